Context: an optimization exercise on an open-source flow, tuned for small area and a short achievable clock period. The choices shown serve that exercise and are no tape-out recipe. At most, simulation tests tie the RTL to the original design; equivalence was not proved. Order is by start time. A run may have started before the one above it ended, and the first run may already hold edits. Not every run is shown, and edits may drop behaviour that the tests do not exercise. The RTL of runs 3 to 16 was laid out without a check of its function. No activity file was given, so power comes from the tool's default toggle rates. The clock port is modelled as an ideal driver; clocking choices that lean on that would not hold on a real chip.

==> flow/design.v <==
`timescale 1ns / 1ps
module v_count(
    input clk,
    input rst,
    input valid,
    input vsync,
    output wire [15:0] o_v_cnt,
    output wire [15:0] o_h_cnt
    );
    reg d_vsync;
    reg d_valid;
    reg [15:0] v_cnt;
    reg [15:0] h_cnt;
    reg init;
    assign o_v_cnt = v_cnt;
    assign o_h_cnt = valid == 1 ? h_cnt : 0;
    always @(posedge clk) begin
      if(rst) begin
        d_vsync <= 1'b0;
        d_valid <= 1'b0;
      end else begin
        d_vsync <= vsync;
        d_valid <= valid;
      end
    end
    always @(posedge clk) begin
      if(rst) begin
        v_cnt <= 0;
        h_cnt <= 0;
      end else begin
      if(d_vsync == 0 && vsync == 1) begin
        v_cnt <= 0;
      end
      if(d_valid == 1 && valid == 0) begin
        v_cnt <= v_cnt + 1;
        h_cnt <= 0;
      end else if(valid == 1) begin
        h_cnt <= h_cnt + 1;
      end
      end
    end
endmodule
`timescale 1ns / 1ps
module data_gen(
    input clk_100mhz,
    output wire d_out,
    input reset,
    input [7:0] red,
    input [7:0] green,
    input [7:0] blue,
    input trig_in,
    output nxt_out,
    output wire t_valid,
    output wire rdy
    );
    localparam T0H=59;  
    localparam T1H=119;  
    localparam T0L=126;  
    localparam T1L=67;  
    localparam minTres=3713;  
    localparam Tres=59400;  
    localparam IDLE=4'b0000, TRANS=4'b0001, TRANS0=4'b0010, TRANS1=4'b0011, UPDATE=4'b0100, FIN=4'b0101; 
    reg [15:0] counter;  
    reg [3:0] state, l_state;
    reg i_out;
    reg trig_reg, trig, d_trig;
    reg [7:0] idx;
    reg [23:0] buf_color;
    reg [23:0] cur_color;  
    reg buf_up;   
    reg nxt;
    assign d_out = i_out;
    assign rdy = (state == IDLE);
    always @(posedge clk_100mhz) begin
	  if(reset) { trig, trig_reg } <= 2'b00;
	  else { trig, trig_reg } <= { trig_reg, trig_in };
	end
    assign t_valid = d_trig;
    assign nxt_out = nxt & !t_valid;
    always @(posedge clk_100mhz) begin
      if(reset) nxt <= 1;
      else if(d_trig == 0 && trig == 1 && (nxt || rdy)) begin
        buf_color <= {green, red, blue};
        nxt <= 0;
      end
      else if(buf_up) nxt <= 1;
      if(reset) d_trig <= 0;
      else d_trig <= trig;
    end
    always @(posedge clk_100mhz) begin
      if(l_state != state) counter <= 0;
      else counter <= counter + 1;
      l_state <= state;
    end
    always @(posedge clk_100mhz) begin
      buf_up <= 0;
      if(reset) begin
        state <= IDLE;
        i_out <= 0;
        idx <= 23;
      end
      else begin
        case(state)
          IDLE: begin
            i_out <= 0;
            if(nxt == 0) begin  
              state <= TRANS;
              cur_color <= buf_color;
              buf_up <= 1;
              idx <= 23;
            end
          end
          TRANS: begin
            i_out <= 0;
            if(cur_color[idx] == 1'b0) state <= TRANS0;
            else state <= TRANS1;
          end
          TRANS0: begin
            if(counter < T0H) i_out <= 1;
            else i_out <= 0;
            if(counter >= T0H+T0L-3) state <= UPDATE;
          end
          TRANS1: begin
            if(counter < T1H) i_out <= 1;
            else i_out <= 0;
            if(counter >= T1H+T1L-3) state <= UPDATE;
          end
          UPDATE: begin
            i_out <= 0;
            if(idx == 0) begin
              if(nxt == 0) begin
                idx <= 23;
                cur_color <= buf_color;
                buf_up <= 1;
                state <= TRANS;
              end else if(counter > minTres) state <= FIN;
            end
            else begin 
              idx <= idx-1;
              state <= TRANS;
            end
          end
          FIN: begin
            i_out <= 0;
            buf_up <= 1;  
            if(counter > Tres - minTres) state <= IDLE;
          end
        endcase
      end
    end
endmodule
`timescale 1ns / 1ps
module get_average_sv #(
    parameter v_pix = 1080,
    parameter h_pix = 1920,
    parameter num_h = 19,
    parameter num_v = 11,
    parameter cnt4pixavg = 64
)(
    input clk,
    input rst,
    input [23:0] rgb,
    input [15:0] h_cnt,
    input [15:0] v_cnt,
    input v_sync,
    input p_valid,
    output reg [23:0] avg_rgb,
    output reg trig,
    input nxt_in,
    input t_valid_in,
    input rdy
    );
    localparam X_BITS = $clog2(cnt4pixavg);  
    localparam MAX_DIST = cnt4pixavg>>($clog2(cnt4pixavg)/2);   
    localparam pix_h = h_pix/num_h;
    localparam pix_v = v_pix/num_v;
    localparam num_leds = num_h+2*num_v-2;
    wire [num_leds:0] [1:0] [15:0] led_pos_lut;  
    genvar gi;
    generate
      for(gi = 0; gi<=num_leds; gi=gi+1) begin : g_lut
        if(gi == num_leds) begin : g_unused
          assign led_pos_lut[gi][0] = 16'd0;
          assign led_pos_lut[gi][1] = 16'd0;
        end else if(gi < num_v) begin : g_left
          assign led_pos_lut[gi][0] = 16'd0;
          assign led_pos_lut[gi][1] = v_pix-pix_v*gi-pix_v/2;
        end else if(gi > num_v+num_h-2) begin : g_right
          assign led_pos_lut[gi][0] = h_pix-1;
          assign led_pos_lut[gi][1] = pix_v/2+pix_v*(gi-num_v-num_h+2);
        end else begin : g_top
          assign led_pos_lut[gi][0] = pix_h/2+pix_h*(gi-num_v+1);
          assign led_pos_lut[gi][1] = 16'd0;
        end
      end
    endgenerate
    wire [7:0] h_pos, v_pos; 
    wire [7:0] led_id;       
    reg [15:0] x_dist;       
    reg [15:0] y_dist;       
    reg d_vsync;             
    reg [7:0] out_cnt;    
    reg t_valid_reg, t_valid;
    reg nxt_reg, nxt;
    reg [23:0] rgb_delayed;
    reg [7:0] led_id_delayed;
    reg buf_valid;
    wire [7+X_BITS:0] r_sum [0:num_leds];
    wire [7+X_BITS:0] g_sum [0:num_leds];
    wire [7+X_BITS:0] b_sum [0:num_leds];
    wire [7+X_BITS:0] out_r_sum [0:num_leds];
    wire [7+X_BITS:0] out_g_sum [0:num_leds];
    wire [7+X_BITS:0] out_b_sum [0:num_leds];
    wire sum_clr;    
    wire sum_add;    
    wire out_load;   
    wire [7+X_BITS:0] r_new, g_new, b_new;
    assign h_pos = h_cnt/pix_h;
    assign v_pos = v_cnt/pix_v;
    assign led_id = (h_pos == 0)       ? num_v-v_pos-1 :  
                    (v_pos == 0)       ? num_v+h_pos-1 :  
                    (h_pos == num_h-1) ? num_v+h_pos+v_pos-1 :  
                    8'hFF;  
    always @(posedge clk) begin
        if(rst) d_vsync <= 1'b0;
        else d_vsync <= v_sync;
    end
    always @(posedge clk) begin
      buf_valid <= 0;
      if(led_id < num_leds && p_valid) begin
        x_dist <= (led_pos_lut[led_id][0]>h_cnt)?(led_pos_lut[led_id][0] - h_cnt):(h_cnt - led_pos_lut[led_id][0]);
        y_dist <= (led_pos_lut[led_id][1]>v_cnt)?(led_pos_lut[led_id][1] - v_cnt):(v_cnt - led_pos_lut[led_id][1]);
        rgb_delayed <= rgb;
        led_id_delayed <= led_id;
        buf_valid <= 1'b1;
      end
      if(rst) buf_valid <= 1'b0;
    end
    assign sum_add = buf_valid && (x_dist+y_dist<MAX_DIST);
    assign sum_clr = rst || (d_vsync == 1 && v_sync == 0);
    assign r_new = r_sum[led_id_delayed] + rgb_delayed[23:16];
    assign g_new = g_sum[led_id_delayed] + rgb_delayed[15:8];
    assign b_new = b_sum[led_id_delayed] + rgb_delayed[7:0];
    genvar li;
    generate
      for(li = 0; li <= num_leds; li = li + 1) begin : g_led
        reg [7+X_BITS:0] r_q, g_q, b_q;
        reg [7+X_BITS:0] out_r_q, out_g_q, out_b_q;
        always @(posedge clk) begin
          if(sum_clr) begin
            r_q <= 0;
            g_q <= 0;
            b_q <= 0;
          end else if(sum_add && led_id_delayed == li) begin
            r_q <= r_new;
            g_q <= g_new;
            b_q <= b_new;
          end
          if(out_load) begin
            out_r_q <= r_q;
            out_g_q <= g_q;
            out_b_q <= b_q;
          end
        end
        assign r_sum[li] = r_q;
        assign g_sum[li] = g_q;
        assign b_sum[li] = b_q;
        assign out_r_sum[li] = out_r_q;
        assign out_g_sum[li] = out_g_q;
        assign out_b_sum[li] = out_b_q;
      end
    endgenerate
    always @(posedge clk) begin
      if(rst) begin
        {t_valid, t_valid_reg} <= 2'b00;
        {nxt, nxt_reg} <= 2'b11;
      end else begin
        {t_valid, t_valid_reg} <= {t_valid_reg, t_valid_in};
        {nxt, nxt_reg} <= {nxt_reg, nxt_in};
      end
    end
    assign out_load = !rst && (d_vsync == 0) && (v_sync == 1) && (out_cnt == num_leds) && rdy;
    always @(posedge clk) begin
      if(rst) begin
        out_cnt <= num_leds;
        trig <= 1'b0;
      end
      else if(out_load) begin
        out_cnt <= 0;
      end
      else if(out_cnt < num_leds) begin
        avg_rgb[23:16] <= out_r_sum[out_cnt][X_BITS+7:X_BITS];
        avg_rgb[15:8] <= out_g_sum[out_cnt][X_BITS+7:X_BITS];
        avg_rgb[7:0] <= out_b_sum[out_cnt][X_BITS+7:X_BITS];
        if(nxt) trig <= 1;
        if(t_valid && trig) begin
          trig <= 0;
          out_cnt <= out_cnt + 1;
        end
      end
      else  
        out_cnt <= num_leds;
    end
endmodule
`timescale 1ns / 1ps
module get_average #(
parameter v_pix = 1080,
    parameter h_pix = 1920,
    parameter num_h = 10,
    parameter num_v = 5,
    parameter cnt4pixavg = 64
)(
    input clk,
    input rst,
    input [23:0] rbg,
    input [15:0] h_cnt,
    input [15:0] v_cnt,
    input p_valid,
    input v_sync,
    output [23:0] avg_rgb,
    output trig,
    input nxt,
    input t_valid,
    input rdy
    );
    wire [23:0] rgb;
    assign rgb = {rbg[23:16], rbg[7:0], rbg[15:8]};
    get_average_sv #(
      .v_pix(v_pix),
      .h_pix(h_pix),
      .num_h(num_h),
      .num_v(num_v),
      .cnt4pixavg(cnt4pixavg)
    ) inst_ave (
      .clk(clk),
      .rst(rst),
      .rgb(rgb),
      .h_cnt(h_cnt),
      .v_cnt(v_cnt),
      .p_valid(p_valid),
      .v_sync(v_sync),
      .avg_rgb(avg_rgb),
      .trig(trig),
      .nxt_in(nxt),
      .t_valid_in(t_valid),
      .rdy(rdy)
    );
endmodule
`timescale 1ns / 1ps
module ambilight (
    input clk,           
    input rst,           
    input [23:0] rbg,    
    input vde,           
    input vsync,         
    output led_data      
    );
    wire [15:0] h_cnt, v_cnt;
    wire [23:0] avg_rgb;
    wire trig, nxt, t_valid, rdy;
    v_count u_v_count (
      .clk(clk),
      .rst(rst),
      .valid(vde),
      .vsync(vsync),
      .o_v_cnt(v_cnt),
      .o_h_cnt(h_cnt)
    );
    get_average #(
      .v_pix(1080),
      .h_pix(1920),
      .num_h(19),
      .num_v(11),
      .cnt4pixavg(64)
    ) u_get_average (
      .clk(clk),
      .rst(rst),
      .rbg(rbg),
      .h_cnt(h_cnt),
      .v_cnt(v_cnt),
      .p_valid(vde),
      .v_sync(vsync),
      .avg_rgb(avg_rgb),
      .trig(trig),
      .nxt(nxt),
      .t_valid(t_valid),
      .rdy(rdy)
    );
    data_gen u_data_gen (
      .clk_100mhz(clk),
      .d_out(led_data),
      .reset(rst),
      .red(avg_rgb[23:16]),
      .green(avg_rgb[15:8]),
      .blue(avg_rgb[7:0]),
      .trig_in(trig),
      .nxt_out(nxt),
      .t_valid(t_valid),
      .rdy(rdy)
    );
endmodule
==> flow/run.sh <==
#!/bin/bash
# synth_recipe.tcl (not shown) runs the flow's synth.tcl, then flattens the netlist and writes it again
# the make line also repeats each setting of config.mk as NAME=value (left out here)
make -C /OpenROAD-flow-scripts/flow DESIGN_CONFIG=/design/flow/config.mk WORK_HOME=/design/flow/orfs CLKGATE_MAP_FILE= SYNTH_SCRIPT=/design/flow/synth_recipe.tcl finish
==> flow/config.mk <==
export PLATFORM = sky130hd
export DESIGN_NAME = ambilight
export DESIGN_NICKNAME = ambilight
export VERILOG_FILES = /design/flow/design.v
export SDC_FILE = /design/flow/constraint.sdc
export NUM_CORES = 8
export LEC_CHECK = 0
export CAP_MARGIN = 40
export CORE_MARGIN = 2
export CORE_UTILIZATION = 40
export SLEW_MARGIN = 40
==> flow/constraint.sdc <==
create_clock -name core_clock -period 20.0 [get_ports {clk}]
set_input_delay 4.0000 -clock core_clock [delete_from_list [all_inputs] [get_ports {clk}]]
set_output_delay 4.0000 -clock core_clock [all_outputs]
set_load 0.01 [all_outputs]
==> flow_summary_export.csv, run 1 <==
group,metric,value,unit
status,outcome,"no timing/DRC/antenna violations",
global_routing,grt_start_max_net_pins,119,
cells_and_area,nFillCells,28100,
job,maxCapViolCount,0,
floorplanning,core,300000,um^2
sta,worst_pin_slew,1040,ps
global_routing,track_usage,0.372,
floorplanning,dieArea,307000,um^2
setup_path,max_stage_delay,510,ps
sta,fin_skew,63.0,ps
sta,finalSetupViolations,0,
cells_and_area,fin_util,0.459,
routing,initialDrtViolationCount,23700,
clock_tree,clkTransAtPathRegs,60,ps
routing,first_pass_iters,9,
place,finalWeightedCongestion,0.952,
setup_path,r2r_slack,3400,ps
clock_tree,cts_root_buffer,"clkbuf_16",
setup_path,cp_data_arrival_time,19380,ps
pwr,power_density,87.9,nW/um^2
cells_and_area,nets,12700,
global_routing,grt_pass1_wl,807,mm
clock_tree,postCtsSetupBuffers,0,
setup_path,critical_path.startpoint_type,"primary input",
floorplanning,io_pins,29,
setup_path,r2r_cells,66,
clock_tree,cts_buffers,299,
floorplanning,start_util,0.403,
routing,antenna_left,0,
logic_synthesis,synth_top_flop_cell,"dfxtp_1",
setup_path,reg2reg_to,"u_get_average.inst_ave.x_dist[14]$_DFFE_PP_",
place,dp_hpwl,342,mm
logic_synthesis,synth_area_per_cell,9.46,um^2
setup_path,timing.rr.start,"u_v_count.v_cnt[11]$_SDFFE_PP0P_",
pwr,p_leak,46.0,nW
clock_tree,cts_sinks,2860,
hold_path,whs_path_depth,0,
place,portBuffers,28,
setup_path,crit_top_cell,"a21o_1",
logic_synthesis,yosys_warnings,3,
sta,hold_viol_final,0,
global_routing,grt_antenna_before_repair,72,
logic_synthesis,synth_seq_area_share,0.564,
hold_path,holdPathEnd,"u_data_gen.cur_color[17]$_DFFE_PP_",
logic_synthesis,async_flop_share,0,
clock_tree,htreeDepth,5,
hold_path,hp-start,"u_data_gen.buf_color[17]$_DFFE_PP_",
sta,final.period_utilization,0.937,
logic_synthesis,synth_edf_count,1096,
routing,via_per_inst,6.76,
place,numPlacedInstances,16200,
cells_and_area,stdcell_count,16800,
routing,drc,0,
sta,rsz0062_at_grt,"no",
clock_tree,cts_tree,"done",
logic_synthesis,syn_inst,12800,
logic_synthesis,synth-seq-cells,2860,
setup_path,path_class,"in -> reg",
clock_tree,cts_buffer_depth,4,
sta,holdWs,411,ps
logic_synthesis,synth.distinct_cells,129,
setup_path,critPathMaxFanout,9,
cells_and_area,largestRegisters,"u_get_average.inst_ave.g_led.b_q x560, u_get_average.inst_ave.g_led.g_q x560, u_get_average.inst_ave.g_led.r_q x560",
clock_tree,clk_latency,910,ps
sta,period_needed,18750,ps
pwr,vdd_drop_max,0.0612,mV
sta,tns,0,ps
sta,timing.fmax,0.0533,GHz
global_routing,grt_pass1_vias,101000,
routing,wl,596,mm
logic_synthesis,syn-cell-area,121000,um^2
floorplanning,rows,201,
setup_path,cp_slowest_cell,"clkdlybuf4s50_1",
cells_and_area,area_delta_synth_final,14.0,%
floorplanning,dieWidth,554,um
sta,maxSlewViolCount,0,
sta,relSlewSlack,0.309,
setup_path,end_kind,"register",
global_routing,grt_overflow_total,0,
setup_path,worstPathRequired,20640,ps
hold_path,hold_class,"reg -> reg",
floorplanning,die_h,554,um
cells_and_area,layout-drive-gt1-share,0.102,
routing,routedWlPerCell,35.4,um
routing,vias,114000,
## Yosys cell counts (12+ instances only)
cell type	number	area (um^2)
nand3_1	144	721
xnor2_1	112	981
a22o_1	193	1690
o21ai_1	16	80.1
o21a_1	19	143
nor4_1	81	507
xor2_1	48	420
inv_1	95	357
dfxtp_1	1764	35300
edfxtp_1	1096	32900
nand2_1	2204	8270
o21bai_1	36	270
a21o_1	60	450
ha_1	122	1530
mux2i_1	41	410
a21oi_1	1647	8240
a211oi_1	262	1970
a222oi_1	67	671
a22oi_1	818	6140
o211ai_1	32	240
nor2_1	1538	5770
a31oi_1	34	213
nand2b_1	26	163
or3_1	28	175
nor3_1	93	465
and2_1	35	219
o31ai_1	26	195
o22ai_1	28	175
clkbuf_1	1001	3760
o21ai_0	113	566
buf_1	58	218
nor2b_1	29	181
o211a_1	12	120
buf_2	14	70.1
and3_1	60	375
nand4_1	301	1880
mux2_2	15	169
a211o_1	12	105
a221oi_1	195	1710
or2_2	22	138
## per-layer routing
metal / GRT usage / share of wire / vias up
met3: 0.139 / 0.16 / 3028
met4: 0.280 / 0.091 / 36
li1: - / - / 45900
met2: 0.520 / 0.40 / 10900
met5: 0 / 0.00054 / -
met1: 0.463 / 0.35 / 53800
## worst max-delay path, delay by kind of cell
family | cells | cell delay [ps]
mux | 2 | 400
simple gates | 15 | 2560
buf+inv | 10 | 1420
xor+xnor | 4 | 500
compound gates | 41 | 8400
fa+ha+maj | 8 | 2110
## timing repair
action / CTS / global route
gates resized for setup: 0 / 2
endpoints found under the setup margin: 0 / 1
hold buffers: 0 / 0
## cell usage in the layout (no fill, tap or decap), types with 41 or more instances in the layout
cell type,count
a221oi_1,195
dfxtp_1,1764
a22o_1,193
buf_4,447
a21oi_1,1641
diode_2,55
clkbuf_1,89
nor2_4,90
clkbuf_16,309
o21ai_0,113
inv_1,93
mux2i_1,41
nand3_1,144
ha_1,121
a211oi_1,261
nor2_1,1448
clkinv_2,49
nor4_1,80
nor3_1,90
xnor2_1,91
a222oi_1,67
a21o_1,59
nand2_1,2163
buf_6,46
a22oi_1,818
edfxtp_1,1096
nand4_1,301
## cells by family after synthesis
family | share of synthesized area
xor+xnor | 0.0121
compound gates | 0.204
other cells | 0.0000310
flops | 0.564
fa+ha+maj | 0.0143
buf+inv | 0.0380
mux | 0.00646
simple gates | 0.161
## worst max-delay path by stage
stage          depth (start not counted)                                               endpoint  slack, ps  from
2_1_floorplan                          3  u_get_average.inst_ave.g_led[0].out_b_q[10]$_DFFE_PP_        690   rst
3_3_place_gp                          84            u_get_average.inst_ave.x_dist[14]$_DFFE_PP_         90   vde
3_5_place_dp                          79            u_get_average.inst_ave.x_dist[14]$_DFFE_PP_        410   vde
4_1_cts                               80            u_get_average.inst_ave.x_dist[14]$_DFFE_PP_       1230   vde
5_1_grt                               78            u_get_average.inst_ave.x_dist[14]$_DFFE_PP_         90   vde
6_report                              80            u_get_average.inst_ave.x_dist[14]$_DFFE_PP_       1250   vde
## layout make-up
cell class / instances / area (um^2) / share of cell area
antenna: 55 / 138 / 0.000998
inverter: 112 / 425 / 0.00309
tap: 3958 / 4950 / 0.0359
multi-input combinational: 8727 / 49500 / 0.359
timing repair buffer: 569 / 5170 / 0.0375
sequential: 2860 / 68200 / 0.495
clock buffer: 426 / 8450 / 0.0613
clock inverter: 109 / 975 / 0.00707
## per-stage QoR
stage               worst slack, ps  cell area (um^2)  total power, mW
global route                   90.2            138000             12.3
global placement               90.5            127000             6.66
floorplan                       693            121000             6.53
CTS                            1230            138000             12.1
finish                         1250            138000             12.1
detailed placement              405            128000             6.67
## power by group
part / switching, mW / leakage, nW / internal [mW]
logic: 0.338 / 17.0 / 0.0885
clock network: 2.43 / 4.63 / 3.12
registers: 0.0410 / 24.4 / 6.10
==> inputs of run 2 (changes only) <==
==> flow/design.v (replaced) <==
`timescale 1ns / 1ps
module ambilight (
    input clk,           
    input rst,           
    input [23:0] rbg,    
    input vde,           
    input vsync,         
    output led_data      
    );
    localparam N = 39;           
    localparam W = 14;           
    reg d_vsync, d_valid;
    reg [6:0] hs, vs;
    reg [4:0] hp;
    reg [3:0] vp;
    wire rise = vsync & ~d_vsync;
    wire fall = ~vsync & d_vsync;
    wire lend = d_valid & ~vde;
    always @(posedge clk) begin
      if (rst) begin
        d_vsync <= 1'b0; d_valid <= 1'b0;
        hs <= 0; hp <= 0; vs <= 0; vp <= 0;
      end else begin
        d_vsync <= vsync; d_valid <= vde;
        if (lend) begin
          hs <= 0; hp <= 0;
          if (vs == 97) begin
            vs <= 0;
            if (vp != 11) vp <= vp + 1'b1;
          end else vs <= vs + 1'b1;
        end else begin
          if (vde) begin
            if (hs == 100) begin
              hs <= 0;
              if (hp != 19) hp <= hp + 1'b1;
            end else hs <= hs + 1'b1;
          end
          if (rise) begin vs <= 0; vp <= 0; end
        end
      end
    end
    wire [6:0] dvl = (vs > 51) ? vs - 7'd51 : 7'd51 - vs;
    wire [6:0] dvr = (vs > 49) ? vs - 7'd49 : 7'd49 - vs;
    wire [6:0] dht = (hs > 50) ? hs - 7'd50 : 7'd50 - hs;
    wire [6:0] dhr = 7'd101 - hs;
    wire in_l = (hp == 0) && (vp <= 10) && (hs < 8) && (dvl < 8) && (hs + dvl < 8);
    wire in_t = (vp == 0) && (hp != 0) && (hp <= 18) && (dht < 8) && (vs < 8) && (dht + vs < 8);
    wire in_r = (hp == 18) && (vp != 0) && (vp <= 10) && (dhr < 8) && (dvr < 8) && (dhr + dvr < 8);
    wire [5:0] led1 = in_l ? 6'd10 - vp : in_t ? 6'd10 + hp : 6'd28 + vp;
    reg pv;
    reg [5:0] pled;
    reg [23:0] pix;      
    always @(posedge clk) begin
      pv <= vde & ~rst & (in_l | in_t | in_r);
      pled <= led1;
      pix <= {rbg[7:0], rbg[23:16], rbg[15:8]};
    end
    wire clr = rst | fall;
    reg [5:0] pos;                   
    reg [5:0] cc;                    
    reg [3*W*N-1:0] ring;            
    wire [3*W-1:0] rin = ring[3*W*N-1 -: 3*W];
    wire stale = (cc != N);
    reg av, bv;
    reg [5:0] aled, bled;
    reg [3*W-1:0] asum;              
    reg [32:0] bsum;                 
    wire ma = av && (aled == pos);
    wire mb = bv && (bled == pos);
    wire [3*W-1:0] bsum_w = {3'b0, bsum[32:22], 3'b0, bsum[21:11], 3'b0, bsum[10:0]};
    wire [3*W-1:0] xadd = ma ? asum : mb ? bsum_w : {3*W{1'b0}};
    wire [3*W-1:0] rbase = stale ? {3*W{1'b0}} : rin;
    wire [3*W-1:0] hsum;
    assign hsum[3*W-1 -: W] = rbase[3*W-1 -: W] + xadd[3*W-1 -: W];
    assign hsum[2*W-1 -: W] = rbase[2*W-1 -: W] + xadd[2*W-1 -: W];
    assign hsum[W-1 -: W]   = rbase[W-1 -: W]   + xadd[W-1 -: W];
    wire a_same = av && (aled == pled);
    wire [3*W-1:0] abase = (a_same && !ma) ? asum : {3*W{1'b0}};
    wire [3*W-1:0] anew;
    assign anew[3*W-1 -: W] = abase[3*W-1 -: W] + pix[23:16];
    assign anew[2*W-1 -: W] = abase[2*W-1 -: W] + pix[15:8];
    assign anew[W-1 -: W]   = abase[W-1 -: W]   + pix[7:0];
    always @(posedge clk) begin
      if (rst) pos <= 0;
      else pos <= (pos == N-1) ? 6'd0 : pos + 1'b1;
      if (clr) cc <= 1;
      else if (cc != N) cc <= cc + 1'b1;
      ring <= {ring[3*W*(N-1)-1:0], clr ? {3*W{1'b0}} : hsum};
      if (clr) begin
        av <= 1'b0; bv <= 1'b0;
      end else begin
        if (ma) av <= 1'b0;
        if (mb) bv <= 1'b0;
        if (pv) begin
          av <= 1'b1; aled <= pled; asum <= anew;
          if (!a_same && av && !ma) begin
            bv <= 1'b1; bled <= aled;
            bsum <= {asum[3*W-4 -: 11], asum[2*W-4 -: 11], asum[W-4 -: 11]};
          end
        end
      end
    end
    reg [6:0] out_cnt_dummy;   
    reg [5:0] out_cnt;
    reg rdy;
    wire load = ~rst & rise & (out_cnt == N) & rdy;
    reg fact;                        
    reg [5:0] fd;                    
    reg [5:0] sleft;                 
    reg sav, sbv;
    reg [5:0] saled, sbled;
    reg [3*W-1:0] sasum;
    reg [32:0] sbsum;
    wire sma = sav && (saled == pos);
    wire smb = sbv && (sbled == pos);
    wire [3*W-1:0] sbsum_w = {3'b0, sbsum[32:22], 3'b0, sbsum[21:11], 3'b0, sbsum[10:0]};
    wire [3*W-1:0] sxadd = sma ? sasum : smb ? sbsum_w : {3*W{1'b0}};
    wire [3*W-1:0] sbase = (sleft != 0) ? {3*W{1'b0}} : rin;
    wire [3*W-1:0] fsum;
    assign fsum[3*W-1 -: W] = sbase[3*W-1 -: W] + sxadd[3*W-1 -: W];
    assign fsum[2*W-1 -: W] = sbase[2*W-1 -: W] + sxadd[2*W-1 -: W];
    assign fsum[W-1 -: W]   = sbase[W-1 -: W]   + sxadd[W-1 -: W];
    wire [3*W-1:0] fsel = load ? hsum : fsum;
    wire [23:0] fval = {fsel[3*W-1 -: 8], fsel[2*W-1 -: 8], fsel[W-1 -: 8]};
    reg [24*N-1:0] oring;            
    reg [5:0] opos;
    always @(posedge clk) begin
      if (rst) begin
        fact <= 1'b0;
      end else if (load) begin
        fact <= 1'b1; fd <= N-2;
        sleft <= stale ? (N-1) - cc : 6'd0;
      end else if (fact) begin
        if (fd == 0) fact <= 1'b0;
        fd <= fd - 1'b1;
        if (sleft != 0) sleft <= sleft - 1'b1;
      end
      if (!fact) begin
        sav <= av; sbv <= bv; saled <= aled; sbled <= bled; sasum <= asum; sbsum <= bsum;
      end
      oring <= {oring[24*(N-1)-1:0], (load | fact) ? fval : oring[24*N-1 -: 24]};
      opos <= pos;
    end
    reg trig, t_valid_reg, t_valid, nxt_reg, nxt_s;
    reg [5:0] avg_led;
    wire d_trig_w;
    wire nxt_out_w;
    always @(posedge clk) begin
      if (rst) begin
        {t_valid, t_valid_reg} <= 2'b00;
        {nxt_s, nxt_reg} <= 2'b11;
      end else begin
        {t_valid, t_valid_reg} <= {t_valid_reg, d_trig_w};
        {nxt_s, nxt_reg} <= {nxt_reg, nxt_out_w};
      end
      if (rst) begin
        out_cnt <= N;
        trig <= 1'b0;
      end else if (load) begin
        out_cnt <= 0;
      end else if (out_cnt < N) begin
        avg_led <= out_cnt;
        if (nxt_s) trig <= 1'b1;
        if (t_valid && trig) begin
          trig <= 1'b0;
          out_cnt <= out_cnt + 1'b1;
        end
      end else
        out_cnt <= N;
    end
    localparam IDLE=3'd0, TRANS=3'd1, TRANSX=3'd2, UPDATE=3'd4, FIN=3'd5;
    reg [2:0] state;
    reg [15:0] counter;
    reg chg;
    reg i_out;
    reg dg_trig_reg, dg_trig, d_trig;
    reg [4:0] idx;
    reg [5:0] buf_led, cur_led;
    reg cur_bit;
    reg buf_up;
    reg nxt;
    reg [2:0] state_n;
    assign led_data = i_out;
    assign d_trig_w = d_trig;
    assign nxt_out_w = nxt & ~d_trig;
    always @(*) rdy = (state == IDLE);
    wire capture = ~d_trig & dg_trig & (nxt | rdy);
    always @(posedge clk) begin
      if (rst) {dg_trig, dg_trig_reg} <= 2'b00;
      else {dg_trig, dg_trig_reg} <= {dg_trig_reg, trig};
      if (rst) nxt <= 1'b1;
      else if (capture) begin
        buf_led <= avg_led;
        nxt <= 1'b0;
      end else if (buf_up) nxt <= 1'b1;
      if (rst) d_trig <= 1'b0;
      else d_trig <= dg_trig;
      if (opos == cur_led) cur_bit <= oring[idx];
    end
    always @(*) begin
      state_n = state;
      if (rst) state_n = IDLE;
      else case (state)
        IDLE:   if (!nxt) state_n = TRANS;
        TRANS:  state_n = TRANSX;
        TRANSX: if (counter >= 16'd182 + cur_bit) state_n = UPDATE;
        UPDATE: if (idx == 0) begin
                  if (!nxt) state_n = TRANS;
                  else if (counter > 16'd3713) state_n = FIN;
                end else state_n = TRANS;
        FIN:    if (counter > 16'd55687) state_n = IDLE;
        default: ;
      endcase
    end
    always @(posedge clk) begin
      counter <= chg ? 16'd0 : counter + 1'b1;
      chg <= (state_n != state);
      state <= state_n;
      buf_up <= 1'b0;
      if (rst) begin
        i_out <= 1'b0;
        idx <= 5'd23;
      end else begin
        case (state)
          IDLE: begin
            i_out <= 1'b0;
            if (!nxt) begin
              cur_led <= buf_led; buf_up <= 1'b1; idx <= 5'd23;
            end
          end
          TRANS: i_out <= 1'b0;
          TRANSX: i_out <= (counter < 16'd59) | ((counter < 16'd119) & cur_bit);
          UPDATE: begin
            i_out <= 1'b0;
            if (idx == 0) begin
              if (!nxt) begin
                idx <= 5'd23; cur_led <= buf_led; buf_up <= 1'b1;
              end
            end else idx <= idx - 1'b1;
          end
          FIN: begin
            i_out <= 1'b0;
            buf_up <= 1'b1;
          end
          default: ;
        endcase
      end
    end
endmodule
==> run 2 against run 1 <==
First-iteration DRC count shrank 94%. Via count shrank 73%. Count of clock-buffer cells in the layout shrank 40. Maximum frequency grew to 3.1 times the previous value. Area after synthesis shrank 41%. Critical path type unchanged.
==> flow_summary_export.csv, run 2 <==
group,metric,value,unit
cells_and_area,stdcell_count,7302,
clock_tree,clk_latency,880,ps
sta,holdWs,285,ps
place,numPlacedInstances,6823,
setup_path,end_kind,"register",
logic_synthesis,synth_seq_area_share,0.846,
setup_path,cp_data_arrival_time,6600,ps
sta,timing.fmax,0.163,GHz
status,outcome,"no timing/DRC/antenna violations",
floorplanning,die_h,426,um
pwr,finalPower,11.6,mW
floorplanning,core,176000,um^2
pwr,power_density,139,nW/um^2
setup_path,path_class,"in -> reg",
floorplanning,io_pins,29,
logic_synthesis,synth_most_common_cell,"dfxtp_1",
routing,via_per_inst,4.23,
global_routing,track_usage,0.115,
sta,worst_pin_slew,807,ps
clock_tree,cts_tree,"done",
clock_tree,clkTransAtPathRegs,60,ps
clock_tree,htreeDepth,5,
setup_path,crit_end,"bsum[4]$_DFFE_PP_",
clock_tree,cts_root_buffer,"clkbuf_16",
sta,maxSlewViolCount,0,
routing,vias,30900,
place,portBuffers,28,
routing,antenna_left,0,
global_routing,grt_antenna_before_repair,5,
cells_and_area,multi_input_area,10300,um^2
setup_path,worstPathRequired,20470,ps
cells_and_area,final_common_cell,"dfxtp_1",
routing,routedWlPerCell,14.2,um
hold_path,hold_class,"reg -> reg",
setup_path,critical_path.startpoint_type,"primary input",
logic_synthesis,synth_edf_count,207,
cells_and_area,largestRegisters,"ring x1638, oring x936",
routing,drc,0,
cells_and_area,largest_reg_flops,1638,
clock_tree,cts_buffer_depth,4,
sta,rsz0062_at_grt,"no",
sta,tns,0,ps
place,dp_hpwl,62.2,mm
setup_path,critPathMaxFanout,49,
cells_and_area,nets,4954,
place,finalWeightedCongestion,0.789,
logic_synthesis,yosysTopAreaCellShare,0.759,
clock_tree,cts_resized,0,
sta,final.period_utilization,0.307,
logic_synthesis,synth-seq-cells,2900,
cells_and_area,nFillCells,15000,
global_routing,grt_overflow_total,0,
routing,wl,104,mm
logic_synthesis,synthTopCellsByArea,"dfxtp_1 (76%), edfxtp_1 (8.7%), ha_1 (2.7%)",
pwr,p_leak,33.4,nW
clock_tree,cts_sinks,2900,
floorplanning,rows,154,
sta,period_needed,6140,ps
routing,first_pass_iters,5,
routing,initialDrtViolationCount,1420,
logic_synthesis,ys_top_cells_by_count,"dfxtp_1 (2693), edfxtp_1 (207), nor2_1 (200)",
floorplanning,dieArea,181000,um^2
clock_tree,cts_buffers,278,
job,maxCapViolCount,0,
global_routing,grt_pass1_vias,30900,
logic_synthesis,synth_top_flop_cell,"dfxtp_1",
logic_synthesis,syn_inst,4522,
clock_tree,postCtsSetupBuffers,0,
setup_path,r2r_cells,16,
setup_path,timing.rr.start,"pos[1]$_SDFF_PP0_",
sta,hold_viol_final,0,
floorplanning,start_util,0.403,
logic_synthesis,async_flop_share,0,
setup_path,reg2reg_to,"oring[15]$_DFF_P_",
cells_and_area,area_delta_synth_final,17.2,%
cells_and_area,regMostFlops,"ring",
cells_and_area,layout-drive-gt1-share,0.101,
logic_synthesis,synth.distinct_cells,92,
cells_and_area,layout.area.seq,60100,um^2
cells_and_area,mostFrequentLayoutCells,"dfxtp_1 (2693), clkbuf_16 (288), edfxtp_1 (207)",
logic_synthesis,synth_area_per_cell,15.7,um^2
sta,relSlewSlack,0.462,
global_routing,grt_pass1_wl,164,mm
setup_path,r2r_slack,14700,ps
sta,fin_skew,61.0,ps
pwr,vdd_drop_max,0.0920,mV
logic_synthesis,synth_top_area_cell,"dfxtp_1",
sta,finalSetupViolations,0,
logic_synthesis,syn-cell-area,71100,um^2
setup_path,crit_start,"vsync",
logic_synthesis,yosys_warnings,1,
clock_tree,ctsHoldBuffers,0,
global_routing,grt_start_max_net_pins,87,
floorplanning,dieWidth,426,um
-- run 2: cell count changes in the layout (fill, tap and decap cells not counted), sizes merged, moves of 279 or more --
cell,change
a21oi,-1541
a22oi,-813
buf,-522
dfxtp,+929
edfxtp,-889
nand2,-2083
nand4,-279
nor2,-1340
-- run 2: kinds of logic after synthesis --
| family | share of synthesized area |
|---|---|
| fa+ha+maj | 0.0293 |
| flops | 0.846 |
| buf+inv | 0.00919 |
| xor+xnor | 0.0218 |
| mux | 0.00569 |
| simple gates | 0.0463 |
| compound gates | 0.0416 |
-- run 2: metrics by stage --
step                      instance area (um^2)   util  worst slack (ps)
after floorplan                          71100      -             13040
after global placement                   74100  0.420             12630
after detailed placement                 74100  0.420             12910
after CTS                                83300  0.472             13830
after global routing                     83300  0.472             13730
final                                    83300  0.472             13860
-- run 2: area by class of cell --
cell class,count,area share
sequential,2900,0.722
multi-input combinational,1461,0.124
clock buffer,386,0.0968
tap,2340,0.0352
clock inverter,89,0.0135
timing repair buffer,47,0.00511
inverter,76,0.00346
antenna,3,0.0000901
-- run 2: where the power goes --
group / leakage [nW] / internal (mW) / switching (mW)
sequential: 23.9 / 6.16 / 0.110
combinational: 5.00 / 0.0678 / 0.104
clock: 4.54 / 3.13 / 2.03
total: 33.4 / 9.35 / 2.24
-- run 2: worst max-delay path, cell delays in order --
cell and delay (ps):
clkdlybuf4s50_1 580, inv_1 120, a21oi_1 150, buf_4 240
and2_2 170, buf_4 590, and3_4 720
-- run 2: worst min path at each step --
| stage | depth (start not counted) | to | start | slack [ps] |
|---|---|---|---|---|
| 5_1_grt | 0 | ring[809]$_DFF_P_ | ring[767]$_DFF_P_ | 280 |
| 2_1_floorplan | 0 | oring[100]$_DFF_P_ | oring[76]$_DFF_P_ | 310 |
| 3_5_place_dp | 0 | oring[235]$_DFF_P_ | oring[211]$_DFF_P_ | 310 |
| 3_3_place_gp | 0 | ring[977]$_DFF_P_ | ring[935]$_DFF_P_ | 310 |
| 4_1_cts | 0 | oring[538]$_DFF_P_ | oring[514]$_DFF_P_ | 270 |
| 6_report | 0 | ring[1110]$_DFF_P_ | ring[1068]$_DFF_P_ | 290 |
-- run 2: layer usage --
layer / vias up / global-route usage / routed length [um]
li1: 15500 / - / -
met4: 0 / 0.0489 / 3480
met2: 534 / 0.175 / 45100
met3: 252 / 0.0287 / 4460
met5: - / 0 / 0
met1: 14600 / 0.155 / 50500
==> inputs of run 3 (changes only) <==
--- a/flow/design.v
+++ b/flow/design.v
@@ -16,27 +16,22 @@
     wire rise = vsync & ~d_vsync;
     wire fall = ~vsync & d_vsync;
     wire lend = d_valid & ~vde;
-    always @(posedge clk) begin
-      if (rst) begin
-        d_vsync <= 1'b0; d_valid <= 1'b0;
-        hs <= 0; hp <= 0; vs <= 0; vp <= 0;
-      end else begin
-        d_vsync <= vsync; d_valid <= vde;
-        if (lend) begin
-          hs <= 0; hp <= 0;
-          if (vs == 97) begin
-            vs <= 0;
-            if (vp != 11) vp <= vp + 1'b1;
-          end else vs <= vs + 1'b1;
-        end else begin
-          if (vde) begin
-            if (hs == 100) begin
-              hs <= 0;
-              if (hp != 19) hp <= hp + 1'b1;
-            end else hs <= hs + 1'b1;
-          end
-          if (rise) begin vs <= 0; vp <= 0; end
-        end
+    wire [6:0] hs_inc = (hs == 100) ? 7'd0 : hs + 1'b1;
+    wire [4:0] hp_inc = (hs == 100 && hp != 19) ? hp + 1'b1 : hp;
+    wire [6:0] vs_inc = (vs == 97) ? 7'd0 : vs + 1'b1;
+    wire [3:0] vp_inc = (vs == 97 && vp != 11) ? vp + 1'b1 : vp;
+    always @(posedge clk) begin
+      d_vsync <= vsync & ~rst;
+      d_valid <= vde & ~rst;
+      if (rst | lend) begin
+        hs <= 0; hp <= 0;
+      end else if (vde) begin
+        hs <= hs_inc; hp <= hp_inc;
+      end
+      if (rst | (rise & ~lend)) begin
+        vs <= 0; vp <= 0;
+      end else if (lend) begin
+        vs <= vs_inc; vp <= vp_inc;
       end
     end
     wire [6:0] dvl = (vs > 51) ? vs - 7'd51 : 7'd51 - vs;
@@ -55,18 +50,19 @@
       pled <= led1;
       pix <= {rbg[7:0], rbg[23:16], rbg[15:8]};
     end
-    wire clr = rst | fall;
+    reg clr_r;                       
+    always @(posedge clk) clr_r <= rst | fall;
     reg [5:0] pos;                   
     reg [5:0] cc;                    
     reg [3*W*N-1:0] ring;            
     wire [3*W-1:0] rin = ring[3*W*N-1 -: 3*W];
-    wire stale = (cc != N);
+    wire stale = (cc != N) | clr_r;
     reg av, bv;
     reg [5:0] aled, bled;
     reg [3*W-1:0] asum;              
     reg [32:0] bsum;                 
-    wire ma = av && (aled == pos);
-    wire mb = bv && (bled == pos);
+    wire ma = av && (aled == pos) && !clr_r;
+    wire mb = bv && (bled == pos) && !clr_r;
     wire [3*W-1:0] bsum_w = {3'b0, bsum[32:22], 3'b0, bsum[21:11], 3'b0, bsum[10:0]};
     wire [3*W-1:0] xadd = ma ? asum : mb ? bsum_w : {3*W{1'b0}};
     wire [3*W-1:0] rbase = stale ? {3*W{1'b0}} : rin;
@@ -74,7 +70,7 @@
     assign hsum[3*W-1 -: W] = rbase[3*W-1 -: W] + xadd[3*W-1 -: W];
     assign hsum[2*W-1 -: W] = rbase[2*W-1 -: W] + xadd[2*W-1 -: W];
     assign hsum[W-1 -: W]   = rbase[W-1 -: W]   + xadd[W-1 -: W];
-    wire a_same = av && (aled == pled);
+    wire a_same = av && (aled == pled) && !clr_r;
     wire [3*W-1:0] abase = (a_same && !ma) ? asum : {3*W{1'b0}};
     wire [3*W-1:0] anew;
     assign anew[3*W-1 -: W] = abase[3*W-1 -: W] + pix[23:16];
@@ -83,11 +79,11 @@
     always @(posedge clk) begin
       if (rst) pos <= 0;
       else pos <= (pos == N-1) ? 6'd0 : pos + 1'b1;
-      if (clr) cc <= 1;
+      if (clr_r) cc <= 1;
       else if (cc != N) cc <= cc + 1'b1;
-      ring <= {ring[3*W*(N-1)-1:0], clr ? {3*W{1'b0}} : hsum};
-      if (clr) begin
-        av <= 1'b0; bv <= 1'b0;
+      ring <= {ring[3*W*(N-1)-1:0], hsum};
+      if (clr_r) begin
+        av <= pv; aled <= pled; asum <= anew; bv <= 1'b0;
       end else begin
         if (ma) av <= 1'b0;
         if (mb) bv <= 1'b0;
@@ -100,7 +96,6 @@
         end
       end
     end
-    reg [6:0] out_cnt_dummy;   
     reg [5:0] out_cnt;
     reg rdy;
     wire load = ~rst & rise & (out_cnt == N) & rdy;
@@ -111,8 +106,9 @@
     reg [5:0] saled, sbled;
     reg [3*W-1:0] sasum;
     reg [32:0] sbsum;
-    wire sma = sav && (saled == pos);
-    wire smb = sbv && (sbled == pos);
+    wire flast = (fd == 0);          
+    wire sma = sav && (saled == pos) && !flast;
+    wire smb = sbv && (sbled == pos) && !flast;
     wire [3*W-1:0] sbsum_w = {3'b0, sbsum[32:22], 3'b0, sbsum[21:11], 3'b0, sbsum[10:0]};
     wire [3*W-1:0] sxadd = sma ? sasum : smb ? sbsum_w : {3*W{1'b0}};
     wire [3*W-1:0] sbase = (sleft != 0) ? {3*W{1'b0}} : rin;
@@ -120,25 +116,25 @@
     assign fsum[3*W-1 -: W] = sbase[3*W-1 -: W] + sxadd[3*W-1 -: W];
     assign fsum[2*W-1 -: W] = sbase[2*W-1 -: W] + sxadd[2*W-1 -: W];
     assign fsum[W-1 -: W]   = sbase[W-1 -: W]   + sxadd[W-1 -: W];
-    wire [3*W-1:0] fsel = load ? hsum : fsum;
-    wire [23:0] fval = {fsel[3*W-1 -: 8], fsel[2*W-1 -: 8], fsel[W-1 -: 8]};
+    wire [23:0] fval = {fsum[3*W-1 -: 8], fsum[2*W-1 -: 8], fsum[W-1 -: 8]};
     reg [24*N-1:0] oring;            
     reg [5:0] opos;
     always @(posedge clk) begin
       if (rst) begin
         fact <= 1'b0;
       end else if (load) begin
-        fact <= 1'b1; fd <= N-2;
-        sleft <= stale ? (N-1) - cc : 6'd0;
+        fact <= 1'b1; fd <= N-1;
+        sleft <= (stale | (cc == N-1)) ? (N-1) - (clr_r ? 6'd0 : cc) : 6'd0;
       end else if (fact) begin
-        if (fd == 0) fact <= 1'b0;
+        if (flast) fact <= 1'b0;
         fd <= fd - 1'b1;
         if (sleft != 0) sleft <= sleft - 1'b1;
       end
       if (!fact) begin
-        sav <= av; sbv <= bv; saled <= aled; sbled <= bled; sasum <= asum; sbsum <= bsum;
-      end
-      oring <= {oring[24*(N-1)-1:0], (load | fact) ? fval : oring[24*N-1 -: 24]};
+        sav <= av & ~clr_r; sbv <= bv & ~clr_r;
+        saled <= aled; sbled <= bled; sasum <= asum; sbsum <= bsum;
+      end
+      oring <= {oring[24*(N-1)-1:0], fact ? fval : oring[24*N-1 -: 24]};
       opos <= pos;
     end
     reg trig, t_valid_reg, t_valid, nxt_reg, nxt_s;
==> run 3 against run 2 <==
Count of clock-buffer cells in the layout up 7. Power down 1.7%. Via count down 2.4%. Die area down 0.41%. Setup slack better by 390 ps. Maximum frequency up 6.7%. Sequential power down 2%. Routed wire length down 6.7%. Critical endpoint is now led_data. Largest cell class unchanged.
==> flow_summary_export.csv, run 3 <==
group,metric,value,unit
status,outcome,"no timing/DRC/antenna violations",
clock_tree,ctsHoldBuffers,0,
clock_tree,clkTransAtPathRegs,60,ps
cells_and_area,multi_input_area,9970,um^2
logic_synthesis,synth_top_area_cell,"dfxtp_1",
setup_path,path_class,"reg -> out",
cells_and_area,regMostFlops,"ring",
sta,finalSetupViolations,0,
logic_synthesis,yosysTopAreaCellShare,0.762,
job,maxCapViolCount,0,
place,dp_hpwl,57.1,mm
setup_path,critical_path.startpoint_type,"register",
global_routing,grt_pass1_vias,30200,
setup_path,crit_family,"buffers and inverters",
routing,antenna_left,0,
global_routing,track_usage,0.109,
pwr,intPower,9.16,mW
cells_and_area,nFillCells,14800,
cells_and_area,mostFrequentLayoutCells,"dfxtp_1 (2692), clkbuf_16 (289), edfxtp_1 (208)",
setup_path,end_kind,"output pin",
clock_tree,htreeDepth,5,
setup_path,path_buf_inv,1,
setup_path,worstPathRequired,16000,ps
place,dp_worst_setup_slack,13700,ps
floorplanning,core,176000,um^2
clock_tree,cts_buffer_depth,4,
cells_and_area,largestRegisters,"ring x1638, oring x936",
cells_and_area,layout-drive-gt1-share,0.107,
logic_synthesis,yosys_warnings,1,
logic_synthesis,synth_seq_area_share,0.850,
logic_synthesis,ys_top_cells_by_count,"dfxtp_1 (2693), edfxtp_1 (208), nor2_1 (167)",
clock_tree,postCtsSetupBuffers,0,
logic_synthesis,syn_inst,4468,
sta,timing.fmax,0.174,GHz
pwr,power_density,137,nW/um^2
cells_and_area,final_cell_area,82900,um^2
routing,first_pass_iters,5,
global_routing,grt_pass1_wl,158,mm
sta,period_needed,5750,ps
floorplanning,start_util,0.402,
global_routing,grt_antenna_before_repair,3,
floorplanning,io_pins,29,
sta,relSlewSlack,0.464,
sta,maxSlewViolCount,0,
cells_and_area,n_antenna_cell,0,
sta,fin_skew,54.2,ps
routing,via_per_inst,4.16,
clock_tree,cts_root_buffer,"clkbuf_16",
routing,vias,30200,
cells_and_area,final_common_cell,"dfxtp_1",
clock_tree,cts_resized,0,
logic_synthesis,synth.distinct_cells,85,
routing,routedWlPerCell,13.3,um
logic_synthesis,async_flop_share,0,
place,finalWeightedCongestion,0.784,
logic_synthesis,synth-seq-cells,2901,
floorplanning,dieArea,180000,um^2
logic_synthesis,synth_most_common_cell,"dfxtp_1",
cells_and_area,largest_reg_flops,1638,
setup_path,worstPathCellList,"clkdlybuf4s50_1",
setup_path,cp_slowest_cell,"clkdlybuf4s50_1",
routing,wl,96.6,mm
pwr,p_leak,33.2,nW
clock_tree,cts_buffers,284,
global_routing,grt_start_max_net_pins,51,
place,portBuffers,28,
sta,rsz0062_at_grt,"no",
routing,initialDrtViolationCount,1431,
sta,tns,0,ps
routing,drc,0,
pwr,switching_share,0.196,
pwr,clock_power_share,0.445,
sta,hold_viol_final,0,
clock_tree,clk_latency,890,ps
hold_path,hold_class,"reg -> reg",
logic_synthesis,synth_edf_count,208,
logic_synthesis,synth_area_per_cell,15.8,um^2
clock_tree,cts_sinks,2901,
pwr,finalPower,11.4,mW
place,placed_area,73900,um^2
logic_synthesis,synth_top_flop_cell,"dfxtp_1",
pwr,power_switching,2.24,mW
setup_path,critPathMaxFanout,2,
cells_and_area,layout.area.seq,60200,um^2
clock_tree,cts_tree,"done",
floorplanning,rows,154,
setup_path,max_stage_delay,540,ps
logic_synthesis,syn-cell-area,70800,um^2
cells_and_area,area_delta_synth_final,17.2,%
sta,fin_ws,14250,ps
logic_synthesis,synthTopCellsByArea,"dfxtp_1 (76%), edfxtp_1 (8.8%), ha_1 (2.8%)",
sta,worst_pin_slew,803,ps
pwr,p_comb_frac,0.016,
sta,final.period_utilization,0.287,
floorplanning,die_h,425,um
cells_and_area,nets,4916,
setup_path,cp_data_arrival_time,1750,ps
pwr,vdd_drop_max,0.0861,mV
floorplanning,dieWidth,425,um
global_routing,grt_overflow_total,0,
pwr,seq_power_share,0.539,
sta,holdWs,287,ps
[run 3: cell types whose count changed after synthesis, moves of 10 or more]
cell / delta
a22o_1: -12
nor2_1: -33
xor2_1: -14
mux2_2: +15
o21ai_0: +12
inv_1: +33
nor3_1: +10
and3_1: -10
xnor2_1: +17
a31oi_1: -14
[run 3: cell families (layout without fill, tap and decap cells)]
kind of cell,after synthesis,count (layout),synth area share
flops,2901,2901,0.850
simple gates,626,626,0.0445
compound gates,372,372,0.0354
buf+inv,183,637,0.00990
xor+xnor,180,180,0.0223
fa+ha+maj,164,164,0.0296
mux,42,42,0.00829
[run 3: final cells by class]
cell class / count / area share
Clock buffer: 393 / 0.0981
Clock inverter: 91 / 0.0112
Inverter: 110 / 0.00499
Multi-Input combinational cell: 1384 / 0.120
Sequential cell: 2901 / 0.725
Tap cell: 2340 / 0.0353
Timing Repair Buffer: 43 / 0.00489
[run 3: worst paths after layout]
path	from	end	slack [ps]	cells past startpoint
min	oring[491]$_DFF_P_	oring[515]$_DFF_P_	290	0
max	i_out$_SDFFE_PP0P_	led_data	14250	1
max reg2reg	clr_r$_DFF_P_	asum[24]$_DFFE_PP_	15040	18
min reg2reg	oring[491]$_DFF_P_	oring[515]$_DFF_P_	290	0
[run 3: routing by layer]
metal	up-vias	share of wire	wire (um)	global-route usage
li1	15200	-	-	-
met1	14200	0.50	48600	0.152
met2	477	0.42	40600	0.159
met3	246	0.045	4370	0.0290
met4	0	0.031	2990	0.0465
met5	-	0	0	0
[run 3: metrics by stage]
stage	instances	util
6_report	7262	0.471
5_1_grt	7262	0.471
4_1_cts	7262	0.471
3_3_place_gp	6777	0.420
3_5_place_dp	6778	0.420
2_1_floorplan	4468	-
[run 3: power by group through the flow]
stage	Clock [mW]	Combinational, mW	Sequential (mW)
2_1_floorplan	0	0.142	6.23
3_3_place_gp	0	0.179	6.26
3_5_place_dp	0	0.187	6.27
4_1_cts	5.24	0.188	6.14
5_1_grt	5.48	0.210	6.16
6_report	5.07	0.185	6.14
==> inputs of run 4 (changes only) <==
--- a/flow/config.mk
+++ b/flow/config.mk
@@ -8,4 +8,7 @@
 export CAP_MARGIN = 40
 export CORE_MARGIN = 2
 export CORE_UTILIZATION = 40
+export CTS_BUF_LIST = sky130_fd_sc_hd__clkbuf_16
+export CTS_CLUSTER_DIAMETER = 60
+export CTS_CLUSTER_SIZE = 30
 export SLEW_MARGIN = 40
==> run 4 against run 3 <==
Sequential share of layout area up 3.9 points. Flip-flop and latch count unchanged. First-iteration DRC count up 5.2%. Critical path depth unchanged. Maximum frequency up 1.2%. Register-to-register slack about the same. Count of clock-buffer cells in the layout down 252. Largest cell class unchanged. Synthesized cell count unchanged. Final cell count down 3.4%. Critical path type unchanged. Clock power down 35%. Hold slack better by 7.2 ps. Via count down 3.6%.
==> flow_summary_export.csv, run 4 <==
group,metric,value,unit
status,outcome,"no timing/DRC/antenna violations",
routing,vias,29100,
sta,rsz0062_at_grt,"no",
pwr,power_density,122,nW/um^2
logic_synthesis,synth.distinct_cells,85,
setup_path,worstPathRequired,16000,ps
clock_tree,cts_buffers,140,
setup_path,cp_slowest_cell,"clkdlybuf4s50_1",
sta,tns,0,ps
cells_and_area,area_delta_synth_final,11.2,%
cells_and_area,nets,4772,
logic_synthesis,yosys_warnings,1,
cells_and_area,largestRegisters,"ring x1638, oring x936",
setup_path,timing.rr.start,"clr_r$_DFF_P_",
clock_tree,cts_tree,"done",
logic_synthesis,synthMuxAreaShare,0.00829,
clock_tree,clk_latency,800,ps
clock_tree,cts_root_buffer,"clkbuf_16",
sta,worst_pin_slew,790,ps
logic_synthesis,synth_simple_gate_area_frac,0.0445,
floorplanning,core,176000,um^2
floorplanning,io_pins,29,
sta,timing.fmax,0.176,GHz
setup_path,r2r_slack,15050,ps
setup_path,critPathMaxFanout,2,
routing,drc,0,
clock_tree,cts_buffer_depth,3,
pwr,vdd_drop_max,0.0926,mV
clock_tree,htreeDepth,4,
pwr,p_leak,31.0,nW
setup_path,reg2reg_to,"asum[24]$_DFFE_PP_",
floorplanning,dieArea,180000,um^2
hold_path,hold_class,"reg -> reg",
floorplanning,die_h,425,um
setup_path,path_buf_inv,1,
global_routing,grt_start_max_net_pins,51,
hold_path,hp-start,"oring[419]$_DFF_P_",
logic_synthesis,synth_edf_count,208,
setup_path,end_kind,"output pin",
hold_path,whs_path_depth,0,
place,placed_area,73900,um^2
floorplanning,dieWidth,425,um
logic_synthesis,synth_top_area_cell,"dfxtp_1",
cells_and_area,regMostFlops,"ring",
logic_synthesis,synth_seq_area_share,0.850,
cells_and_area,mostFrequentLayoutCells,"dfxtp_1 (2692), edfxtp_1 (208), nor2_1 (165)",
routing,routedWlPerCell,13.1,um
logic_synthesis,synthTopCellsByArea,"dfxtp_1 (76%), edfxtp_1 (8.8%), ha_1 (2.8%)",
sta,relSlewSlack,0.472,
logic_synthesis,synth_top_family_by_area,"simple AND/OR/NAND/NOR gates",
cells_and_area,layout-drive-gt1-share,0.0683,
place,dp_worst_setup_slack,13700,ps
floorplanning,start_util,0.402,
cells_and_area,final_common_cell,"dfxtp_1",
sta,fin_skew,41.9,ps
logic_synthesis,synth_compound_area_frac,0.0354,
clock_tree,cts_resized,0,
sta,fin_ws,14320,ps
logic_synthesis,synth_top_flop_cell,"dfxtp_1",
sta,holdWs,295,ps
global_routing,grt_pass1_wl,150,mm
logic_synthesis,synth-seq-cells,2901,
clock_tree,clkTransAtPathRegs,100,ps
logic_synthesis,synth_most_common_cell,"dfxtp_1",
setup_path,cp_data_arrival_time,1680,ps
routing,first_pass_iters,5,
cells_and_area,stdcell_count,7012,
place,dp_hpwl,57.1,mm
clock_tree,cts_sinks,2901,
setup_path,crit_family,"buffers and inverters",
clock_tree,ctsHoldBuffers,0,
setup_path,max_stage_delay,540,ps
place,portBuffers,28,
logic_synthesis,syn-cell-area,70800,um^2
logic_synthesis,syn_inst,4468,
global_routing,grt_antenna_before_repair,4,
global_routing,grt_pass1_vias,28300,
routing,antenna_left,0,
logic_synthesis,ys_top_cells_by_count,"dfxtp_1 (2693), edfxtp_1 (208), nor2_1 (167)",
cells_and_area,final_cell_area,78700,um^2
logic_synthesis,async_flop_share,0,
setup_path,worstPathCellList,"clkdlybuf4s50_1",
logic_synthesis,synth_area_per_cell,15.8,um^2
hold_path,holdPathEnd,"oring[443]$_DFF_P_",
job,maxCapViolCount,0,
routing,wl,91.8,mm
setup_path,path_class,"reg -> out",
cells_and_area,nFillCells,15200,
sta,finalSetupViolations,0,
clock_tree,postCtsSetupBuffers,0,
setup_path,r2r_cells,18,
sta,period_needed,5680,ps
setup_path,critical_path.startpoint_type,"register",
global_routing,track_usage,0.103,
routing,via_per_inst,4.15,
logic_synthesis,synth_fa_ha_area_frac,0.0296,
sta,final.period_utilization,0.284,
place,finalWeightedCongestion,0.784,
routing,initialDrtViolationCount,1505,
global_routing,grt_overflow_total,0,
cells_and_area,largest_reg_flops,1638,
floorplanning,rows,154,
logic_synthesis,yosysTopAreaCellShare,0.762,
place,numPlacedInstances,6778,
logic_synthesis,yosys.area_share.xor_xnor,0.0223,
sta,hold_viol_final,0,
sta,maxSlewViolCount,0,
run 4: cell count changes in the layout (fill, tap and decap cells not counted), sizes merged:
cell	before	now
clkinv	55	32
clkbuf	393	141
bufinv	15	2
diode	0	1
inv	126	162
clkinvlp	5	6
run 4: cells by family (layout without fill, tap and decap cells):
logic type               Yosys count  count (layout)
buffers and inverters            183             386
XOR/XNOR                         180             180
AO/OA/AOI/OAI                    372             372
adder cells (fa/ha/maj)          164             164
other                              0               1
flip-flops                      2901            2901
multiplexers                      42              42
AND/OR/NAND/NOR                  626             626
run 4: how the worst max path moves through the flow:
stage,from,endpoint,depth (start not counted)
4_1_cts,i_out$_SDFFE_PP0P_,led_data,1
3_3_place_gp,rst,sleft[0]$_DFFE_PP_,5
3_5_place_dp,rst,sleft[3]$_DFFE_PP_,5
6_report,i_out$_SDFFE_PP0P_,led_data,1
5_1_grt,i_out$_SDFFE_PP0P_,led_data,1
2_1_floorplan,rst,cur_led[0]$_DFFE_PP_,3
run 4: layout make-up:
cell class / instances / area, um^2 / share of cell area
diodes: 1 / 2.50 / 0.0000318
clock buffers: 141 / 3530 / 0.0449
clock inverters: 92 / 1260 / 0.0160
inverters: 110 / 414 / 0.00526
multi-input cells: 1384 / 9970 / 0.127
flip-flops and latches: 2901 / 60200 / 0.765
well taps: 2340 / 2930 / 0.0372
repair buffers: 43 / 405 / 0.00515
run 4: routing by layer:
layer | global-route usage | up-vias | wire (um)
li1 | - | 14800 | -
met1 | 0.150 | 13800 | 47700
met2 | 0.151 | 341 | 38200
met3 | 0.0209 | 160 | 3360
met4 | 0.0389 | 0 | 2510
met5 | 0 | - | 0
run 4: per-stage QoR:
step / power, mW / util
after floorplan: 6.37 / -
after global placement: 6.44 / 0.420
after detailed placement: 6.46 / 0.420
after CTS: 9.77 / 0.447
after global routing: 10.0 / 0.447
final: 9.63 / 0.447
run 4: report_power, final:
part | internal, mW | leakage, nW | switching, mW | total (mW)
clock | 1.43 | 2.33 | 1.89 | 3.32
combinational | 0.0732 | 4.93 | 0.112 | 0.185
sequential | 6.05 | 23.8 | 0.0841 | 6.13
total | 7.55 | 31.0 | 2.08 | 9.63
==> inputs of run 5 (changes only) <==
--- a/flow/config.mk
+++ b/flow/config.mk
@@ -7,8 +7,8 @@
 export LEC_CHECK = 0
 export CAP_MARGIN = 40
 export CORE_MARGIN = 2
-export CORE_UTILIZATION = 40
+export CORE_UTILIZATION = 60
 export CTS_BUF_LIST = sky130_fd_sc_hd__clkbuf_16
-export CTS_CLUSTER_DIAMETER = 60
-export CTS_CLUSTER_SIZE = 30
+export CTS_CLUSTER_DIAMETER = 50
+export CTS_CLUSTER_SIZE = 24
 export SLEW_MARGIN = 40
==> run 5 against run 4 <==
Cell area fell by 0.24%. Maximum frequency rose by 0.24%. Via count rose by 0.86%. Setup slack improved by 14 ps. Synthesized cell count did not move. First-iteration DRC count rose by 10%. Global-route usage rose by 5.3 points. Final cell count fell by 11%. Combinational power barely moved. Count of clock-buffer cells in the layout rose by 28. Power rose by 3.2%. Largest cell class unchanged. Largest power group unchanged.
==> flow_summary_export.csv, run 5 <==
group,metric,value,unit
status,outcome,"no timing/DRC/antenna violations",
place,portBuffers,28,
hold_path,hp-start,"oring[460]$_DFF_P_",
logic_synthesis,synth_top_area_cell,"dfxtp_1",
setup_path,worstPathCellList,"clkdlybuf4s50_1",
pwr,vdd_drop_max,0.108,mV
setup_path,timing.rr.start,"clr_r$_DFF_P_",
floorplanning,dieArea,121000,um^2
pwr,power_density,127,nW/um^2
pwr,p_comb_frac,0.019,
setup_path,path_class,"reg -> out",
setup_path,path_buf_inv,1,
setup_path,r2r_slack,15130,ps
logic_synthesis,synth.distinct_cells,85,
clock_tree,clk_latency,790,ps
cells_and_area,mostFrequentLayoutCells,"dfxtp_1 (2692), edfxtp_1 (208), clkbuf_16 (169)",
sta,fin_skew,34.2,ps
sta,final.period_utilization,0.283,
setup_path,r2r_cells,18,
logic_synthesis,synth-seq-cells,2901,
global_routing,grt_antenna_before_repair,8,
setup_path,critPathMaxFanout,2,
global_routing,grt_pass1_wl,149,mm
place,dp_worst_setup_slack,13710,ps
clock_tree,cts_buffer_depth,3,
logic_synthesis,syn-cell-area,70800,um^2
sta,timing.fmax,0.177,GHz
pwr,power_switching,2.12,mW
hold_path,whs_path_depth,0,
routing,drc,0,
global_routing,grt_overflow_total,0,
cells_and_area,nets,4801,
job,maxCapViolCount,0,
floorplanning,io_pins,29,
place,finalWeightedCongestion,0.810,
routing,initialDrtViolationCount,1655,
pwr,intPower,7.82,mW
floorplanning,rows,125,
logic_synthesis,syn_inst,4468,
cells_and_area,final_common_cell,"dfxtp_1",
cells_and_area,layout-drive-gt1-share,0.0766,
logic_synthesis,synth_seq_area_share,0.850,
clock_tree,cts_resized,0,
clock_tree,cts_sinks,2901,
sta,fin_ws,14330,ps
setup_path,cp_num_cells,1,
setup_path,crit_start,"i_out$_SDFFE_PP0P_",
cells_and_area,largestRegisters,"ring x1638, oring x936",
global_routing,grt_start_max_net_pins,56,
clock_tree,cts_buffers,168,
sta,finalSetupViolations,0,
logic_synthesis,synth_most_common_cell,"dfxtp_1",
global_routing,grt_pass1_vias,28400,
cells_and_area,fin_util,0.673,
pwr,clock_power_share,0.365,
place,dp_hpwl,56.2,mm
setup_path,worstPathRequired,16000,ps
floorplanning,die_h,347,um
setup_path,reg2reg_to,"asum[38]$_DFFE_PP_",
clock_tree,cts_tree,"done",
routing,via_per_inst,4.69,
routing,wl,93.0,mm
setup_path,end_kind,"output pin",
logic_synthesis,synthTopCellsByArea,"dfxtp_1 (76%), edfxtp_1 (8.8%), ha_1 (2.8%)",
cells_and_area,regMostFlops,"ring",
setup_path,cp_data_arrival_time,1670,ps
sta,tns,0,ps
logic_synthesis,synth_edf_count,208,
setup_path,max_stage_delay,540,ps
setup_path,critical_path.startpoint_type,"register",
pwr,switching_share,0.213,
logic_synthesis,yosys_warnings,1,
sta,relSlewSlack,0.480,
clock_tree,ctsHoldBuffers,0,
logic_synthesis,yosysTopAreaCellShare,0.762,
logic_synthesis,synth_top_flop_cell,"dfxtp_1",
sta,maxSlewViolCount,0,
pwr,seq_power_share,0.616,
routing,first_pass_iters,5,
routing,antenna_left,0,
cells_and_area,area_delta_synth_final,10.9,%
sta,worst_pin_slew,780,ps
setup_path,cp_slowest_cell,"clkdlybuf4s50_1",
hold_path,hold_class,"reg -> reg",
logic_synthesis,ys_top_cells_by_count,"dfxtp_1 (2693), edfxtp_1 (208), nor2_1 (167)",
setup_path,crit_family,"buffers and inverters",
clock_tree,postCtsSetupBuffers,0,
global_routing,track_usage,0.156,
clock_tree,htreeDepth,4,
cells_and_area,largest_reg_flops,1638,
sta,hold_viol_final,0,
pwr,p_leak,31.4,nW
hold_path,holdPathEnd,"oring[484]$_DFF_P_",
sta,rsz0062_at_grt,"no",
floorplanning,dieWidth,347,um
sta,period_needed,5670,ps
floorplanning,core,117000,um^2
clock_tree,clkTransAtPathRegs,80,ps
clock_tree,cts_root_buffer,"clkbuf_16",
logic_synthesis,synth_area_per_cell,15.8,um^2
routing,routedWlPerCell,14.9,um
logic_synthesis,async_flop_share,0,
routing,vias,29300,
floorplanning,start_util,0.607,
[run 5: cell counts after synthesis]
Identical to the previous run, type by type.
[run 5: kinds of logic after synthesis]
kind of cell | after synthesis | share of synthesized area
multiplexers | 42 | 0.00829
AO/OA/AOI/OAI | 372 | 0.0354
XOR/XNOR | 180 | 0.0223
flip-flops | 2901 | 0.850
AND/OR/NAND/NOR | 626 | 0.0445
adder cells (fa/ha/maj) | 164 | 0.0296
buffers and inverters | 183 | 0.00990
[run 5: per-layer routing]
layer	vias up	global-route usage	routed length [um]
met5	-	0	19
met4	2	0.0543	2170
met3	162	0.0286	3560
met2	373	0.231	39200
met1	13900	0.232	48000
li1	14900	-	-
[run 5: how the worst max path moves through the flow]
stage / end
floorplan: cur_led[0]$_DFFE_PP_
global placement: sleft[4]$_DFFE_PP_
detailed placement: sleft[5]$_DFFE_PP_
CTS: led_data
global route: led_data
finish: led_data
[run 5: layout make-up]
| class | instances | area, um^2 |
|---|---|---|
| multi-input cells | 1384 | 9970 |
| clock buffers | 169 | 4230 |
| repair buffers | 44 | 400 |
| diodes | 4 | 10.0 |
| flip-flops and latches | 2901 | 60200 |
| inverters | 110 | 414 |
| clock inverters | 117 | 1380 |
| fillers | 8102 | 38000 |
| well taps | 1524 | 1910 |
[run 5: power by group through the flow]
stage / Combinational [mW] / Clock (mW) / Sequential (mW)
floorplan: 0.142 / 0 / 6.23
global placement: 0.181 / 0 / 6.26
detailed placement: 0.185 / 0 / 6.27
CTS: 0.188 / 3.74 / 6.13
global route: 0.207 / 3.96 / 6.15
finish: 0.185 / 3.63 / 6.13
[run 5: metrics by stage]
| stage | cells | total power [mW] | cell area [um^2] | hold WS (ps) |
|---|---|---|---|---|
| detailed placement | 5963 | 6.45 | 72800 | 312 |
| global route | 6249 | 10.3 | 78500 | 317 |
| floorplan | 4468 | 6.37 | 70800 | 310 |
| global placement | 5963 | 6.44 | 72800 | 310 |
| finish | 6253 | 9.94 | 78500 | 316 |
| CTS | 6249 | 10.1 | 78400 | 309 |
==> inputs of run 6 (changes only) <==
--- a/flow/config.mk
+++ b/flow/config.mk
@@ -7,8 +7,8 @@
 export LEC_CHECK = 0
 export CAP_MARGIN = 40
 export CORE_MARGIN = 2
-export CORE_UTILIZATION = 60
+export CORE_UTILIZATION = 40
 export CTS_BUF_LIST = sky130_fd_sc_hd__clkbuf_16
 export CTS_CLUSTER_DIAMETER = 50
-export CTS_CLUSTER_SIZE = 24
+export CTS_CLUSTER_SIZE = 36
 export SLEW_MARGIN = 40
==> run 6 against run 5 <==
Still clean on timing, DRC and antenna. Via count fell by 0.32%. Count of clock-buffer cells in the layout fell by 10. Combinational power barely moved. Area after synthesis did not move. Setup slack got worse by 21 ps. Power rose by 2.9%. Critical path depth did not move. Sequential share of layout area fell by 1.7 points. Clock skew rose by 17 ps. Flip-flop and latch count did not move. Final cell count rose by 13%. Critical path type unchanged. Highest routed layer is now met4.
==> flow_summary_export.csv, run 6 <==
group,metric,value,unit
logic_synthesis,ys_top_cells_by_count,"dfxtp_1 (2693), edfxtp_1 (208), nor2_1 (167)",
setup_path,path_buf_inv,1,
cells_and_area,fin_util,0.456,
logic_synthesis,yosys_warnings,1,
logic_synthesis,synth.distinct_cells,85,
cells_and_area,largestRegisters,"ring x1638, oring x936",
setup_path,max_stage_delay,540,ps
global_routing,grt_start_max_net_pins,51,
hold_path,hold_class,"reg -> reg",
cells_and_area,final_common_cell,"dfxtp_1",
routing,vias,29300,
logic_synthesis,syn_inst,4468,
floorplanning,dieArea,180000,um^2
cells_and_area,area_delta_synth_final,13.4,%
place,finalWeightedCongestion,0.784,
global_routing,grt_pass1_wl,150,mm
routing,initialDrtViolationCount,1524,
setup_path,cp_data_arrival_time,1690,ps
routing,m1WireLength,47.8,mm
routing,first_pass_iters,5,
sta,relSlewSlack,0.474,
sta,fin_skew,50.7,ps
sta,maxSlewViolCount,0,
routing,route.met2.wl,38.7,mm
setup_path,cp_slowest_cell,"clkdlybuf4s50_1",
clock_tree,cts_root_buffer,"clkbuf_16",
cells_and_area,layout-drive-gt1-share,0.0818,
cells_and_area,regMostFlops,"ring",
logic_synthesis,synth_area_per_cell,15.8,um^2
clock_tree,ctsHoldBuffers,0,
floorplanning,rows,154,
global_routing,track_usage,0.104,
logic_synthesis,syn-cell-area,70800,um^2
setup_path,end_kind,"output pin",
clock_tree,clkTransAtPathRegs,110,ps
clock_tree,cts_tree,"done",
logic_synthesis,synth_seq_area_share,0.850,
clock_tree,cts_buffers,158,
setup_path,r2r_slack,15100,ps
logic_synthesis,synthTopCellsByArea,"dfxtp_1 (76%), edfxtp_1 (8.8%), ha_1 (2.8%)",
floorplanning,dieWidth,425,um
routing,wl,92.5,mm
routing,dr_wl_met3,3.53,mm
pwr,p_leak,31.7,nW
cells_and_area,mostFrequentLayoutCells,"dfxtp_1 (2692), edfxtp_1 (208), nor2_1 (165)",
place,portBuffers,28,
logic_synthesis,synth_most_common_cell,"dfxtp_1",
global_routing,grt_antenna_before_repair,4,
routing,via_per_inst,4.14,
floorplanning,start_util,0.402,
setup_path,worstPathRequired,16000,ps
clock_tree,cts_resized,0,
floorplanning,core,176000,um^2
logic_synthesis,synth_edf_count,208,
logic_synthesis,yosysTopAreaCellShare,0.762,
sta,rsz0062_at_grt,"no",
floorplanning,die_h,425,um
cells_and_area,largest_reg_flops,1638,
place,dp_worst_setup_slack,13700,ps
place,dp_hpwl,57.1,mm
setup_path,crit_family,"buffers and inverters",
sta,finalSetupViolations,0,
setup_path,path_class,"reg -> out",
cells_and_area,stdcell_count,7072,
logic_synthesis,synth_top_flop_cell,"dfxtp_1",
routing,top_layer_used,"met4",
place,numPlacedInstances,6778,
global_routing,grt_overflow_total,0,
setup_path,worstPathCellList,"clkdlybuf4s50_1",
clock_tree,clk_latency,820,ps
clock_tree,cts_buffer_depth,3,
cells_and_area,nets,4790,
job,maxCapViolCount,0,
clock_tree,htreeDepth,4,
setup_path,critPathMaxFanout,2,
clock_tree,postCtsSetupBuffers,0,
pwr,power_density,128,nW/um^2
sta,period_needed,5690,ps
sta,hold_viol_final,0,
setup_path,critical_path.startpoint_type,"register",
clock_tree,cts_sinks,2901,
sta,worst_pin_slew,788,ps
sta,timing.fmax,0.176,GHz
global_routing,grt_pass1_vias,28500,
logic_synthesis,synth_top_area_cell,"dfxtp_1",
floorplanning,io_pins,29,
routing,drc,0,
sta,fin_ws,14310,ps
routing,routedWlPerCell,13.1,um
logic_synthesis,async_flop_share,0,
logic_synthesis,synth-seq-cells,2901,
sta,final.period_utilization,0.284,
status,outcome,"no timing/DRC/antenna violations",
pwr,finalPower,10.2,mW
sta,tns,0,ps
routing,antenna_left,0,
pwr,vdd_drop_max,0.0963,mV
run 6: cell counts after synthesis:
Identical to the previous run, type by type.
run 6: path summary, 6_finish.rpt:
| path | endpoint | startpoint | cells past startpoint |
|---|---|---|---|
| setup / recovery | led_data | i_out$_SDFFE_PP0P_ | 1 |
| hold / removal | ring[578]$_DFF_P_ | ring[536]$_DFF_P_ | 0 |
| setup reg to reg | asum[24]$_DFFE_PP_ | clr_r$_DFF_P_ | 18 |
| hold reg to reg | ring[578]$_DFF_P_ | ring[536]$_DFF_P_ | 0 |
run 6: power by group:
| group | leakage [nW] | switching, mW | internal [mW] | total, mW |
|---|---|---|---|---|
| sequential | 23.8 | 0.0838 | 6.05 | 6.13 |
| combinational | 4.93 | 0.112 | 0.0732 | 0.185 |
| clock | 3.01 | 2.18 | 1.73 | 3.91 |
| total | 31.7 | 2.38 | 7.85 | 10.2 |
run 6: layout make-up:
cell class | count | area [um^2]
fill | 15000 | 95700
clock inverter | 134 | 2380
timing repair buffer | 43 | 405
antenna | 1 | 2.50
clock buffer | 159 | 3980
inverter | 110 | 414
tap | 2340 | 2930
sequential | 2901 | 60200
multi-input combinational | 1384 | 9970
run 6: cells by family (layout without fill, tap and decap cells):
group	after synthesis	in the layout	share of synthesized area
compound gates	372	372	0.0354
xor+xnor	180	180	0.0223
fa+ha+maj	164	164	0.0296
buf+inv	183	446	0.00990
flops	2901	2901	0.850
mux	42	42	0.00829
other cells	0	1	0
simple gates	626	626	0.0445
run 6: layer usage:
layer / vias up / GRT usage
li1: 14900 / -
met1: 13800 / 0.149
met2: 366 / 0.152
met3: 176 / 0.0222
met4: 0 / 0.0390
met5: - / 0
run 6: stage by stage:
stage               hold WS, ps  instance area [um^2]
floorplan                   310                 70800
global placement            310                 73800
detailed placement          312                 73900
CTS                         294                 80200
global route                295                 80200
finish                      297                 80200
==> inputs of run 7 (changes only) <==
==> flow/flow/run.sh (new file) <==
#!/bin/bash
# Standard layout, with the port buffers made from buf_4 cells instead of
# the default (slow delay) buffer cell.
bash standard.sh "BUFFER_PORTS_ARGS=-buffer_cell sky130_fd_sc_hd__buf_4" finish > standard.log 2>&1
==> flow/standard.sh (new file) <==
#!/bin/bash
# synth_recipe.tcl (not shown) runs the flow's synth.tcl, then flattens the netlist and writes it again
# the make line also repeats each setting of config.mk as NAME=value (left out here)
make -C /OpenROAD-flow-scripts/flow DESIGN_CONFIG=/design/flow/config.mk WORK_HOME=/design/flow/orfs CLKGATE_MAP_FILE= SYNTH_SCRIPT=/design/flow/synth_recipe.tcl "${@:-finish}"
--- a/flow/config.mk
+++ b/flow/config.mk
@@ -9,6 +9,6 @@
 export CORE_MARGIN = 2
 export CORE_UTILIZATION = 40
 export CTS_BUF_LIST = sky130_fd_sc_hd__clkbuf_16
-export CTS_CLUSTER_DIAMETER = 50
-export CTS_CLUSTER_SIZE = 36
+export CTS_CLUSTER_DIAMETER = 60
+export CTS_CLUSTER_SIZE = 30
 export SLEW_MARGIN = 40
removed: flow/run.sh
==> run 7 against run 6 <==
Still clean. Count of clock-buffer cells in the layout fell by 17. Clock skew fell by 13 ps. Routed wire length hardly changed. Maximum frequency grew 7.5%. Utilization decreased by 0.88 points. Largest cell class unchanged. Largest power group unchanged.
==> flow_summary_export.csv, run 7 <==
group,metric,value,unit
status,outcome,"no timing/DRC/antenna violations",
floorplanning,dieWidth,425,um
cells_and_area,nets,4774,
pwr,intPower,7.57,mW
logic_synthesis,yosys_warnings,1,
logic_synthesis,synth_top_flop_cell,"dfxtp_1",
setup_path,cp_num_cells,1,
sta,worst_pin_slew,805,ps
routing,first_pass_iters,5,
pwr,clock_power_share,0.346,
global_routing,grt_pass1_vias,28500,
cells_and_area,nFillCells,15200,
routing,vias,29100,
setup_path,path_class,"reg -> out",
setup_path,r2r_slack,15090,ps
pwr,seq_power_share,0.634,
sta,maxSlewViolCount,0,
floorplanning,start_util,0.402,
setup_path,end_kind,"output pin",
logic_synthesis,synth_area_per_cell,15.8,um^2
sta,relSlewSlack,0.462,
hold_path,hold_class,"reg -> reg",
setup_path,crit_family,"flip-flops",
global_routing,grt_antenna_before_repair,2,
clock_tree,cts_resized,0,
sta,timing.fmax,0.189,GHz
floorplanning,die_h,425,um
logic_synthesis,synth_seq_area_share,0.850,
setup_path,worstPathRequired,16000,ps
global_routing,track_usage,0.103,
clock_tree,postCtsSetupBuffers,0,
place,portBuffers,28,
routing,routedWlPerCell,13.2,um
setup_path,worstPathCellList,"buf_4",
place,numPlacedInstances,6780,
clock_tree,cts_buffers,140,
logic_synthesis,yosys.area_share.xor_xnor,0.0223,
pwr,finalPower,9.66,mW
pwr,switching_share,0.216,
logic_synthesis,syn-cell-area,70800,um^2
pwr,p_comb_frac,0.019,
pwr,vdd_drop_max,0.0902,mV
clock_tree,cts_tree,"done",
logic_synthesis,synth_top_family_by_area,"simple AND/OR/NAND/NOR gates",
logic_synthesis,synthMuxAreaShare,0.00829,
logic_synthesis,yosysTopAreaCellShare,0.762,
clock_tree,ctsHoldBuffers,0,
routing,antenna_left,0,
setup_path,crit_start,"i_out$_SDFFE_PP0P_",
clock_tree,clk_latency,800,ps
logic_synthesis,synth-seq-cells,2901,
place,finalWeightedCongestion,0.791,
sta,holdWs,299,ps
setup_path,timing.rr.start,"clr_r$_DFF_P_",
floorplanning,dieArea,180000,um^2
cells_and_area,stdcell_count,7015,
setup_path,cp_data_arrival_time,1290,ps
sta,fin_skew,37.6,ps
logic_synthesis,synth_top_area_cell,"dfxtp_1",
cells_and_area,largest_reg_flops,1638,
routing,drc,0,
clock_tree,cts_buffer_depth,3,
floorplanning,core,176000,um^2
logic_synthesis,syn_inst,4468,
global_routing,grt_pass1_wl,149,mm
setup_path,critPathMaxFanout,2,
cells_and_area,final_common_cell,"dfxtp_1",
setup_path,crit_end,"led_data",
routing,initialDrtViolationCount,1747,
clock_tree,cts_sinks,2901,
global_routing,grt_start_max_net_pins,50,
logic_synthesis,synth_fa_ha_area_frac,0.0296,
setup_path,max_stage_delay,370,ps
sta,finalSetupViolations,0,
routing,via_per_inst,4.15,
setup_path,r2r_cells,18,
logic_synthesis,synthTopCellsByArea,"dfxtp_1 (76%), edfxtp_1 (8.8%), ha_1 (2.8%)",
global_routing,grt_overflow_total,0,
cells_and_area,regMostFlops,"ring",
cells_and_area,largestRegisters,"ring x1638, oring x936",
pwr,p_leak,31.1,nW
routing,wl,92.4,mm
clock_tree,htreeDepth,4,
floorplanning,io_pins,29,
job,maxCapViolCount,0,
logic_synthesis,ys_top_cells_by_count,"dfxtp_1 (2693), edfxtp_1 (208), nor2_1 (167)",
sta,tns,0,ps
pwr,power_density,123,nW/um^2
setup_path,reg2reg_to,"asum[26]$_DFFE_PP_",
logic_synthesis,synth.distinct_cells,85,
cells_and_area,mostFrequentLayoutCells,"dfxtp_1 (2692), edfxtp_1 (208), nor2_1 (165)",
clock_tree,clkTransAtPathRegs,100,ps
sta,period_needed,5290,ps
logic_synthesis,synth_compound_area_frac,0.0354,
sta,hold_viol_final,0,
logic_synthesis,synth_most_common_cell,"dfxtp_1",
sta,rsz0062_at_grt,"no",
place,dp_hpwl,57.4,mm
setup_path,critical_path.startpoint_type,"register",
setup_path,cp_slowest_cell,"dfxtp_1",
cells_and_area,area_delta_synth_final,11.2,%
pwr,power_switching,2.09,mW
logic_synthesis,async_flop_share,0,
logic_synthesis,synth_edf_count,208,
clock_tree,cts_root_buffer,"clkbuf_16",
logic_synthesis,synth_simple_gate_area_frac,0.0445,
setup_path,path_buf_inv,1,
floorplanning,rows,154,
sta,final.period_utilization,0.265,
cells_and_area,layout-drive-gt1-share,0.0736,
run 7: how the worst min path moves through the flow:
stage | end | cells after the start | from | slack (ps)
2_1_floorplan | oring[100]$_DFF_P_ | 0 | oring[76]$_DFF_P_ | 310
3_3_place_gp | ring[807]$_DFF_P_ | 0 | ring[765]$_DFF_P_ | 310
3_5_place_dp | oring[788]$_DFF_P_ | 0 | oring[764]$_DFF_P_ | 310
4_1_cts | ring[618]$_DFF_P_ | 0 | ring[576]$_DFF_P_ | 290
5_1_grt | ring[618]$_DFF_P_ | 0 | ring[576]$_DFF_P_ | 300
6_report | ring[618]$_DFF_P_ | 0 | ring[576]$_DFF_P_ | 300
run 7: kinds of logic (layout without fill, tap and decap cells):
logic type | Yosys count | count (layout)
adder cells (fa/ha/maj) | 164 | 164
multiplexers | 42 | 42
flip-flops | 2901 | 2901
AO/OA/AOI/OAI | 372 | 372
XOR/XNOR | 180 | 180
AND/OR/NAND/NOR | 626 | 626
buffers and inverters | 183 | 389
other | 0 | 1
run 7: area by class of cell:
type	instances	area [um^2]	area share
Multi-Input combinational cell	1384	9960	0.127
Tap cell	2340	2930	0.0372
Sequential cell	2901	60200	0.764
Timing Repair Buffer	45	350	0.00445
Clock inverter	92	1330	0.0169
Clock buffer	142	3550	0.0452
Antenna cell	1	2.50	0.0000318
Inverter	110	414	0.00526
run 7: per-stage QoR:
step	utilization	setup WS (ps)	instance area [um^2]
after detailed placement	0.419	14130	73800
after global routing	0.447	14610	78700
after floorplan	-	14470	70800
after global placement	0.419	14220	73800
final	0.447	14710	78700
after CTS	0.447	14610	78700
run 7: power by group through the flow:
stage                     registers [mW]  logic (mW)  clock network (mW)
after global placement              6.26       0.178                   0
after detailed placement            6.27       0.189                   0
after floorplan                     6.23       0.142                   0
after global routing                6.16       0.210                3.69
final                               6.13       0.185                3.35
after CTS                           6.14       0.190                3.47
run 7: layer usage:
layer	GRT usage	share of wire	vias up
li1	-	-	14800
met5	0	0	-
met2	0.151	0.41	306
met1	0.149	0.52	13800
met3	0.0215	0.033	179
met4	0.0431	0.033	0
==> inputs of run 8 (changes only) <==
==> flow/flow/run.sh (replaced) <==
#!/bin/bash
bash standard.sh "BUFFER_PORTS_ARGS=-buffer_cell sky130_fd_sc_hd__buf_4" "CTS_ARGS=-sink_clustering_enable -repair_clock_nets -sink_clustering_size 30 -sink_clustering_max_diameter 60 -buf_list sky130_fd_sc_hd__clkbuf_16 -dont_use_dummy_load" finish > standard.log 2>&1
--- a/flow/config.mk
+++ b/flow/config.mk
@@ -8,7 +8,4 @@
 export CAP_MARGIN = 40
 export CORE_MARGIN = 2
 export CORE_UTILIZATION = 40
-export CTS_BUF_LIST = sky130_fd_sc_hd__clkbuf_16
-export CTS_CLUSTER_DIAMETER = 60
-export CTS_CLUSTER_SIZE = 30
 export SLEW_MARGIN = 40
==> run 8 against run 7 <==
Highest routed layer unchanged. Non-clock buffer count unchanged. Clock skew increased by 51 ps. Via count is 0.53% lower. Largest cell class unchanged. Maximum frequency rose by 1.4%. Still clean on timing, DRC and antenna. Hold slack got worse by 72 ps.
==> flow_summary_export.csv, run 8 <==
group,metric,value,unit
routing,wl,91.9,mm
setup_path,cp_data_arrival_time,1220,ps
cells_and_area,nets,4774,
setup_path,end_kind,"output pin",
global_routing,use_met3,0.0217,
clock_tree,postCtsSetupBuffers,0,
logic_synthesis,synth.distinct_cells,85,
global_routing,grt_overflow_total,0,
global_routing,grt_start_max_net_pins,50,
hold_path,whs_path_depth,0,
setup_path,timing.rr.start,"clr_r$_DFF_P_",
setup_path,critPathMaxFanout,2,
pwr,intPower,7.37,mW
logic_synthesis,synthTopCellsByArea,"dfxtp_1 (76%), edfxtp_1 (8.8%), ha_1 (2.8%)",
sta,holdWs,226,ps
routing,vias,29000,
setup_path,path_class,"reg -> out",
logic_synthesis,synth_top_area_cell,"dfxtp_1",
sta,tns,0,ps
logic_synthesis,ys_top_cells_by_count,"dfxtp_1 (2693), edfxtp_1 (208), nor2_1 (167)",
clock_tree,cts_buffer_depth,3,
sta,fin_skew,88.2,ps
clock_tree,cts_resized,0,
sta,maxSlewViolCount,0,
cells_and_area,multi_input_area,9960,um^2
setup_path,r2r_slack,15090,ps
clock_tree,clkTransAtPathRegs,100,ps
cells_and_area,nFillCells,15400,
pwr,switching_share,0.195,
logic_synthesis,yosys_warnings,1,
cells_and_area,layout-drive-gt1-share,0.0579,
global_routing,grt_pass1_wl,148,mm
sta,relSlewSlack,0.459,
logic_synthesis,synth_area_per_cell,15.8,um^2
sta,rsz0062_at_grt,"no",
cells_and_area,mostFrequentLayoutCells,"dfxtp_1 (2692), edfxtp_1 (208), nor2_1 (165)",
logic_synthesis,synth_edf_count,208,
pwr,p_comb_frac,0.020,
status,outcome,"no timing/DRC/antenna violations",
logic_synthesis,yosysTopAreaCellShare,0.762,
global_routing,grt.met2_usage,0.151,
floorplanning,die_h,425,um
hold_path,hp-start,"ring[576]$_DFF_P_",
setup_path,worstPathRequired,16000,ps
routing,via_per_inst,4.18,
sta,worst_pin_slew,810,ps
cells_and_area,layout.area.seq,60200,um^2
global_routing,grt_antenna_before_repair,2,
cells_and_area,regMostFlops,"ring",
routing,drc,0,
place,numPlacedInstances,6780,
sta,fin_ws,14780,ps
pwr,vdd_drop_max,0.0891,mV
job,maxCapViolCount,0,
floorplanning,dieArea,180000,um^2
cells_and_area,area_delta_synth_final,9.25,%
floorplanning,io_pins,29,
routing,initialDrtViolationCount,1649,
floorplanning,core,176000,um^2
hold_path,hold_class,"reg -> reg",
setup_path,r2r_cells,18,
logic_synthesis,syn-cell-area,70800,um^2
clock_tree,clk_latency,770,ps
place,portBuffers,28,
clock_tree,cts_sinks,2901,
clock_tree,cts_tree,"done",
logic_synthesis,syn_inst,4468,
floorplanning,dieWidth,425,um
global_routing,grt_pass1_vias,28300,
clock_tree,cts_buffers,140,
setup_path,worstPathCellList,"buf_4",
setup_path,critical_path.startpoint_type,"register",
pwr,power_density,118,nW/um^2
place,dp_worst_setup_slack,14130,ps
sta,hold_viol_final,0,
setup_path,path_buf_inv,1,
routing,routedWlPerCell,13.3,um
logic_synthesis,synth-seq-cells,2901,
cells_and_area,largest_reg_flops,1638,
clock_tree,htreeDepth,4,
routing,antenna_left,0,
clock_tree,ctsHoldBuffers,0,
setup_path,reg2reg_to,"asum[26]$_DFFE_PP_",
global_routing,track_usage,0.103,
floorplanning,rows,154,
place,dp_hpwl,57.4,mm
logic_synthesis,async_flop_share,0,
global_routing,grt_util_met1,0.147,
place,finalWeightedCongestion,0.791,
pwr,clock_power_share,0.310,
pwr,finalPower,9.16,mW
logic_synthesis,synth_most_common_cell,"dfxtp_1",
cells_and_area,largestRegisters,"ring x1638, oring x936",
setup_path,max_stage_delay,350,ps
sta,final.period_utilization,0.261,
logic_synthesis,synth_seq_area_share,0.850,
floorplanning,start_util,0.402,
pwr,power_switching,1.79,mW
global_routing,busiest_layer,"met2",
pwr,seq_power_share,0.669,
sta,timing.fmax,0.192,GHz
setup_path,crit_family,"flip-flops",
sta,period_needed,5220,ps
sta,finalSetupViolations,0,
clock_tree,cts_root_buffer,"clkbuf_16",
pwr,p_leak,30.5,nW
cells_and_area,stdcell_count,6921,
setup_path,cp_slowest_cell,"dfxtp_1",
logic_synthesis,synth_top_flop_cell,"dfxtp_1",
hold_path,holdPathEnd,"ring[618]$_DFF_P_",
routing,first_pass_iters,5,
cells_and_area,final_common_cell,"dfxtp_1",
[run 8: cell count changes in the layout (fill, tap and decap cells not counted), sizes merged]
| cell | change |
|---|---|
| bufinv | -3 |
| clkinvlp | -5 |
| clkinv | -39 |
| clkbuf | -2 |
| inv | -45 |
[run 8: worst max path at each step]
stage / startpoint / to / slack, ps / cells past startpoint
after detailed placement: rst / sleft[0]$_DFFE_PP_ / 14130 / 4
after global placement: rst / sleft[3]$_DFFE_PP_ / 14220 / 4
after global routing: clr_r$_DFF_P_ / asum[24]$_DFFE_PP_ / 14650 / 18
after CTS: i_out$_SDFFE_PP0P_ / led_data / 14670 / 1
after floorplan: rst / cur_led[0]$_DFFE_PP_ / 14470 / 3
final: i_out$_SDFFE_PP0P_ / led_data / 14780 / 1
[run 8: layout make-up]
type / count / share of cell area
multi-input combinational: 1384 / 0.129
clock buffer: 140 / 0.0453
timing repair buffer: 45 / 0.00453
sequential: 2901 / 0.778
antenna: 1 / 0.0000324
tap: 2340 / 0.0379
inverter: 110 / 0.00536
[run 8: kinds of logic after synthesis]
family,count (synthesis),synth area share
xor gates and xnor gates,180,0.0223
buffers and inverters,183,0.00990
and+or+nand+nor,626,0.0445
adders and majority gates,164,0.0296
muxes,42,0.00829
AOI/OAI and AO/OA,372,0.0354
DFF,2901,0.850
[run 8: power groups by stage]
stage	Clock, mW	Combinational (mW)	Sequential, mW
finish	2.84	0.185	6.13
global route	3.17	0.210	6.16
CTS	2.96	0.189	6.14
detailed placement	0	0.189	6.27
global placement	0	0.178	6.26
floorplan	0	0.142	6.23
[run 8: worst reg2reg max path, delay by kind of cell (launching register included)]
family | cells | cell delay [ps]
adder cells (fa/ha/maj) | 2 | 570
buffers and inverters | 2 | 370
flip-flops | 1 | 510
AO/OA/AOI/OAI | 6 | 1280
AND/OR/NAND/NOR | 7 | 1760
XOR/XNOR | 1 | 140
[run 8: stage by stage]
stage	utilization	cell area, um^2
final	0.439	77300
after CTS	0.439	77300
after floorplan	-	70800
after global placement	0.419	73800
after detailed placement	0.419	73800
after global routing	0.439	77300
[run 8: routing by layer]
layer | share of wire | vias to the layer above | wire length, um
met5 | 0 | - | 0
met4 | 0.032 | 0 | 2970
met3 | 0.035 | 180 | 3180
met2 | 0.41 | 324 | 37900
met1 | 0.52 | 13700 | 47800
li1 | - | 14700 | -
==> inputs of run 9 (changes only) <==
==> flow/flow/run.sh (replaced) <==
#!/bin/bash
bash standard.sh "BUFFER_PORTS_ARGS=-buffer_cell sky130_fd_sc_hd__buf_4" "CTS_ARGS=-sink_clustering_enable -repair_clock_nets -sink_clustering_size 20 -sink_clustering_max_diameter 50 -buf_list sky130_fd_sc_hd__clkbuf_8 -dont_use_dummy_load" finish > standard.log 2>&1
==> run 9 against run 8 <==
Still clean on timing, DRC and antenna. Count of clock-buffer cells in the layout is 50 higher. Via count is 0.66% higher. Combinational power hardly changed. Setup slack worse by 160 ps. Die area stayed put. Maximum frequency is 2.9% lower. Routed wire length is 0.49% higher. Power is 4.8% lower. Area after synthesis stayed put. Cell area is 1.1% lower. Critical path depth stayed put. Synthesized cell count stayed put. Largest cell class unchanged.
==> flow_summary_export.csv, run 9 <==
group,metric,value,unit
place,finalWeightedCongestion,0.791,
hold_path,hp-start,"oring[855]$_DFF_P_",
setup_path,end_kind,"output pin",
setup_path,path_buf_inv,1,
routing,routedWlPerCell,13.2,um
floorplanning,io_pins,29,
logic_synthesis,syn_inst,4468,
logic_synthesis,syn-cell-area,70800,um^2
setup_path,cp_slowest_cell,"dfxtp_1",
pwr,p_leak,30.1,nW
logic_synthesis,synth.distinct_cells,85,
place,portBuffers,28,
setup_path,max_stage_delay,350,ps
sta,hold_viol_final,0,
setup_path,path_class,"reg -> out",
sta,final.period_utilization,0.269,
pwr,seq_power_share,0.703,
floorplanning,rows,154,
logic_synthesis,synth_area_per_cell,15.8,um^2
logic_synthesis,async_flop_share,0,
cells_and_area,largest_reg_flops,1638,
sta,period_needed,5370,ps
pwr,intPower,6.97,mW
pwr,clock_power_share,0.276,
cells_and_area,nFillCells,15500,
logic_synthesis,ys_top_cells_by_count,"dfxtp_1 (2693), edfxtp_1 (208), nor2_1 (167)",
setup_path,worstPathRequired,16000,ps
global_routing,grt_overflow_total,0,
pwr,p_comb_frac,0.021,
setup_path,critical_path.startpoint_type,"register",
pwr,power_switching,1.75,mW
hold_path,hold_class,"reg -> reg",
sta,finalSetupViolations,0,
cells_and_area,nets,4824,
sta,timing.fmax,0.186,GHz
cells_and_area,largestRegisters,"ring x1638, oring x936",
cells_and_area,final_common_cell,"dfxtp_1",
clock_tree,clk_latency,930,ps
clock_tree,cts_resized,0,
clock_tree,ctsHoldBuffers,0,
pwr,finalPower,8.73,mW
pwr,power_density,114,nW/um^2
sta,fin_skew,122,ps
floorplanning,die_h,425,um
logic_synthesis,synth-seq-cells,2901,
setup_path,worstPathCellList,"buf_4",
floorplanning,start_util,0.402,
global_routing,track_usage,0.103,
sta,worst_pin_slew,811,ps
sta,relSlewSlack,0.458,
routing,antenna_left,0,
global_routing,grt_pass1_vias,28800,
clock_tree,cts_sinks,2901,
clock_tree,cts_root_buffer,"clkbuf_8",
clock_tree,htreeDepth,4,
logic_synthesis,synth_most_common_cell,"dfxtp_1",
global_routing,grt_pass1_wl,150,mm
cells_and_area,layout-drive-gt1-share,0.0680,
logic_synthesis,synth_top_flop_cell,"dfxtp_1",
clock_tree,postCtsSetupBuffers,0,
clock_tree,cts_buffers,190,
cells_and_area,area_delta_synth_final,7.99,%
pwr,switching_share,0.201,
routing,via_per_inst,4.18,
clock_tree,cts_buffer_depth,3,
routing,drc,0,
routing,wl,92.3,mm
global_routing,grt_start_max_net_pins,50,
setup_path,cp_data_arrival_time,1370,ps
place,dp_hpwl,57.4,mm
sta,rsz0062_at_grt,"no",
floorplanning,core,176000,um^2
cells_and_area,regMostFlops,"ring",
logic_synthesis,synth_seq_area_share,0.850,
place,numPlacedInstances,6780,
status,outcome,"no timing/DRC/antenna violations",
logic_synthesis,synth_top_area_cell,"dfxtp_1",
logic_synthesis,synthTopCellsByArea,"dfxtp_1 (76%), edfxtp_1 (8.8%), ha_1 (2.8%)",
logic_synthesis,yosysTopAreaCellShare,0.762,
setup_path,crit_start,"i_out$_SDFFE_PP0P_",
cells_and_area,layout.area.seq,60200,um^2
cells_and_area,mostFrequentLayoutCells,"dfxtp_1 (2692), edfxtp_1 (208), clkbuf_8 (190)",
floorplanning,dieWidth,425,um
routing,initialDrtViolationCount,1633,
setup_path,crit_family,"flip-flops",
floorplanning,dieArea,180000,um^2
sta,maxSlewViolCount,0,
setup_path,timing.rr.start,"clr_r$_DFF_P_",
setup_path,critPathMaxFanout,2,
logic_synthesis,synth_edf_count,208,
logic_synthesis,yosys_warnings,1,
routing,first_pass_iters,5,
cells_and_area,stdcell_count,6971,
cells_and_area,multi_input_area,9960,um^2
routing,vias,29100,
sta,tns,0,ps
global_routing,grt_antenna_before_repair,4,
clock_tree,clkTransAtPathRegs,80,ps
pwr,vdd_drop_max,0.0810,mV
job,maxCapViolCount,0,
clock_tree,cts_tree,"done",
[run 9: cell counts after synthesis]
No cell type changed its count.
[run 9: layout make-up]
type | count | share of cell area
inverters | 110 | 0.00542
well taps | 2340 | 0.0383
clock buffers | 190 | 0.0342
multi-input cells | 1384 | 0.130
repair buffers | 45 | 0.00458
diodes | 1 | 0.0000327
flip-flops and latches | 2901 | 0.787
[run 9: cell families (layout without fill, tap and decap cells)]
group | Yosys count | count (layout) | share of synthesized area
other | 0 | 1 | 0
XOR/XNOR | 180 | 180 | 0.0223
adder cells (fa/ha/maj) | 164 | 164 | 0.0296
flip-flops | 2901 | 2901 | 0.850
AO/OA/AOI/OAI | 372 | 372 | 0.0354
multiplexers | 42 | 42 | 0.00829
buffers and inverters | 183 | 345 | 0.00990
AND/OR/NAND/NOR | 626 | 626 | 0.0445
[run 9: power by group through the flow]
stage                     registers (mW)  logic, mW  clock network, mW
after floorplan                     6.23      0.142                  0
after global placement              6.26      0.178                  0
after detailed placement            6.27      0.189                  0
after CTS                           6.14      0.189               2.54
after global routing                6.16      0.210               2.75
final                               6.13      0.185               2.41
[run 9: through the flow]
step	setup slack (ps)	util	hold slack [ps]	instance area [um^2]
after floorplan	14470	-	310	70800
after global placement	14220	0.419	310	73800
after detailed placement	14130	0.419	312	73800
after CTS	14440	0.434	183	76400
after global routing	14470	0.434	193	76400
final	14630	0.434	193	76400
[run 9: final timing paths]
path | depth (start not counted) | to | slack (ps)
min | 0 | oring[879]$_DFF_P_ | 190
min reg2reg | 0 | oring[879]$_DFF_P_ | 190
max reg2reg | 18 | asum[26]$_DFFE_PP_ | 15050
max | 1 | led_data | 14630
[run 9: worst reg2reg max path, stage by stage (launching register included)]
cell,delay [ps]
dfxtp_1,520
nor2b_1,390
nand4_1,140
nor4_1,560
nor2b_2,260
buf_4,310
and2_1,220
ha_1,160
inv_1,50
fa_1,410
nor2b_1,120
o21ai_0,100
a21boi_0,290
o21ai_0,180
a21boi_0,270
o21ai_0,210
a21oi_1,240
xnor2_1,140
nor2_1,60
[run 9: routing by layer]
metal  part of all wire  vias to the layer above  GRT usage
li1                   -                    14800          -
met1               0.52                    13800      0.147
met2               0.41                      356      0.152
met3              0.040                      186     0.0250
met4              0.027                        0     0.0387
met5                  0                        -          0
==> inputs of run 10 (changes only) <==
--- a/flow/design.v
+++ b/flow/design.v
@@ -9,6 +9,8 @@
     );
     localparam N = 39;           
     localparam W = 14;           
+    reg rst_r;                   
+    always @(posedge clk) rst_r <= rst;
     reg d_vsync, d_valid;
     reg [6:0] hs, vs;
     reg [4:0] hp;
@@ -16,22 +18,30 @@
     wire rise = vsync & ~d_vsync;
     wire fall = ~vsync & d_vsync;
     wire lend = d_valid & ~vde;
-    wire [6:0] hs_inc = (hs == 100) ? 7'd0 : hs + 1'b1;
-    wire [4:0] hp_inc = (hs == 100 && hp != 19) ? hp + 1'b1 : hp;
-    wire [6:0] vs_inc = (vs == 97) ? 7'd0 : vs + 1'b1;
-    wire [3:0] vp_inc = (vs == 97 && vp != 11) ? vp + 1'b1 : vp;
+    wire [6:0] hsb = rst_r ? 7'd0 : hs;
+    wire [4:0] hpb = rst_r ? 5'd0 : hp;
+    wire [6:0] vsb = rst_r ? 7'd0 : vs;
+    wire [3:0] vpb = rst_r ? 4'd0 : vp;
+    wire [6:0] hs_inc = (hsb == 100) ? 7'd0 : hsb + 1'b1;
+    wire [4:0] hp_inc = (hsb == 100 && hpb != 19) ? hpb + 1'b1 : hpb;
+    wire [6:0] vs_inc = (vsb == 97) ? 7'd0 : vsb + 1'b1;
+    wire [3:0] vp_inc = (vsb == 97 && vpb != 11) ? vpb + 1'b1 : vpb;
     always @(posedge clk) begin
       d_vsync <= vsync & ~rst;
       d_valid <= vde & ~rst;
-      if (rst | lend) begin
+      if (vde) begin
+        hs <= hs_inc; hp <= hp_inc;
+      end else if (d_valid) begin
         hs <= 0; hp <= 0;
-      end else if (vde) begin
-        hs <= hs_inc; hp <= hp_inc;
-      end
-      if (rst | (rise & ~lend)) begin
+      end else begin
+        hs <= hsb; hp <= hpb;
+      end
+      if (lend) begin
+        vs <= vs_inc; vp <= vp_inc;
+      end else if (rise) begin
         vs <= 0; vp <= 0;
-      end else if (lend) begin
-        vs <= vs_inc; vp <= vp_inc;
+      end else begin
+        vs <= vsb; vp <= vpb;
       end
     end
     wire [6:0] dvl = (vs > 51) ? vs - 7'd51 : 7'd51 - vs;
@@ -41,12 +51,13 @@
     wire in_l = (hp == 0) && (vp <= 10) && (hs < 8) && (dvl < 8) && (hs + dvl < 8);
     wire in_t = (vp == 0) && (hp != 0) && (hp <= 18) && (dht < 8) && (vs < 8) && (dht + vs < 8);
     wire in_r = (hp == 18) && (vp != 0) && (vp <= 10) && (dhr < 8) && (dvr < 8) && (dhr + dvr < 8);
+    wire in_any = in_l | in_t | in_r;
     wire [5:0] led1 = in_l ? 6'd10 - vp : in_t ? 6'd10 + hp : 6'd28 + vp;
     reg pv;
     reg [5:0] pled;
     reg [23:0] pix;      
     always @(posedge clk) begin
-      pv <= vde & ~rst & (in_l | in_t | in_r);
+      pv <= vde & ~rst & ~rst_r & in_any;
       pled <= led1;
       pix <= {rbg[7:0], rbg[23:16], rbg[15:8]};
     end
@@ -77,7 +88,7 @@
     assign anew[2*W-1 -: W] = abase[2*W-1 -: W] + pix[15:8];
     assign anew[W-1 -: W]   = abase[W-1 -: W]   + pix[7:0];
     always @(posedge clk) begin
-      if (rst) pos <= 0;
+      if (rst_r) pos <= 0;
       else pos <= (pos == N-1) ? 6'd0 : pos + 1'b1;
       if (clr_r) cc <= 1;
       else if (cc != N) cc <= cc + 1'b1;
@@ -98,20 +109,24 @@
     end
     reg [5:0] out_cnt;
     reg rdy;
-    wire load = ~rst & rise & (out_cnt == N) & rdy;
+    reg load_r;
+    wire ready = (out_cnt == N) & rdy;
+    always @(posedge clk) load_r <= rise & ~rst & (ready | rst_r);
     reg fact;                        
     reg [5:0] fd;                    
-    reg [5:0] sleft;                 
+    reg [5:0] fcc;                   
     reg sav, sbv;
     reg [5:0] saled, sbled;
     reg [3*W-1:0] sasum;
     reg [32:0] sbsum;
-    wire flast = (fd == 0);          
+    wire fnow = load_r | fact;
+    wire flast = fact & (fd == 0);   
+    wire sstale = load_r ? stale : (fcc != N);
     wire sma = sav && (saled == pos) && !flast;
     wire smb = sbv && (sbled == pos) && !flast;
     wire [3*W-1:0] sbsum_w = {3'b0, sbsum[32:22], 3'b0, sbsum[21:11], 3'b0, sbsum[10:0]};
     wire [3*W-1:0] sxadd = sma ? sasum : smb ? sbsum_w : {3*W{1'b0}};
-    wire [3*W-1:0] sbase = (sleft != 0) ? {3*W{1'b0}} : rin;
+    wire [3*W-1:0] sbase = (sstale && !flast) ? {3*W{1'b0}} : rin;
     wire [3*W-1:0] fsum;
     assign fsum[3*W-1 -: W] = sbase[3*W-1 -: W] + sxadd[3*W-1 -: W];
     assign fsum[2*W-1 -: W] = sbase[2*W-1 -: W] + sxadd[2*W-1 -: W];
@@ -120,21 +135,21 @@
     reg [24*N-1:0] oring;            
     reg [5:0] opos;
     always @(posedge clk) begin
-      if (rst) begin
+      if (rst_r) begin
         fact <= 1'b0;
-      end else if (load) begin
-        fact <= 1'b1; fd <= N-1;
-        sleft <= (stale | (cc == N-1)) ? (N-1) - (clr_r ? 6'd0 : cc) : 6'd0;
+      end else if (load_r) begin
+        fact <= 1'b1; fd <= N-2;
+        fcc <= (cc == N) ? cc : cc + 1'b1;
       end else if (fact) begin
-        if (flast) fact <= 1'b0;
+        if (fd == 0) fact <= 1'b0;
         fd <= fd - 1'b1;
-        if (sleft != 0) sleft <= sleft - 1'b1;
-      end
-      if (!fact) begin
+        if (fcc != N) fcc <= fcc + 1'b1;
+      end
+      if (!fnow) begin
         sav <= av & ~clr_r; sbv <= bv & ~clr_r;
         saled <= aled; sbled <= bled; sasum <= asum; sbsum <= bsum;
       end
-      oring <= {oring[24*(N-1)-1:0], fact ? fval : oring[24*N-1 -: 24]};
+      oring <= {oring[24*(N-1)-1:0], fnow ? fval : oring[24*N-1 -: 24]};
       opos <= pos;
     end
     reg trig, t_valid_reg, t_valid, nxt_reg, nxt_s;
@@ -142,18 +157,20 @@
     wire d_trig_w;
     wire nxt_out_w;
     always @(posedge clk) begin
-      if (rst) begin
+      if (rst_r) begin
         {t_valid, t_valid_reg} <= 2'b00;
         {nxt_s, nxt_reg} <= 2'b11;
       end else begin
         {t_valid, t_valid_reg} <= {t_valid_reg, d_trig_w};
         {nxt_s, nxt_reg} <= {nxt_reg, nxt_out_w};
       end
-      if (rst) begin
+      if (rst_r) begin
         out_cnt <= N;
         trig <= 1'b0;
-      end else if (load) begin
+      end else if (load_r) begin
         out_cnt <= 0;
+        avg_led <= 0;
+        if (nxt_s) trig <= 1'b1;
       end else if (out_cnt < N) begin
         avg_led <= out_cnt;
         if (nxt_s) trig <= 1'b1;
@@ -176,26 +193,27 @@
     reg buf_up;
     reg nxt;
     reg [2:0] state_n;
+    reg i_next;
     assign led_data = i_out;
     assign d_trig_w = d_trig;
     assign nxt_out_w = nxt & ~d_trig;
     always @(*) rdy = (state == IDLE);
     wire capture = ~d_trig & dg_trig & (nxt | rdy);
     always @(posedge clk) begin
-      if (rst) {dg_trig, dg_trig_reg} <= 2'b00;
+      if (rst_r) {dg_trig, dg_trig_reg} <= 2'b00;
       else {dg_trig, dg_trig_reg} <= {dg_trig_reg, trig};
-      if (rst) nxt <= 1'b1;
+      if (rst_r) nxt <= 1'b1;
       else if (capture) begin
         buf_led <= avg_led;
         nxt <= 1'b0;
       end else if (buf_up) nxt <= 1'b1;
-      if (rst) d_trig <= 1'b0;
+      if (rst_r) d_trig <= 1'b0;
       else d_trig <= dg_trig;
       if (opos == cur_led) cur_bit <= oring[idx];
     end
     always @(*) begin
       state_n = state;
-      if (rst) state_n = IDLE;
+      if (rst_r) state_n = IDLE;
       else case (state)
         IDLE:   if (!nxt) state_n = TRANS;
         TRANS:  state_n = TRANSX;
@@ -208,36 +226,34 @@
         default: ;
       endcase
     end
+    always @(*) begin
+      i_next = 1'b0;
+      if (!rst_r && state == TRANSX)
+        i_next = (counter < 16'd59) | ((counter < 16'd119) & cur_bit);
+    end
     always @(posedge clk) begin
       counter <= chg ? 16'd0 : counter + 1'b1;
       chg <= (state_n != state);
       state <= state_n;
+      i_out <= i_next & ~rst;
       buf_up <= 1'b0;
-      if (rst) begin
-        i_out <= 1'b0;
+      if (rst_r) begin
         idx <= 5'd23;
       end else begin
         case (state)
           IDLE: begin
-            i_out <= 1'b0;
             if (!nxt) begin
               cur_led <= buf_led; buf_up <= 1'b1; idx <= 5'd23;
             end
           end
-          TRANS: i_out <= 1'b0;
-          TRANSX: i_out <= (counter < 16'd59) | ((counter < 16'd119) & cur_bit);
           UPDATE: begin
-            i_out <= 1'b0;
             if (idx == 0) begin
               if (!nxt) begin
                 idx <= 5'd23; cur_led <= buf_led; buf_up <= 1'b1;
               end
             end else idx <= idx - 1'b1;
           end
-          FIN: begin
-            i_out <= 1'b0;
-            buf_up <= 1'b1;
-          end
+          FIN: buf_up <= 1'b1;
           default: ;
         endcase
       end
==> flow/flow/run.sh (replaced) <==
#!/bin/bash
bash standard.sh "BUFFER_PORTS_ARGS=-buffer_cell sky130_fd_sc_hd__buf_4" "CTS_ARGS=-sink_clustering_enable -repair_clock_nets -sink_clustering_size 30 -sink_clustering_max_diameter 60 -buf_list sky130_fd_sc_hd__clkbuf_16 -dont_use_dummy_load" finish > standard.log 2>&1
==> run 10 against run 9 <==
Critical path type is now reg -> reg. Non-clock buffer count fell by 4. Maximum frequency grew 1.3%. Clock skew fell by 40 ps. Utilization is 0.38 points higher. Critical path depth grew 16. Critical endpoint is now oring[23]$_DFF_P_. Sequential share of layout area is 0.54 points lower.
==> flow_summary_export.csv, run 10 <==
group,metric,value,unit
status,outcome,"no timing/DRC/antenna violations",
place,finalWeightedCongestion,0.768,
pwr,p_leak,30.5,nW
logic_synthesis,synth_area_per_cell,15.9,um^2
setup_path,crit_start,"fd[0]$_SDFFCE_PP1P_",
place,placed_area,73500,um^2
place,numPlacedInstances,6752,
logic_synthesis,synth_edf_count,208,
setup_path,cp_data_arrival_time,5950,ps
pwr,vdd_drop_max,0.0935,mV
logic_synthesis,yosysTopAreaCellShare,0.765,
logic_synthesis,ys_top_cells_by_count,"dfxtp_1 (2695), edfxtp_1 (208), nor2_1 (164)",
setup_path,end_kind,"register",
clock_tree,ctsHoldBuffers,0,
cells_and_area,area_delta_synth_final,9.16,%
setup_path,r2r_cells,17,
routing,via_per_inst,4.17,
cells_and_area,layout.area.seq,60200,um^2
sta,holdWs,245,ps
setup_path,r2r_slack,14690,ps
floorplanning,start_util,0.401,
cells_and_area,layout-drive-gt1-share,0.0501,
setup_path,path_class,"reg -> reg",
clock_tree,postCtsSetupBuffers,0,
setup_path,reg2reg_to,"oring[23]$_DFF_P_",
place,dp_worst_setup_slack,14440,ps
sta,timing.fmax,0.188,GHz
logic_synthesis,yosys_warnings,1,
logic_synthesis,synth_seq_area_share,0.853,
routing,vias,28700,
place,dp_hpwl,57.0,mm
hold_path,hp-start,"ring[787]$_DFF_P_",
logic_synthesis,syn-cell-area,70500,um^2
hold_path,holdPathEnd,"ring[829]$_DFF_P_",
sta,finalSetupViolations,0,
cells_and_area,regMostFlops,"ring",
routing,routedWlPerCell,13.4,um
logic_synthesis,synth_top_area_cell,"dfxtp_1",
setup_path,critPathMaxFanout,19,
cells_and_area,final_cell_area,77000,um^2
clock_tree,cts_resized,0,
logic_synthesis,synth_top_flop_cell,"dfxtp_1",
clock_tree,clkTransAtPathRegs,100,ps
logic_synthesis,async_flop_share,0,
global_routing,grt_overflow_total,0,
cells_and_area,nets,4741,
cells_and_area,fin_util,0.438,
sta,period_needed,5310,ps
clock_tree,clk_latency,790,ps
clock_tree,cts_buffers,139,
setup_path,worstPathRequired,20640,ps
setup_path,critical_path.startpoint_type,"register",
hold_path,whs_path_depth,0,
routing,antenna_left,0,
cells_and_area,stdcell_count,6894,
sta,fin_skew,81.6,ps
sta,hold_viol_final,0,
sta,relSlewSlack,0.431,
logic_synthesis,syn_inst,4441,
routing,first_pass_iters,5,
pwr,power_density,117,nW/um^2
job,maxCapViolCount,0,
sta,final.period_utilization,0.265,
cells_and_area,largestRegisters,"ring x1638, oring x936",
clock_tree,htreeDepth,4,
global_routing,grt_antenna_before_repair,2,
cells_and_area,largest_reg_flops,1638,
routing,initialDrtViolationCount,1031,
setup_path,timing.rr.start,"fd[0]$_SDFFCE_PP1P_",
place,portBuffers,28,
cells_and_area,multi_input_area,9720,um^2
routing,wl,92.1,mm
floorplanning,die_h,424,um
hold_path,hold_class,"reg -> reg",
clock_tree,cts_buffer_depth,3,
sta,maxSlewViolCount,0,
routing,drc,0,
cells_and_area,mostFrequentLayoutCells,"dfxtp_1 (2693), edfxtp_1 (208), nor2_1 (163)",
logic_synthesis,synth-seq-cells,2903,
floorplanning,core,176000,um^2
clock_tree,cts_tree,"done",
sta,tns,0,ps
floorplanning,dieWidth,424,um
floorplanning,dieArea,180000,um^2
sta,worst_pin_slew,846,ps
sta,rsz0062_at_grt,"no",
global_routing,grt_pass1_wl,147,mm
clock_tree,cts_sinks,2903,
cells_and_area,nFillCells,15500,
logic_synthesis,synth.distinct_cells,80,
global_routing,grt_start_max_net_pins,86,
logic_synthesis,synth_most_common_cell,"dfxtp_1",
logic_synthesis,synthTopCellsByArea,"dfxtp_1 (76%), edfxtp_1 (8.9%), ha_1 (2.7%)",
clock_tree,cts_root_buffer,"clkbuf_16",
cells_and_area,final_common_cell,"dfxtp_1",
floorplanning,io_pins,29,
global_routing,grt_pass1_vias,27800,
global_routing,track_usage,0.103,
sta,fin_ws,14690,ps
pwr,finalPower,9.01,mW
floorplanning,rows,154,
## run 10: cell types whose count changed in the layout (fill, tap and decap cells not counted), sizes merged, moves of 7 or more
cell    before  now
nand3       37   47
nor2b       25   39
xnor2      122  107
a22o        51   60
o21a        12    5
inv        109   96
a21oi       99   82
nand2b       8   20
nand2      132  125
nor4        15   22
clkbuf     190  139
mux2        20    4
nor3        46   38
## run 10: how the worst max path moves through the flow
stage                        end  slack, ps  depth (start not counted)
2_1_floorplan      hp[4]$_DFF_P_      14800                          6
3_3_place_gp       vp[3]$_DFF_P_      14420                          6
3_5_place_dp       vp[3]$_DFF_P_      14440                          6
4_1_cts        oring[23]$_DFF_P_      14690                         17
5_1_grt        oring[23]$_DFF_P_      14360                         17
6_report       oring[23]$_DFF_P_      14690                         17
## run 10: final cells by class
cell class              count  share of cell area
diodes                      3           0.0000975
flip-flops and latches   2903               0.782
inverters                  96             0.00471
clock buffers             139              0.0452
repair buffers             41             0.00405
multi-input cells        1372               0.126
well taps                2340              0.0380
## run 10: logic make-up after synthesis
group           count (synthesis)  share of synthesized area
flops                        2903                      0.853
simple gates                  650                     0.0473
compound gates                375                     0.0354
buf+inv                       166                    0.00935
xor+xnor                      160                     0.0199
fa+ha+maj                     160                     0.0290
mux                            27                    0.00573
## run 10: layer usage
layer | share of wire | up-vias | track usage
met1 | 0.53 | 13600 | 0.150
met4 | 0.030 | 0 | 0.0397
met2 | 0.41 | 338 | 0.149
met5 | 0 | - | 0
met3 | 0.036 | 169 | 0.0209
li1 | - | 14700 | -
## run 10: power breakdown
part           switching, mW  total, mW  internal [mW]
registers             0.0652       6.07           6.01
logic                 0.0621      0.107         0.0450
clock network           1.59       2.83           1.24
## run 10: critical path: stages, from the launching register on
cell       delay (ps)
edfxtp_1          380
inv_1              50
ha_1              210
nor3b_2           180
and3_1            260
nor3_1            730
nor2b_2           630
buf_4             380
a22o_1            180
ha_1              240
a21o_1            180
a2111oi_0         400
o21bai_1          150
a221oi_2          460
o21ai_2           150
o41ai_1           330
xnor2_1           170
a21oi_1            80
==> inputs of run 11 (changes only) <==
==> flow/flow/run.sh (replaced) <==
#!/bin/bash
bash standard.sh "BUFFER_PORTS_ARGS=-buffer_cell sky130_fd_sc_hd__buf_4" "CTS_ARGS=-sink_clustering_enable -repair_clock_nets -sink_clustering_size 24 -sink_clustering_max_diameter 45 -buf_list sky130_fd_sc_hd__clkbuf_16 -dont_use_dummy_load" finish > standard.log 2>&1
==> run 11 against run 10 <==
Final cell count rose by 0.75%. Flip-flop and latch count did not move. Largest cell class unchanged. Register-to-register slack improved by 70 ps. Hold slack got worse by 27 ps. Via count rose by 1.1%. Non-clock buffer count did not move. Maximum frequency rose by 1.3%. Global-route usage rose by 0.17 points. Area after synthesis did not move. Combinational power barely moved.
==> flow_summary_export.csv, run 11 <==
group,metric,value,unit
logic_synthesis,yosys_warnings,1,
clock_tree,cts_tree,"done",
logic_synthesis,synth-seq-cells,2903,
logic_synthesis,synth_top_flop_cell,"dfxtp_1",
routing,antenna_left,0,
place,dp_hpwl,57.0,mm
setup_path,cp_slowest_cell,"nor3_1",
cells_and_area,largestRegisters,"ring x1638, oring x936",
clock_tree,ctsHoldBuffers,0,
sta,fin_ws,14760,ps
routing,first_pass_iters,5,
floorplanning,start_util,0.401,
floorplanning,dieArea,180000,um^2
setup_path,worstPathCellList,"inv_1, ha_1, nor3b_2, and3_1, nor3_1, nor2b_2, buf_4, a22o_1, ha_1, a21o_1, a2111oi_0, o21bai_1, a221oi_2, o21ai_2, o41ai_1, xnor2_1, a21oi_1",
setup_path,crit_top_cell,"ha_1",
setup_path,crit_family,"compound AO/OA/AOI/OAI gates",
sta,fin_skew,106,ps
logic_synthesis,ys_top_cells_by_count,"dfxtp_1 (2695), edfxtp_1 (208), nor2_1 (164)",
cells_and_area,largest_reg_flops,1638,
pwr,clock_power_share,0.351,
setup_path,critPathMaxFanout,19,
sta,rsz0062_at_grt,"no",
logic_synthesis,synth_most_common_cell,"dfxtp_1",
cells_and_area,layout-drive-gt1-share,0.0606,
logic_synthesis,synth_seq_area_share,0.853,
logic_synthesis,synth.distinct_cells,80,
routing,wl,92.8,mm
setup_path,crit_start,"fd[0]$_SDFFCE_PP1P_",
global_routing,use_met3,0.0233,
hold_path,hold_class,"reg -> reg",
sta,period_needed,5240,ps
pwr,power_density,122,nW/um^2
routing,initialDrtViolationCount,968,
clock_tree,cts_buffers,190,
pwr,intPower,7.72,mW
sta,final.period_utilization,0.262,
global_routing,grt_pass1_vias,28400,
logic_synthesis,yosysTopAreaCellShare,0.765,
place,dp_worst_setup_slack,14440,ps
status,outcome,"no timing/DRC/antenna violations",
global_routing,grt_start_max_net_pins,86,
setup_path,end_kind,"register",
global_routing,track_usage,0.104,
sta,tns,0,ps
clock_tree,cts_root_buffer,"clkbuf_16",
pwr,finalPower,9.52,mW
floorplanning,core,176000,um^2
logic_synthesis,synthTopCellsByArea,"dfxtp_1 (76%), edfxtp_1 (8.9%), ha_1 (2.7%)",
pwr,p_leak,31.1,nW
global_routing,grt_antenna_before_repair,3,
setup_path,worstPathRequired,20630,ps
pwr,p_comb_frac,0.011,
sta,worst_pin_slew,790,ps
sta,relSlewSlack,0.474,
clock_tree,cts_resized,0,
sta,hold_viol_final,0,
logic_synthesis,synth_area_per_cell,15.9,um^2
cells_and_area,regMostFlops,"ring",
setup_path,timing.rr.start,"fd[0]$_SDFFCE_PP1P_",
hold_path,hp-start,"oring[826]$_DFF_P_",
floorplanning,dieWidth,424,um
pwr,power_switching,1.80,mW
cells_and_area,mostFrequentLayoutCells,"dfxtp_1 (2693), edfxtp_1 (208), clkbuf_16 (190)",
routing,routedWlPerCell,13.4,um
place,finalWeightedCongestion,0.768,
logic_synthesis,synth_top_area_cell,"dfxtp_1",
clock_tree,clkTransAtPathRegs,80,ps
logic_synthesis,syn-cell-area,70500,um^2
place,portBuffers,28,
global_routing,grt_overflow_total,0,
routing,drc,0,
routing,via_per_inst,4.18,
clock_tree,postCtsSetupBuffers,0,
clock_tree,cts_buffer_depth,3,
global_routing,grt_util_met1,0.151,
floorplanning,rows,154,
cells_and_area,final_cell_area,78300,um^2
clock_tree,htreeDepth,4,
setup_path,cp_data_arrival_time,5860,ps
cells_and_area,nFillCells,15400,
cells_and_area,nets,4792,
setup_path,critical_path.startpoint_type,"register",
setup_path,path_buf_inv,2,
floorplanning,die_h,424,um
pwr,seq_power_share,0.638,
global_routing,grt_pass1_wl,150,mm
setup_path,max_stage_delay,640,ps
global_routing,grt.met2_usage,0.151,
place,numPlacedInstances,6752,
logic_synthesis,syn_inst,4441,
sta,finalSetupViolations,0,
routing,vias,29100,
cells_and_area,area_delta_synth_final,11.0,%
global_routing,busiest_layer,"met2",
sta,maxSlewViolCount,0,
job,maxCapViolCount,0,
floorplanning,io_pins,29,
cells_and_area,final_common_cell,"dfxtp_1",
clock_tree,cts_sinks,2903,
logic_synthesis,synth_edf_count,208,
pwr,switching_share,0.189,
sta,timing.fmax,0.191,GHz
logic_synthesis,async_flop_share,0,
setup_path,path_class,"reg -> reg",
pwr,vdd_drop_max,0.0898,mV
cells_and_area,layout.area.seq,60200,um^2
cells_and_area,fin_util,0.446,
place,placed_area,73500,um^2
cells_and_area,multi_input_area,9720,um^2
clock_tree,clk_latency,830,ps
sta,holdWs,218,ps
cells_and_area,stdcell_count,6946,
## run 11: final cells by class
| cell class | count | share of cell area |
|---|---|---|
| diodes | 4 | 0.000128 |
| clock buffers | 190 | 0.0607 |
| inverters | 96 | 0.00463 |
| multi-input cells | 1372 | 0.124 |
| flip-flops and latches | 2903 | 0.769 |
| well taps | 2340 | 0.0374 |
| repair buffers | 41 | 0.00398 |
## run 11: cell families (layout without fill, tap and decap cells)
group | count (synthesis) | count (layout) | share of synthesized area
flops | 2903 | 2903 | 0.853
simple gates | 650 | 650 | 0.0473
compound gates | 375 | 375 | 0.0354
buf+inv | 166 | 327 | 0.00935
fa+ha+maj | 160 | 160 | 0.0290
xor+xnor | 160 | 160 | 0.0199
mux | 27 | 27 | 0.00573
other cells | 0 | 4 | 0
## run 11: worst paths after layout
check                             to  slack (ps)  cells after the start
setup / recovery   oring[23]$_DFF_P_       14760                     17
hold / removal    oring[850]$_DFF_P_         220                      0
setup reg to reg   oring[23]$_DFF_P_       14760                     17
hold reg to reg   oring[850]$_DFF_P_         220                      0
## run 11: worst reg2reg max path: cells and delay by family, from the launching register on
family	cells	cell delay [ps]
buffers and inverters	2	430
adders and majority gates	2	450
and+or+nand+nor	4	1720
AOI/OAI and AO/OA	8	1940
DFF	1	370
xor gates and xnor gates	1	170
## run 11: layer usage
metal	vias to the layer above	wire length, um	part of all wire
met5	-	0	0
met4	0	2860	0.031
met3	194	3570	0.038
met2	355	38000	0.41
met1	13700	48400	0.52
li1	14800	-	-
## run 11: power groups by stage
stage               Sequential, mW  Combinational (mW)  Clock, mW
global placement              6.20               0.105          0
finish                        6.07               0.107       3.34
floorplan                     6.17              0.0851          0
global route                  6.09               0.122       3.68
detailed placement            6.21               0.108          0
CTS                           6.08               0.109       3.47
==> inputs of run 12 (changes only) <==
--- a/flow/design.v
+++ b/flow/design.v
@@ -67,13 +67,17 @@
     reg [5:0] cc;                    
     reg [3*W*N-1:0] ring;            
     wire [3*W-1:0] rin = ring[3*W*N-1 -: 3*W];
-    wire stale = (cc != N) | clr_r;
+    reg st_r;                        
+    wire stale = st_r | clr_r;
+    wire [5:0] pos_n = (rst_r || pos == N-1) ? 6'd0 : pos + 1'b1;
+    wire [5:0] cc_n = clr_r ? 6'd1 : (cc == N) ? cc : cc + 1'b1;
     reg av, bv;
     reg [5:0] aled, bled;
     reg [3*W-1:0] asum;              
     reg [32:0] bsum;                 
-    wire ma = av && (aled == pos) && !clr_r;
-    wire mb = bv && (bled == pos) && !clr_r;
+    reg ma_r, mb_r;                  
+    wire ma = ma_r & ~clr_r;
+    wire mb = mb_r & ~clr_r;
     wire [3*W-1:0] bsum_w = {3'b0, bsum[32:22], 3'b0, bsum[21:11], 3'b0, bsum[10:0]};
     wire [3*W-1:0] xadd = ma ? asum : mb ? bsum_w : {3*W{1'b0}};
     wire [3*W-1:0] rbase = stale ? {3*W{1'b0}} : rin;
@@ -82,29 +86,32 @@
     assign hsum[2*W-1 -: W] = rbase[2*W-1 -: W] + xadd[2*W-1 -: W];
     assign hsum[W-1 -: W]   = rbase[W-1 -: W]   + xadd[W-1 -: W];
     wire a_same = av && (aled == pled) && !clr_r;
-    wire [3*W-1:0] abase = (a_same && !ma) ? asum : {3*W{1'b0}};
+    wire akeep = pv ? (a_same && !ma) : 1'b1;
+    wire [3*W-1:0] abase = akeep ? asum : {3*W{1'b0}};
+    wire [23:0] apix = pv ? pix : 24'd0;
     wire [3*W-1:0] anew;
-    assign anew[3*W-1 -: W] = abase[3*W-1 -: W] + pix[23:16];
-    assign anew[2*W-1 -: W] = abase[2*W-1 -: W] + pix[15:8];
-    assign anew[W-1 -: W]   = abase[W-1 -: W]   + pix[7:0];
-    always @(posedge clk) begin
-      if (rst_r) pos <= 0;
-      else pos <= (pos == N-1) ? 6'd0 : pos + 1'b1;
-      if (clr_r) cc <= 1;
-      else if (cc != N) cc <= cc + 1'b1;
+    assign anew[3*W-1 -: W] = abase[3*W-1 -: W] + apix[23:16];
+    assign anew[2*W-1 -: W] = abase[2*W-1 -: W] + apix[15:8];
+    assign anew[W-1 -: W]   = abase[W-1 -: W]   + apix[7:0];
+    wire move = !clr_r && pv && !a_same && av && !ma;      
+    wire av_n = pv | (~clr_r & av & ~ma);
+    wire [5:0] aled_n = (pv | clr_r) ? pled : aled;
+    wire bv_n = ~clr_r & (move | (bv & ~mb));
+    wire [5:0] bled_n = move ? aled : bled;
+    always @(posedge clk) begin
+      pos <= pos_n;
+      cc <= cc_n;
+      st_r <= (cc_n != N);
+      ma_r <= av_n & (aled_n == pos_n);
+      mb_r <= bv_n & (bled_n == pos_n);
       ring <= {ring[3*W*(N-1)-1:0], hsum};
-      if (clr_r) begin
-        av <= pv; aled <= pled; asum <= anew; bv <= 1'b0;
-      end else begin
-        if (ma) av <= 1'b0;
-        if (mb) bv <= 1'b0;
-        if (pv) begin
-          av <= 1'b1; aled <= pled; asum <= anew;
-          if (!a_same && av && !ma) begin
-            bv <= 1'b1; bled <= aled;
-            bsum <= {asum[3*W-4 -: 11], asum[2*W-4 -: 11], asum[W-4 -: 11]};
-          end
-        end
+      av <= av_n;
+      bv <= bv_n;
+      asum <= anew;
+      if (pv | clr_r) aled <= pled;
+      if (move) begin
+        bled <= aled;
+        bsum <= {asum[3*W-4 -: 11], asum[2*W-4 -: 11], asum[W-4 -: 11]};
       end
     end
     reg [5:0] out_cnt;
@@ -115,42 +122,45 @@
     reg fact;                        
     reg [5:0] fd;                    
     reg [5:0] fcc;                   
+    reg fst;                         
+    reg flast_r;                     
     reg sav, sbv;
-    reg [5:0] saled, sbled;
+    reg [5:0] saled;
     reg [3*W-1:0] sasum;
-    reg [32:0] sbsum;
+    reg sma_r, smb_r;                
     wire fnow = load_r | fact;
-    wire flast = fact & (fd == 0);   
-    wire sstale = load_r ? stale : (fcc != N);
-    wire sma = sav && (saled == pos) && !flast;
-    wire smb = sbv && (sbled == pos) && !flast;
-    wire [3*W-1:0] sbsum_w = {3'b0, sbsum[32:22], 3'b0, sbsum[21:11], 3'b0, sbsum[10:0]};
-    wire [3*W-1:0] sxadd = sma ? sasum : smb ? sbsum_w : {3*W{1'b0}};
-    wire [3*W-1:0] sbase = (sstale && !flast) ? {3*W{1'b0}} : rin;
+    wire [3*W-1:0] sxadd = sma_r ? sasum : smb_r ? bsum_w : {3*W{1'b0}};
+    wire [3*W-1:0] sbase = fst ? {3*W{1'b0}} : rin;
     wire [3*W-1:0] fsum;
     assign fsum[3*W-1 -: W] = sbase[3*W-1 -: W] + sxadd[3*W-1 -: W];
     assign fsum[2*W-1 -: W] = sbase[2*W-1 -: W] + sxadd[2*W-1 -: W];
     assign fsum[W-1 -: W]   = sbase[W-1 -: W]   + sxadd[W-1 -: W];
     wire [23:0] fval = {fsum[3*W-1 -: 8], fsum[2*W-1 -: 8], fsum[W-1 -: 8]};
     reg [24*N-1:0] oring;            
-    reg [5:0] opos;
+    reg hit;                         
+    wire [5:0] fcc_n = fnow ? ((fcc == N) ? fcc : fcc + 1'b1) : cc_n;
+    wire flast_n = fact & (fd == 1);
+    wire sav_n = fnow ? sav : av & ~clr_r;
+    wire [5:0] saled_n = fnow ? saled : aled;
+    wire sbv_n = fnow ? sbv : bv & ~clr_r;
     always @(posedge clk) begin
       if (rst_r) begin
         fact <= 1'b0;
       end else if (load_r) begin
         fact <= 1'b1; fd <= N-2;
-        fcc <= (cc == N) ? cc : cc + 1'b1;
       end else if (fact) begin
         if (fd == 0) fact <= 1'b0;
         fd <= fd - 1'b1;
-        if (fcc != N) fcc <= fcc + 1'b1;
-      end
-      if (!fnow) begin
-        sav <= av & ~clr_r; sbv <= bv & ~clr_r;
-        saled <= aled; sbled <= bled; sasum <= asum; sbsum <= bsum;
-      end
+      end
+      fcc <= fcc_n;
+      fst <= (fcc_n != N) & ~flast_n;
+      flast_r <= flast_n;
+      sav <= sav_n; sbv <= sbv_n; saled <= saled_n;
+      if (!fnow) sasum <= asum;
+      sma_r <= sav_n & (saled_n == pos_n) & ~flast_n;
+      smb_r <= sbv_n & (bled == pos_n) & ~flast_n;
       oring <= {oring[24*(N-1)-1:0], fnow ? fval : oring[24*N-1 -: 24]};
-      opos <= pos;
+      hit <= (pos == cur_led);
     end
     reg trig, t_valid_reg, t_valid, nxt_reg, nxt_s;
     reg [5:0] avg_led;
@@ -209,7 +219,7 @@
       end else if (buf_up) nxt <= 1'b1;
       if (rst_r) d_trig <= 1'b0;
       else d_trig <= dg_trig;
-      if (opos == cur_led) cur_bit <= oring[idx];
+      if (hit) cur_bit <= oring[idx];
     end
     always @(*) begin
       state_n = state;
==> flow/flow/run.sh (replaced) <==
#!/bin/bash
bash standard.sh "BUFFER_PORTS_ARGS=-buffer_cell sky130_fd_sc_hd__buf_4" "CTS_ARGS=-sink_clustering_enable -repair_clock_nets -sink_clustering_size 36 -sink_clustering_max_diameter 80 -buf_list sky130_fd_sc_hd__clkbuf_16 -dont_use_dummy_load" finish > standard.log 2>&1
==> run 12 against run 11 <==
Setup slack improved by 120 ps. Hold slack improved by 14 ps. Final cell count fell by 0.88%. Register-to-register slack improved by 890 ps. Non-clock buffer count did not move. Area after synthesis fell by 1.7%. Maximum frequency rose by 2.3%. First-iteration DRC count rose by 22%. Combinational power fell by 7%. Utilization fell by 0.98 points. Cell area fell by 4.3%. Largest cell class unchanged.
==> flow_summary_export.csv, run 12 <==
group,metric,value,unit
cells_and_area,area_delta_synth_final,8.01,%
status,outcome,"no timing/DRC/antenna violations",
sta,final.period_utilization,0.256,
global_routing,grt_start_max_net_pins,76,
cells_and_area,final_common_cell,"dfxtp_1",
routing,drc,0,
setup_path,critical_path.startpoint_type,"register",
logic_synthesis,synth.distinct_cells,85,
floorplanning,io_pins,29,
pwr,vdd_drop_max,0.0714,mV
clock_tree,ctsHoldBuffers,0,
pwr,finalPower,8.60,mW
setup_path,crit_start,"i_out$_DFF_P_",
global_routing,grt_pass1_wl,147,mm
place,dp_hpwl,54.6,mm
routing,wl,90.8,mm
logic_synthesis,synth-seq-cells,2865,
cells_and_area,largest_reg_flops,1638,
hold_path,hold_class,"reg -> reg",
clock_tree,cts_resized,0,
routing,first_pass_iters,7,
logic_synthesis,synth_most_common_cell,"dfxtp_1",
floorplanning,die_h,420,um
sta,tns,0,ps
logic_synthesis,yosys_warnings,1,
floorplanning,start_util,0.403,
routing,antenna_left,0,
routing,initialDrtViolationCount,1182,
setup_path,cp_data_arrival_time,1120,ps
setup_path,worstPathCellList,"buf_4",
setup_path,crit_family,"flip-flops",
clock_tree,clkTransAtPathRegs,120,ps
clock_tree,cts_sinks,2865,
logic_synthesis,yosysTopAreaCellShare,0.798,
cells_and_area,regMostFlops,"ring",
setup_path,worstPathRequired,16000,ps
setup_path,critPathMaxFanout,1,
sta,holdWs,232,ps
floorplanning,dieArea,177000,um^2
sta,maxSlewViolCount,0,
logic_synthesis,syn-cell-area,69400,um^2
routing,via_per_inst,4.18,
global_routing,grt_overflow_total,0,
global_routing,track_usage,0.103,
pwr,power_density,115,nW/um^2
setup_path,cp_slowest_cell,"dfxtp_1",
setup_path,path_buf_inv,1,
setup_path,end_kind,"output pin",
logic_synthesis,synth_top_flop_cell,"dfxtp_1",
clock_tree,clk_latency,750,ps
cells_and_area,nFillCells,15300,
sta,period_needed,5120,ps
cells_and_area,nets,4763,
cells_and_area,layout-drive-gt1-share,0.0486,
clock_tree,cts_buffer_depth,3,
sta,timing.fmax,0.195,GHz
logic_synthesis,synth_top_area_cell,"dfxtp_1",
job,maxCapViolCount,0,
sta,relSlewSlack,0.438,
hold_path,hp-start,"ring[520]$_DFF_P_",
setup_path,timing.rr.start,"vs[2]$_DFF_P_",
global_routing,grt_antenna_before_repair,4,
cells_and_area,largestRegisters,"ring x1638, oring x936",
floorplanning,core,172000,um^2
sta,hold_viol_final,0,
clock_tree,cts_buffers,105,
logic_synthesis,synth_area_per_cell,15.4,um^2
sta,worst_pin_slew,832,ps
clock_tree,cts_root_buffer,"clkbuf_16",
pwr,p_leak,29.8,nW
logic_synthesis,synth_seq_area_share,0.841,
cells_and_area,mostFrequentLayoutCells,"dfxtp_1 (2761), nand2_1 (184), ha_1 (155)",
routing,routedWlPerCell,13.2,um
place,portBuffers,28,
logic_synthesis,ys_top_cells_by_count,"dfxtp_1 (2765), nand2_1 (184), ha_1 (155)",
sta,fin_skew,95.1,ps
place,finalWeightedCongestion,0.762,
global_routing,grt_pass1_vias,27900,
clock_tree,cts_tree,"done",
sta,rsz0062_at_grt,"no",
logic_synthesis,synthTopCellsByArea,"dfxtp_1 (80%), edfxtp_1 (4.3%), ha_1 (2.8%)",
setup_path,path_class,"reg -> out",
setup_path,max_stage_delay,320,ps
clock_tree,postCtsSetupBuffers,0,
routing,vias,28800,
logic_synthesis,synth_edf_count,100,
logic_synthesis,async_flop_share,0,
floorplanning,dieWidth,420,um
sta,finalSetupViolations,0,
logic_synthesis,syn_inst,4505,
clock_tree,htreeDepth,3,
floorplanning,rows,152,
-- run 12: cell types whose count changed after synthesis, moves of 9 or more --
cell / delta
edfxtp_1: -108
dfxtp_1: +70
clkbuf_1: +9
inv_1: -26
mux2_2: +10
nand2_1: +59
nor2b_1: +38
nor2_1: -34
a21boi_0: -15
a22o_1: -30
a21oi_1: +28
xnor2_1: +11
-- run 12: report_power, final --
part           switching, mW  leakage [nW]  internal [mW]
combinational         0.0580          4.98         0.0418
sequential            0.0724          23.5           5.96
clock                   1.53          1.29          0.945
-- run 12: cell families (layout without fill, tap and decap cells) --
family / count (synthesis) / after routing / synth area share
AO/OA/AOI/OAI: 383 / 383 / 0.0362
XOR/XNOR: 174 / 174 / 0.0221
adder cells (fa/ha/maj): 161 / 161 / 0.0297
buffers and inverters: 148 / 215 / 0.00860
flip-flops: 2865 / 2865 / 0.841
multiplexers: 38 / 38 / 0.00759
other: 0 / 3 / 0
AND/OR/NAND/NOR: 736 / 736 / 0.0545
-- run 12: area by class of cell --
| type | instances | area [um^2] | share of cell area |
|---|---|---|---|
| Inverter | 69 | 259 | 0.00346 |
| Tap cell | 2310 | 2890 | 0.0386 |
| Antenna cell | 3 | 7.51 | 0.000100 |
| Multi-Input combinational cell | 1492 | 10400 | 0.139 |
| Clock buffer | 105 | 2630 | 0.0351 |
| Timing Repair Buffer | 41 | 324 | 0.00433 |
| Sequential cell | 2865 | 58400 | 0.779 |
-- run 12: per-layer routing --
| layer | vias to the layer above | track usage | part of all wire |
|---|---|---|---|
| met4 | 2 | 0.0353 | 0.024 |
| li1 | 14700 | - | - |
| met2 | 280 | 0.152 | 0.41 |
| met3 | 124 | 0.0170 | 0.036 |
| met5 | - | 0 | 0.000088 |
| met1 | 13700 | 0.154 | 0.53 |
-- run 12: metrics by stage --
stage,util,worst slack (ps),area (um^2),std cells
after detailed placement,0.420,14780,72300,6776
after global routing,0.436,14820,74900,6882
after floorplan,-,15030,69400,4505
after global placement,0.420,14820,72200,6776
after CTS,0.436,14780,74900,6881
final,0.436,14880,74900,6885
-- run 12: worst paths after layout --
check	cells after the start	endpoint	slack, ps
max	1	led_data	14880
min	0	ring[562]$_DFF_P_	230
max reg2reg	14	pled[2]$_DFF_P_	15650
min reg2reg	0	ring[562]$_DFF_P_	230
==> inputs of run 13 (changes only) <==
--- a/flow/design.v
+++ b/flow/design.v
@@ -9,6 +9,17 @@
     );
     localparam N = 39;           
     localparam W = 14;           
+    function automatic [13:0] radd(input [13:0] a, input [13:0] b);
+      integer i;
+      reg c;
+      begin
+        c = 1'b0;
+        for (i = 0; i < 14; i = i + 1) begin
+          radd[i] = a[i] ^ b[i] ^ c;
+          c = (a[i] & b[i]) | (a[i] & c) | (b[i] & c);
+        end
+      end
+    endfunction
     reg rst_r;                   
     always @(posedge clk) rst_r <= rst;
     reg d_vsync, d_valid;
@@ -82,17 +93,17 @@
     wire [3*W-1:0] xadd = ma ? asum : mb ? bsum_w : {3*W{1'b0}};
     wire [3*W-1:0] rbase = stale ? {3*W{1'b0}} : rin;
     wire [3*W-1:0] hsum;
-    assign hsum[3*W-1 -: W] = rbase[3*W-1 -: W] + xadd[3*W-1 -: W];
-    assign hsum[2*W-1 -: W] = rbase[2*W-1 -: W] + xadd[2*W-1 -: W];
-    assign hsum[W-1 -: W]   = rbase[W-1 -: W]   + xadd[W-1 -: W];
+    assign hsum[3*W-1 -: W] = radd(rbase[3*W-1 -: W], xadd[3*W-1 -: W]);
+    assign hsum[2*W-1 -: W] = radd(rbase[2*W-1 -: W], xadd[2*W-1 -: W]);
+    assign hsum[W-1 -: W] = radd(rbase[W-1 -: W], xadd[W-1 -: W]);
     wire a_same = av && (aled == pled) && !clr_r;
     wire akeep = pv ? (a_same && !ma) : 1'b1;
     wire [3*W-1:0] abase = akeep ? asum : {3*W{1'b0}};
     wire [23:0] apix = pv ? pix : 24'd0;
     wire [3*W-1:0] anew;
-    assign anew[3*W-1 -: W] = abase[3*W-1 -: W] + apix[23:16];
-    assign anew[2*W-1 -: W] = abase[2*W-1 -: W] + apix[15:8];
-    assign anew[W-1 -: W]   = abase[W-1 -: W]   + apix[7:0];
+    assign anew[3*W-1 -: W] = radd(abase[3*W-1 -: W], {6'd0, apix[23:16]});
+    assign anew[2*W-1 -: W] = radd(abase[2*W-1 -: W], {6'd0, apix[15:8]});
+    assign anew[W-1 -: W] = radd(abase[W-1 -: W], {6'd0, apix[7:0]});
     wire move = !clr_r && pv && !a_same && av && !ma;      
     wire av_n = pv | (~clr_r & av & ~ma);
     wire [5:0] aled_n = (pv | clr_r) ? pled : aled;
@@ -132,9 +143,9 @@
     wire [3*W-1:0] sxadd = sma_r ? sasum : smb_r ? bsum_w : {3*W{1'b0}};
     wire [3*W-1:0] sbase = fst ? {3*W{1'b0}} : rin;
     wire [3*W-1:0] fsum;
-    assign fsum[3*W-1 -: W] = sbase[3*W-1 -: W] + sxadd[3*W-1 -: W];
-    assign fsum[2*W-1 -: W] = sbase[2*W-1 -: W] + sxadd[2*W-1 -: W];
-    assign fsum[W-1 -: W]   = sbase[W-1 -: W]   + sxadd[W-1 -: W];
+    assign fsum[3*W-1 -: W] = radd(sbase[3*W-1 -: W], sxadd[3*W-1 -: W]);
+    assign fsum[2*W-1 -: W] = radd(sbase[2*W-1 -: W], sxadd[2*W-1 -: W]);
+    assign fsum[W-1 -: W] = radd(sbase[W-1 -: W], sxadd[W-1 -: W]);
     wire [23:0] fval = {fsum[3*W-1 -: 8], fsum[2*W-1 -: 8], fsum[W-1 -: 8]};
     reg [24*N-1:0] oring;            
     reg hit;                         
==> run 13 against run 12 <==
Clock power down 4%. Clock skew up 1.9 ps. Register-to-register slack worse by 1900 ps. Hold slack better by 44 ps. Final cell count down 6.5%. Power down 4.4%. Non-clock buffer count down 3. Count of clock-buffer cells in the layout down 10. Setup slack worse by 1200 ps. Die area down 2.2%.
==> flow_summary_export.csv, run 13 <==
group,metric,value,unit
global_routing,grt_start_max_net_pins,83,
global_routing,grt_pass1_wl,137,mm
routing,initialDrtViolationCount,1473,
floorplanning,core,169000,um^2
place,portBuffers,28,
sta,hold_viol_final,0,
hold_path,hold_class,"reg -> reg",
pwr,power_density,113,nW/um^2
logic_synthesis,synth_seq_area_share,0.861,
place,dp_hpwl,53.1,mm
setup_path,max_stage_delay,660,ps
pwr,power_switching,1.56,mW
pwr,switching_share,0.190,
sta,final.period_utilization,0.314,
floorplanning,start_util,0.401,
cells_and_area,nets,4399,
clock_tree,postCtsSetupBuffers,0,
cells_and_area,final_common_cell,"dfxtp_1",
logic_synthesis,synth_top_area_cell,"dfxtp_1",
setup_path,crit_top_cell,"fa_1",
cells_and_area,fin_util,0.432,
floorplanning,dieArea,173000,um^2
setup_path,crit_start,"clr_r$_DFF_P_",
setup_path,r2r_cells,19,
floorplanning,io_pins,29,
place,finalWeightedCongestion,0.798,
logic_synthesis,synth_top_flop_cell,"dfxtp_1",
global_routing,grt_antenna_before_repair,6,
place,placed_area,70600,um^2
clock_tree,clkTransAtPathRegs,120,ps
cells_and_area,mostFrequentLayoutCells,"dfxtp_1 (2761), nand2_1 (170), and2_1 (117)",
setup_path,worstPathCellList,"nor2b_4, buf_4, a22o_1, ha_1, fa_1, inv_1, fa_1, inv_1, fa_1, fa_1, fa_1, fa_1, fa_1, fa_1, fa_1, fa_1, fa_1, fa_1, xnor2_1",
sta,finalSetupViolations,0,
routing,vias,26500,
cells_and_area,largest_reg_flops,1638,
clock_tree,cts_sinks,2865,
place,dp_worst_setup_slack,13650,ps
global_routing,grt_util_met1,0.145,
sta,fin_ws,13720,ps
routing,first_pass_iters,5,
clock_tree,ctsHoldBuffers,0,
cells_and_area,layout-drive-gt1-share,0.0441,
setup_path,cp_slowest_cell,"dfxtp_1",
cells_and_area,stdcell_count,6435,
setup_path,r2r_slack,13720,ps
logic_synthesis,ys_top_cells_by_count,"dfxtp_1 (2765), nand2_1 (170), and2_1 (117)",
logic_synthesis,synth-seq-cells,2865,
routing,drc,0,
logic_synthesis,syn_inst,4160,
global_routing,busiest_layer,"met1",
clock_tree,htreeDepth,3,
global_routing,grt_overflow_total,0,
setup_path,cp_data_arrival_time,6890,ps
pwr,clock_power_share,0.287,
sta,rsz0062_at_grt,"no",
pwr,p_comb_frac,0.010,
logic_synthesis,synth_area_per_cell,16.3,um^2
global_routing,grt_pass1_vias,25500,
logic_synthesis,synth_most_common_cell,"dfxtp_1",
setup_path,cp_num_cells,19,
setup_path,reg2reg_to,"ring[41]$_DFF_P_",
logic_synthesis,async_flop_share,0,
status,outcome,"no timing/DRC/antenna violations",
floorplanning,dieWidth,416,um
setup_path,end_kind,"register",
setup_path,critical_path.startpoint_type,"register",
routing,via_per_inst,4.11,
pwr,intPower,6.66,mW
clock_tree,cts_buffer_depth,3,
logic_synthesis,synth.distinct_cells,76,
logic_synthesis,synth_edf_count,100,
sta,tns,0,ps
setup_path,path_buf_inv,3,
cells_and_area,final_cell_area,73000,um^2
logic_synthesis,yosys_warnings,1,
routing,routedWlPerCell,13.3,um
cells_and_area,largestRegisters,"ring x1638, oring x936",
clock_tree,cts_tree,"done",
clock_tree,cts_root_buffer,"clkbuf_16",
setup_path,crit_family,"adder cells",
setup_path,critPathMaxFanout,42,
global_routing,track_usage,0.0984,
job,maxCapViolCount,0,
routing,antenna_left,0,
setup_path,path_class,"reg -> reg",
sta,relSlewSlack,0.445,
clock_tree,cts_buffers,95,
logic_synthesis,syn-cell-area,67800,um^2
setup_path,timing.rr.start,"clr_r$_DFF_P_",
sta,maxSlewViolCount,0,
pwr,vdd_drop_max,0.0600,mV
cells_and_area,regMostFlops,"ring",
place,numPlacedInstances,6337,
global_routing,grt.met2_usage,0.143,
logic_synthesis,synthTopCellsByArea,"dfxtp_1 (82%), edfxtp_1 (4.4%), fa_1 (2.3%)",
floorplanning,die_h,416,um
global_routing,use_met3,0.0186,
pwr,seq_power_share,0.704,
pwr,finalPower,8.22,mW
sta,period_needed,6280,ps
sta,holdWs,276,ps
sta,fin_skew,97.0,ps
setup_path,crit_end,"ring[41]$_DFF_P_",
sta,worst_pin_slew,821,ps
logic_synthesis,yosysTopAreaCellShare,0.816,
clock_tree,cts_resized,0,
sta,timing.fmax,0.159,GHz
clock_tree,clk_latency,750,ps
cells_and_area,area_delta_synth_final,7.61,%
setup_path,worstPathRequired,20610,ps
pwr,p_leak,28.7,nW
floorplanning,rows,151,
routing,wl,85.5,mm
run 13: cell count changes after synthesis, moves of 11 or more:
| cell | change |
|---|---|
| nor2b_1 | -26 |
| a21oi_1 | -65 |
| fa_1 | +72 |
| o21ai_0 | -43 |
| ha_1 | -78 |
| a21o_1 | -18 |
| nand3_1 | -18 |
| xnor2_1 | -68 |
| xor2_1 | -18 |
| a22o_1 | +28 |
| nor2_1 | -50 |
| nand2_1 | -14 |
| inv_1 | -11 |
run 13: cells by family after synthesis:
group | after synthesis | synth area share
AO/OA/AOI/OAI | 255 | 0.0266
AND/OR/NAND/NOR | 610 | 0.0469
buffers and inverters | 139 | 0.00795
adder cells (fa/ha/maj) | 163 | 0.0384
flip-flops | 2865 | 0.861
multiplexers | 41 | 0.00829
XOR/XNOR | 87 | 0.0112
run 13: how the worst min path moves through the flow:
stage	startpoint	to	slack [ps]	cells after the start
2_1_floorplan	oring[76]$_DFF_P_	oring[100]$_DFF_P_	310	0
3_3_place_gp	ring[1119]$_DFF_P_	ring[1161]$_DFF_P_	310	0
3_5_place_dp	oring[122]$_DFF_P_	oring[146]$_DFF_P_	310	0
4_1_cts	oring[411]$_DFF_P_	oring[435]$_DFF_P_	280	0
5_1_grt	ring[893]$_DFF_P_	ring[935]$_DFF_P_	280	0
6_report	oring[314]$_DFF_P_	oring[338]$_DFF_P_	280	0
run 13: power by group through the flow:
stage	logic (mW)	clock network [mW]	registers, mW
floorplan	0.0621	0	5.90
global placement	0.0763	0	5.92
detailed placement	0.0791	0	5.92
CTS	0.0796	2.45	5.79
global route	0.0892	2.64	5.79
finish	0.0781	2.36	5.79
run 13: layer usage:
layer / vias up / routed length (um)
met2: 274 / 34700
met3: 139 / 2750
li1: 13400 / -
met5: - / 8
met1: 12600 / 45000
met4: 2 / 3040
run 13: layout make-up:
class	count	area, um^2
fillers	15000	95900
repair buffers	38	289
clock buffers	95	2380
well taps	2218	2780
multi-input cells	1156	8930
inverters	60	225
diodes	3	7.51
flip-flops and latches	2865	58400
==> inputs of run 14 (changes only) <==
--- a/flow/design.v
+++ b/flow/design.v
@@ -9,17 +9,6 @@
     );
     localparam N = 39;           
     localparam W = 14;           
-    function automatic [13:0] radd(input [13:0] a, input [13:0] b);
-      integer i;
-      reg c;
-      begin
-        c = 1'b0;
-        for (i = 0; i < 14; i = i + 1) begin
-          radd[i] = a[i] ^ b[i] ^ c;
-          c = (a[i] & b[i]) | (a[i] & c) | (b[i] & c);
-        end
-      end
-    endfunction
     reg rst_r;                   
     always @(posedge clk) rst_r <= rst;
     reg d_vsync, d_valid;
@@ -55,15 +44,18 @@
         vs <= vsb; vp <= vpb;
       end
     end
-    wire [6:0] dvl = (vs > 51) ? vs - 7'd51 : 7'd51 - vs;
-    wire [6:0] dvr = (vs > 49) ? vs - 7'd49 : 7'd49 - vs;
-    wire [6:0] dht = (hs > 50) ? hs - 7'd50 : 7'd50 - hs;
-    wire [6:0] dhr = 7'd101 - hs;
-    wire in_l = (hp == 0) && (vp <= 10) && (hs < 8) && (dvl < 8) && (hs + dvl < 8);
-    wire in_t = (vp == 0) && (hp != 0) && (hp <= 18) && (dht < 8) && (vs < 8) && (dht + vs < 8);
-    wire in_r = (hp == 18) && (vp != 0) && (vp <= 10) && (dhr < 8) && (dvr < 8) && (dhr + dvr < 8);
-    wire in_any = in_l | in_t | in_r;
-    wire [5:0] led1 = in_l ? 6'd10 - vp : in_t ? 6'd10 + hp : 6'd28 + vp;
+    wire reg_l = (hp == 0) & (vp <= 10);
+    wire reg_t = (vp == 0) & (hp != 0) & (hp <= 18);
+    wire reg_r = (hp == 18) & (vp != 0) & (vp <= 10);
+    wire [6:0] cx = reg_l ? 7'd0 : reg_t ? 7'd50 : 7'd101;
+    wire [6:0] cy = reg_l ? 7'd51 : reg_t ? 7'd0 : 7'd49;
+    wire [7:0] ex = {1'b0, hs} - {1'b0, cx};
+    wire [7:0] ey = {1'b0, vs} - {1'b0, cy};
+    wire [6:0] dx = ex[7] ? -ex[6:0] : ex[6:0];
+    wire [6:0] dy = ey[7] ? -ey[6:0] : ey[6:0];
+    wire [3:0] dsum = dx[2:0] + dy[2:0];
+    wire in_any = (reg_l | reg_t | reg_r) & (dx[6:3] == 0) & (dy[6:3] == 0) & ~dsum[3];
+    wire [5:0] led1 = reg_l ? 6'd10 - vp : reg_t ? 6'd10 + hp : 6'd28 + vp;
     reg pv;
     reg [5:0] pled;
     reg [23:0] pix;      
@@ -93,17 +85,17 @@
     wire [3*W-1:0] xadd = ma ? asum : mb ? bsum_w : {3*W{1'b0}};
     wire [3*W-1:0] rbase = stale ? {3*W{1'b0}} : rin;
     wire [3*W-1:0] hsum;
-    assign hsum[3*W-1 -: W] = radd(rbase[3*W-1 -: W], xadd[3*W-1 -: W]);
-    assign hsum[2*W-1 -: W] = radd(rbase[2*W-1 -: W], xadd[2*W-1 -: W]);
-    assign hsum[W-1 -: W] = radd(rbase[W-1 -: W], xadd[W-1 -: W]);
+    assign hsum[3*W-1 -: W] = rbase[3*W-1 -: W] + xadd[3*W-1 -: W];
+    assign hsum[2*W-1 -: W] = rbase[2*W-1 -: W] + xadd[2*W-1 -: W];
+    assign hsum[W-1 -: W]   = rbase[W-1 -: W]   + xadd[W-1 -: W];
     wire a_same = av && (aled == pled) && !clr_r;
     wire akeep = pv ? (a_same && !ma) : 1'b1;
     wire [3*W-1:0] abase = akeep ? asum : {3*W{1'b0}};
     wire [23:0] apix = pv ? pix : 24'd0;
     wire [3*W-1:0] anew;
-    assign anew[3*W-1 -: W] = radd(abase[3*W-1 -: W], {6'd0, apix[23:16]});
-    assign anew[2*W-1 -: W] = radd(abase[2*W-1 -: W], {6'd0, apix[15:8]});
-    assign anew[W-1 -: W] = radd(abase[W-1 -: W], {6'd0, apix[7:0]});
+    assign anew[3*W-1 -: W] = abase[3*W-1 -: W] + apix[23:16];
+    assign anew[2*W-1 -: W] = abase[2*W-1 -: W] + apix[15:8];
+    assign anew[W-1 -: W]   = abase[W-1 -: W]   + apix[7:0];
     wire move = !clr_r && pv && !a_same && av && !ma;      
     wire av_n = pv | (~clr_r & av & ~ma);
     wire [5:0] aled_n = (pv | clr_r) ? pled : aled;
@@ -143,9 +135,9 @@
     wire [3*W-1:0] sxadd = sma_r ? sasum : smb_r ? bsum_w : {3*W{1'b0}};
     wire [3*W-1:0] sbase = fst ? {3*W{1'b0}} : rin;
     wire [3*W-1:0] fsum;
-    assign fsum[3*W-1 -: W] = radd(sbase[3*W-1 -: W], sxadd[3*W-1 -: W]);
-    assign fsum[2*W-1 -: W] = radd(sbase[2*W-1 -: W], sxadd[2*W-1 -: W]);
-    assign fsum[W-1 -: W] = radd(sbase[W-1 -: W], sxadd[W-1 -: W]);
+    assign fsum[3*W-1 -: W] = sbase[3*W-1 -: W] + sxadd[3*W-1 -: W];
+    assign fsum[2*W-1 -: W] = sbase[2*W-1 -: W] + sxadd[2*W-1 -: W];
+    assign fsum[W-1 -: W]   = sbase[W-1 -: W]   + sxadd[W-1 -: W];
     wire [23:0] fval = {fsum[3*W-1 -: 8], fsum[2*W-1 -: 8], fsum[W-1 -: 8]};
     reg [24*N-1:0] oring;            
     reg hit;                         
==> flow/flow/run.sh (replaced) <==
#!/bin/bash
bash standard.sh "BUFFER_PORTS_ARGS=-buffer_cell sky130_fd_sc_hd__buf_4" "CTS_ARGS=-sink_clustering_enable -repair_clock_nets -sink_clustering_size 33 -sink_clustering_max_diameter 80 -buf_list sky130_fd_sc_hd__clkbuf_16 -dont_use_dummy_load " finish > standard.log 2>&1
==> run 14 against run 13 <==
Final cell count increased by 7.0%. Via count increased by 8.5%. Utilization increased by 0.35 points. Hold slack got worse by 54 ps. Count of clock-buffer cells in the layout increased by 16. Clock skew decreased by 3.9 ps. Clock power increased by 7%. Highest routed layer is now met4.
==> flow_summary_export.csv, run 14 <==
group,metric,value,unit
global_routing,grt_start_max_net_pins,76,
cells_and_area,largest_reg_flops,1638,
clock_tree,cts_buffers,111,
sta,timing.fmax,0.194,GHz
floorplanning,rows,152,
pwr,finalPower,8.66,mW
cells_and_area,mostFrequentLayoutCells,"dfxtp_1 (2760), nand2_1 (193), nor2_1 (144)",
setup_path,critical_path.startpoint_type,"register",
sta,maxSlewViolCount,0,
cells_and_area,multi_input_area,10100,um^2
floorplanning,die_h,419,um
setup_path,reg2reg_to,"pv$_DFF_P_",
cells_and_area,stdcell_count,6883,
sta,worst_pin_slew,814,ps
hold_path,whs_path_depth,0,
place,numPlacedInstances,6770,
routing,antenna_left,0,
floorplanning,core,172000,um^2
clock_tree,clk_latency,770,ps
sta,hold_viol_final,0,
logic_synthesis,syn_inst,4492,
pwr,p_leak,29.8,nW
setup_path,cp_slowest_cell,"dfxtp_1",
logic_synthesis,yosysTopAreaCellShare,0.802,
routing,via_per_inst,4.18,
setup_path,crit_family,"flip-flops",
sta,holdWs,222,ps
clock_tree,clkTransAtPathRegs,110,ps
setup_path,timing.rr.start,"hp[1]$_DFF_P_",
logic_synthesis,syn-cell-area,69000,um^2
logic_synthesis,synth_seq_area_share,0.846,
hold_path,hold_class,"reg -> reg",
global_routing,grt_pass1_wl,149,mm
logic_synthesis,synthTopCellsByArea,"dfxtp_1 (80%), edfxtp_1 (4.4%), ha_1 (2.5%)",
routing,initialDrtViolationCount,1498,
routing,routedWlPerCell,13.3,um
cells_and_area,largestRegisters,"ring x1638, oring x936",
place,finalWeightedCongestion,0.781,
sta,period_needed,5140,ps
cells_and_area,layout.area.seq,58400,um^2
floorplanning,start_util,0.402,
setup_path,critPathMaxFanout,1,
routing,first_pass_iters,5,
sta,relSlewSlack,0.457,
global_routing,track_usage,0.106,
place,portBuffers,28,
cells_and_area,fin_util,0.436,
job,maxCapViolCount,0,
global_routing,grt_pass1_vias,28400,
clock_tree,postCtsSetupBuffers,0,
logic_synthesis,synth-seq-cells,2865,
clock_tree,ctsHoldBuffers,0,
clock_tree,cts_tree,"done",
clock_tree,htreeDepth,3,
hold_path,holdPathEnd,"oring[582]$_DFF_P_",
cells_and_area,layout-drive-gt1-share,0.0451,
logic_synthesis,synth.distinct_cells,76,
pwr,power_density,116,nW/um^2
floorplanning,io_pins,29,
status,outcome,"no timing/DRC/antenna violations",
clock_tree,cts_buffer_depth,3,
routing,wl,91.7,mm
routing,vias,28700,
pwr,vdd_drop_max,0.0831,mV
global_routing,grt_antenna_before_repair,4,
cells_and_area,nets,4749,
sta,fin_skew,93.1,ps
logic_synthesis,synth_top_area_cell,"dfxtp_1",
sta,rsz0062_at_grt,"no",
sta,final.period_utilization,0.257,
sta,finalSetupViolations,0,
cells_and_area,regMostFlops,"ring",
global_routing,grt_overflow_total,0,
logic_synthesis,synth_area_per_cell,15.4,um^2
logic_synthesis,synth_edf_count,100,
setup_path,cp_data_arrival_time,1140,ps
clock_tree,cts_resized,0,
clock_tree,cts_sinks,2865,
cells_and_area,area_delta_synth_final,8.30,%
hold_path,hp-start,"oring[558]$_DFF_P_",
floorplanning,dieWidth,419,um
sta,tns,0,ps
cells_and_area,final_common_cell,"dfxtp_1",
setup_path,worstPathRequired,16000,ps
setup_path,max_stage_delay,310,ps
logic_synthesis,async_flop_share,0,
setup_path,r2r_slack,15340,ps
logic_synthesis,yosys_warnings,1,
setup_path,path_class,"reg -> out",
setup_path,r2r_cells,19,
floorplanning,dieArea,176000,um^2
logic_synthesis,synth_most_common_cell,"dfxtp_1",
clock_tree,cts_root_buffer,"clkbuf_16",
setup_path,path_buf_inv,1,
setup_path,worstPathCellList,"buf_4",
setup_path,end_kind,"output pin",
place,dp_hpwl,56.9,mm
logic_synthesis,ys_top_cells_by_count,"dfxtp_1 (2765), nand2_1 (193), nor2_1 (145)",
cells_and_area,nFillCells,15500,
routing,drc,0,
logic_synthesis,synth_top_flop_cell,"dfxtp_1",
-- run 14: cells by family (layout without fill, tap and decap cells) --
family                   Yosys count  after routing  synth area share
adder cells (fa/ha/maj)          149            149            0.0279
XOR/XNOR                         171            171            0.0217
buffers and inverters            161            240           0.00883
AO/OA/AOI/OAI                    383            383            0.0359
AND/OR/NAND/NOR                  732            732            0.0533
other                              0              2                 0
multiplexers                      31             31           0.00658
flip-flops                      2865           2865             0.846
-- run 14: how the worst max path moves through the flow --
stage,to,cells past startpoint,startpoint,slack [ps]
2_1_floorplan,vp[3]$_DFF_P_,6,vde,14840
3_3_place_gp,vp[3]$_DFF_P_,6,vde,14400
3_5_place_dp,vp[3]$_DFF_P_,6,vde,14400
4_1_cts,led_data,1,i_out$_DFF_P_,14770
5_1_grt,led_data,1,i_out$_DFF_P_,14770
6_report,led_data,1,i_out$_DFF_P_,14860
-- run 14: power by group --
group | leakage (nW) | total [mW] | switching [mW] | internal [mW]
clock | 1.37 | 2.53 | 1.53 | 0.994
combinational | 4.89 | 0.0934 | 0.0522 | 0.0412
sequential | 23.5 | 6.04 | 0.0731 | 5.96
total | 29.8 | 8.66 | 1.66 | 7.00
-- run 14: cell type report --
cell class / instances / area share
inverters: 91 / 0.00457
diodes: 2 / 0.0000670
well taps: 2310 / 0.0387
flip-flops and latches: 2865 / 0.781
repair buffers: 38 / 0.00382
clock buffers: 111 / 0.0372
multi-input cells: 1466 / 0.135
-- run 14: through the flow --
step	worst slack, ps	instance area, um^2
after global placement	14400	71900
after detailed placement	14400	71900
after CTS	14770	74700
after global routing	14770	74700
after floorplan	14840	69000
final	14860	74700
-- run 14: routing by layer --
layer	vias up	share of wire	GRT usage
li1	14700	-	-
met1	13600	0.51	0.150
met2	304	0.41	0.158
met3	161	0.037	0.0214
met4	0	0.037	0.0423
met5	-	0	0
==> inputs of run 15 (changes only) <==
==> flow/flow/run.sh (replaced) <==
#!/bin/bash
bash standard.sh "BUFFER_PORTS_ARGS=-buffer_cell sky130_fd_sc_hd__buf_4" "CTS_ARGS=-sink_clustering_enable -repair_clock_nets -sink_clustering_size 36 -sink_clustering_max_diameter 80 -buf_list sky130_fd_sc_hd__clkbuf_16 -dont_use_dummy_load" finish > standard.log 2>&1
==> run 15 against run 14 <==
Clock power down 2%. Maximum frequency increased by 0.66%. Utilization fell by 0.090 points. Critical endpoint unchanged. First-iteration DRC count is 0.87% lower. Area after synthesis unchanged. Still clean on timing, DRC and antenna.
==> flow_summary_export.csv, run 15 <==
group,metric,value,unit
clock_tree,cts_root_buffer,"clkbuf_16",
logic_synthesis,synth_top_flop_cell,"dfxtp_1",
sta,hold_viol_final,0,
clock_tree,postCtsSetupBuffers,0,
clock_tree,cts_buffer_depth,3,
place,dp_hpwl,56.9,mm
logic_synthesis,yosysTopAreaCellShare,0.802,
logic_synthesis,yosys_warnings,1,
routing,first_pass_iters,4,
setup_path,path_class,"reg -> out",
logic_synthesis,synth_top_area_cell,"dfxtp_1",
routing,routedWlPerCell,13.3,um
cells_and_area,layout-drive-gt1-share,0.0438,
clock_tree,htreeDepth,3,
routing,wl,91.6,mm
pwr,vdd_drop_max,0.0885,mV
setup_path,cp_slowest_cell,"dfxtp_1",
logic_synthesis,ys_top_cells_by_count,"dfxtp_1 (2765), nand2_1 (193), nor2_1 (145)",
global_routing,track_usage,0.105,
global_routing,grt_start_max_net_pins,76,
clock_tree,cts_tree,"done",
setup_path,r2r_cells,19,
routing,vias,28700,
logic_synthesis,synth_area_per_cell,15.4,um^2
logic_synthesis,async_flop_share,0,
floorplanning,start_util,0.402,
clock_tree,clk_latency,770,ps
logic_synthesis,synth_seq_area_share,0.846,
setup_path,max_stage_delay,300,ps
cells_and_area,nets,4743,
global_routing,grt_antenna_before_repair,4,
floorplanning,die_h,419,um
hold_path,hold_class,"reg -> reg",
job,maxCapViolCount,0,
floorplanning,rows,152,
routing,antenna_left,0,
setup_path,cp_data_arrival_time,1110,ps
cells_and_area,final_common_cell,"dfxtp_1",
logic_synthesis,synth_edf_count,100,
cells_and_area,stdcell_count,6875,
floorplanning,dieWidth,419,um
place,portBuffers,28,
place,finalWeightedCongestion,0.781,
cells_and_area,n_antenna_cell,0,
sta,tns,0,ps
floorplanning,io_pins,29,
sta,fin_skew,127,ps
cells_and_area,area_delta_synth_final,8.07,%
setup_path,critical_path.startpoint_type,"register",
setup_path,end_kind,"output pin",
pwr,p_leak,29.7,nW
clock_tree,clkTransAtPathRegs,110,ps
place,numPlacedInstances,6770,
cells_and_area,nFillCells,15500,
sta,period_needed,5110,ps
logic_synthesis,syn-cell-area,69000,um^2
logic_synthesis,synthTopCellsByArea,"dfxtp_1 (80%), edfxtp_1 (4.4%), ha_1 (2.5%)",
setup_path,crit_family,"flip-flops",
sta,relSlewSlack,0.439,
pwr,power_density,115,nW/um^2
routing,initialDrtViolationCount,1485,
setup_path,worstPathCellList,"buf_4",
hold_path,whs_path_depth,0,
sta,rsz0062_at_grt,"no",
sta,timing.fmax,0.196,GHz
setup_path,worstPathRequired,16000,ps
clock_tree,cts_resized,0,
clock_tree,cts_buffers,105,
floorplanning,core,172000,um^2
cells_and_area,multi_input_area,10100,um^2
cells_and_area,largestRegisters,"ring x1638, oring x936",
global_routing,grt_pass1_wl,148,mm
floorplanning,dieArea,176000,um^2
sta,maxSlewViolCount,0,
status,outcome,"no timing/DRC/antenna violations",
routing,via_per_inst,4.17,
cells_and_area,largest_reg_flops,1638,
global_routing,grt_overflow_total,0,
sta,final.period_utilization,0.256,
clock_tree,ctsHoldBuffers,0,
setup_path,cp_num_cells,1,
logic_synthesis,syn_inst,4492,
cells_and_area,layout.area.seq,58400,um^2
setup_path,path_buf_inv,1,
global_routing,grt_pass1_vias,28300,
sta,worst_pin_slew,834,ps
cells_and_area,regMostFlops,"ring",
clock_tree,cts_sinks,2865,
setup_path,critPathMaxFanout,1,
routing,drc,0,
logic_synthesis,synth-seq-cells,2865,
cells_and_area,mostFrequentLayoutCells,"dfxtp_1 (2760), nand2_1 (193), nor2_1 (144)",
logic_synthesis,synth.distinct_cells,76,
sta,finalSetupViolations,0,
logic_synthesis,synth_most_common_cell,"dfxtp_1",
run 15: cell counts after synthesis:
No cell type changed its count.
run 15: final timing paths:
check,endpoint,startpoint,slack (ps)
max reg2reg,pv$_DFF_P_,hp[1]$_DFF_P_,15340
max,led_data,i_out$_DFF_P_,14890
min,oring[534]$_DFF_P_,oring[510]$_DFF_P_,200
min reg2reg,oring[534]$_DFF_P_,oring[510]$_DFF_P_,200
run 15: logic make-up after synthesis:
| group | share of synthesized area |
|---|---|
| DFF | 0.846 |
| and+or+nand+nor | 0.0533 |
| AOI/OAI and AO/OA | 0.0359 |
| xor gates and xnor gates | 0.0217 |
| buffers and inverters | 0.00883 |
| adders and majority gates | 0.0279 |
| muxes | 0.00658 |
run 15: cell type report:
| class | count | area share |
|---|---|---|
| clock buffers | 105 | 0.0352 |
| well taps | 2310 | 0.0388 |
| repair buffers | 38 | 0.00383 |
| multi-input cells | 1466 | 0.135 |
| inverters | 91 | 0.00458 |
| flip-flops and latches | 2865 | 0.783 |
run 15: routing by layer:
layer / GRT usage / vias to the layer above / wire (um)
met5: 0 / - / 0
met4: 0.0430 / 0 / 3180
met3: 0.0183 / 144 / 3220
met2: 0.158 / 312 / 38000
met1: 0.150 / 13600 / 47200
li1: - / 14600 / -
run 15: per-stage QoR:
stage                      util  hold slack (ps)  power [mW]  setup WS (ps)  instance area [um^2]
after floorplan               -              310        6.21          14840                 69000
after global placement    0.419              310        6.26          14400                 71900
after detailed placement  0.419              312        6.27          14400                 71900
after CTS                 0.435              198        8.72          14790                 74600
after global routing      0.435              205        8.94          14820                 74600
final                     0.435              200        8.60          14890                 74600
run 15: power breakdown:
part | total (mW) | switching, mW | internal (mW) | leakage (nW)
clock network | 2.47 | 1.52 | 0.945 | 1.29
registers | 6.04 | 0.0736 | 5.97 | 23.5
logic | 0.0937 | 0.0525 | 0.0412 | 4.89
total | 8.60 | 1.65 | 6.95 | 29.7
==> inputs of run 16 (changes only) <==
--- a/flow/config.mk
+++ b/flow/config.mk
@@ -7,5 +7,5 @@
 export LEC_CHECK = 0
 export CAP_MARGIN = 40
 export CORE_MARGIN = 2
-export CORE_UTILIZATION = 40
+export CORE_UTILIZATION = 55
 export SLEW_MARGIN = 40
==> run 16 against run 15 <==
Routed wire length fell by 4.0%. Global-route usage rose by 3.4 points. Clock skew fell by 35 ps. Non-clock buffer count rose by 3. First-iteration DRC count rose by 3.5%. Hold slack improved by 52 ps. Largest cell class unchanged. Synthesized cell count did not move. Still clean. Clock power fell by 4%. Setup slack got worse by 56 ps. Utilization rose by 16 points.
==> flow_summary_export.csv, run 16 <==
group,metric,value,unit
sta,maxSlewViolCount,0,
pwr,p_leak,29.6,nW
pwr,vdd_drop_max,0.0825,mV
logic_synthesis,yosys.area_share.xor_xnor,0.0217,
setup_path,r2r_cells,18,
sta,hold_viol_final,0,
job,maxCapViolCount,0,
place,finalWeightedCongestion,0.790,
logic_synthesis,synth_top_family_by_area,"simple AND/OR/NAND/NOR gates",
routing,vias,28100,
pwr,power_density,116,nW/um^2
place,dp_worst_setup_slack,14450,ps
logic_synthesis,synth_simple_gate_area_frac,0.0533,
cells_and_area,largest_reg_flops,1638,
routing,antenna_left,0,
hold_path,hold_class,"reg -> reg",
clock_tree,ctsHoldBuffers,0,
clock_tree,htreeDepth,3,
sta,fin_skew,92.2,ps
floorplanning,dieWidth,358,um
global_routing,track_usage,0.139,
cells_and_area,largestRegisters,"ring x1638, oring x936",
cells_and_area,area_delta_synth_final,6.55,%
logic_synthesis,synth-seq-cells,2865,
sta,tns,0,ps
logic_synthesis,synth.distinct_cells,76,
clock_tree,cts_resized,0,
routing,via_per_inst,4.54,
floorplanning,dieArea,128000,um^2
setup_path,timing.rr.start,"vp[2]$_DFF_P_",
global_routing,grt_start_max_net_pins,66,
clock_tree,cts_tree,"done",
setup_path,crit_family,"flip-flops",
sta,worst_pin_slew,696,ps
cells_and_area,nets,4737,
clock_tree,cts_buffer_depth,3,
clock_tree,clkTransAtPathRegs,120,ps
setup_path,worstPathRequired,16000,ps
setup_path,cp_data_arrival_time,1170,ps
place,portBuffers,28,
floorplanning,rows,129,
sta,relSlewSlack,0.536,
clock_tree,cts_buffers,96,
setup_path,max_stage_delay,330,ps
logic_synthesis,synth_top_flop_cell,"dfxtp_1",
sta,fin_ws,14830,ps
sta,period_needed,5170,ps
routing,first_pass_iters,5,
global_routing,grt_overflow_total,0,
setup_path,worstPathCellList,"buf_4",
logic_synthesis,synth_edf_count,100,
floorplanning,die_h,358,um
place,dp_hpwl,54.6,mm
logic_synthesis,synthTopCellsByArea,"dfxtp_1 (80%), edfxtp_1 (4.4%), ha_1 (2.5%)",
clock_tree,cts_sinks,2865,
setup_path,crit_start,"i_out$_DFF_P_",
floorplanning,start_util,0.556,
logic_synthesis,synth_top_area_cell,"dfxtp_1",
sta,finalSetupViolations,0,
clock_tree,cts_root_buffer,"clkbuf_16",
sta,rsz0062_at_grt,"no",
routing,initialDrtViolationCount,1537,
routing,drc,0,
logic_synthesis,yosysTopAreaCellShare,0.802,
logic_synthesis,syn_inst,4492,
global_routing,grt_antenna_before_repair,1,
setup_path,path_class,"reg -> out",
setup_path,cp_num_cells,1,
setup_path,reg2reg_to,"pv$_DFF_P_",
cells_and_area,regMostFlops,"ring",
cells_and_area,layout-drive-gt1-share,0.0421,
logic_synthesis,synth_compound_area_frac,0.0359,
global_routing,grt_pass1_wl,142,mm
cells_and_area,layout.area.seq,58400,um^2
logic_synthesis,yosys_warnings,1,
logic_synthesis,synth_fa_ha_area_frac,0.0279,
logic_synthesis,synthMuxAreaShare,0.00658,
cells_and_area,nFillCells,9688,
global_routing,grt_pass1_vias,27100,
setup_path,critPathMaxFanout,1,
status,outcome,"no timing/DRC/antenna violations",
routing,wl,88.0,mm
cells_and_area,multi_input_area,10000,um^2
setup_path,r2r_slack,15390,ps
logic_synthesis,ys_top_cells_by_count,"dfxtp_1 (2765), nand2_1 (193), nor2_1 (145)",
logic_synthesis,async_flop_share,0,
setup_path,end_kind,"output pin",
cells_and_area,final_common_cell,"dfxtp_1",
setup_path,crit_end,"led_data",
logic_synthesis,synth_seq_area_share,0.846,
cells_and_area,mostFrequentLayoutCells,"dfxtp_1 (2762), nand2_1 (193), nor2_1 (144)",
clock_tree,clk_latency,720,ps
logic_synthesis,syn-cell-area,69000,um^2
sta,timing.fmax,0.194,GHz
routing,routedWlPerCell,14.2,um
clock_tree,postCtsSetupBuffers,0,
sta,final.period_utilization,0.258,
logic_synthesis,synth_most_common_cell,"dfxtp_1",
setup_path,path_buf_inv,1,
setup_path,cp_slowest_cell,"dfxtp_1",
logic_synthesis,synth_area_per_cell,15.4,um^2
setup_path,critical_path.startpoint_type,"register",
floorplanning,core,124000,um^2
floorplanning,io_pins,29,
## run 16: metrics by stage
| stage | cell area [um^2] | hold WS, ps | util | power, mW | std cells |
|---|---|---|---|---|---|
| 2_1_floorplan | 69000 | 310 | - | 6.21 | 4492 |
| 3_3_place_gp | 71100 | 310 | 0.573 | 6.26 | 6100 |
| 3_5_place_dp | 71100 | 312 | 0.573 | 6.27 | 6100 |
| 4_1_cts | 73500 | 253 | 0.592 | 8.61 | 6196 |
| 5_1_grt | 73500 | 260 | 0.592 | 8.83 | 6196 |
| 6_report | 73500 | 252 | 0.592 | 8.50 | 6198 |
## run 16: report_power, final
group | switching, mW | internal, mW | leakage, nW
clock network | 1.50 | 0.871 | 1.18
registers | 0.0751 | 5.97 | 23.5
logic | 0.0537 | 0.0415 | 4.91
## run 16: layer usage
layer,track usage,wire (um)
met1,0.218,49000
met2,0.197,33900
met3,0.0234,2480
met4,0.0423,2520
met5,0,0
## run 16: worst min-delay path by stage
| stage | from | end | depth (start not counted) |
|---|---|---|---|
| after detailed placement | oring[790]$_DFF_P_ | oring[814]$_DFF_P_ | 0 |
| after CTS | ring[1552]$_DFF_P_ | ring[1594]$_DFF_P_ | 0 |
| after global routing | ring[1468]$_DFF_P_ | ring[1510]$_DFF_P_ | 0 |
| after global placement | ring[1202]$_DFF_P_ | ring[1244]$_DFF_P_ | 0 |
| final | ring[1552]$_DFF_P_ | ring[1594]$_DFF_P_ | 0 |
| after floorplan | oring[76]$_DFF_P_ | oring[100]$_DFF_P_ | 0 |
## run 16: cell families after synthesis
group	after synthesis
buffers and inverters	161
and+or+nand+nor	732
adders and majority gates	149
xor gates and xnor gates	171
muxes	31
AOI/OAI and AO/OA	383
DFF	2865
## run 16: area by class of cell
cell class,instances,area share
antenna,2,0.0000681
clock buffer,96,0.0327
timing repair buffer,41,0.00419
tap,1637,0.0279
inverter,91,0.00465
multi-input combinational,1466,0.137
sequential,2865,0.794
==> inputs of run 17 (changes only) <==
--- a/flow/design.v
+++ b/flow/design.v
@@ -9,6 +9,26 @@
     );
     localparam N = 39;           
     localparam W = 14;           
+    function automatic [13:0] bkadd(input [13:0] a, input [13:0] b);
+      reg [15:0] p, G, P;
+      integer s, i;
+      begin
+        p = {2'b00, a ^ b};
+        G = {2'b00, a & b};
+        P = p;
+        for (s = 1; s < 16; s = s * 2)
+          for (i = 2 * s - 1; i < 16; i = i + 2 * s) begin
+            G[i] = G[i] | (P[i] & G[i - s]);
+            P[i] = P[i] & P[i - s];
+          end
+        for (s = 4; s >= 1; s = s / 2)
+          for (i = 3 * s - 1; i < 16; i = i + 2 * s) begin
+            G[i] = G[i] | (P[i] & G[i - s]);
+            P[i] = P[i] & P[i - s];
+          end
+        bkadd = p[13:0] ^ {G[12:0], 1'b0};
+      end
+    endfunction
     reg rst_r;                   
     always @(posedge clk) rst_r <= rst;
     reg d_vsync, d_valid;
@@ -85,17 +105,17 @@
     wire [3*W-1:0] xadd = ma ? asum : mb ? bsum_w : {3*W{1'b0}};
     wire [3*W-1:0] rbase = stale ? {3*W{1'b0}} : rin;
     wire [3*W-1:0] hsum;
-    assign hsum[3*W-1 -: W] = rbase[3*W-1 -: W] + xadd[3*W-1 -: W];
-    assign hsum[2*W-1 -: W] = rbase[2*W-1 -: W] + xadd[2*W-1 -: W];
-    assign hsum[W-1 -: W]   = rbase[W-1 -: W]   + xadd[W-1 -: W];
+    assign hsum[3*W-1 -: W] = bkadd(rbase[3*W-1 -: W], xadd[3*W-1 -: W]);
+    assign hsum[2*W-1 -: W] = bkadd(rbase[2*W-1 -: W], xadd[2*W-1 -: W]);
+    assign hsum[W-1 -: W] = bkadd(rbase[W-1 -: W], xadd[W-1 -: W]);
     wire a_same = av && (aled == pled) && !clr_r;
     wire akeep = pv ? (a_same && !ma) : 1'b1;
     wire [3*W-1:0] abase = akeep ? asum : {3*W{1'b0}};
     wire [23:0] apix = pv ? pix : 24'd0;
     wire [3*W-1:0] anew;
-    assign anew[3*W-1 -: W] = abase[3*W-1 -: W] + apix[23:16];
-    assign anew[2*W-1 -: W] = abase[2*W-1 -: W] + apix[15:8];
-    assign anew[W-1 -: W]   = abase[W-1 -: W]   + apix[7:0];
+    assign anew[3*W-1 -: W] = bkadd(abase[3*W-1 -: W], {6'd0, apix[23:16]});
+    assign anew[2*W-1 -: W] = bkadd(abase[2*W-1 -: W], {6'd0, apix[15:8]});
+    assign anew[W-1 -: W] = bkadd(abase[W-1 -: W], {6'd0, apix[7:0]});
     wire move = !clr_r && pv && !a_same && av && !ma;      
     wire av_n = pv | (~clr_r & av & ~ma);
     wire [5:0] aled_n = (pv | clr_r) ? pled : aled;
@@ -132,20 +152,21 @@
     reg [3*W-1:0] sasum;
     reg sma_r, smb_r;                
     wire fnow = load_r | fact;
+    wire fhold = fnow & ~rst_r;      
     wire [3*W-1:0] sxadd = sma_r ? sasum : smb_r ? bsum_w : {3*W{1'b0}};
     wire [3*W-1:0] sbase = fst ? {3*W{1'b0}} : rin;
     wire [3*W-1:0] fsum;
-    assign fsum[3*W-1 -: W] = sbase[3*W-1 -: W] + sxadd[3*W-1 -: W];
-    assign fsum[2*W-1 -: W] = sbase[2*W-1 -: W] + sxadd[2*W-1 -: W];
-    assign fsum[W-1 -: W]   = sbase[W-1 -: W]   + sxadd[W-1 -: W];
+    assign fsum[3*W-1 -: W] = bkadd(sbase[3*W-1 -: W], sxadd[3*W-1 -: W]);
+    assign fsum[2*W-1 -: W] = bkadd(sbase[2*W-1 -: W], sxadd[2*W-1 -: W]);
+    assign fsum[W-1 -: W] = bkadd(sbase[W-1 -: W], sxadd[W-1 -: W]);
     wire [23:0] fval = {fsum[3*W-1 -: 8], fsum[2*W-1 -: 8], fsum[W-1 -: 8]};
     reg [24*N-1:0] oring;            
     reg hit;                         
-    wire [5:0] fcc_n = fnow ? ((fcc == N) ? fcc : fcc + 1'b1) : cc_n;
-    wire flast_n = fact & (fd == 1);
-    wire sav_n = fnow ? sav : av & ~clr_r;
-    wire [5:0] saled_n = fnow ? saled : aled;
-    wire sbv_n = fnow ? sbv : bv & ~clr_r;
+    wire [5:0] fcc_n = fhold ? ((fcc == N) ? fcc : fcc + 1'b1) : cc_n;
+    wire flast_n = fact & (fd == 1) & ~rst_r;
+    wire sav_n = fhold ? sav : av & ~clr_r;
+    wire [5:0] saled_n = fhold ? saled : aled;
+    wire sbv_n = fhold ? sbv : bv & ~clr_r;
     always @(posedge clk) begin
       if (rst_r) begin
         fact <= 1'b0;
@@ -159,14 +180,13 @@
       fst <= (fcc_n != N) & ~flast_n;
       flast_r <= flast_n;
       sav <= sav_n; sbv <= sbv_n; saled <= saled_n;
-      if (!fnow) sasum <= asum;
+      if (!fhold) sasum <= asum;
       sma_r <= sav_n & (saled_n == pos_n) & ~flast_n;
       smb_r <= sbv_n & (bled == pos_n) & ~flast_n;
       oring <= {oring[24*(N-1)-1:0], fnow ? fval : oring[24*N-1 -: 24]};
       hit <= (pos == cur_led);
     end
     reg trig, t_valid_reg, t_valid, nxt_reg, nxt_s;
-    reg [5:0] avg_led;
     wire d_trig_w;
     wire nxt_out_w;
     always @(posedge clk) begin
@@ -182,10 +202,8 @@
         trig <= 1'b0;
       end else if (load_r) begin
         out_cnt <= 0;
-        avg_led <= 0;
         if (nxt_s) trig <= 1'b1;
       end else if (out_cnt < N) begin
-        avg_led <= out_cnt;
         if (nxt_s) trig <= 1'b1;
         if (t_valid && trig) begin
           trig <= 1'b0;
@@ -201,7 +219,7 @@
     reg i_out;
     reg dg_trig_reg, dg_trig, d_trig;
     reg [4:0] idx;
-    reg [5:0] buf_led, cur_led;
+    reg [5:0] cur_led;               
     reg cur_bit;
     reg buf_up;
     reg nxt;
@@ -217,7 +235,6 @@
       else {dg_trig, dg_trig_reg} <= {dg_trig_reg, trig};
       if (rst_r) nxt <= 1'b1;
       else if (capture) begin
-        buf_led <= avg_led;
         nxt <= 1'b0;
       end else if (buf_up) nxt <= 1'b1;
       if (rst_r) d_trig <= 1'b0;
@@ -250,19 +267,20 @@
       state <= state_n;
       i_out <= i_next & ~rst;
       buf_up <= 1'b0;
+      if (load_r) cur_led <= 6'h3f;
       if (rst_r) begin
         idx <= 5'd23;
       end else begin
         case (state)
           IDLE: begin
             if (!nxt) begin
-              cur_led <= buf_led; buf_up <= 1'b1; idx <= 5'd23;
+              cur_led <= cur_led + 1'b1; buf_up <= 1'b1; idx <= 5'd23;
             end
           end
           UPDATE: begin
             if (idx == 0) begin
               if (!nxt) begin
-                idx <= 5'd23; cur_led <= buf_led; buf_up <= 1'b1;
+                idx <= 5'd23; cur_led <= cur_led + 1'b1; buf_up <= 1'b1;
               end
             end else idx <= idx - 1'b1;
           end
==> flow/flow/run.sh (replaced) <==
#!/bin/bash
bash standard.sh "BUFFER_PORTS_ARGS=-buffer_cell sky130_fd_sc_hd__buf_4" "CTS_ARGS=-sink_clustering_enable -repair_clock_nets -sink_clustering_size 33 -sink_clustering_max_diameter 80 -buf_list sky130_fd_sc_hd__clkbuf_16 -dont_use_dummy_load " finish > standard.log 2>&1
--- a/flow/config.mk
+++ b/flow/config.mk
@@ -7,5 +7,6 @@
 export LEC_CHECK = 0
 export CAP_MARGIN = 40
 export CORE_MARGIN = 2
-export CORE_UTILIZATION = 55
+export CORE_UTILIZATION = 50
+export PLACE_DENSITY = 0.8
 export SLEW_MARGIN = 40
==> run 17 against run 16 <==
Critical path type unchanged. Via count fell by 0.26%. Clock power rose by 2%. Final cell count fell by 0.13%. Register-to-register slack improved by 80 ps. Die area rose by 9.0%. Hold slack improved by 6.8 ps.
==> flow_summary_export.csv, run 17 <==
group,metric,value,unit
status,outcome,"no timing/DRC/antenna violations",
sta,worst_pin_slew,801,ps
global_routing,grt.met2_usage,0.223,
logic_synthesis,synthMuxAreaShare,0.00859,
clock_tree,cts_resized,0,
sta,final.period_utilization,0.255,
pwr,vdd_drop_max,0.0907,mV
setup_path,worstPathRequired,16000,ps
cells_and_area,layout-drive-gt1-share,0.0488,
sta,hold_viol_final,0,
clock_tree,cts_sinks,2853,
floorplanning,dieWidth,374,um
setup_path,cp_data_arrival_time,1090,ps
setup_path,cp_slowest_cell,"dfxtp_1",
place,numPlacedInstances,6090,
clock_tree,cts_root_buffer,"clkbuf_16",
global_routing,grt_antenna_before_repair,4,
cells_and_area,nets,4623,
clock_tree,cts_buffers,99,
logic_synthesis,synth_area_per_cell,15.8,um^2
clock_tree,htreeDepth,3,
place,finalWeightedCongestion,0.757,
cells_and_area,largest_reg_flops,1638,
pwr,p_comb_frac,0.011,
setup_path,path_buf_inv,1,
logic_synthesis,synth_fa_ha_area_frac,0.0390,
logic_synthesis,ys_top_cells_by_count,"dfxtp_1 (2771), nand2_1 (162), ha_1 (138)",
sta,tns,0,ps
clock_tree,postCtsSetupBuffers,0,
setup_path,worstPathCellList,"buf_4",
cells_and_area,mostFrequentLayoutCells,"dfxtp_1 (2770), nand2_1 (162), ha_1 (138)",
hold_path,hp-start,"ring[644]$_DFF_P_",
cells_and_area,regMostFlops,"ring",
routing,routedWlPerCell,15.4,um
setup_path,critPathMaxFanout,1,
cells_and_area,stdcell_count,6190,
clock_tree,clkTransAtPathRegs,110,ps
global_routing,grt_overflow_total,0,
logic_synthesis,synth_top_family_by_area,"simple AND/OR/NAND/NOR gates",
sta,maxSlewViolCount,0,
logic_synthesis,synth.distinct_cells,79,
floorplanning,io_pins,29,
cells_and_area,nFillCells,10100,
pwr,power_density,113,nW/um^2
logic_synthesis,synth-seq-cells,2853,
sta,timing.fmax,0.196,GHz
global_routing,grt_util_met1,0.185,
logic_synthesis,syn-cell-area,68400,um^2
pwr,switching_share,0.193,
pwr,clock_power_share,0.292,
floorplanning,rows,135,
place,dp_hpwl,56.4,mm
logic_synthesis,synth_most_common_cell,"dfxtp_1",
setup_path,crit_start,"i_out$_DFF_P_",
cells_and_area,final_common_cell,"dfxtp_1",
cells_and_area,largestRegisters,"ring x1638, oring x936",
setup_path,end_kind,"output pin",
logic_synthesis,yosysTopAreaCellShare,0.811,
sta,rsz0062_at_grt,"no",
global_routing,use_met3,0.0195,
floorplanning,start_util,0.505,
floorplanning,dieArea,140000,um^2
logic_synthesis,async_flop_share,0,
logic_synthesis,syn_inst,4335,
hold_path,hold_class,"reg -> reg",
global_routing,grt_pass1_wl,153,mm
sta,relSlewSlack,0.465,
setup_path,path_class,"reg -> out",
logic_synthesis,yosys.area_share.xor_xnor,0.0164,
global_routing,busiest_layer,"met2",
pwr,intPower,6.67,mW
routing,antenna_left,0,
setup_path,critical_path.startpoint_type,"register",
pwr,power_switching,1.59,mW
routing,wl,95.4,mm
sta,fin_skew,75.6,ps
hold_path,whs_path_depth,0,
clock_tree,cts_tree,"done",
logic_synthesis,yosys_warnings,1,
job,maxCapViolCount,0,
logic_synthesis,synth_compound_area_frac,0.0341,
logic_synthesis,synth_seq_area_share,0.847,
routing,vias,28000,
logic_synthesis,synthTopCellsByArea,"dfxtp_1 (81%), edfxtp_1 (3.6%), ha_1 (2.5%)",
setup_path,cp_num_cells,1,
logic_synthesis,synth_top_area_cell,"dfxtp_1",
global_routing,track_usage,0.136,
clock_tree,clk_latency,740,ps
routing,drc,0,
pwr,finalPower,8.26,mW
logic_synthesis,synth_top_flop_cell,"dfxtp_1",
cells_and_area,area_delta_synth_final,6.96,%
setup_path,r2r_cells,20,
sta,finalSetupViolations,0,
clock_tree,cts_buffer_depth,3,
sta,period_needed,5090,ps
place,portBuffers,28,
pwr,p_leak,29.6,nW
setup_path,timing.rr.start,"vp[2]$_DFF_P_",
pwr,seq_power_share,0.697,
global_routing,grt_pass1_vias,29000,
setup_path,crit_family,"flip-flops",
setup_path,max_stage_delay,310,ps
logic_synthesis,synth_simple_gate_area_frac,0.0437,
routing,first_pass_iters,5,
floorplanning,die_h,374,um
routing,initialDrtViolationCount,1482,
floorplanning,core,136000,um^2
global_routing,grt_start_max_net_pins,49,
routing,via_per_inst,4.53,
clock_tree,ctsHoldBuffers,0,
logic_synthesis,synth_edf_count,82,
## run 17: cell types whose count changed in the layout (fill, tap and decap cells not counted), sizes merged, moves of 22 or more
cell and change:
a21oi -32, inv +47, nor3 -22, fa +39, nand2 -31, nor2 -44
xnor2 -35, a22o +30
## run 17: power groups by stage
stage	combinational (mW)	clock, mW	sequential, mW
after floorplan	0.0717	0	5.87
after CTS	0.0878	2.47	5.76
after detailed placement	0.0865	0	5.89
after global routing	0.0986	2.65	5.76
after global placement	0.0825	0	5.89
final	0.0874	2.41	5.76
## run 17: final timing paths
path | to | slack, ps
worst max-delay path | led_data | 14910
worst min-delay path | ring[686]$_DFF_P_ | 260
worst max register to register | pv$_DFF_P_ | 15470
worst min register to register | ring[686]$_DFF_P_ | 260
## run 17: cell families after synthesis
group	Yosys count
muxes	43
xor gates and xnor gates	128
AOI/OAI and AO/OA	341
adders and majority gates	185
and+or+nand+nor	580
DFF	2853
buffers and inverters	205
## run 17: area by class of cell
cell class | instances | area, um^2 | share of cell area
timing repair buffer | 40 | 300 | 0.00410
clock buffer | 99 | 2480 | 0.0338
multi-input combinational | 1277 | 9730 | 0.133
inverter | 139 | 522 | 0.00713
tap | 1781 | 2230 | 0.0304
sequential | 2853 | 57900 | 0.792
antenna | 1 | 2.50 | 0.0000342
## run 17: routing by layer
layer / up-vias / routed length (um)
met5: - / 0
met4: 0 / 2690
met3: 160 / 3260
met2: 417 / 44400
met1: 13500 / 45100
li1: 14000 / -
## run 17: per-stage QoR
stage | hold WS [ps] | util | setup WS (ps) | area (um^2)
2_1_floorplan | 310 | - | 14790 | 68400
3_3_place_gp | 309 | 0.521 | 14440 | 70700
3_5_place_dp | 312 | 0.521 | 14410 | 70700
4_1_cts | 255 | 0.540 | 14850 | 73200
5_1_grt | 255 | 0.540 | 14860 | 73200
6_report | 259 | 0.540 | 14910 | 73200

separate check: timing with driven ports:
In the flow no input, the clock included, has a driving cell. The finished layouts below were timed again as built, in two steps. Step 1 (the two cells are an assumption about what drives the block):
set clk [get_ports {clk}]
set_driving_cell -lib_cell sky130_fd_sc_hd__clkbuf_16 $clk
set_driving_cell -lib_cell sky130_fd_sc_hd__buf_2 [delete_from_list [all_inputs] $clk]
Step 2, shift: input delay + t, output delay - t, t = (earliest + latest rising clock arrival at the registers) / 2. This alone moves slack from input paths to output paths. a / b / c = ideal ports / drivers / drivers and shift; a / b = the first two.
run	t, ns	slack for setup (ns)	hold WS [ns]	pins driven straight from the clock port
run 1	0.980	1.253 / 1.230 / 0.250	0.411 / 0.411 / 0.411	1
run 2	0.929	13.863 / 13.916 / 12.987	0.285 / 0.285 / 0.285	1
run 3	0.931	14.250 / 14.172 / 13.756	0.287 / 0.287 / 0.287	1
run 4	0.859	14.321 / 14.243 / 13.778	0.295 / 0.295 / 0.295	1
run 5	0.835	14.335 / 14.268 / 13.749	0.316 / 0.316 / 0.316	1
run 6	0.879	14.314 / 14.236 / 13.751	0.297 / 0.297 / 0.297	1
run 7	0.853	14.709 / 14.637 / 14.207	0.299 / 0.299 / 0.299	1
run 8	0.816	14.783 / 14.711 / 14.181	0.226 / 0.226 / 0.226	1
run 9	0.934	14.626 / 14.555 / 14.193	0.193 / 0.193 / 0.193	1
run 10	0.824	14.695 / 14.695 / 14.426	0.245 / 0.245 / 0.245	1
run 11	0.859	14.764 / 14.735 / 14.381	0.218 / 0.218 / 0.218	1
run 12	0.769	14.879 / 14.806 / 14.733	0.232 / 0.232 / 0.232	1
run 13	0.752	13.725 / 13.725 / 13.725	0.276 / 0.276 / 0.276	1
run 14	0.794	14.855 / 14.777 / 14.397	0.222 / 0.222 / 0.222	1
run 15	0.781	14.889 / 14.817 / 14.363	0.200 / 0.200 / 0.200	1
run 16	0.750	14.833 / 14.761 / 14.481	0.252 / 0.252 / 0.252	1
run 17	0.748	14.908 / 14.842 / 14.390	0.259 / 0.259 / 0.259	1
After both steps setup and hold are still met in every run listed. For run 1, which loses most, drivers alone change the setup slack by -0.023 ns; drivers and shift together by -1.003 ns.
